From an optimization exercise on the open Yosys and OpenROAD flow, aimed at small area; shortcuts taken in it are not production practice. Where RTL was checked, it was by simulation tests only, not by an equivalence proof against the original. Runs are listed by start time; runs that overlapped did not see each other's results, and the first one shown may already differ from the original design. Not every run is shown, and edits may drop behaviour that the tests do not exercise. No functional check of the RTL was part of runs 2 to 4. The clock port is modelled as an ideal driver; clocking choices that lean on that would not hold on a real chip. No activity file was given, so power comes from the tool's default toggle rates.

==> flow/design.v <==
module cdc_rx #(
    parameter int DW = 32,
    parameter int SYNC_DP = 2
) (
    input  logic i_vld,
    output logic i_rdy,
    input  logic [DW-1:0] i_dat,
    output logic o_vld,
    input  logic o_rdy,
    output logic [DW-1:0] o_dat,
    input  logic clk,
    input  logic rst_n
);
logic [SYNC_DP:0] sync_vld;
always_ff @(posedge clk or negedge rst_n) begin: p_sync_vld
    if (!rst_n)
        sync_vld <= {SYNC_DP+1{1'b0}};
    else
        sync_vld <= {i_vld,sync_vld[SYNC_DP:1]};
end: p_sync_vld
wire i_vld_sync = sync_vld[1];
wire i_vld_sync_nedge = (~i_vld_sync) & sync_vld[0];
wire i_rdy_set = ~o_vld & i_vld_sync & ~i_rdy;
always_ff @(posedge clk or negedge rst_n) begin: p_i_rdy
    if (!rst_n)
        i_rdy <= 1'b0;
    else if (i_rdy_set | i_vld_sync_nedge)
        i_rdy <= i_rdy_set | ~i_vld_sync_nedge;
end: p_i_rdy
always_ff @(posedge clk or negedge rst_n) begin: p_dat_r
    if (!rst_n)
        o_dat <= {DW{1'b0}};
    else if (i_rdy_set)
        o_dat <= i_dat;
end: p_dat_r
wire vld_clr = o_vld & o_rdy;
always_ff @(posedge clk or negedge rst_n) begin: p_o_vld
    if (!rst_n)
        o_vld <= 1'b0;
    else if (i_rdy_set | vld_clr)
        o_vld <= i_rdy_set | ~vld_clr;
end: p_o_vld
endmodule
module cdc_tx #(
    parameter int DW = 32,
    parameter int SYNC_DP = 2
) (
    input  logic i_vld,
    output logic i_rdy,
    input  logic [DW-1:0] i_dat,
    output logic o_vld,
    input  logic o_rdy,
    output logic [DW-1:0] o_dat,
    input  logic clk,
    input  logic rst_n
);
logic[SYNC_DP:0] sync_rdy;
always @(posedge clk or negedge rst_n) begin: p_sync_rdy
    if (!rst_n)
        sync_rdy <= {SYNC_DP+1{1'b0}};
    else
        sync_rdy <= {o_rdy,sync_rdy[SYNC_DP:1]};
end: p_sync_rdy
wire o_rdy_sync = sync_rdy[1];
wire o_rdy_nedge = ~o_rdy_sync & sync_rdy[0];
wire vld_set = i_vld & i_rdy;
wire vld_clr = o_vld & o_rdy_sync;
always @(posedge clk or negedge rst_n) begin: p_vld_r
    if (!rst_n)
        o_vld <= 1'b0;
    else if (vld_set | vld_clr)
        o_vld <= vld_set | (~vld_clr);
end: p_vld_r
always @(posedge clk or negedge rst_n) begin: p_dat_r
    if (!rst_n)
        o_dat <= {DW{1'b0}};
    else if (vld_set)
        o_dat <= i_dat;
end: p_dat_r
logic nrdy_r;
always @(posedge clk or negedge rst_n) begin: p_nrdy_r
    if (!rst_n)
        nrdy_r <= 1'b0;
    else if (vld_set | o_rdy_nedge)
        nrdy_r <= vld_set | (~o_rdy_nedge);
end: p_nrdy_r
assign i_rdy = (~nrdy_r) | o_rdy_nedge;
endmodule
module riscv_jtag_dtm_0p11 #(
   parameter int ASYNC_FF_LEVELS  = 2,
   parameter int DEBUG_DATA_BITS  = 34,
   parameter int DEBUG_ADDR_BITS = 5,  
   parameter int DEBUG_OP_BITS = 2,  
   parameter int DBUS_REQ_BITS = DEBUG_OP_BITS + DEBUG_ADDR_BITS + DEBUG_DATA_BITS,
   parameter int DBUS_RESP_BITS = DEBUG_OP_BITS + DEBUG_DATA_BITS,
   parameter int JTAG_VERSION  = 4'h1,
   parameter int JTAG_PART_NUM = 16'h0E31,  
   parameter int JTAG_MANUF_ID = 11'h489,   
   parameter int DBUS_IDLE_CYCLES = 3'h5
) (
    input  logic tdi,
    output logic tdo,
    output logic tdo_oe,
    input  logic tck,
    input  logic tms,
    input  logic trst,
    output logic                     dtm_req_valid,
    input  logic                     dtm_req_ready,
    output logic[DBUS_REQ_BITS-1:0]  dtm_req_bits,
    input  logic                     dtm_resp_valid,
    output logic                     dtm_resp_ready,
    input  logic[DBUS_RESP_BITS-1:0] dtm_resp_bits
);
   localparam IR_BITS = 5;
   localparam DEBUG_VERSION = 0;
   localparam TEST_LOGIC_RESET  = 4'h0;
   localparam RUN_TEST_IDLE     = 4'h1;
   localparam SELECT_DR         = 4'h2;
   localparam CAPTURE_DR        = 4'h3;
   localparam SHIFT_DR          = 4'h4;
   localparam EXIT1_DR          = 4'h5;
   localparam PAUSE_DR          = 4'h6;
   localparam EXIT2_DR          = 4'h7;
   localparam UPDATE_DR         = 4'h8;
   localparam SELECT_IR         = 4'h9;
   localparam CAPTURE_IR        = 4'hA;
   localparam SHIFT_IR          = 4'hB;
   localparam EXIT1_IR          = 4'hC;
   localparam PAUSE_IR          = 4'hD;
   localparam EXIT2_IR          = 4'hE;
   localparam UPDATE_IR         = 4'hF;
   localparam REG_BYPASS       = 5'b11111;
   localparam REG_IDCODE       = 5'b00001;
   localparam REG_DEBUG_ACCESS = 5'b10001;
   localparam REG_DTM_INFO     = 5'b10000;
   localparam DBUS_REG_BITS = DBUS_REQ_BITS;
   localparam SHIFT_REG_BITS = DBUS_REG_BITS;
   wire                                 i_dtm_req_valid;
   wire                                 i_dtm_req_ready;
   wire [DBUS_REQ_BITS - 1 :0]          i_dtm_req_bits;
   wire                                 i_dtm_resp_valid;
   wire                                 i_dtm_resp_ready;
   wire[DBUS_RESP_BITS - 1 : 0]         i_dtm_resp_bits;
   reg [IR_BITS -1 : 0 ]                irReg;
   wire [31:0]                          idcode;
   wire [31:0]                          dtminfo;
   reg [DBUS_REG_BITS - 1 : 0]          dbusReg;
   reg                                  dbusValidReg;
   reg [3:0]                            jtagStateReg;
   reg [SHIFT_REG_BITS -1 : 0]          shiftReg;
   reg                                  doDbusWriteReg;
   reg                                  doDbusReadReg;
   reg                                  busyReg;
   reg                                  stickyBusyReg;
   reg                                  stickyNonzeroRespReg;
   reg                                  skipOpReg;  
   reg                                  downgradeOpReg;  
   wire                                 busy;
   wire                                 nonzeroResp;
   wire [SHIFT_REG_BITS -1 : 0]         busyResponse;
   wire [SHIFT_REG_BITS -1 : 0]         nonbusyResponse;
   assign idcode  = {JTAG_VERSION[3:0], JTAG_PART_NUM[15:0], JTAG_MANUF_ID[10:0], 1'h1};
   wire [3:0]                           debugAddrBits = DEBUG_ADDR_BITS[3:0];
   wire [3:0]                           debugVersion = DEBUG_VERSION[3:0];
   wire [1:0]                           dbusStatus;
   wire [2:0]                           dbusIdleCycles;
   wire                                 dbusReset;
   assign dbusIdleCycles = DBUS_IDLE_CYCLES[2:0];
   assign dbusStatus = {stickyNonzeroRespReg, stickyNonzeroRespReg | stickyBusyReg};
   assign dbusReset = shiftReg[16];
   assign dtminfo = {15'b0,
                     1'b0,  
                     3'b0,
                     dbusIdleCycles,
                     dbusStatus,
                     debugAddrBits,
                     debugVersion};
   assign busy = (busyReg & ~i_dtm_resp_valid) | stickyBusyReg;
   assign nonzeroResp = (i_dtm_resp_valid ? | {i_dtm_resp_bits[DEBUG_OP_BITS-1:0]} : 1'b0) | stickyNonzeroRespReg;
   assign i_dtm_resp_ready = (jtagStateReg == CAPTURE_DR) &&
                           (irReg        == REG_DEBUG_ACCESS) &&
                           i_dtm_resp_valid;
   assign i_dtm_req_valid = dbusValidReg;
   assign i_dtm_req_bits  = dbusReg;
   assign busyResponse  = {{(DEBUG_ADDR_BITS +  DEBUG_DATA_BITS){1'b0}},
                           {(DEBUG_OP_BITS){1'b1}}};                                     
   assign nonbusyResponse =  {dbusReg[(DEBUG_DATA_BITS + DEBUG_OP_BITS) +: DEBUG_ADDR_BITS] ,      
                              i_dtm_resp_bits[DEBUG_OP_BITS +: DEBUG_DATA_BITS] ,                    
                              i_dtm_resp_bits[0 +: DEBUG_OP_BITS]                                    
                              };
   always @(posedge tck or posedge trst) begin
      if (trst) begin
         jtagStateReg <= TEST_LOGIC_RESET;
      end else begin
         case (jtagStateReg)
           TEST_LOGIC_RESET  : jtagStateReg <= tms ? TEST_LOGIC_RESET : RUN_TEST_IDLE;
           RUN_TEST_IDLE     : jtagStateReg <= tms ? SELECT_DR        : RUN_TEST_IDLE;
           SELECT_DR         : jtagStateReg <= tms ? SELECT_IR        : CAPTURE_DR;
           CAPTURE_DR        : jtagStateReg <= tms ? EXIT1_DR         : SHIFT_DR;
           SHIFT_DR          : jtagStateReg <= tms ? EXIT1_DR         : SHIFT_DR;
           EXIT1_DR          : jtagStateReg <= tms ? UPDATE_DR        : PAUSE_DR;
           PAUSE_DR          : jtagStateReg <= tms ? EXIT2_DR         : PAUSE_DR;
           EXIT2_DR          : jtagStateReg <= tms ? UPDATE_DR        : SHIFT_DR;
           UPDATE_DR         : jtagStateReg <= tms ? SELECT_DR        : RUN_TEST_IDLE;
           SELECT_IR         : jtagStateReg <= tms ? TEST_LOGIC_RESET : CAPTURE_IR;
           CAPTURE_IR        : jtagStateReg <= tms ? EXIT1_IR         : SHIFT_IR;
           SHIFT_IR          : jtagStateReg <= tms ? EXIT1_IR         : SHIFT_IR;
           EXIT1_IR          : jtagStateReg <= tms ? UPDATE_IR        : PAUSE_IR;
           PAUSE_IR          : jtagStateReg <= tms ? EXIT2_IR         : PAUSE_IR;
           EXIT2_IR          : jtagStateReg <= tms ? UPDATE_IR        : SHIFT_IR;
           UPDATE_IR         : jtagStateReg <= tms ? SELECT_DR        : RUN_TEST_IDLE;
         endcase  
      end  
   end  
   always @(posedge tck) begin
      case (jtagStateReg)
        CAPTURE_IR : shiftReg <= {{(SHIFT_REG_BITS-1){1'b0}}, 1'b1};  
        SHIFT_IR   : shiftReg <= {{(SHIFT_REG_BITS-IR_BITS){1'b0}}, tdi, shiftReg[IR_BITS-1 : 1]};
        CAPTURE_DR : case (irReg)
                       REG_BYPASS       : shiftReg <= {(SHIFT_REG_BITS){1'b0}};
                       REG_IDCODE       : shiftReg <= {{(SHIFT_REG_BITS-32){1'b0}}, idcode};
                       REG_DTM_INFO     : shiftReg <= {{(SHIFT_REG_BITS-32){1'b0}}, dtminfo};
                       REG_DEBUG_ACCESS : shiftReg <= busy ? busyResponse : nonbusyResponse;
                       default :  
                         shiftReg <= {(SHIFT_REG_BITS){1'b0}};
                     endcase
        SHIFT_DR   : case (irReg)
                       REG_BYPASS   : shiftReg <= {{(SHIFT_REG_BITS- 1){1'b0}}, tdi};
                       REG_IDCODE   : shiftReg <= {{(SHIFT_REG_BITS-32){1'b0}}, tdi, shiftReg[31:1]};
                       REG_DTM_INFO : shiftReg <= {{(SHIFT_REG_BITS-32){1'b0}}, tdi, shiftReg[31:1]};
                       REG_DEBUG_ACCESS : shiftReg <= {tdi, shiftReg[SHIFT_REG_BITS -1 : 1 ]};
                       default:  
                        shiftReg <= {{(SHIFT_REG_BITS- 1){1'b0}} , tdi};
                     endcase  
      endcase  
   end
   always @(negedge tck or posedge trst) begin
      if (trst) begin
         irReg <= REG_IDCODE;
      end else if (jtagStateReg == TEST_LOGIC_RESET) begin
         irReg <= REG_IDCODE;
      end else if (jtagStateReg == UPDATE_IR) begin
         irReg <= shiftReg[IR_BITS-1:0];
      end
   end
   always @(posedge tck or posedge trst) begin
      if (trst) begin
         busyReg <= 1'b0;
      end else if (i_dtm_req_valid) begin  
         busyReg <= 1'b1;
      end else if (i_dtm_resp_valid & i_dtm_resp_ready) begin  
         busyReg <= 1'b0;
      end
   end  
   always @(posedge tck or posedge trst) begin
      if (trst) begin
         skipOpReg            <= 1'b0;
         downgradeOpReg       <= 1'b0;
         stickyBusyReg        <= 1'b0;
         stickyNonzeroRespReg <= 1'b0;
      end else if (irReg == REG_DEBUG_ACCESS) begin
         case(jtagStateReg)
           CAPTURE_DR: begin
              skipOpReg      <= busy;
              downgradeOpReg <= (~busy & nonzeroResp);
              stickyBusyReg  <= busy;
              stickyNonzeroRespReg <= nonzeroResp;
           end
           UPDATE_DR: begin
              skipOpReg      <= 1'b0;
              downgradeOpReg <= 1'b0;
           end
         endcase  
      end else if (irReg == REG_DTM_INFO) begin
         case(jtagStateReg)
           UPDATE_DR: begin
              if (dbusReset) begin
                 stickyNonzeroRespReg <= 1'b0;
                 stickyBusyReg        <= 1'b0;
              end
           end
         endcase  
      end
   end  
   always @(posedge tck or posedge trst) begin
      if (trst) begin
         dbusReg <= {(DBUS_REG_BITS) {1'b0}};
         dbusValidReg <= 1'b0;
      end else if (jtagStateReg == UPDATE_DR) begin
         if (irReg == REG_DEBUG_ACCESS) begin
            if (skipOpReg) begin
            end else if (downgradeOpReg) begin
               dbusReg      <= {(DBUS_REG_BITS){1'b0}};  
               dbusValidReg <= 1'b1;
            end else begin
               dbusReg      <= shiftReg[DBUS_REG_BITS-1:0];
               dbusValidReg <= 1'b1;
            end
         end
      end else if (i_dtm_req_ready) begin
         dbusValidReg <= 1'b0;
      end
   end  
   always @(negedge tck or posedge trst) begin
      if (trst) begin
         tdo    <= 1'b0;
         tdo_oe <= 1'b0;
      end else if (jtagStateReg == SHIFT_IR) begin
         tdo    <= shiftReg[0];
         tdo_oe <= 1'b1;
      end else if (jtagStateReg == SHIFT_DR) begin
         tdo    <= shiftReg[0];
         tdo_oe <= 1'b1;
      end else begin
         tdo    <= 1'b0;
         tdo_oe <= 1'b0;
      end
   end  
   cdc_tx#(
     .DW      (41),
     .SYNC_DP (ASYNC_FF_LEVELS)
   ) u_cdc_tx (
     .o_vld  (dtm_req_valid),
     .o_rdy  (dtm_req_ready),
     .o_dat  (dtm_req_bits ),
     .i_vld  (i_dtm_req_valid),
     .i_rdy  (i_dtm_req_ready),
     .i_dat  (i_dtm_req_bits ),
     .clk    (tck),
     .rst_n  (~trst)
   );
   cdc_rx#(
     .DW      (36),
     .SYNC_DP (ASYNC_FF_LEVELS)
   ) u_cdc_rx (
     .i_vld  (dtm_resp_valid),
     .i_rdy  (dtm_resp_ready),
     .i_dat  (dtm_resp_bits ),
     .o_vld  (i_dtm_resp_valid),
     .o_rdy  (i_dtm_resp_ready),
     .o_dat  (i_dtm_resp_bits ),
     .clk    (tck),
     .rst_n  (~trst)
   );
endmodule
==> flow/run.sh <==
#!/bin/bash
# synth_recipe.tcl (not shown) runs the flow's synth.tcl, then flattens the netlist and writes it again
# the make line also repeats each setting of config.mk as NAME=value (left out here)
make -C /OpenROAD-flow-scripts/flow DESIGN_CONFIG=/design/flow/config.mk WORK_HOME=/design/flow/orfs CLKGATE_MAP_FILE= SYNTH_SCRIPT=/design/flow/synth_recipe.tcl finish
==> flow/config.mk <==
export PLATFORM = sky130hd
export DESIGN_NAME = riscv_jtag_dtm_0p11
export DESIGN_NICKNAME = riscv_jtag_dtm_0p11
export VERILOG_FILES = /design/flow/design.v
export SDC_FILE = /design/flow/constraint.sdc
export NUM_CORES = 4
export LEC_CHECK = 0
export ABC_AREA = 1
export CAP_MARGIN = 20
export CORE_MARGIN = 2
export CORE_UTILIZATION = 40
export SLEW_MARGIN = 20
==> flow/constraint.sdc <==
create_clock -name core_clock -period 20.0 [get_ports {tck}]
set_input_delay 4.0000 -clock core_clock [delete_from_list [all_inputs] [get_ports {tck}]]
set_output_delay 4.0000 -clock core_clock [all_outputs]
set_load 0.01 [all_outputs]
==> qor.yml, run 1 <==
status: "complete, no violations"
peakVddDrop_uv: 60.7
track_usage_pct: 17.3
antenna_cells: 0
grt-ovfl-total: 0
layoutNonFillerInstCount: 1182
max_slew_margin_pct: 43.9
ys_types: 38
core_area_um2: 19300
synthMuxAreaShare_pct: 2.87
worst_pin_slew_ns: 0.842
cts_tree: "yes"
hold_viol: 0
cts_setup_buffers: 0
finalSetupTns_ns: 0
worstPathBufferInverterCount: 1
globalplace.congestion: 0.900
drt_iter0_drc: 400
grt_setup_unrepaired: "false"
cts_resized: 0
cp.arrival_ns: 11.31
yosys_warnings: 3
cp_slowest_stage_delay_ns: 0.53
p_leak_uw: 0.00458
cts_htree_levels: 4
clk_pin_slew_worst_paths_ns: 0.06
die_area_um2: 20700
dieWidth_um: 144
syn_area_um2: 7830
drt.antenna.violating_nets: 0
path_cells: "clkdlybuf4s50_1"
dpl.hpwl_um: 11600
grt_pass1_wl_um: 27500
grt_pass1_vias: 5252
dr_total_vias: 5542
start_kind: "flip-flop"
ios: 87
synth.avg_cell_area_um2: 9.47
clock_latency_ns: 0.44
holdBufCountCts: 0
drt-total-wl_um: 16900
wl_met1_um: 9040
std_cell_rows: 51
wl_met3_um: 891
yosys.area_share.adder_pct: 0
cts.path.max_buffers: 2
power.density_nw_per_um2: 116
start_util_pct: 40.5
dr_wl_met2_um: 6740
areaGrowthSynthToFinish_pct: 21.5
final_max_slew_viol_count: 0
critPathKind: "reg2out"
critical_path_required_ns: 16.00
design_area_um2: 9520
place_inst: 1151
min_path_type: "reg2reg"
clock-sinks: 186
finalClockSkew_ns: 0.0337
synth_top_family_by_area: "simple AND/OR/NAND/NOR gates"
setup_viol: 0
timing.hold.ws_ns: 0.350
wl_per_cell_um: 14.3
endpoint_kind: "output port"
synth_compound_area_share_pct: 6.18
drive_above_1_share_pct: 9.71
yosys.area_share.simple_pct: 23.7
fillers: 1865
die_y_um: 144
critical_path.top_delay_family: "buffers and inverters"
pre_cts_ws_ns: 4.99
critical_path.slowest_cell: "clkdlybuf4s50_1"
antenna_found_initial: 0
io_buffers: 86
startpoint: "tdo_oe"
root_buffer: "clkbuf_16"
placed_cell_area_um2: 8920
postSynthCellCount: 827
drv_cap: 0
firstDrtPassIters: 5
highest_layer: "met4"
route.detailed.drc: 0
seq_area_frac_synth_pct: 62.1
final_nets: 947
postLayoutSetupSlackWorst_ns: 4.69
cts_buffers: 17
synth-xor-area-share_pct: 0
reg2reg_from: "irReg[0]"
worst-path-max-fanout: 1
ys_ff_latch: 186
grt_max_degree: 80
syn-num-nets: 869
vias_per_cell: 4.69
hold_start: "u_cdc_rx.sync_vld[2]"
## state kept, by name (all words and copies together) (netlist names), 3 cells and up
register	cells
dbusReg	41
u_cdc_tx.o_dat	41
u_cdc_rx.sync_vld	3
irReg	5
shiftReg	41
jtagStateReg	4
u_cdc_rx.o_dat	36
u_cdc_tx.sync_rdy	3
## layer usage
layer,global-route usage (%),up-vias
li1,-,2818
met1,27.5,2561
met2,23.1,147
met3,3.63,16
met4,6.14,0
met5,0,-
## final timing paths
path | endpoint | slack [ns] | cells past startpoint
worst max-delay path | tdo_oe | 4.69 | 1
worst min-delay path | u_cdc_rx.sync_vld[1] | 0.35 | 0
worst max register to register | dbusReg[15] | 7.78 | 8
worst min register to register | u_cdc_rx.sync_vld[1] | 0.35 | 0
max in group asynchronous | irReg[0] | 5.49 | 2
min in group asynchronous | u_cdc_tx.o_dat[25] | 4.08 | 2
## through the flow
step	utilization [%]	power, uW
2_1_floorplan	-	701
3_3_place_gp	46.0	771
3_5_place_dp	46.1	776
4_1_cts	49.2	1120
5_1_grt	49.2	1170
6_report	49.2	1110
## cell usage after synthesis
library cell,n,share of area (%)
nand2_1,326,16
buf_4,5,0.48
mux2_2,20,2.9
buf_2,9,0.57
o21ai_1,6,0.38
dfstp_2,1,0.34
inv_2,4,0.19
nand4_1,1,0.080
buf_6,3,0.43
nand2_4,2,0.29
o22ai_1,1,0.080
nor2_4,3,0.43
nand3b_1,1,0.096
buf_8,1,0.19
a22oi_2,1,0.16
buf_1,3,0.14
o21ai_2,10,1.1
nor2_8,1,0.26
a21boi_0,1,0.096
dfrtp_1,138,44
nand3_4,1,0.22
inv_1,49,2.3
clkinv_1,1,0.048
o21a_1,1,0.096
nand3_2,2,0.26
nand3_1,70,4.5
o211ai_1,2,0.19
dfrtn_1,6,1.9
o21ai_0,42,2.7
clkinv_4,1,0.11
nor2_2,2,0.16
a21oi_1,19,1.2
nor2_1,36,1.7
a31oi_1,2,0.16
clkinv_2,1,0.064
clkbuf_1,13,0.62
edfxtp_1,41,16
nand2_2,1,0.080
## cells by family (layout without fill, tap and decap cells)
| family | count (synthesis) | count (layout) |
|---|---|---|
| compound gates | 85 | 85 |
| simple gates | 446 | 446 |
| buf+inv | 90 | 180 |
| mux | 20 | 20 |
| flops | 186 | 186 |
## power by group
part	switching (uW)	internal, uW	leakage, uW
sequential	54.8	494	0.00229
clock	149	192	0.000300
combinational	140	78.5	0.00199
total	343	765	0.00458
## placed cells by master (no fill, tap or decap), types with 2 or more instances in the layout
cell	synthesis	layout
nand3_1	70	70
clkinv_4	1	3
inv_1	49	48
a21oi_1	19	19
edfxtp_1	41	41
nand2_1	326	326
dfrtn_1	6	6
nand3_2	2	2
nand2_4	2	2
dfrtp_1	138	138
inv_6	0	2
a31oi_1	2	2
buf_4	5	6
nor2_1	36	36
inv_2	4	4
nor2_4	3	3
clkdlybuf4s50_1	0	86
nor2_2	2	2
clkbuf_16	0	19
o21ai_1	6	6
o211ai_1	2	2
o21ai_2	10	11
mux2_2	20	20
o21ai_0	42	41
clkinv_2	1	3
## layout make-up
class / count / area [um^2] / share of cell area [%]
Tap cell: 265 / 332 / 3.48
Clock inverter: 11 / 111 / 1.17
Clock buffer: 21 / 493 / 5.18
Timing Repair Buffer: 93 / 933 / 9.81
Inverter: 55 / 218 / 2.29
Sequential cell: 186 / 4860 / 51.1
Multi-Input combinational cell: 551 / 2570 / 27.0
==> inputs of run 2 (changes only) <==
==> flow/design.v (replaced) <==
module riscv_jtag_dtm_0p11 (
    input  logic        tdi,
    output logic        tdo,
    output logic        tdo_oe,
    input  logic        tck,
    input  logic        tms,
    input  logic        trst,
    output logic        dtm_req_valid,
    input  logic        dtm_req_ready,
    output logic [40:0] dtm_req_bits,
    input  logic        dtm_resp_valid,
    output logic        dtm_resp_ready,
    input  logic [35:0] dtm_resp_bits
);
   localparam logic [3:0] TEST_LOGIC_RESET  = 4'h0;
   localparam logic [3:0] RUN_TEST_IDLE     = 4'h1;
   localparam logic [3:0] SELECT_DR         = 4'h2;
   localparam logic [3:0] CAPTURE_DR        = 4'h3;
   localparam logic [3:0] SHIFT_DR          = 4'h4;
   localparam logic [3:0] EXIT1_DR          = 4'h5;
   localparam logic [3:0] PAUSE_DR          = 4'h6;
   localparam logic [3:0] EXIT2_DR          = 4'h7;
   localparam logic [3:0] UPDATE_DR         = 4'h8;
   localparam logic [3:0] SELECT_IR         = 4'h9;
   localparam logic [3:0] CAPTURE_IR        = 4'hA;
   localparam logic [3:0] SHIFT_IR          = 4'hB;
   localparam logic [3:0] EXIT1_IR          = 4'hC;
   localparam logic [3:0] PAUSE_IR          = 4'hD;
   localparam logic [3:0] EXIT2_IR          = 4'hE;
   localparam logic [3:0] UPDATE_IR         = 4'hF;
   localparam logic [1:0] C_IDCODE  = 2'd0;
   localparam logic [1:0] C_DTMINFO = 2'd1;
   localparam logic [1:0] C_DBUS    = 2'd2;
   localparam logic [1:0] C_BYPASS  = 2'd3;
   localparam logic [31:0] IDCODE = 32'h10e31913;
   logic [3:0]  st;
   logic [1:0]  irc;
   logic [40:0] sr_n;         
   wire  [40:0] sr = ~sr_n;
   logic [40:0] dbus;         
   logic [35:0] rx_dat;       
   logic        rx_seen;      
   logic        got;          
   logic        busy_r;       
   logic        st_busy, st_err;
   logic        dbus_vld;     
   logic        nrdy;         
   logic [2:0]  rq_sync;
   logic [2:0]  rs_sync;
   wire s_cdr = (st == CAPTURE_DR);
   wire s_sdr = (st == SHIFT_DR);
   wire s_udr = (st == UPDATE_DR);
   wire s_cir = (st == CAPTURE_IR);
   wire s_sir = (st == SHIFT_IR);
   wire s_uir = (st == UPDATE_IR);
   wire s_tlr = (st == TEST_LOGIC_RESET);
   wire c_dbus = (irc == C_DBUS);
   wire c_info = (irc == C_DTMINFO);
   wire c_id   = (irc == C_IDCODE);
   wire c_byp  = (irc == C_BYPASS);
   wire busy = (busy_r & ~got) | st_busy;
   wire err  = (got & (|rx_dat[1:0])) | st_err;
   wire take = s_cdr & c_dbus & got;
   always_ff @(posedge tck or posedge trst) begin
      if (trst) begin
         st <= TEST_LOGIC_RESET;
      end else begin
         case (st)
           TEST_LOGIC_RESET  : st <= tms ? TEST_LOGIC_RESET : RUN_TEST_IDLE;
           RUN_TEST_IDLE     : st <= tms ? SELECT_DR        : RUN_TEST_IDLE;
           SELECT_DR         : st <= tms ? SELECT_IR        : CAPTURE_DR;
           CAPTURE_DR        : st <= tms ? EXIT1_DR         : SHIFT_DR;
           SHIFT_DR          : st <= tms ? EXIT1_DR         : SHIFT_DR;
           EXIT1_DR          : st <= tms ? UPDATE_DR        : PAUSE_DR;
           PAUSE_DR          : st <= tms ? EXIT2_DR         : PAUSE_DR;
           EXIT2_DR          : st <= tms ? UPDATE_DR        : SHIFT_DR;
           UPDATE_DR         : st <= tms ? SELECT_DR        : RUN_TEST_IDLE;
           SELECT_IR         : st <= tms ? TEST_LOGIC_RESET : CAPTURE_IR;
           CAPTURE_IR        : st <= tms ? EXIT1_IR         : SHIFT_IR;
           SHIFT_IR          : st <= tms ? EXIT1_IR         : SHIFT_IR;
           EXIT1_IR          : st <= tms ? UPDATE_IR        : PAUSE_IR;
           PAUSE_IR          : st <= tms ? EXIT2_IR         : PAUSE_IR;
           EXIT2_IR          : st <= tms ? UPDATE_IR        : SHIFT_IR;
           default           : st <= tms ? SELECT_DR        : RUN_TEST_IDLE;
         endcase
      end
   end
   always_ff @(posedge tck or posedge trst) begin
      if (trst)
         irc <= C_IDCODE;
      else if (s_tlr)
         irc <= C_IDCODE;
      else if (s_uir)
         case (sr[4:0])
           5'h01:   irc <= C_IDCODE;
           5'h10:   irc <= C_DTMINFO;
           5'h11:   irc <= C_DBUS;
           default: irc <= C_BYPASS;
         endcase
   end
   logic [40:0] cap;
   always_comb begin
      cap = '0;
      if (s_cir) begin
         cap[0] = 1'b1;
      end else begin
         case (irc)
           C_IDCODE:  cap[31:0] = IDCODE;
           C_DTMINFO: cap[31:0] = {22'b0, 3'd5, st_err, st_err | st_busy, 4'd5, 4'd0};
           C_DBUS:    cap = busy ? 41'd3 : {dbus[40:36], rx_seen ? rx_dat : 36'd0};
           default:   cap = '0;
         endcase
      end
   end
   logic [40:0] shv;
   always_comb begin
      shv = {tdi, sr[40:1]};
      if (s_sir)
         shv[4] = tdi;
      else if (c_id | c_info)
         shv[31] = tdi;
      else if (c_byp)
         shv[0] = tdi;
   end
   always_ff @(posedge tck) begin
      if (s_cir | s_cdr)
         sr_n <= ~cap;
      else if (s_sir | s_sdr)
         sr_n <= ~shv;
   end
   always_ff @(posedge tck or posedge trst) begin
      if (trst) begin
         st_busy <= 1'b0;
         st_err  <= 1'b0;
      end else if (s_cdr & c_dbus) begin
         st_busy <= busy;
         st_err  <= err;
      end else if (s_udr & c_info & sr[16]) begin
         st_busy <= 1'b0;
         st_err  <= 1'b0;
      end
   end
   wire send = s_udr & c_dbus & ~st_busy;
   always_ff @(posedge tck or posedge trst) begin
      if (trst)
         dbus[40:36] <= '0;
      else if (send)
         dbus[40:36] <= st_err ? 5'd0 : sr[40:36];
   end
   always_ff @(posedge tck) begin
      if (send)
         dbus[35:0] <= st_err ? 36'd0 : sr[35:0];
   end
   wire rq_rdy   = rq_sync[1];
   wire rq_nedge = ~rq_sync[1] & rq_sync[0];
   wire rq_irdy  = ~nrdy | rq_nedge;
   wire rq_set   = dbus_vld & rq_irdy;
   always_ff @(posedge tck) begin
      rq_sync <= {dtm_req_ready, rq_sync[2:1]};
   end
   always_ff @(posedge tck or posedge trst) begin
      if (trst)
         dbus_vld <= 1'b0;
      else if (send)
         dbus_vld <= 1'b1;
      else if (~s_udr & rq_irdy)
         dbus_vld <= 1'b0;
   end
   always_ff @(posedge tck or posedge trst) begin
      if (trst)
         busy_r <= 1'b0;
      else if (dbus_vld)
         busy_r <= 1'b1;
      else if (take)
         busy_r <= 1'b0;
   end
   always_ff @(posedge tck or posedge trst) begin
      if (trst)
         dtm_req_valid <= 1'b0;
      else if (rq_set)
         dtm_req_valid <= 1'b1;
      else if (rq_rdy)
         dtm_req_valid <= 1'b0;
   end
   always_ff @(posedge tck or posedge trst) begin
      if (trst)
         nrdy <= 1'b0;
      else if (rq_set)
         nrdy <= 1'b1;
      else if (rq_nedge)
         nrdy <= 1'b0;
   end
   always_ff @(posedge tck) begin
      if (rq_set)
         dtm_req_bits <= dbus;
   end
   wire rs_vld   = rs_sync[1];
   wire rs_nedge = ~rs_sync[1] & rs_sync[0];
   wire rs_set   = ~got & rs_vld & ~dtm_resp_ready;
   always_ff @(posedge tck or posedge trst) begin
      if (trst)
         rs_sync[2:1] <= '0;
      else
         rs_sync[2:1] <= {dtm_resp_valid, rs_sync[2]};
   end
   always_ff @(posedge tck) begin
      rs_sync[0] <= rs_sync[1];
   end
   always_ff @(posedge tck or posedge trst) begin
      if (trst)
         dtm_resp_ready <= 1'b0;
      else if (rs_set)
         dtm_resp_ready <= 1'b1;
      else if (rs_nedge)
         dtm_resp_ready <= 1'b0;
   end
   always_ff @(posedge tck or posedge trst) begin
      if (trst)
         got <= 1'b0;
      else if (rs_set)
         got <= 1'b1;
      else if (take)
         got <= 1'b0;
   end
   always_ff @(posedge tck or posedge trst) begin
      if (trst)
         rx_seen <= 1'b0;
      else if (rs_set)
         rx_seen <= 1'b1;
   end
   always_ff @(posedge tck) begin
      if (rs_set)
         rx_dat <= dtm_resp_bits;
   end
   always_ff @(negedge tck or posedge trst) begin
      if (trst) begin
         tdo    <= 1'b0;
         tdo_oe <= 1'b0;
      end else begin
         tdo    <= (s_sir | s_sdr) & sr[0];
         tdo_oe <= s_sir | s_sdr;
      end
   end
endmodule
--- a/flow/config.mk
+++ b/flow/config.mk
@@ -9,4 +9,7 @@
 export CAP_MARGIN = 20
 export CORE_MARGIN = 2
 export CORE_UTILIZATION = 40
+export CTS_BUF_LIST = sky130_fd_sc_hd__clkbuf_4 sky130_fd_sc_hd__clkbuf_8
+export CTS_CLUSTER_DIAMETER = 100
+export CTS_CLUSTER_SIZE = 30
 export SLEW_MARGIN = 20
==> run 2 against run 1 <==
  * Core utilization is 0.14 points higher
  * Sequential cell count is 4 lower
  * Count of clock-buffer cells in the layout shrank 3
  * Cell count down 27%
  * Global-route usage decreased by 2.2 points
==> qor.yml, run 2 <==
place_inst: 834  # -28%
ys_types: 39  # +2.6%
firstDrtPassIters: 6  # +1
grt-ovfl-total: 0  # unchanged
critical_path_required_ns: 16.00  # about the same
ys_ff_latch: 182  # -2.2%
power.total_uw: 1020  # -7.6%
synth.avg_cell_area_um2: 13.0  # +38%
drv_cap: 0  # unchanged
clk_pin_slew_worst_paths_ns: 0.09  # +0.03 ns
grt_pass1_vias: 4061  # -23%
cts.path.max_buffers: 2  # unchanged
hold_start: "rq_sync[2]"
dpl.hpwl_um: 9260  # -20%
cts_setup_buffers: 0  # unchanged
core_area_um2: 17200  # -11%
drt.antenna.violating_nets: 0  # unchanged
areaGrowthSynthToFinish_pct: 21.3
startpoint: "tdo_oe"
peakVddDrop_uv: 49.2  # -19%
globalplace.congestion: 0.890  # -1.1%
clock-sinks: 182  # -2.2%
hold_viol: 0  # unchanged
worst_pin_slew_ns: 0.929  # +0.0868 ns
finalSetupTns_ns: 0  # unchanged
layoutNonFillerInstCount: 867  # -27%
std_cell_rows: 48  # -5.9%
synth_area_leaders: "edfxtp_1 66%, dfrtp_1 7.9%, nand2_1 4.2%"
postSynthCellCount: 536  # -35%
cts_tree: "yes"
reg2reg_from: "st[1]"
track_usage_pct: 15.2  # -2.2 points
start_util_pct: 40.7  # +0.17 points
start_kind: "flip-flop"
holdBufCountCts: 0  # unchanged
synthArstFlopShare_pct: 13.2  # -65 points
seq_area_frac_synth_pct: 75.9  # +14 points
grt_pass1_wl_um: 21200  # -23%
synth_edf_count: 154  # +280%
io_buffers: 86  # unchanged
antenna_found_initial: 0  # unchanged
ys_top_cells_by_count: "154 x edfxtp_1, 78 x nand2_1, 65 x nor2_1"
setup_viol: 0  # unchanged
mostFrequentLayoutCell: "edfxtp_1"
drt_iter0_drc: 335  # -16%
grt_max_degree: 42  # -48%
power.density_nw_per_um2: 121  # +3.7%
clock_latency_ns: 0.46  # +0.02 ns
critical_path.slowest_cell: "clkdlybuf4s50_1"
reg_top3: "dbus (41), dtm_req_bits (41), sr_n (41)"
yosys_warnings: 1  # -2
syn_area_um2: 6990  # -11%
final_cell_mix: "154 x edfxtp_1, 86 x clkdlybuf4s50_1, 78 x nand2_1, 65 x nor2_1, 49 x inv_1"
die_area_um2: 18500  # -10%
max_slew_margin_pct: 37.7  # -6.2 points
synth_ff_type: "edfxtp_1"
yosysMostFrequentCell: "edfxtp_1"
route.detailed.drc: 0  # unchanged
root_buffer: "clkbuf_8"
cts_htree_levels: 4  # unchanged
cts_resized: 0  # unchanged
synth_largest_area_cell: "edfxtp_1"
critical_path.top_delay_family: "buffers and inverters"
syn-num-nets: 578  # -33%
cp_slowest_stage_delay_ns: 0.53  # about the same
wl_per_cell_um: 15.3  # +7.3%
dieWidth_um: 136  # -5.4%
timing.hold.ws_ns: 0.337  # -0.0128 ns
path_cells: "clkdlybuf4s50_1"
die_y_um: 136  # -5.4%
min_path_type: "reg2reg"
grt_setup_unrepaired: "false"
critPathKind: "reg2out"
drt-total-wl_um: 13300  # -21%
endpoint_kind: "output port"
cts_buffers: 17  # unchanged
dr_total_vias: 4253  # -23%
worstPathBufferInverterCount: 1  # unchanged
synth_top_area_share_pct: 66.2  # +22 points
vias_per_cell: 4.91  # +4.6%
ios: 87  # unchanged
p_leak_uw: 0.00319  # -30%
status: "complete, no violations"
finalClockSkew_ns: 0.0539  # +0.0203 ns
cp.arrival_ns: 11.32  # about the same
drive_above_1_share_pct: 9.50  # -0.20 points
final_nets: 671  # -29%
final_max_slew_viol_count: 0  # unchanged
antenna_cells: 0  # unchanged
worst-path-max-fanout: 1  # unchanged
-- run 2: cell types whose count changed in the layout (fill, tap and decap cells not counted), moves of 4 or more --
cell	delta
clkbuf_16	-19
nor2_1	+29
clkbuf_8	+16
edfxtp_1	+113
mux2_2	-20
nand4_1	+23
dfrtn_1	-4
o21ai_1	+18
dfrtp_1	-116
nand3_1	-45
o21ai_0	-22
nand2_1	-248
dfxtp_1	+4
o21ai_2	-11
-- run 2: per-layer routing --
| layer | global-route usage, % | up-vias | part of all wire, % |
|---|---|---|---|
| met2 | 21.5 | 162 | 44 |
| met3 | 3.88 | 26 | 6.8 |
| met5 | 0 | - | 0 |
| met4 | 7.58 | 0 | 2.2 |
| li1 | - | 2057 | - |
| met1 | 21.7 | 2008 | 47 |
-- run 2: layout make-up --
| type | instances | area (um^2) |
|---|---|---|
| Fill cell | 1500 | 8700 |
| Sequential cell | 182 | 5310 |
| Multi-Input combinational cell | 278 | 1360 |
| Timing Repair Buffer | 91 | 911 |
| Tap cell | 225 | 282 |
| Clock buffer | 18 | 241 |
| Inverter | 59 | 224 |
| Clock inverter | 14 | 158 |
-- run 2: cells by family after synthesis --
family / synth area share (%)
simple gates: 13.9
flops: 75.9
buf+inv: 4.74
compound gates: 5.41
-- run 2: path summary, 6_finish.rpt --
kind | endpoint | slack [ns] | cells past startpoint
min in group asynchronous | dbus[40] | 3.92 | 2
hold reg to reg | rq_sync[1] | 0.34 | 0
hold / removal | rq_sync[1] | 0.34 | 0
setup / recovery | tdo_oe | 4.68 | 1
max in group asynchronous | tdo_oe | 5.67 | 2
setup reg to reg | tdo | 8.73 | 4
-- run 2: per-stage QoR --
stage / worst slack [ns] / utilization [%] / area (um^2)
5_1_grt: 4.62 / 49.4 / 8480
4_1_cts: 4.65 / 49.2 / 8460
3_3_place_gp: 4.93 / 46.9 / 8060
6_report: 4.68 / 49.4 / 8480
3_5_place_dp: 4.83 / 46.9 / 8060
2_1_floorplan: 5.59 / - / 6990
-- run 2: power by group --
part	leakage, uW	total, uW	switching, uW	internal [uW]
sequential	0.00174	566	51.3	515
combinational	0.00125	212	140	72.1
clock	0.000201	246	140	106
==> inputs of run 3 (changes only) <==
==> flow/flow/run.sh (new file) <==
#!/bin/bash
# The standard layout, with two changes: port buffers use the smallest
# buffer cell, and clock tree synthesis uses small clock buffers in larger
# clusters and adds no dummy loads.
set -o pipefail
bash standard.sh \
  BUFFER_PORTS_ARGS="-buffer_cell sky130_fd_sc_hd__buf_1" \
  CTS_ARGS="-sink_clustering_enable -repair_clock_nets -dont_use_dummy_load -buf_list {sky130_fd_sc_hd__clkbuf_4 sky130_fd_sc_hd__clkbuf_8} -sink_clustering_size 30 -sink_clustering_max_diameter 100" \
  finish > standard.log 2>&1
==> flow/standard.sh (new file) <==
#!/bin/bash
# synth_recipe.tcl (not shown) runs the flow's synth.tcl, then flattens the netlist and writes it again
# the make line also repeats each setting of config.mk as NAME=value (left out here)
make -C /OpenROAD-flow-scripts/flow DESIGN_CONFIG=/design/flow/config.mk WORK_HOME=/design/flow/orfs CLKGATE_MAP_FILE= SYNTH_SCRIPT=/design/flow/synth_recipe.tcl "${@:-finish}"
--- a/flow/config.mk
+++ b/flow/config.mk
@@ -9,7 +9,4 @@
 export CAP_MARGIN = 20
 export CORE_MARGIN = 2
 export CORE_UTILIZATION = 40
-export CTS_BUF_LIST = sky130_fd_sc_hd__clkbuf_4 sky130_fd_sc_hd__clkbuf_8
-export CTS_CLUSTER_DIAMETER = 100
-export CTS_CLUSTER_SIZE = 30
 export SLEW_MARGIN = 20
removed: flow/run.sh
==> run 3 against run 2 <==
  * Sequential power is essentially flat
  * Register-to-register slack about the same
  * Cell count decreased by 1.7%
  * Routed wire length rose by 1.2%
  * Final area down 8.3%
  * Critical endpoint is now tdo
==> qor.yml, run 3 <==
synth_top_family_by_area: "simple AND/OR/NAND/NOR gates"
synth_top_area_share_pct: 66.2  # unchanged
min_path_type: "reg2reg"
finalSetupTns_ns: 0  # unchanged
die_area_um2: 18500  # unchanged
synth.avg_cell_area_um2: 13.0  # unchanged
worstHoldEndpoint: "rq_sync[1]"
rr_endpoint: "tdo"
p_leak_uw: 0.00288  # -9.7%
yosys_warnings: 1  # unchanged
synthArstFlopShare_pct: 13.2  # unchanged
critical_path.slowest_cell: "dfrtn_1"
cts_tree: "yes"
critPathKind: "reg2out"
seq_area_frac_synth_pct: 75.9  # unchanged
cp_slowest_stage_delay_ns: 0.38  # -0.15 ns
areaGrowthSynthToFinish_pct: 11.2
track_usage_pct: 15.2  # +0.055 points
cts_resized: 0  # unchanged
route.detailed.drc: 0  # unchanged
cp.arrival_ns: 10.92  # -0.40 ns
multi_input_area_um2: 1360  # unchanged
reg_top3: "dbus (41), dtm_req_bits (41), sr_n (41)"
endpoint_kind: "output port"
die_y_um: 136  # unchanged
ys_ff_latch: 182  # unchanged
ios: 87  # unchanged
syn-num-nets: 578  # unchanged
mostFrequentLayoutCell: "edfxtp_1"
seq_area_um2: 5310  # unchanged
setup_viol: 0  # unchanged
hold_depth: 0  # unchanged
yosys.area_share.simple_pct: 13.9  # unchanged
critical_path_required_ns: 16.00  # about the same
status: "complete, no violations"
postLayoutSetupSlackWorst_ns: 5.08  # +0.403 ns
hold_viol: 0  # unchanged
hold_start: "rq_sync[2]"
reg2reg_from: "st[1]"
cts_setup_buffers: 0  # unchanged
final_cell_mix: "154 x edfxtp_1, 86 x buf_1, 78 x nand2_1, 65 x nor2_1, 50 x inv_1"
antenna_cells: 0  # unchanged
dpl.hpwl_um: 9470  # +2.3%
dr_total_vias: 4270  # +0.40%
ys_types: 39  # unchanged
utilization_pct: 45.3  # -4.1 points
postSynthCellCount: 536  # unchanged
critical_path.top_delay_family: "flip-flops"
synth_area_leaders: "edfxtp_1 66%, dfrtp_1 7.9%, nand2_1 4.2%"
synth_edf_count: 154  # unchanged
worstPathBufferInverterCount: 1  # unchanged
cts.path.max_buffers: 2  # unchanged
pre_cts_ws_ns: 5.17  # +0.347 ns
max_slew_margin_pct: 36.2  # -1.5 points
power.density_nw_per_um2: 123  # +1.6%
ff2ff_path_depth: 4  # unchanged
start_util_pct: 40.7  # unchanged
clk_pin_slew_worst_paths_ns: 0.07  # -0.02 ns
synth_compound_area_share_pct: 5.41  # unchanged
final_max_slew_viol_count: 0  # unchanged
clock-sinks: 182  # unchanged
start_kind: "flip-flop"
antenna_found_initial: 0  # unchanged
finalClockSkew_ns: 0.0548  # +0.000848 ns
grt_pass1_vias: 3999  # -1.5%
root_buffer: "clkbuf_8"
rrSetupSlack_ns: 8.72  # about the same
grt_max_degree: 42  # unchanged
grt_pass1_wl_um: 21300  # +0.52%
synth_ff_type: "edfxtp_1"
ys_top_cells_by_count: "154 x edfxtp_1, 78 x nand2_1, 65 x nor2_1"
peakVddDrop_uv: 48.4  # -1.6%
cts_htree_levels: 4  # unchanged
placed_cell_area_um2: 7520  # -6.7%
syn_area_um2: 6990  # unchanged
power.total_uw: 954  # -6.8%
synth_largest_area_cell: "edfxtp_1"
grt-ovfl-total: 0  # unchanged
path_cells: "buf_1"
std_cell_rows: 48  # unchanged
worst_pin_slew_ns: 0.957  # +0.0279 ns
core_area_um2: 17200  # unchanged
drt_iter0_drc: 457  # +36%
fillers: 1601  # +6.7%
yosysMostFrequentCell: "edfxtp_1"
drt-total-wl_um: 13400  # +1.2%
vias_per_cell: 5.01  # +2.2%
holdBufCountCts: 0  # unchanged
yosys.area_share.adder_pct: 0  # unchanged
drt.antenna.violating_nets: 0  # unchanged
firstDrtPassIters: 6  # unchanged
cts_buffers: 17  # unchanged
design_area_um2: 7770  # -8.3%
dieWidth_um: 136  # unchanged
worst-path-max-fanout: 1  # unchanged
synth-xor-area-share_pct: 0  # unchanged
drv_cap: 0  # unchanged
globalplace.congestion: 0.826  # -7.2%
grt_setup_unrepaired: "false"
io_buffers: 86  # unchanged
wl_per_cell_um: 15.8  # +2.9%
clock_latency_ns: 0.44  # -0.02 ns
drive_above_1_share_pct: 7.34  # -2.2 points
final_nets: 671  # unchanged
startpoint: "tdo"
synthMuxAreaShare_pct: 0  # unchanged
## run 3: cell count changes in the layout (fill, tap and decap cells not counted)
cell	previous run	this run
clkinv_1	2	1
buf_1	0	86
clkinv_8	1	0
clkdlybuf4s50_1	86	0
bufinv_16	1	0
inv_1	49	50
inv_8	3	0
clkinvlp_4	1	0
clkbuf_4	1	0
clkinv_4	4	0
inv_6	4	0
## run 3: layout make-up
cell class	instances	area share (%)
repair buffers	91	4.80
inverters	59	2.88
clock buffers	17	3.01
multi-input cells	278	17.5
flip-flops and latches	182	68.2
well taps	225	3.62
## run 3: report_power, final
group	switching (uW)	internal (uW)	total (uW)	leakage (uW)
clock network	109	75.2	184	0.000122
logic	139	64.9	203	0.00102
registers	51.4	515	567	0.00174
## run 3: per-layer routing
| layer | routed length, um | global-route usage [%] | up-vias |
|---|---|---|---|
| met5 | 0 | 0 | - |
| met3 | 900 | 4.18 | 20 |
| met2 | 5960 | 21.6 | 173 |
| met4 | 203 | 5.96 | 0 |
| li1 | - | - | 2038 |
| met1 | 6370 | 22.3 | 2039 |
## run 3: logic make-up after synthesis
kind of cell | after synthesis
and+or+nand+nor | 209
DFF | 182
buffers and inverters | 76
AOI/OAI and AO/OA | 69
## run 3: stage by stage
| stage | cells | hold WS, ns |
|---|---|---|
| 2_1_floorplan | 536 | 0.310 |
| 3_3_place_gp | 834 | 0.313 |
| 3_5_place_dp | 834 | 0.317 |
| 4_1_cts | 851 | 0.336 |
| 5_1_grt | 852 | 0.349 |
| 6_report | 852 | 0.332 |
## run 3: worst max path at each step
stage | end | slack [ns] | cells past startpoint
final | tdo | 5.08 | 1
after global routing | tdo | 5.01 | 1
after CTS | tdo | 5.04 | 1
after detailed placement | tdo | 5.17 | 2
after global placement | tdo | 5.26 | 2
after floorplan | tdo | 5.59 | 0
==> inputs of run 4 (changes only) <==
--- a/flow/design.v
+++ b/flow/design.v
@@ -13,21 +13,21 @@
     input  logic [35:0] dtm_resp_bits
 );
    localparam logic [3:0] TEST_LOGIC_RESET  = 4'h0;
-   localparam logic [3:0] RUN_TEST_IDLE     = 4'h1;
-   localparam logic [3:0] SELECT_DR         = 4'h2;
-   localparam logic [3:0] CAPTURE_DR        = 4'h3;
-   localparam logic [3:0] SHIFT_DR          = 4'h4;
-   localparam logic [3:0] EXIT1_DR          = 4'h5;
-   localparam logic [3:0] PAUSE_DR          = 4'h6;
-   localparam logic [3:0] EXIT2_DR          = 4'h7;
-   localparam logic [3:0] UPDATE_DR         = 4'h8;
-   localparam logic [3:0] SELECT_IR         = 4'h9;
-   localparam logic [3:0] CAPTURE_IR        = 4'hA;
-   localparam logic [3:0] SHIFT_IR          = 4'hB;
-   localparam logic [3:0] EXIT1_IR          = 4'hC;
-   localparam logic [3:0] PAUSE_IR          = 4'hD;
-   localparam logic [3:0] EXIT2_IR          = 4'hE;
-   localparam logic [3:0] UPDATE_IR         = 4'hF;
+   localparam logic [3:0] RUN_TEST_IDLE     = 4'h9;
+   localparam logic [3:0] SELECT_DR         = 4'h8;
+   localparam logic [3:0] CAPTURE_DR        = 4'hB;
+   localparam logic [3:0] SHIFT_DR          = 4'hD;
+   localparam logic [3:0] EXIT1_DR          = 4'hE;
+   localparam logic [3:0] PAUSE_DR          = 4'hC;
+   localparam logic [3:0] EXIT2_DR          = 4'hF;
+   localparam logic [3:0] UPDATE_DR         = 4'hA;
+   localparam logic [3:0] SELECT_IR         = 4'h3;
+   localparam logic [3:0] CAPTURE_IR        = 4'h1;
+   localparam logic [3:0] SHIFT_IR          = 4'h5;
+   localparam logic [3:0] EXIT1_IR          = 4'h6;
+   localparam logic [3:0] PAUSE_IR          = 4'h4;
+   localparam logic [3:0] EXIT2_IR          = 4'h7;
+   localparam logic [3:0] UPDATE_IR         = 4'h2;
    localparam logic [1:0] C_IDCODE  = 2'd0;
    localparam logic [1:0] C_DTMINFO = 2'd1;
    localparam logic [1:0] C_DBUS    = 2'd2;
@@ -35,8 +35,7 @@
    localparam logic [31:0] IDCODE = 32'h10e31913;
    logic [3:0]  st;
    logic [1:0]  irc;
-   logic [40:0] sr_n;         
-   wire  [40:0] sr = ~sr_n;
+   logic [40:0] sr;           
    logic [40:0] dbus;         
    logic [35:0] rx_dat;       
    logic        rx_seen;      
@@ -98,35 +97,45 @@
            default: irc <= C_BYPASS;
          endcase
    end
+   wire g_rx  = c_dbus & ~busy & rx_seen;    
+   wire g_ad  = ~busy;                       
+   wire g_by  = c_dbus & busy;               
+   wire g_id  = c_id;
+   wire g_in  = c_info;
+   wire id_in = c_id | c_info;
    logic [40:0] cap;
    always_comb begin
-      cap = '0;
-      if (s_cir) begin
-         cap[0] = 1'b1;
-      end else begin
-         case (irc)
-           C_IDCODE:  cap[31:0] = IDCODE;
-           C_DTMINFO: cap[31:0] = {22'b0, 3'd5, st_err, st_err | st_busy, 4'd5, 4'd0};
-           C_DBUS:    cap = busy ? 41'd3 : {dbus[40:36], rx_seen ? rx_dat : 36'd0};
-           default:   cap = '0;
-         endcase
-      end
+      cap = {41{g_rx}} & {5'd0, rx_dat};
+      cap[40:36] = {5{g_ad}} & dbus[40:36];
+      cap[0] = g_by | (g_rx & rx_dat[0]) | g_id;
+      cap[1] = g_by | (g_rx & rx_dat[1]) | g_id;
+      for (int i = 2; i < 32; i++)
+         if (IDCODE[i])
+            cap[i] = cap[i] | g_id;
+      cap[4]  = cap[4]  | g_in;
+      cap[6]  = cap[6]  | g_in;
+      cap[8]  = cap[8]  | (g_in & (st_err | st_busy));
+      cap[9]  = cap[9]  | (g_in & st_err);
+      cap[10] = cap[10] | g_in;
+      cap[12] = cap[12] | g_in;
+      if (s_cir)
+         cap[4:0] = 5'd1;
    end
    logic [40:0] shv;
    always_comb begin
       shv = {tdi, sr[40:1]};
+      if (id_in)
+         shv[31] = tdi;
       if (s_sir)
          shv[4] = tdi;
-      else if (c_id | c_info)
-         shv[31] = tdi;
-      else if (c_byp)
+      if (s_sdr & c_byp)
          shv[0] = tdi;
    end
    always_ff @(posedge tck) begin
       if (s_cir | s_cdr)
-         sr_n <= ~cap;
+         sr <= cap;
       else if (s_sir | s_sdr)
-         sr_n <= ~shv;
+         sr <= shv;
    end
    always_ff @(posedge tck or posedge trst) begin
       if (trst) begin
==> flow/flow/run.sh (replaced) <==
#!/bin/bash
# Layout flow: the standard flow (standard.sh) with these changes.
#  - Synthesis is the standard synthesis script, except that ABC maps the
#    combinational logic with an area-only script (flow/abc_area.script);
#    registers are mapped before ABC runs, so they are the standard ones.
#  - Port buffers use the smallest buffer cell.
#  - Clock tree synthesis adds no dummy loads; its leaf buffers are then
#    sized down to the smallest clock buffer that keeps the clock slew low.
# Each tool's output goes to a log file in this folder.
set -o pipefail
WORK=$PWD
export FLOW_DIR=$WORK/flow
export CLK_LEAF_SLEW_NS=${CLK_LEAF_SLEW_NS:-0.105}

# synthesis script: synth_recipe.tcl, sourcing a copy of ORFS synth.tcl whose
# abc call uses our script
sed 's|^  log_cmd abc {\*}\$abc_args|  lset abc_args 1 $::env(FLOW_DIR)/abc_area.script\n  log_cmd abc {*}$abc_args|' \
  $FLOW_HOME/scripts/synth.tcl > $WORK/synth_core.tcl
grep -q 'lset abc_args 1' $WORK/synth_core.tcl || { echo "synth.tcl patch failed"; exit 1; }
sed "s|source \$::env(SCRIPTS_DIR)/synth.tcl|source $WORK/synth_core.tcl|" synth_recipe.tcl > $WORK/own_synth.tcl
grep -q synth_core.tcl $WORK/own_synth.tcl || { echo "synth_recipe.tcl patch failed"; exit 1; }

bash standard.sh \
  SYNTH_SCRIPT=$WORK/own_synth.tcl \
  BUFFER_PORTS_ARGS="-buffer_cell sky130_fd_sc_hd__buf_1" \
  CTS_ARGS="-sink_clustering_enable -repair_clock_nets -dont_use_dummy_load -buf_list {sky130_fd_sc_hd__clkbuf_4} -root_buf sky130_fd_sc_hd__clkbuf_8" \
  POST_CTS_TCL=$FLOW_DIR/post_cts.tcl \
  finish > standard.log 2>&1
==> flow/flow/abc_area.script (new file) <==
strash
dch -f
amap
topo
==> flow/flow/post_cts.tcl (new file) <==
# Runs after clock tree synthesis: give each leaf clock buffer the smallest
# clock buffer cell that keeps its estimated output slew under the limit,
# then legalize the placement again.
source $::env(FLOW_DIR)/size_clk.tcl
estimate_parasitics -placement
size_clock_buffers $::env(CLK_LEAF_SLEW_NS) {sky130_fd_sc_hd__clkbuf_4 sky130_fd_sc_hd__clkbuf_8 sky130_fd_sc_hd__clkbuf_16}
detailed_placement
estimate_parasitics -placement
==> flow/flow/size_clk.tcl (new file) <==
# Give each clock tree buffer that drives flip-flops the smallest clock
# buffer cell whose output slew, estimated from placement, stays under a limit.
proc clk_out_pin {inst} {
  return [get_pins -of_objects [get_cells [$inst getName]] -filter "direction==output"]
}
proc drives_flops {inst} {
  foreach it [[[$inst findITerm X] getNet] getITerms] {
    if {[string match "*df*" [[[$it getInst] getMaster] getName]]} { return 1 }
  }
  return 0
}
proc size_clock_buffers {limit_ns cells} {
  set block [ord::get_db_block]
  foreach inst [$block getInsts] {
    set mname [[$inst getMaster] getName]
    if {![string match "sky130_fd_sc_hd__clkbuf_*" $mname]} { continue }
    if {![drives_flops $inst]} { continue }
    foreach c $cells {
      replace_cell [get_cells [$inst getName]] $c
      estimate_parasitics -placement
      if {[get_property [clk_out_pin $inst] slew_max] <= $limit_ns} { break }
    }
    puts "size_clock_buffers: [$inst getName] -> [[$inst getMaster] getName] slew [get_property [clk_out_pin $inst] slew_max]"
  }
}
==> run 4 against run 3 <==
  * Global-route usage is 0.28 points lower
  * Total power is 7.4% higher
  * Core utilization is 1.4 points higher
  * Sequential power is 2% higher
  * Non-clock buffer count is 2 higher
  * Area after synthesis is 6.4% lower
  * Synthesized cell count is 18% lower
  * First-iteration DRC count is 34% lower
  * Highest routed layer unchanged
  * Routed wire length is 8.1% lower
  * Final area is 4.4% lower
  * Count of clock-buffer cells in the layout stayed put
==> qor.yml, run 4 <==
fillers: 1473  # -8.0%
vias_per_cell: 4.91  # -2.1%
cp.arrival_ns: 10.93  # about the same
syn_area_um2: 6550  # -6.4%
dr_total_vias: 3758  # -12%
syn-num-nets: 482  # -17%
status: "complete, no violations"
clk_pin_slew_worst_paths_ns: 0.07  # about the same
final_cell_mix: "154 x edfxtp_1, 86 x buf_1, 62 x clkinv_1, 59 x a21oi_1, 53 x nor2_1"
areaGrowthSynthToFinish_pct: 13.6
placed_cell_area_um2: 7220  # -4.0%
gr-max-usage-layer: "met2"
drive_above_1_share_pct: 5.27  # -2.1 points
peakVddDrop_uv: 60.4  # +25%
grt_pass1_vias: 3814  # -4.6%
seq_area_frac_synth_pct: 81.1  # +5.2 points
synth_ff_type: "edfxtp_1"
dieWidth_um: 132  # -3.1%
path_cells: "buf_1"
wl_per_cell_um: 16.1  # +2.2%
antenna_cells: 0  # unchanged
final_nets: 594  # -11%
cts_tree: "yes"
synth.avg_cell_area_um2: 14.9  # +14%
yosys_warnings: 1  # unchanged
hold_viol: 0  # unchanged
grt_setup_unrepaired: "false"
route.detailed.drc: 0  # unchanged
start_util_pct: 41.1  # +0.36 points
ios: 87  # unchanged
synth_top_area_share_pct: 70.7  # +4.5 points
drv_cap: 0  # unchanged
finalClockSkew_ns: 0.0406  # -0.0141 ns
io_buffers: 86  # unchanged
mostFrequentLayoutCell: "edfxtp_1"
setup_viol: 0  # unchanged
globalplace.congestion: 0.824  # -0.22%
grt-ovfl-total: 0  # unchanged
min_path_type: "reg2reg"
worstPathBufferInverterCount: 1  # unchanged
final_max_slew_viol_count: 0  # unchanged
synthArstFlopShare_pct: 13.2  # unchanged
synth_edf_count: 154  # unchanged
p_leak_uw: 0.00247  # -14%
std_cell_rows: 46  # -4.2%
clock-sinks: 182  # unchanged
critPathKind: "reg2out"
core_area_um2: 15900  # -7.2%
track_usage_pct: 15.0  # -0.28 points
max_slew_margin_pct: 40.4  # +4.2 points
clock_latency_ns: 0.43  # about the same
grt_max_degree: 44  # +4.8%
critical_path.top_delay_family: "flip-flops"
power.density_nw_per_um2: 138  # +12%
critical_path.slowest_cell: "dfrtn_1"
ys_top_cells_by_count: "154 x edfxtp_1, 62 x clkinv_1, 59 x a21oi_1"
cp_slowest_stage_delay_ns: 0.39  # about the same
postSynthCellCount: 440  # -18%
firstDrtPassIters: 5  # -1
reg_top3: "dbus (41), dtm_req_bits (41), sr (41)"
die_area_um2: 17400  # -6.2%
use_met1_pct: 17.9  # -4.4 points
synth_largest_area_cell: "edfxtp_1"
endpoint_kind: "output port"
worst_pin_slew_ns: 0.889  # -0.0675 ns
drt.antenna.violating_nets: 0  # unchanged
grt_pass1_wl_um: 19700  # -7.6%
design_area_um2: 7430  # -4.4%
multi_input_area_um2: 1040  # -23%
use_met3_pct: 4.31  # +0.13 points
worst-path-max-fanout: 1  # unchanged
met2_usage_pct: 25.5  # +3.9 points
drt-total-wl_um: 12300  # -8.1%
ys_ff_latch: 182  # unchanged
seq_area_um2: 5310  # unchanged
start_kind: "flip-flop"
die_y_um: 132  # -3.1%
critical_path_required_ns: 16.00  # about the same
finalSetupTns_ns: 0  # unchanged
synth_area_leaders: "edfxtp_1 71%, dfrtp_1 8.4%, a21oi_1 4.5%"
yosysMostFrequentCell: "edfxtp_1"
ys_types: 25  # -36%
dpl.hpwl_um: 7960  # -16%
drt_iter0_drc: 300  # -34%
antenna_found_initial: 0  # unchanged
-- run 4: cell count changes after synthesis, moves of 7 or more --
cell / delta
nand2_1: -64
clkinv_1: +61
inv_1: -50
a21oi_1: +43
o21ai_1: -24
nand4_1: -23
nand3_1: -21
a32o_1: +11
nor2_1: -10
inv_2: -7
-- run 4: per-layer routing --
| layer | wire [um] | vias to the layer above |
|---|---|---|
| met5 | 0 | - |
| met4 | 209 | 0 |
| met3 | 601 | 15 |
| met2 | 6400 | 107 |
| met1 | 5130 | 1812 |
| li1 | - | 1824 |
-- run 4: layout make-up --
class / instances / share of cell area (%)
clock buffer: 17 / 2.81
inverter: 62 / 3.13
multi-input combinational: 196 / 14.0
sequential: 182 / 71.4
tap: 216 / 3.64
timing repair buffer: 93 / 5.05
-- run 4: worst paths after layout --
check,startpoint,endpoint,slack [ns],cells after the start
max,tdo,tdo,5.07,1
min,rq_sync[2],rq_sync[1],0.33,0
max reg2reg,st[1],tdo,8.71,5
min in group asynchronous,trst,dbus[40],3.61,2
min reg2reg,rq_sync[2],rq_sync[1],0.33,0
max in group asynchronous,trst,tdo_oe,6.02,2
-- run 4: power by group --
part | switching [uW] | total, uW | internal, uW
logic | 193 | 273 | 80.3
registers | 33.5 | 578 | 545
clock network | 106 | 173 | 66.9
-- run 4: cell families (layout without fill, tap and decap cells) --
logic type | after synthesis | after routing | share of synthesized area (%)
AOI/OAI and AO/OA | 105 | 105 | 9.48
and+or+nand+nor | 91 | 91 | 5.91
buffers and inverters | 62 | 172 | 3.56
DFF | 182 | 182 | 81.1
-- run 4: worst reg2reg max path, stage by stage (launching register included) --
cell	delay (ns)
dfrtp_1	0.43
clkinv_1	0.11
nand2_1	0.12
nor2_1	0.22
clkinv_1	0.21
nor2_1	0.18
-- run 4: stage by stage --
stage          utilization (%)  cells  hold slack (ns)  setup WS, ns  power (uW)
2_1_floorplan                -    440            0.310          5.59         771
3_3_place_gp              45.3    749            0.313          5.49         849
3_5_place_dp              45.3    749            0.315          5.47         865
5_1_grt                   46.6    766            0.335          5.02        1090
6_report                  46.6    766            0.330          5.07        1020
==> inputs of run 5 (changes only) <==
--- a/flow/design.v
+++ b/flow/design.v
@@ -35,7 +35,8 @@
    localparam logic [31:0] IDCODE = 32'h10e31913;
    logic [3:0]  st;
    logic [1:0]  irc;
-   logic [40:0] sr;           
+   logic [40:0] sr_n;         
+   wire  [40:0] sr = ~sr_n;
    logic [40:0] dbus;         
    logic [35:0] rx_dat;       
    logic        rx_seen;      
@@ -131,11 +132,11 @@
       if (s_sdr & c_byp)
          shv[0] = tdi;
    end
-   always_ff @(posedge tck) begin
-      if (s_cir | s_cdr)
-         sr <= cap;
-      else if (s_sir | s_sdr)
-         sr <= shv;
+   wire sr_cap = s_cir | s_cdr;
+   wire sr_sh  = s_sir | s_sdr;
+   wire sr_hd  = ~(sr_cap | sr_sh);
+   always_ff @(posedge tck) begin
+      sr_n <= ~(({41{sr_cap}} & cap) | ({41{sr_sh}} & shv) | ({41{sr_hd}} & sr));
    end
    always_ff @(posedge tck or posedge trst) begin
       if (trst) begin
@@ -156,9 +157,10 @@
       else if (send)
          dbus[40:36] <= st_err ? 5'd0 : sr[40:36];
    end
-   always_ff @(posedge tck) begin
-      if (send)
-         dbus[35:0] <= st_err ? 36'd0 : sr[35:0];
+   wire db_ld = send & ~st_err;
+   wire db_hd = ~send & dbus_vld;
+   always_ff @(posedge tck) begin
+      dbus[35:0] <= ({36{db_ld}} & sr[35:0]) | ({36{db_hd}} & dbus[35:0]);
    end
    wire rq_rdy   = rq_sync[1];
    wire rq_nedge = ~rq_sync[1] & rq_sync[0];
--- a/flow/flow/run.sh
+++ b/flow/flow/run.sh
@@ -10,7 +10,7 @@
 set -o pipefail
 WORK=$PWD
 export FLOW_DIR=$WORK/flow
-export CLK_LEAF_SLEW_NS=${CLK_LEAF_SLEW_NS:-0.105}
+export CLK_LEAF_SLEW_NS=${CLK_LEAF_SLEW_NS:-0.115}
 
 # synthesis script: synth_recipe.tcl, sourcing a copy of ORFS synth.tcl whose
 # abc call uses our script
==> run 5 against run 4 <==
  * Via count rose by 6.1%
  * Combinational power fell by 29%
  * Sequential power fell by 15%
  * First-iteration DRC count fell by 5.7%
  * Count of clock-buffer cells in the layout did not move
  * Largest cell class unchanged
==> qor.yml, run 5 <==
max_slew_margin_pct: 27.2  # -13 points
wl_per_cell_um: 15.9  # -1.2%
utilization_pct: 46.7  # +0.089 points
areaGrowthSynthToFinish_pct: 13.3
postSynthCellCount: 476  # +8.2%
p_leak_uw: 0.00233  # -5.8%
synth_edf_count: 77  # -50%
antenna_found_initial: 0  # unchanged
min_path_type: "reg2reg"
synth_area_leaders: "edfxtp_1 38%, dfxtp_1 27%, dfrtp_1 9.2%"
hold_viol: 0  # unchanged
antenna_cells: 0  # unchanged
clock-sinks: 182  # unchanged
clk_pin_slew_worst_paths_ns: 0.10  # +0.03 ns
io_buffers: 86  # unchanged
worst_pin_slew_ns: 1.08  # +0.194 ns
critical_path_required_ns: 16.00  # about the same
dieWidth_um: 127  # -4.0%
ys_ff_latch: 182  # unchanged
yosysMostFrequentCell: "dfxtp_1"
final_cell_mix: "86 x buf_1, 81 x dfxtp_1, 77 x edfxtp_1, 68 x o22ai_1, 67 x clkinv_1"
synth_ff_type: "dfxtp_1"
synthArstFlopShare_pct: 13.2  # unchanged
dr_total_vias: 3989  # +6.1%
critical_path.slowest_cell: "dfrtn_1"
track_usage_pct: 15.9  # +0.94 points
drt-total-wl_um: 12300  # -0.66%
seq_area_frac_synth_pct: 75.4  # -5.7 points
drt_iter0_drc: 283  # -5.7%
clock_latency_ns: 0.45  # +0.02 ns
setup_viol: 0  # unchanged
die_y_um: 127  # -4.0%
grt_pass1_vias: 3938  # +3.3%
globalplace.congestion: 0.891  # +8.1%
final_max_slew_viol_count: 0  # unchanged
status: "complete, no violations"
worst-path-max-fanout: 1  # unchanged
grt_max_degree: 42  # -4.5%
hold_start: "rq_sync[2]"
ff2ff_path_depth: 6  # +1
synth_top_area_share_pct: 38.4  # -32 points
cp_slowest_stage_delay_ns: 0.40  # about the same
seq_area_um2: 4530  # -15%
synth.avg_cell_area_um2: 12.6  # -15%
cp.arrival_ns: 10.95  # +0.02 ns
reg_top3: "dbus (41), dtm_req_bits (41), sr_n (41)"
finalClockSkew_ns: 0.0626  # +0.0219 ns
multi_input_area_um2: 1240  # +19%
rr_endpoint: "tdo"
dpl.hpwl_um: 8240  # +3.5%
finalSetupTns_ns: 0  # unchanged
endpoint_kind: "output port"
syn-num-nets: 518  # +7.5%
drt.antenna.violating_nets: 0  # unchanged
drv_cap: 0  # unchanged
grt_pass1_wl_um: 19700  # +0.35%
vias_per_cell: 5.18  # +5.6%
grt-ovfl-total: 0  # unchanged
hold_depth: 0  # unchanged
ys_top_cells_by_count: "81 x dfxtp_1, 77 x edfxtp_1, 68 x o22ai_1"
power.density_nw_per_um2: 124  # -9.7%
start_kind: "flip-flop"
mostFrequentLayoutCell: "buf_1"
yosys_warnings: 1  # unchanged
firstDrtPassIters: 5  # unchanged
critPathKind: "reg2out"
worstHoldEndpoint: "rq_sync[1]"
critical_path.top_delay_family: "flip-flops"
path_cells: "buf_1"
fillers: 1321  # -10%
final_nets: 630  # +6.1%
ios: 87  # unchanged
ys_types: 27  # +8.0%
worstPathBufferInverterCount: 1  # unchanged
cts_tree: "yes"
start_util_pct: 41.2  # +0.17 points
core_area_um2: 14600  # -8.5%
route.detailed.drc: 0  # unchanged
die_area_um2: 16000  # -7.9%
synth_largest_area_cell: "edfxtp_1"
std_cell_rows: 44  # -4.3%
drive_above_1_share_pct: 4.44  # -0.84 points
syn_area_um2: 6010  # -8.1%
reg2reg_from: "st[1]"
rrSetupSlack_ns: 8.36  # -0.35 ns
cp.depth: 1  # unchanged
grt_setup_unrepaired: "false"
peakVddDrop_uv: 63.5  # +5.1%
-- run 5: cell count changes after synthesis, moves of 10 or more --
cell and change:
dfxtp_1 +77, edfxtp_1 -77, o22ai_1 +61, a21oi_1 -38, nor3_1 +13, a32o_1 -11
o21ai_0 -11, a2111oi_0 +10
-- run 5: worst max path at each step --
| stage | start | endpoint | slack, ns |
|---|---|---|---|
| 3_3_place_gp | tdo_oe | tdo_oe | 5.48 |
| 2_1_floorplan | tdo | tdo | 5.59 |
| 5_1_grt | tdo_oe | tdo_oe | 5.00 |
| 3_5_place_dp | tdo | tdo | 5.48 |
| 6_report | tdo_oe | tdo_oe | 5.05 |
-- run 5: layer usage --
layer,up-vias,GRT usage (%),wire length (um)
met3,17,4.22,626
met4,0,6.92,191
met1,1900,20.6,5480
met5,-,0,0
met2,127,25.3,5970
li1,1945,-,-
-- run 5: where the power goes --
group	internal, uW	switching [uW]	total, uW	leakage [uW]
logic	67.5	127	195	0.000488
registers	447	45.4	492	0.00174
clock network	58.6	103	161	0.000102
total	573	275	848	0.00233
-- run 5: area by class of cell --
class                      instances  area share, %
clock buffer                      17           2.70
inverter                          67           3.69
multi-input combinational        227           18.2
sequential                       182           66.5
tap                              184           3.38
timing repair buffer              93           5.51
-- run 5: kinds of logic after synthesis --
| family | synth area share (%) |
|---|---|
| AND/OR/NAND/NOR | 7.11 |
| flip-flops | 75.4 |
| AO/OA/AOI/OAI | 13.3 |
| buffers and inverters | 4.18 |
-- run 5: per-stage QoR --
| stage | total power, uW | setup WS [ns] | hold slack, ns | instances | instance area, um^2 |
|---|---|---|---|---|---|
| 6_report | 848 | 5.05 | 0.336 | 770 | 6810 |
| 5_1_grt | 899 | 5.00 | 0.352 | 770 | 6810 |
| 3_5_place_dp | 692 | 5.48 | 0.314 | 753 | 6630 |
| 3_3_place_gp | 679 | 5.48 | 0.310 | 753 | 6630 |
| 2_1_floorplan | 623 | 5.59 | 0.310 | 476 | 6010 |
==> inputs of run 6 (changes only) <==
--- a/flow/flow/run.sh
+++ b/flow/flow/run.sh
@@ -10,7 +10,7 @@
 set -o pipefail
 WORK=$PWD
 export FLOW_DIR=$WORK/flow
-export CLK_LEAF_SLEW_NS=${CLK_LEAF_SLEW_NS:-0.115}
+export CLK_LEAF_SLEW_NS=${CLK_LEAF_SLEW_NS:-0.12}
 
 # synthesis script: synth_recipe.tcl, sourcing a copy of ORFS synth.tcl whose
 # abc call uses our script
@@ -24,5 +24,6 @@
   SYNTH_SCRIPT=$WORK/own_synth.tcl \
   BUFFER_PORTS_ARGS="-buffer_cell sky130_fd_sc_hd__buf_1" \
   CTS_ARGS="-sink_clustering_enable -repair_clock_nets -dont_use_dummy_load -buf_list {sky130_fd_sc_hd__clkbuf_4} -root_buf sky130_fd_sc_hd__clkbuf_8" \
+  SLEW_MARGIN=5 CAP_MARGIN=5 \
   POST_CTS_TCL=$FLOW_DIR/post_cts.tcl \
   finish > standard.log 2>&1
==> flow/flow/post_cts.tcl (replaced) <==
# Runs after clock tree synthesis: give each leaf clock buffer the smallest
# clock buffer cell that keeps its estimated output slew under the limit,
# then legalize the placement again.
source $::env(FLOW_DIR)/size_clk.tcl
estimate_parasitics -placement
size_clock_buffers $::env(CLK_LEAF_SLEW_NS) {sky130_fd_sc_hd__clkbuf_2 sky130_fd_sc_hd__clkbuf_4 sky130_fd_sc_hd__clkbuf_8 sky130_fd_sc_hd__clkbuf_16}
detailed_placement
estimate_parasitics -placement
==> run 6 against run 5 <==
  * Synthesized cell count is the same
  * Largest cell class unchanged
  * Critical path depth unchanged
  * Area after synthesis is the same
  * Core utilization down 0.086 points
  * Count of clock-buffer cells in the layout unchanged
  * Via count shrank 0.13%
  * Final area decreased by 0.18%
  * Worst hold slack about the same
  * Register-to-register slack gained 0.03 ns
  * Die area is the same
  * Sequential cell count did not move
  * Clock skew is 0.018 ns lower
  * Critical endpoint unchanged
==> qor.yml, run 6 <==
route.detailed.drc: 0  # unchanged
drt.antenna.violating_nets: 0  # unchanged
drive_above_1_share_pct: 4.44  # unchanged
synth_ff_type: "dfxtp_1"
postLayoutSetupSlackWorst_ns: 5.05  # +0.00271 ns
postSynthCellCount: 476  # unchanged
antenna_cells: 0  # unchanged
yosys_warnings: 1  # unchanged
areaGrowthSynthToFinish_pct: 13.1
peakVddDrop_uv: 63.4  # -0.23%
synth_largest_area_cell: "edfxtp_1"
grt-ovfl-total: 0  # unchanged
std_cell_rows: 44  # unchanged
endpoint_kind: "output port"
synth_top_area_share_pct: 38.4  # unchanged
cts_tree: "yes"
grt_pass1_vias: 3921  # -0.43%
final_max_slew_viol_count: 0  # unchanged
die_area_um2: 16000  # unchanged
mostFrequentLayoutCell: "buf_1"
yosysMostFrequentCell: "dfxtp_1"
status: "complete, no violations"
pre_cts_ws_ns: 5.48  # unchanged
p_leak_uw: 0.00232  # -0.22%
p_sw_share_pct: 32.6  # +0.13 points
critical_path.top_delay_family: "flip-flops"
synth_edf_count: 77  # unchanged
drv_cap: 0  # unchanged
multi_input_area_um2: 1240  # unchanged
io_buffers: 86  # unchanged
finalSetupTns_ns: 0  # unchanged
grt_max_degree: 42  # unchanged
clk_pin_slew_worst_paths_ns: 0.10  # about the same
worst_pin_slew_ns: 1.09  # +0.0101 ns
synthArstFlopShare_pct: 13.2  # unchanged
clock-sinks: 182  # unchanged
fillers: 1322  # +0.076%
critical_path.slowest_cell: "dfrtn_1"
start_util_pct: 41.2  # unchanged
start_kind: "flip-flop"
globalplace.congestion: 0.891  # unchanged
wl_per_cell_um: 15.9  # -0.28%
power.share.clock_pct: 18.6  # -0.4 points
antenna_found_initial: 0  # unchanged
cp.arrival_ns: 10.95  # about the same
drt-total-wl_um: 12200  # -0.28%
ys_top_cells_by_count: "81 x dfxtp_1, 77 x edfxtp_1, 68 x o22ai_1"
vias_per_cell: 5.17  # -0.13%
syn_area_um2: 6010  # unchanged
ys_types: 27  # unchanged
synth.avg_cell_area_um2: 12.6  # unchanged
internal_power_uw: 569  # -0.73%
grt_setup_unrepaired: "false"
dr_total_vias: 3984  # -0.13%
syn-num-nets: 518  # unchanged
critical_path_required_ns: 16.00  # about the same
cp_slowest_stage_delay_ns: 0.40  # about the same
dpl.hpwl_um: 8240  # unchanged
ys_ff_latch: 182  # unchanged
power.density_nw_per_um2: 124  # -0.36%
core_area_um2: 14600  # unchanged
die_y_um: 127  # unchanged
setup_viol: 0  # unchanged
rrSetupSlack_ns: 8.39  # +0.03 ns
grt_pass1_wl_um: 19700  # -0.31%
worst-path-max-fanout: 1  # unchanged
finalClockSkew_ns: 0.0448  # -0.0177 ns
worstPathBufferInverterCount: 1  # unchanged
final_nets: 630  # unchanged
seq_area_frac_synth_pct: 75.4  # unchanged
seq_area_um2: 4530  # unchanged
combPwrFrac_pct: 23.1  # +0.2 points
dieWidth_um: 127  # unchanged
min_path_type: "reg2reg"
firstDrtPassIters: 5  # unchanged
clock_latency_ns: 0.44  # about the same
ios: 87  # unchanged
synth_area_leaders: "edfxtp_1 38%, dfxtp_1 27%, dfrtp_1 9.2%"
max_slew_margin_pct: 26.5  # -0.68 points
drt_iter0_drc: 317  # +12%
critPathKind: "reg2out"
reg_top3: "dbus (41), dtm_req_bits (41), sr_n (41)"
final_cell_mix: "86 x buf_1, 81 x dfxtp_1, 77 x edfxtp_1, 68 x o22ai_1, 67 x clkinv_1"
track_usage_pct: 15.9  # -0.045 points
switchingPower_uw: 275  # -0.16%
hold_viol: 0  # unchanged
path_cells: "buf_1"
seqPwrFrac_pct: 58.3  # +0.3 points
run 6: power by group through the flow:
| stage | registers [uW] | logic [uW] | clock network, uW |
|---|---|---|---|
| floorplan | 487 | 136 | 0 |
| finish | 492 | 195 | 157 |
| global placement | 497 | 183 | 0 |
| global route | 498 | 217 | 180 |
| detailed placement | 499 | 193 | 0 |
run 6: stage by stage:
step                hold slack, ns  cells  cell area (um^2)  util [%]  total power, uW
global route                 0.352    770              6800      46.6              894
floorplan                    0.310    476              6010         -              623
detailed placement           0.314    753              6630      45.4              692
global placement             0.310    753              6630      45.4              679
finish                       0.336    770              6800      46.6              844
run 6: worst paths after layout:
check                                start         end  depth (start not counted)
worst max-delay path                tdo_oe      tdo_oe                          1
worst min register to register  rq_sync[2]  rq_sync[1]                          0
worst min-delay path            rq_sync[2]  rq_sync[1]                          0
min in group asynchronous             trst    dbus[37]                          2
max in group asynchronous             trst      tdo_oe                          2
worst max register to register       st[1]         tdo                          6
run 6: area by class of cell:
type | instances | area share, %
well taps | 184 | 3.38
flip-flops and latches | 182 | 66.7
clock buffers | 17 | 2.52
repair buffers | 93 | 5.52
multi-input cells | 227 | 18.2
inverters | 67 | 3.70
run 6: metal layers:
layer	GRT usage (%)	share of wire, %	up-vias	wire [um]
met2	25.2	48	130	5910
met3	4.22	5.2	20	642
met1	20.6	45	1886	5460
li1	-	-	1948	-
met4	6.92	1.8	0	215
met5	0	0	-	0
run 6: cells by family (layout without fill, tap and decap cells):
logic type	after synthesis	count (layout)	share of synthesized area (%)
buffers and inverters	67	177	4.18
and+or+nand+nor	103	103	7.11
AOI/OAI and AO/OA	124	124	13.3
DFF	182	182	75.4
==> inputs of run 7 (changes only) <==
--- a/flow/design.v
+++ b/flow/design.v
@@ -201,9 +201,9 @@
       else if (rq_nedge)
          nrdy <= 1'b0;
    end
-   always_ff @(posedge tck) begin
-      if (rq_set)
-         dtm_req_bits <= dbus;
+   wire tx_hd = ~rq_set & dtm_req_valid;
+   always_ff @(posedge tck) begin
+      dtm_req_bits <= ({41{rq_set}} & dbus) | ({41{tx_hd}} & dtm_req_bits);
    end
    wire rs_vld   = rs_sync[1];
    wire rs_nedge = ~rs_sync[1] & rs_sync[0];
@@ -239,9 +239,9 @@
       else if (rs_set)
          rx_seen <= 1'b1;
    end
-   always_ff @(posedge tck) begin
-      if (rs_set)
-         rx_dat <= dtm_resp_bits;
+   wire rx_hd = ~rs_set & rx_seen;
+   always_ff @(posedge tck) begin
+      rx_dat <= ({36{rs_set}} & dtm_resp_bits) | ({36{rx_hd}} & rx_dat);
    end
    always_ff @(negedge tck or posedge trst) begin
       if (trst) begin
--- a/flow/flow/run.sh
+++ b/flow/flow/run.sh
@@ -10,7 +10,7 @@
 set -o pipefail
 WORK=$PWD
 export FLOW_DIR=$WORK/flow
-export CLK_LEAF_SLEW_NS=${CLK_LEAF_SLEW_NS:-0.12}
+export CLK_LEAF_SLEW_NS=${CLK_LEAF_SLEW_NS:-0.115}
 
 # synthesis script: synth_recipe.tcl, sourcing a copy of ORFS synth.tcl whose
 # abc call uses our script
@@ -24,6 +24,5 @@
   SYNTH_SCRIPT=$WORK/own_synth.tcl \
   BUFFER_PORTS_ARGS="-buffer_cell sky130_fd_sc_hd__buf_1" \
   CTS_ARGS="-sink_clustering_enable -repair_clock_nets -dont_use_dummy_load -buf_list {sky130_fd_sc_hd__clkbuf_4} -root_buf sky130_fd_sc_hd__clkbuf_8" \
-  SLEW_MARGIN=5 CAP_MARGIN=5 \
   POST_CTS_TCL=$FLOW_DIR/post_cts.tcl \
   finish > standard.log 2>&1
==> flow/flow/abc_area.script (replaced) <==
strash
&get -n
&st
&syn4
&dch
&nf -a -p
&put
topo
==> run 7 against run 6 <==
  * Sequential power up 2%
  * Highest routed layer unchanged
  * Register-to-register slack better by 0.08 ns
  * Total power up 6.5%
  * Synthesized cell count down 0.63%
  * Largest cell class unchanged
  * Cell count down 0.65%
  * Worst hold slack better by 0.0012 ns
==> qor.yml, run 7 <==
critPathKind: "reg2out"
drt.antenna.violating_nets: 0  # unchanged
seq_area_frac_synth_pct: 65.3  # -10 points
grt_pass1_wl_um: 22200  # +13%
ys_ff_latch: 182  # unchanged
drv_cap: 0  # unchanged
p_sw_share_pct: 33.5  # +0.94 points
worst-path-max-fanout: 1  # unchanged
hold_depth: 0  # unchanged
rr_endpoint: "tdo_oe"
hold_start: "rq_sync[2]"
grt_max_degree: 44  # +4.8%
syn_area_um2: 5770  # -4.1%
final_cell_mix: "158 x dfxtp_1, 86 x buf_1, 76 x a22o_1, 38 x o2bb2ai_1, 38 x o22ai_1"
finalClockSkew_ns: 0.0637  # +0.0189 ns
start_kind: "flip-flop"
yosysMostFrequentCell: "dfxtp_1"
drt-total-wl_um: 13900  # +13%
vias_per_cell: 5.69  # +10%
endpoint_kind: "output port"
final_nets: 629  # -0.16%
antenna_cells: 0  # unchanged
layoutNonFillerInstCount: 765  # -0.65%
worstHoldEndpoint: "rq_sync[1]"
clk_pin_slew_worst_paths_ns: 0.08  # -0.02 ns
final_max_slew_viol_count: 0  # unchanged
dpl.hpwl_um: 8520  # +3.5%
synth.avg_cell_area_um2: 12.2  # -3.5%
worstPathBufferInverterCount: 1  # unchanged
start_util_pct: 41.2  # about the same
hold_viol: 0  # unchanged
cp.arrival_ns: 10.93  # -0.02 ns
drive_above_1_share_pct: 5.47  # +1.0 points
route.detailed.drc: 0  # unchanged
combPwrFrac_pct: 24.5  # +1.4 points
yosys.area_share.simple_pct: 5.16  # -2.0 points
mostFrequentLayoutCell: "dfxtp_1"
io_buffers: 86  # unchanged
reg2reg_from: "st[2]"
synth_largest_area_cell: "dfxtp_1"
grt_setup_unrepaired: "false"
ys_types: 33  # +22%
power.share.clock_pct: 19.3  # +0.7 points
dr_total_vias: 4356  # +9.3%
antenna_found_initial: 0  # unchanged
max_slew_margin_pct: 33.3  # +6.8 points
synth_ff_type: "dfxtp_1"
clock-sinks: 182  # unchanged
std_cell_rows: 43  # -2.3%
ys_top_cells_by_count: "158 x dfxtp_1, 76 x a22o_1, 38 x o22ai_1, 38 x o2bb2ai_1, 27 x a21oi_1"
place_inst: 746  # -0.93%
die_area_um2: 15400  # -4.0%
drt_iter0_drc: 408  # +29%
firstDrtPassIters: 5  # unchanged
synthArstFlopShare_pct: 13.2  # unchanged
highest_layer: "met4"
syn-num-nets: 515  # -0.58%
cp_slowest_stage_delay_ns: 0.39  # about the same
p_leak_uw: 0.00251  # +7.8%
synth_compound_area_share_pct: 28.8  # +15 points
worst_pin_slew_ns: 1.00  # -0.0929 ns
status: "complete, no violations"
internal_power_uw: 597  # +5.0%
synth-xor-area-share_pct: 0.304  # +0.30 points
yosys_warnings: 1  # unchanged
wl_per_cell_um: 18.1  # +14%
globalplace.congestion: 0.849  # -4.7%
synthMuxAreaShare_pct: 0  # unchanged
yosys.area_share.adder_pct: 0  # unchanged
grt_pass1_vias: 4291  # +9.4%
finalSetupTns_ns: 0  # unchanged
reg_top3: "dbus (41), dtm_req_bits (41), sr_n (41)"
power.density_nw_per_um2: 134  # +8.3%
clock_latency_ns: 0.44  # about the same
wl_met1_um: 6510  # +19%
synth_top_family_by_area: "compound AO/OA/AOI/OAI gates"
path_cells: "buf_1"
wl_met3_um: 753  # +17%
setup_viol: 0  # unchanged
critical_path.slowest_cell: "dfrtn_1"
critical_path.top_delay_family: "flip-flops"
peakVddDrop_uv: 54.8  # -14%
areaGrowthSynthToFinish_pct: 16.0
synth_edf_count: 0  # -100%
switchingPower_uw: 301  # +9.6%
die_y_um: 124  # -2.0%
grt-ovfl-total: 0  # unchanged
track_usage_pct: 18.9  # +3.0 points
power.total_uw: 899  # +6.5%
rrSetupSlack_ns: 8.47  # +0.08 ns
min_path_type: "reg2reg"
dr_wl_met2_um: 6420  # +8.6%
postSynthCellCount: 473  # -0.63%
cts_tree: "yes"
synth_top_area_share_pct: 54.8  # +16 points
critical_path_required_ns: 16.00  # about the same
synth_area_leaders: "dfxtp_1 55%, a22o_1 12%, dfrtp_1 9.5%"
seqPwrFrac_pct: 56.1  # -2.2 points
dieWidth_um: 124  # -2.0%
core_area_um2: 14000  # -4.1%
ff2ff_path_depth: 3  # -3
ios: 87  # unchanged
[run 7: cell types whose count changed after synthesis, sizes merged, moves of 9 or more]
cell,change
o22ai,-30
edfxtp,-77
clkinv,-60
a22o,+76
nor3,-16
o2bb2ai,+38
nor2,-41
a211oi,+9
a2111oi,-10
dfxtp,+77
[run 7: worst max-delay path by stage]
stage / startpoint / endpoint / slack [ns] / cells after the start
3_3_place_gp: tdo_oe / tdo_oe / 5.48 / 1
3_5_place_dp: tdo_oe / tdo_oe / 5.47 / 1
6_report: tdo_oe / tdo_oe / 5.07 / 1
5_1_grt: tdo / tdo / 5.00 / 1
2_1_floorplan: tdo / tdo / 5.59 / 0
[run 7: worst reg2reg max path, delay by kind of cell, from the launching register on]
kind / cells / cell delay, ns
buffers and inverters: 2 / 0.65
DFF: 1 / 0.51
and+or+nand+nor: 1 / 0.15
[run 7: routing by layer]
metal / GRT usage, % / vias to the layer above
met5: 0 / -
met3: 5.27 / 12
met4: 5.06 / 0
met2: 30.0 / 126
li1: - / 2097
met1: 25.4 / 2121
[run 7: power groups by stage]
| stage | clock network, uW | registers [uW] | logic (uW) |
|---|---|---|---|
| detailed placement | 0 | 511 | 216 |
| global placement | 0 | 509 | 208 |
| floorplan | 0 | 492 | 154 |
| global route | 193 | 515 | 247 |
| finish | 173 | 504 | 221 |
[run 7: through the flow]
stage               cell area (um^2)  setup WS (ns)  utilization [%]  hold slack [ns]
floorplan                       5770           5.59                -            0.310
global placement                6420           5.48             45.9            0.317
detailed placement              6420           5.47             45.9            0.326
global route                    6690           5.00             47.8            0.347
finish                          6690           5.07             47.8            0.337
[run 7: cells by family (layout without fill, tap and decap cells)]
kind of cell / count (synthesis) / after routing
compound gates: 222 / 222
flops: 182 / 182
simple gates: 60 / 60
buf+inv: 7 / 119
xor+xnor: 2 / 2
[run 7: layout make-up]
type                    instances  area, um^2
fillers                      1337        7300
flip-flops and latches        182        3760
inverters                       7        26.3
repair buffers                 95         430
well taps                     180         225
clock buffers                  17         209
multi-input cells             284        2030
==> inputs of run 8 (changes only) <==
--- a/flow/flow/run.sh
+++ b/flow/flow/run.sh
@@ -24,5 +24,6 @@
   SYNTH_SCRIPT=$WORK/own_synth.tcl \
   BUFFER_PORTS_ARGS="-buffer_cell sky130_fd_sc_hd__buf_1" \
   CTS_ARGS="-sink_clustering_enable -repair_clock_nets -dont_use_dummy_load -buf_list {sky130_fd_sc_hd__clkbuf_4} -root_buf sky130_fd_sc_hd__clkbuf_8" \
+  SLEW_MARGIN=10 CAP_MARGIN=10 \
   POST_CTS_TCL=$FLOW_DIR/post_cts.tcl \
   finish > standard.log 2>&1
==> run 8 against run 7 <==
  * Still clean
  * Sequential share of layout area rose by 0.47 points
  * Synthesized cell count did not move
  * Combinational power fell by 2%
==> qor.yml, run 8 <==
status: "complete, no violations"
syn-num-nets: 515  # unchanged
peakVddDrop_uv: 54.9  # +0.12%
grt_pass1_vias: 4291  # unchanged
std_cell_rows: 43  # unchanged
timing.hold.ws_ns: 0.337  # +0.0000280 ns
synth_edf_count: 0  # unchanged
yosys_warnings: 1  # unchanged
critical_path.top_delay_family: "flip-flops"
route.detailed.drc: 0  # unchanged
ys_types: 33  # unchanged
grt-ovfl-total: 0  # unchanged
synth_ff_type: "dfxtp_1"
power.density_nw_per_um2: 135  # +0.29%
core_area_um2: 14000  # unchanged
hold_viol: 0  # unchanged
track_usage_pct: 18.9  # unchanged
final_max_slew_viol_count: 0  # unchanged
use_met1_pct: 25.4  # unchanged
firstDrtPassIters: 5  # unchanged
synth_largest_area_cell: "dfxtp_1"
cp.arrival_ns: 10.92  # about the same
use_met3_pct: 5.27  # unchanged
synth_area_leaders: "dfxtp_1 55%, a22o_1 12%, dfrtp_1 9.5%"
critical_path_required_ns: 16.00  # about the same
antenna_found_initial: 0  # unchanged
ios: 87  # unchanged
die_area_um2: 15400  # unchanged
drv_cap: 0  # unchanged
die_y_um: 124  # unchanged
dpl.hpwl_um: 8520  # unchanged
grt_pass1_wl_um: 22200  # unchanged
mostFrequentLayoutCell: "dfxtp_1"
io_buffers: 86  # unchanged
path_cells: "buf_1"
clock-sinks: 182  # unchanged
start_util_pct: 41.2  # unchanged
clk_pin_slew_worst_paths_ns: 0.07  # about the same
start_kind: "flip-flop"
seq_area_frac_synth_pct: 65.3  # unchanged
gr-max-usage-layer: "met2"
critPathKind: "reg2out"
endpoint_kind: "output port"
critical_path.slowest_cell: "dfrtn_1"
finalSetupTns_ns: 0  # unchanged
synth_top_area_share_pct: 54.8  # unchanged
antenna_cells: 0  # unchanged
grt_setup_unrepaired: "false"
setup_viol: 0  # unchanged
final_cell_mix: "158 x dfxtp_1, 86 x buf_1, 76 x a22o_1, 38 x o2bb2ai_1, 38 x o22ai_1"
cp_slowest_stage_delay_ns: 0.39  # about the same
yosysMostFrequentCell: "dfxtp_1"
max_slew_margin_pct: 25.9  # -7.4 points
met2_usage_pct: 30.0  # unchanged
drive_above_1_share_pct: 5.15  # -0.32 points
reg_top3: "dbus (41), dtm_req_bits (41), sr_n (41)"
design_area_um2: 6630  # -0.82%
areaGrowthSynthToFinish_pct: 15.0
clock_latency_ns: 0.44  # about the same
dieWidth_um: 124  # unchanged
worst_pin_slew_ns: 1.11  # +0.109 ns
dr_total_vias: 4367  # +0.25%
drt.antenna.violating_nets: 0  # unchanged
grt_max_degree: 44  # unchanged
p_leak_uw: 0.00248  # -0.92%
finalClockSkew_ns: 0.0614  # -0.00235 ns
final_nets: 627  # -0.32%
syn_area_um2: 5770  # unchanged
vias_per_cell: 5.72  # +0.52%
drt-total-wl_um: 13800  # -0.42%
synthArstFlopShare_pct: 13.2  # unchanged
placed_cell_area_um2: 6420  # unchanged
ys_top_cells_by_count: "158 x dfxtp_1, 76 x a22o_1, 38 x o22ai_1, 38 x o2bb2ai_1, 27 x a21oi_1"
globalplace.congestion: 0.849  # unchanged
synth.avg_cell_area_um2: 12.2  # unchanged
cts_tree: "yes"
drt_iter0_drc: 386  # -5.4%
ys_ff_latch: 182  # unchanged
postSynthCellCount: 473  # unchanged
worst-path-max-fanout: 1  # unchanged
worstPathBufferInverterCount: 1  # unchanged
min_path_type: "reg2reg"
wl_per_cell_um: 18.1  # -0.16%
==> run 8: kinds of logic (layout without fill, tap and decap cells) <==
| logic type | count (synthesis) | in the layout | share of synthesized area, % |
|---|---|---|---|
| xor gates and xnor gates | 2 | 2 | 0.304 |
| AOI/OAI and AO/OA | 222 | 222 | 28.8 |
| and+or+nand+nor | 60 | 60 | 5.16 |
| DFF | 182 | 182 | 65.3 |
| buffers and inverters | 7 | 117 | 0.456 |
==> run 8: layer usage <==
layer | up-vias | wire length (um)
met5 | - | 0
met4 | 0 | 148
met3 | 9 | 808
met2 | 124 | 6440
met1 | 2147 | 6410
li1 | 2087 | -
==> run 8: layout make-up <==
| type | count | area (um^2) |
|---|---|---|
| fillers | 1342 | 7350 |
| flip-flops and latches | 182 | 3760 |
| multi-input cells | 284 | 2030 |
| repair buffers | 93 | 375 |
| well taps | 180 | 225 |
| clock buffers | 17 | 209 |
| inverters | 7 | 26.3 |
==> run 8: path summary, 6_finish.rpt <==
kind                            start    endpoint  slack (ns)  depth (start not counted)
hold / removal             rq_sync[2]  rq_sync[1]        0.34                          0
max in group asynchronous        trst         tdo        5.98                          2
setup / recovery               tdo_oe      tdo_oe        5.08                          1
min in group asynchronous        trst      irc[0]        3.61                          2
hold reg to reg            rq_sync[2]  rq_sync[1]        0.34                          0
setup reg to reg                st[1]      tdo_oe        8.48                          3
==> run 8: metrics by stage <==
| stage | util [%] | power [uW] | std cells | setup WS, ns |
|---|---|---|---|---|
| global placement | 45.9 | 717 | 746 | 5.48 |
| finish | 47.4 | 894 | 763 | 5.08 |
| floorplan | - | 646 | 473 | 5.59 |
| global route | 47.4 | 951 | 763 | 5.00 |
| detailed placement | 45.9 | 728 | 746 | 5.47 |
==> run 8: worst reg2reg max path, stage by stage (launching register included) <==
cell      delay (ns)
dfrtp_1         0.49
nand3b_1        0.15
buf_4           0.44
clkinv_1        0.20
==> run 8: report_power, final <==
| group | switching [uW] | leakage (uW) | internal (uW) |
|---|---|---|---|
| Sequential | 66.0 | 0.00160 | 439 |
| Clock | 106 | 0.000112 | 67.0 |
| Combinational | 128 | 0.000775 | 88.6 |
| Total | 299 | 0.00248 | 594 |
==> inputs of run 9 (changes only) <==
--- a/flow/flow/run.sh
+++ b/flow/flow/run.sh
@@ -24,6 +24,6 @@
   SYNTH_SCRIPT=$WORK/own_synth.tcl \
   BUFFER_PORTS_ARGS="-buffer_cell sky130_fd_sc_hd__buf_1" \
   CTS_ARGS="-sink_clustering_enable -repair_clock_nets -dont_use_dummy_load -buf_list {sky130_fd_sc_hd__clkbuf_4} -root_buf sky130_fd_sc_hd__clkbuf_8" \
-  SLEW_MARGIN=10 CAP_MARGIN=10 \
+  SLEW_MARGIN=0 CAP_MARGIN=0 \
   POST_CTS_TCL=$FLOW_DIR/post_cts.tcl \
   finish > standard.log 2>&1
==> run 9 against run 8 <==
  * Sequential cell count did not move
  * Via count did not move
  * Critical endpoint unchanged
  * Critical path depth did not move
  * Total power did not move
  * Count of clock-buffer cells in the layout did not move
  * Non-clock buffer count did not move
  * Sequential share of layout area did not move
  * Still clean on timing, DRC and antenna
  * Routed wire length did not move
  * Highest routed layer unchanged
  * Global-route usage did not move
  * Die area did not move
  * Combinational power barely moved
==> qor.yml, run 9 <==
synthMuxAreaShare_pct: 0  # unchanged
power.total_uw: 894  # unchanged
vias_per_cell: 5.72  # unchanged
utilization_pct: 47.4  # unchanged
seq_area_frac_synth_pct: 65.3  # unchanged
syn-num-nets: 515  # unchanged
endpoint_kind: "output port"
p_leak_uw: 0.00248  # unchanged
synth_area_leaders: "dfxtp_1 55%, a22o_1 12%, dfrtp_1 9.5%"
clock-sinks: 182  # unchanged
core_area_um2: 14000  # unchanged
critical_path.top_delay_family: "flip-flops"
globalplace.congestion: 0.849  # unchanged
ios: 87  # unchanged
track_usage_pct: 18.9  # unchanged
worstPathBufferInverterCount: 1  # unchanged
worst-path-max-fanout: 1  # unchanged
yosys.area_share.adder_pct: 0  # unchanged
clock_latency_ns: 0.44  # about the same
synth_edf_count: 0  # unchanged
synth-xor-area-share_pct: 0.304  # unchanged
fillers: 1342  # unchanged
cts_tree: "yes"
mostFrequentLayoutCell: "dfxtp_1"
synth_largest_area_cell: "dfxtp_1"
layoutNonFillerInstCount: 763  # unchanged
clk_pin_slew_worst_paths_ns: 0.07  # about the same
dieWidth_um: 124  # unchanged
areaGrowthSynthToFinish_pct: 15.0  # unchanged
antenna_found_initial: 0  # unchanged
io_buffers: 86  # unchanged
cp.arrival_ns: 10.92  # about the same
die_area_um2: 15400  # unchanged
reg_top3: "dbus (41), dtm_req_bits (41), sr_n (41)"
crit_path_end: "tdo_oe"
ys_top_cells_by_count: "158 x dfxtp_1, 76 x a22o_1, 38 x o22ai_1, 38 x o2bb2ai_1, 27 x a21oi_1"
setup_viol: 0  # unchanged
postSynthCellCount: 473  # unchanged
yosys_warnings: 1  # unchanged
cp.depth: 1  # unchanged
final_nets: 627  # unchanged
start_kind: "flip-flop"
hold_viol: 0  # unchanged
syn_area_um2: 5770  # unchanged
firstDrtPassIters: 5  # unchanged
die_y_um: 124  # unchanged
critPathKind: "reg2out"
ff2ff_path_depth: 3  # unchanged
grt_pass1_wl_um: 22200  # unchanged
ys_ff_latch: 182  # unchanged
path_cells: "buf_1"
reg2reg_from: "st[1]"
start_util_pct: 41.2  # unchanged
antenna_cells: 0  # unchanged
worst_pin_slew_ns: 1.11  # unchanged
hold_start: "rq_sync[2]"
final_cell_mix: "158 x dfxtp_1, 86 x buf_1, 76 x a22o_1, 38 x o2bb2ai_1, 38 x o22ai_1"
synthArstFlopShare_pct: 13.2  # unchanged
cp_slowest_stage_delay_ns: 0.39  # about the same
grt_setup_unrepaired: "false"
placed_cell_area_um2: 6420  # unchanged
synth.avg_cell_area_um2: 12.2  # unchanged
power.density_nw_per_um2: 135  # unchanged
synth_compound_area_share_pct: 28.8  # unchanged
drive_above_1_share_pct: 5.15  # unchanged
yosys.area_share.simple_pct: 5.16  # unchanged
finalClockSkew_ns: 0.0614  # unchanged
drt-total-wl_um: 13800  # unchanged
grt_max_degree: 44  # unchanged
drv_cap: 0  # unchanged
dr_total_vias: 4367  # unchanged
critical_path.slowest_cell: "dfrtn_1"
design_area_um2: 6630  # unchanged
grt_pass1_vias: 4291  # unchanged
yosysMostFrequentCell: "dfxtp_1"
wl_per_cell_um: 18.1  # unchanged
startpoint: "tdo_oe"
place_inst: 746  # unchanged
synth_top_family_by_area: "compound AO/OA/AOI/OAI gates"
std_cell_rows: 43  # unchanged
max_slew_margin_pct: 25.9  # unchanged
drt.antenna.violating_nets: 0  # unchanged
route.detailed.drc: 0  # unchanged
final_max_slew_viol_count: 0  # unchanged
drt_iter0_drc: 386  # unchanged
grt-ovfl-total: 0  # unchanged
dpl.hpwl_um: 8520  # unchanged
ys_types: 33  # unchanged
peakVddDrop_uv: 54.9  # unchanged
status: "complete, no violations"
synth_ff_type: "dfxtp_1"
min_path_type: "reg2reg"
rrSetupSlack_ns: 8.48  # about the same
rr_endpoint: "tdo_oe"
synth_top_area_share_pct: 54.8  # unchanged
finalSetupTns_ns: 0  # unchanged
critical_path_required_ns: 16.00  # about the same
==> run 9: worst min-delay path by stage <==
stage	slack, ns	endpoint	depth (start not counted)
final	0.34	rq_sync[1]	0
after global routing	0.35	rq_sync[1]	0
after global placement	0.32	rq_sync[1]	0
after detailed placement	0.33	rq_sync[1]	0
after floorplan	0.31	rq_sync[1]	0
==> run 9: layout make-up <==
| type | instances | area [um^2] | share of cell area [%] |
|---|---|---|---|
| tap | 180 | 225 | 3.39 |
| clock buffer | 17 | 209 | 3.15 |
| timing repair buffer | 93 | 375 | 5.66 |
| inverter | 7 | 26.3 | 0.396 |
| multi-input combinational | 284 | 2030 | 30.7 |
| sequential | 182 | 3760 | 56.7 |
==> run 9: through the flow <==
step | setup slack [ns] | hold slack (ns)
3_3_place_gp | 5.48 | 0.317
6_report | 5.08 | 0.337
3_5_place_dp | 5.47 | 0.326
2_1_floorplan | 5.59 | 0.310
5_1_grt | 5.00 | 0.347
==> run 9: kinds of logic (layout without fill, tap and decap cells) <==
group / after synthesis / in the layout
compound gates: 222 / 222
flops: 182 / 182
simple gates: 60 / 60
buf+inv: 7 / 117
xor+xnor: 2 / 2
==> run 9: where the power goes <==
group | internal (uW) | switching (uW) | leakage [uW]
logic | 88.6 | 128 | 0.000775
clock network | 67.0 | 106 | 0.000112
registers | 439 | 66.0 | 0.00160
total | 594 | 299 | 0.00248
==> run 9: metal layers <==
layer	wire [um]	track usage (%)
met1	6410	25.4
met2	6440	30.0
met3	808	5.27
met4	148	5.06
met5	0	0
==> inputs of run 10 (changes only) <==
--- a/flow/flow/run.sh
+++ b/flow/flow/run.sh
@@ -24,6 +24,6 @@
   SYNTH_SCRIPT=$WORK/own_synth.tcl \
   BUFFER_PORTS_ARGS="-buffer_cell sky130_fd_sc_hd__buf_1" \
   CTS_ARGS="-sink_clustering_enable -repair_clock_nets -dont_use_dummy_load -buf_list {sky130_fd_sc_hd__clkbuf_4} -root_buf sky130_fd_sc_hd__clkbuf_8" \
-  SLEW_MARGIN=0 CAP_MARGIN=0 \
+  SLEW_MARGIN=10 CAP_MARGIN=10 CORE_UTILIZATION=60 \
   POST_CTS_TCL=$FLOW_DIR/post_cts.tcl \
   finish > standard.log 2>&1
==> run 10 against run 9 <==
  * Die area fell by 32%
  * Total power fell by 0.98%
  * Largest cell class unchanged
  * Count of clock-buffer cells in the layout unchanged
  * Non-clock buffer count is 1 higher
  * Final area fell by 1.2%
  * Critical endpoint is now tdo
  * Highest routed layer unchanged
  * Core utilization rose by 23 points
==> qor.yml, run 10 <==
crit_path_end: "tdo"
grt_max_degree: 44  # unchanged
globalplace.congestion: 0.854  # +0.66%
ys_ff_latch: 182  # unchanged
synth.avg_cell_area_um2: 12.2  # unchanged
final_cell_mix: "158 x dfxtp_1, 86 x buf_1, 76 x a22o_1, 38 x o2bb2ai_1, 38 x o22ai_1"
setup_viol: 0  # unchanged
synth_largest_area_cell: "dfxtp_1"
ff2ff_path_depth: 3  # unchanged
endpoint_kind: "output port"
antenna_found_initial: 0  # unchanged
dieWidth_um: 102  # -18%
drt-total-wl_um: 13000  # -6.1%
hold_start: "rq_sync[2]"
timing.hold.ws_ns: 0.330  # -0.00690 ns
mostFrequentLayoutCell: "dfxtp_1"
clock_latency_ns: 0.42  # -0.02 ns
std_cell_rows: 35  # -19%
startpoint: "tdo"
vias_per_cell: 6.14  # +7.3%
ys_top_cells_by_count: "158 x dfxtp_1, 76 x a22o_1, 38 x o22ai_1, 38 x o2bb2ai_1, 27 x a21oi_1"
yosys_warnings: 1  # unchanged
power.share.clock_pct: 18.3  # -1.0 points
grt_pass1_wl_um: 20900  # -6.2%
route.detailed.drc: 0  # unchanged
critical_path_required_ns: 16.00  # about the same
min_path_type: "reg2reg"
reg2reg_from: "st[2]"
die_area_um2: 10400  # -32%
die_y_um: 102  # -18%
wl_per_cell_um: 18.2  # +0.52%
rr_endpoint: "tdo_oe"
yosysMostFrequentCell: "dfxtp_1"
core_area_um2: 9280  # -34%
synth_edf_count: 0  # unchanged
rrSetupSlack_ns: 8.53  # +0.05 ns
switchingPower_uw: 299  # -0.21%
io_buffers: 86  # unchanged
path_cells: "buf_1"
grt_setup_unrepaired: "false"
finalClockSkew_ns: 0.0479  # -0.0135 ns
max_slew_margin_pct: 27.0  # +1.1 points
peakVddDrop_uv: 94.8  # +73%
drt.antenna.violating_nets: 0  # unchanged
cp_slowest_stage_delay_ns: 0.40  # about the same
drv_cap: 0  # unchanged
worst-path-max-fanout: 1  # unchanged
grt_pass1_vias: 4111  # -4.2%
critPathKind: "reg2out"
ios: 87  # unchanged
track_usage_pct: 26.0  # +7.1 points
p_sw_share_pct: 33.8  # +0.26 points
worst_pin_slew_ns: 1.09  # -0.0166 ns
seqPwrFrac_pct: 57.2  # +0.7 points
status: "complete, no violations"
reg_top3: "dbus (41), dtm_req_bits (41), sr_n (41)"
synthArstFlopShare_pct: 13.2  # unchanged
postSynthCellCount: 473  # unchanged
cts_tree: "yes"
internal_power_uw: 586  # -1.4%
syn_area_um2: 5770  # unchanged
p_leak_uw: 0.00248  # -0.22%
combPwrFrac_pct: 24.4  # +0.2 points
syn-num-nets: 515  # unchanged
areaGrowthSynthToFinish_pct: 13.6
synth_top_area_share_pct: 54.8  # unchanged
start_util_pct: 62.1  # +21 points
synth_ff_type: "dfxtp_1"
clock-sinks: 182  # unchanged
power.density_nw_per_um2: 135  # +0.25%
start_kind: "flip-flop"
final_max_slew_viol_count: 0  # unchanged
antenna_cells: 0  # unchanged
critical_path.top_delay_family: "flip-flops"
finalSetupTns_ns: 0  # unchanged
clk_pin_slew_worst_paths_ns: 0.08  # about the same
cp.depth: 1  # unchanged
cp.arrival_ns: 10.95  # +0.03 ns
synth_area_leaders: "dfxtp_1 55%, a22o_1 12%, dfrtp_1 9.5%"
grt-ovfl-total: 0  # unchanged
final_nets: 628  # +0.16%
dr_total_vias: 4378  # +0.25%
seq_area_frac_synth_pct: 65.3  # unchanged
hold_viol: 0  # unchanged
worstPathBufferInverterCount: 1  # unchanged
firstDrtPassIters: 4  # -1
drive_above_1_share_pct: 5.31  # +0.16 points
drt_iter0_drc: 221  # -43%
critical_path.slowest_cell: "dfrtn_1"
dpl.hpwl_um: 7820  # -8.3%
ys_types: 33  # unchanged
==> run 10: worst min path at each step <==
stage,end,depth (start not counted)
floorplan,rq_sync[1],0
global placement,rq_sync[1],0
detailed placement,rq_sync[1],0
global route,rq_sync[1],0
finish,rq_sync[1],0
==> run 10: power groups by stage <==
| stage | registers, uW | logic, uW | clock network (uW) |
|---|---|---|---|
| after floorplan | 492 | 154 | 0 |
| after global placement | 508 | 206 | 0 |
| after detailed placement | 512 | 216 | 0 |
| after global routing | 515 | 243 | 180 |
| final | 506 | 216 | 162 |
==> run 10: through the flow <==
stage	total power (uW)	util (%)	instance area, um^2	std cells	worst slack (ns)
2_1_floorplan	646	-	5770	473	5.59
3_3_place_gp	714	68.6	6370	696	5.45
5_1_grt	937	70.6	6550	713	5.00
3_5_place_dp	727	68.6	6370	696	5.45
6_report	885	70.6	6550	713	5.05
==> run 10: cells by family (layout without fill, tap and decap cells) <==
| group | after synthesis | count (layout) | synth area share (%) |
|---|---|---|---|
| flip-flops | 182 | 182 | 65.3 |
| AND/OR/NAND/NOR | 60 | 60 | 5.16 |
| XOR/XNOR | 2 | 2 | 0.304 |
| buffers and inverters | 7 | 118 | 0.456 |
| AO/OA/AOI/OAI | 222 | 222 | 28.8 |
==> run 10: cell type report <==
cell class	count	area, um^2
clock buffers	17	184
fillers	737	2730
inverters	7	26.3
multi-input cells	284	2030
flip-flops and latches	182	3760
well taps	129	161
repair buffers	94	383
==> run 10: routing by layer <==
layer | up-vias | share of wire (%) | GRT usage, %
met3 | 8 | 6.0 | 5.81
met1 | 2137 | 47 | 37.4
li1 | 2095 | - | -
met4 | 0 | 0.66 | 6.77
met2 | 138 | 46 | 40.2
met5 | - | 0 | 0
==> run 10: worst reg2reg max path, cell delays in order (launching register included) <==
cell and delay [ns]:
dfrtp_1 0.52, nand3b_1 0.15, buf_4 0.44, clkinv_1 0.17
==> inputs of run 11 (changes only) <==
--- a/flow/flow/run.sh
+++ b/flow/flow/run.sh
@@ -10,7 +10,7 @@
 set -o pipefail
 WORK=$PWD
 export FLOW_DIR=$WORK/flow
-export CLK_LEAF_SLEW_NS=${CLK_LEAF_SLEW_NS:-0.115}
+export CLK_LEAF_SLEW_NS=${CLK_LEAF_SLEW_NS:-0.11}
 
 # synthesis script: synth_recipe.tcl, sourcing a copy of ORFS synth.tcl whose
 # abc call uses our script
@@ -24,6 +24,6 @@
   SYNTH_SCRIPT=$WORK/own_synth.tcl \
   BUFFER_PORTS_ARGS="-buffer_cell sky130_fd_sc_hd__buf_1" \
   CTS_ARGS="-sink_clustering_enable -repair_clock_nets -dont_use_dummy_load -buf_list {sky130_fd_sc_hd__clkbuf_4} -root_buf sky130_fd_sc_hd__clkbuf_8" \
-  SLEW_MARGIN=10 CAP_MARGIN=10 CORE_UTILIZATION=60 \
+  SLEW_MARGIN=10 CAP_MARGIN=10 CORE_UTILIZATION=75 \
   POST_CTS_TCL=$FLOW_DIR/post_cts.tcl \
   finish > standard.log 2>&1
==> run 11 against run 10 <==
  * Core utilization grew 18 points
  * Routed wire length grew 13%
  * Largest cell class unchanged
  * Via count grew 7.7%
  * Total power grew 1.7%
  * Critical path type unchanged
  * Sequential share of layout area grew 0.45 points
  * Combinational power grew 4%
  * Non-clock buffer count shrank 1
  * Register-to-register slack lost 0.05 ns
  * Sequential cell count is the same
  * Critical path depth is the same
  * Clock skew shrank 0.0056 ns
  * Clock power is essentially flat
==> qor.yml, run 11 <==
synth_ff_type: "dfxtp_1"
hold_start: "rq_sync[2]"
finalClockSkew_ns: 0.0423  # -0.00561 ns
drt_iter0_drc: 447  # +100%
min_path_type: "reg2reg"
clock_latency_ns: 0.43  # about the same
globalplace.congestion: 0.921  # +7.8%
design_area_um2: 6500  # -0.78%
grt_pass1_vias: 4566  # +11%
finalSetupTns_ns: 0  # unchanged
antenna_cells: 0  # unchanged
die_area_um2: 8410  # -19%
met2_usage_pct: 57.8  # +18 points
use_met3_pct: 7.40  # +1.6 points
synth.avg_cell_area_um2: 12.2  # unchanged
setup_viol: 0  # unchanged
drive_above_1_share_pct: 5.15  # -0.16 points
use_met1_pct: 48.5  # +11 points
grt_pass1_wl_um: 23600  # +13%
startpoint: "tdo"
p_leak_uw: 0.00247  # -0.30%
critPathKind: "reg2out"
dpl.hpwl_um: 8620  # +10%
final_nets: 627  # -0.16%
ys_top_cells_by_count: "158 x dfxtp_1, 76 x a22o_1, 38 x o22ai_1, 38 x o2bb2ai_1, 27 x a21oi_1"
yosysMostFrequentCell: "dfxtp_1"
worstPathBufferInverterCount: 1  # unchanged
reg_top3: "dbus (41), dtm_req_bits (41), sr_n (41)"
antenna_found_initial: 0  # unchanged
status: "complete, no violations"
ys_ff_latch: 182  # unchanged
grt-ovfl-total: 0  # unchanged
synth_area_leaders: "dfxtp_1 55%, a22o_1 12%, dfrtp_1 9.5%"
track_usage_pct: 36.2  # +10 points
power.density_nw_per_um2: 138  # +2.5%
timing.hold.ws_ns: 0.340  # +0.00908 ns
hold_viol: 0  # unchanged
synth_top_area_share_pct: 54.8  # unchanged
core_area_um2: 7330  # -21%
final_max_slew_viol_count: 0  # unchanged
vias_per_cell: 6.91  # +13%
critical_path_required_ns: 16.00  # about the same
ys_types: 33  # unchanged
synthArstFlopShare_pct: 13.2  # unchanged
synth_largest_area_cell: "dfxtp_1"
synth_edf_count: 0  # unchanged
final_cell_mix: "158 x dfxtp_1, 86 x buf_1, 76 x a22o_1, 38 x o2bb2ai_1, 38 x o22ai_1"
utilization_pct: 88.7  # +18 points
grt_max_degree: 44  # unchanged
clock-sinks: 182  # unchanged
pre_cts_ws_ns: 5.46  # +0.00312 ns
cp.arrival_ns: 10.97  # +0.02 ns
die_y_um: 91.7  # -10%
postLayoutSetupSlackWorst_ns: 5.03  # -0.0252 ns
gr-max-usage-layer: "met2"
mostFrequentLayoutCell: "dfxtp_1"
reg2reg_from: "st[2]"
areaGrowthSynthToFinish_pct: 12.7
max_slew_margin_pct: 27.7  # +0.69 points
firstDrtPassIters: 7  # +3
endpoint_kind: "output port"
critical_path.top_delay_family: "flip-flops"
dieWidth_um: 91.7  # -10%
grt_setup_unrepaired: "false"
worst_pin_slew_ns: 1.08  # -0.0104 ns
path_cells: "buf_1"
yosys_warnings: 1  # unchanged
std_cell_rows: 31  # -11%
peakVddDrop_uv: 97.8  # +3.1%
critical_path.slowest_cell: "dfrtn_1"
io_buffers: 86  # unchanged
clk_pin_slew_worst_paths_ns: 0.09  # about the same
wl_per_cell_um: 21.5  # +18%
dr_total_vias: 4713  # +7.7%
worst-path-max-fanout: 1  # unchanged
start_util_pct: 78.7  # +17 points
syn-num-nets: 515  # unchanged
drv_cap: 0  # unchanged
postSynthCellCount: 473  # unchanged
route.detailed.drc: 0  # unchanged
placed_cell_area_um2: 6320  # -0.71%
cp_slowest_stage_delay_ns: 0.42  # +0.02 ns
syn_area_um2: 5770  # unchanged
drt-total-wl_um: 14700  # +13%
drt.antenna.violating_nets: 0  # unchanged
seq_area_frac_synth_pct: 65.3  # unchanged
ios: 87  # unchanged
start_kind: "flip-flop"
cts_tree: "yes"
run 11: cell count changes in the layout (fill, tap and decap cells not counted):
cell      delta
clkbuf_8     -1
clkbuf_4     +1
buf_4        -1
run 11: layout make-up:
cell class                 count  area (um^2)
inverter                       7         26.3
clock buffer                  17          178
sequential                   182         3760
tap                           99          124
fill                         345          830
timing repair buffer          93          375
multi-input combinational    284         2030
run 11: report_power, final:
part           internal [uW]  switching, uW
clock network           56.7            106
logic                   88.7            137
registers                439           73.8
run 11: cells by family (layout without fill, tap and decap cells):
group                     Yosys count  after routing  synth area share [%]
AOI/OAI and AO/OA                 222            222                  28.8
xor gates and xnor gates            2              2                 0.304
buffers and inverters               7            117                 0.456
DFF                               182            182                  65.3
and+or+nand+nor                    60             60                  5.16
run 11: path summary, 6_finish.rpt:
path	endpoint	cells after the start	slack, ns
min reg2reg	rq_sync[1]	0	0.34
max	tdo	1	5.03
min in group asynchronous	irc[1]	2	3.60
max reg2reg	tdo_oe	3	8.48
max in group asynchronous	tdo_oe	2	6.05
min	rq_sync[1]	0	0.34
run 11: per-stage QoR:
stage          power (uW)  std cells
6_report              900        682
3_5_place_dp          729        665
5_1_grt               940        682
2_1_floorplan         646        473
3_3_place_gp          709        665
run 11: metal layers:
layer,wire (um),vias to the layer above
met1,6010,2257
met4,523,0
met5,0,-
met2,6950,310
met3,1170,54
li1,-,2092
==> inputs of run 12 (changes only) <==
--- a/flow/flow/run.sh
+++ b/flow/flow/run.sh
@@ -24,6 +24,6 @@
   SYNTH_SCRIPT=$WORK/own_synth.tcl \
   BUFFER_PORTS_ARGS="-buffer_cell sky130_fd_sc_hd__buf_1" \
   CTS_ARGS="-sink_clustering_enable -repair_clock_nets -dont_use_dummy_load -buf_list {sky130_fd_sc_hd__clkbuf_4} -root_buf sky130_fd_sc_hd__clkbuf_8" \
-  SLEW_MARGIN=10 CAP_MARGIN=10 CORE_UTILIZATION=75 \
+  SLEW_MARGIN=10 CAP_MARGIN=10 CORE_UTILIZATION=60 \
   POST_CTS_TCL=$FLOW_DIR/post_cts.tcl \
   finish > standard.log 2>&1
==> run 12 against run 11 <==
  * Largest cell class unchanged
  * Highest routed layer unchanged
  * Area after synthesis unchanged
  * Clock skew increased by 0.0087 ns
  * Combinational power decreased by 4%
  * Via count decreased by 7.0%
  * Sequential share of layout area decreased by 0.56 points
  * Critical path depth unchanged
  * Total power decreased by 1.1%
  * First-iteration DRC count decreased by 36%
  * Critical path type unchanged
  * Final area increased by 0.98%
==> qor.yml, run 12 <==
yosys_warnings: 1  # unchanged
std_cell_rows: 35  # +13%
wl_per_cell_um: 18.2  # -15%
drt_iter0_drc: 288  # -36%
finalClockSkew_ns: 0.0510  # +0.00872 ns
start_kind: "flip-flop"
cp.arrival_ns: 10.95  # -0.02 ns
cts_tree: "yes"
hold_depth: 0  # unchanged
route.detailed.drc: 0  # unchanged
worst-path-max-fanout: 1  # unchanged
yosysMostFrequentCell: "dfxtp_1"
critical_path.slowest_cell: "dfrtn_1"
drt-total-wl_um: 13000  # -11%
worstPathBufferInverterCount: 1  # unchanged
synth_top_area_share_pct: 54.8  # unchanged
critical_path.top_delay_family: "flip-flops"
die_y_um: 102  # +11%
vias_per_cell: 6.15  # -11%
clk_pin_slew_worst_paths_ns: 0.08  # about the same
syn-num-nets: 515  # unchanged
ys_ff_latch: 182  # unchanged
syn_area_um2: 5770  # unchanged
synth.avg_cell_area_um2: 12.2  # unchanged
final_max_slew_viol_count: 0  # unchanged
path_cells: "buf_1"
io_buffers: 86  # unchanged
fillers: 737  # +110%
pre_cts_ws_ns: 5.45  # -0.00312 ns
ios: 87  # unchanged
multi_input_area_um2: 2030  # unchanged
synth_area_leaders: "dfxtp_1 55%, a22o_1 12%, dfrtp_1 9.5%"
track_usage_pct: 26.1  # -10 points
globalplace.congestion: 0.854  # -7.3%
final_nets: 628  # +0.16%
reg_top3: "dbus (41), dtm_req_bits (41), sr_n (41)"
grt_pass1_wl_um: 20900  # -11%
dieWidth_um: 102  # +11%
grt_setup_unrepaired: "false"
endpoint_kind: "output port"
seq_area_frac_synth_pct: 65.3  # unchanged
postLayoutSetupSlackWorst_ns: 5.05  # +0.0219 ns
core_area_um2: 9280  # +27%
critPathKind: "reg2out"
firstDrtPassIters: 4  # -3
synth_largest_area_cell: "dfxtp_1"
synth_ff_type: "dfxtp_1"
grt_pass1_vias: 4109  # -10%
drv_cap: 0  # unchanged
p_leak_uw: 0.00248  # +0.51%
min_path_type: "reg2reg"
antenna_cells: 0  # unchanged
antenna_found_initial: 0  # unchanged
critical_path_required_ns: 16.00  # about the same
drive_above_1_share_pct: 5.31  # +0.16 points
ys_types: 33  # unchanged
dr_total_vias: 4382  # -7.0%
cp_slowest_stage_delay_ns: 0.40  # -0.02 ns
max_slew_margin_pct: 26.2  # -1.5 points
power.total_uw: 890  # -1.1%
final_cell_mix: "158 x dfxtp_1, 86 x buf_1, 76 x a22o_1, 38 x o2bb2ai_1, 38 x o22ai_1"
status: "complete, no violations"
areaGrowthSynthToFinish_pct: 13.8
mostFrequentLayoutCell: "dfxtp_1"
clock_latency_ns: 0.43  # about the same
finalSetupTns_ns: 0  # unchanged
dpl.hpwl_um: 7820  # -9.3%
postSynthCellCount: 473  # unchanged
clock-sinks: 182  # unchanged
cp.depth: 1  # unchanged
die_area_um2: 10400  # +24%
grt_max_degree: 44  # unchanged
peakVddDrop_uv: 93.8  # -4.1%
ff2ff_path_depth: 3  # unchanged
grt-ovfl-total: 0  # unchanged
seq_area_um2: 3760  # unchanged
synthArstFlopShare_pct: 13.2  # unchanged
setup_viol: 0  # unchanged
ys_top_cells_by_count: "158 x dfxtp_1, 76 x a22o_1, 38 x o22ai_1, 38 x o2bb2ai_1, 27 x a21oi_1"
worst_pin_slew_ns: 1.10  # +0.0217 ns
power.density_nw_per_um2: 136  # -2.1%
drt.antenna.violating_nets: 0  # unchanged
hold_viol: 0  # unchanged
start_util_pct: 62.1  # -17 points
synth_edf_count: 0  # unchanged
## run 12: cell types whose count changed in the layout (fill, tap and decap cells not counted)
cell,delta
clkbuf_8,+3
buf_4,+1
clkbuf_4,-3
## run 12: logic make-up (layout without fill, tap and decap cells)
logic type      count (synthesis)  after routing  synth area share (%)
xor+xnor                        2              2                 0.304
buf+inv                         7            118                 0.456
compound gates                222            222                  28.8
flops                         182            182                  65.3
simple gates                   60             60                  5.16
## run 12: through the flow
stage / instances / hold WS (ns) / instance area [um^2] / utilization (%)
3_3_place_gp: 696 / 0.311 / 6370 / 68.6
3_5_place_dp: 696 / 0.313 / 6370 / 68.6
2_1_floorplan: 473 / 0.310 / 5770 / -
6_report: 713 / 0.333 / 6570 / 70.7
5_1_grt: 713 / 0.336 / 6570 / 70.7
## run 12: layer usage
| metal | part of all wire, % | track usage, % | vias to the layer above |
|---|---|---|---|
| li1 | - | - | 2092 |
| met1 | 48 | 37.5 | 2155 |
| met2 | 46 | 40.1 | 133 |
| met3 | 5.6 | 6.63 | 2 |
| met4 | 0.28 | 6.15 | 0 |
| met5 | 0 | 0 | - |
## run 12: area by class of cell
class / count / share of cell area (%)
Sequential cell: 182 / 57.3
Timing Repair Buffer: 94 / 5.83
Tap cell: 129 / 2.46
Inverter: 7 / 0.400
Clock buffer: 17 / 2.99
Multi-Input combinational cell: 284 / 31.0
## run 12: power breakdown
part / internal (uW) / switching (uW) / total, uW
clock network: 63.0 / 104 / 167
registers: 439 / 67.6 / 506
logic: 88.7 / 128 / 217
## run 12: final timing paths
kind                                 start          to  slack, ns
worst min register to register  rq_sync[2]  rq_sync[1]       0.33
worst max register to register       st[2]      tdo_oe       8.49
min in group asynchronous             trst      busy_r       3.58
worst min-delay path            rq_sync[2]  rq_sync[1]       0.33
worst max-delay path                   tdo         tdo       5.05
max in group asynchronous             trst      tdo_oe       6.21
==> inputs of run 13 (changes only) <==
--- a/flow/flow/run.sh
+++ b/flow/flow/run.sh
@@ -6,6 +6,8 @@
 #  - Port buffers use the smallest buffer cell.
 #  - Clock tree synthesis adds no dummy loads; its leaf buffers are then
 #    sized down to the smallest clock buffer that keeps the clock slew low.
+#  - A denser floorplan (CORE_UTILIZATION) and smaller repair margins
+#    (SLEW_MARGIN, CAP_MARGIN) than the defaults.
 # Each tool's output goes to a log file in this folder.
 set -o pipefail
 WORK=$PWD
@@ -24,6 +26,6 @@
   SYNTH_SCRIPT=$WORK/own_synth.tcl \
   BUFFER_PORTS_ARGS="-buffer_cell sky130_fd_sc_hd__buf_1" \
   CTS_ARGS="-sink_clustering_enable -repair_clock_nets -dont_use_dummy_load -buf_list {sky130_fd_sc_hd__clkbuf_4} -root_buf sky130_fd_sc_hd__clkbuf_8" \
-  SLEW_MARGIN=10 CAP_MARGIN=10 CORE_UTILIZATION=60 \
+  SLEW_MARGIN=10 CAP_MARGIN=10 CORE_UTILIZATION=70 \
   POST_CTS_TCL=$FLOW_DIR/post_cts.tcl \
   finish > standard.log 2>&1
==> run 13 against run 12 <==
  * First-iteration DRC count fell by 12%
  * Global-route usage grew 6.3 points
  * Via count up 4.7%
  * Sequential share of layout area increased by 0.37 points
==> qor.yml, run 13 <==
grt_setup_unrepaired: "false"
grt_pass1_wl_um: 22300  # +6.6%
grt_max_degree: 43  # -2.3%
fillers: 519  # -30%
peakVddDrop_uv: 103  # +10%
std_cell_rows: 33  # -5.7%
power.total_uw: 890  # about the same
drv_cap: 0  # unchanged
cp_slowest_stage_delay_ns: 0.42  # +0.02 ns
final_max_slew_viol_count: 0  # unchanged
vias_per_cell: 6.66  # +8.3%
critical_path.slowest_cell: "dfrtn_1"
worstPathBufferInverterCount: 1  # unchanged
antenna_cells: 0  # unchanged
ios: 87  # unchanged
drive_above_1_share_pct: 5.31  # unchanged
reg_top3: "dbus (41), dtm_req_bits (41), sr_n (41)"
mostFrequentLayoutCell: "dfxtp_1"
cp.arrival_ns: 10.95  # about the same
seq_area_frac_synth_pct: 65.3  # unchanged
hold_start: "rq_sync[2]"
yosys_warnings: 1  # unchanged
start_util_pct: 71.3  # +9.1 points
worst_pin_slew_ns: 1.13  # +0.0292 ns
finalSetupTns_ns: 0  # unchanged
areaGrowthSynthToFinish_pct: 13.1
clock-sinks: 182  # unchanged
synth_largest_area_cell: "dfxtp_1"
critical_path_required_ns: 16.00  # about the same
grt-ovfl-total: 0  # unchanged
path_cells: "buf_1"
wl_per_cell_um: 20.0  # +9.7%
synthArstFlopShare_pct: 13.2  # unchanged
synth_edf_count: 0  # unchanged
yosysMostFrequentCell: "dfxtp_1"
cts_tree: "yes"
drt.antenna.violating_nets: 0  # unchanged
utilization_pct: 80.6  # +9.9 points
drt-total-wl_um: 13800  # +6.0%
route.detailed.drc: 0  # unchanged
globalplace.congestion: 0.858  # +0.46%
final_nets: 628  # unchanged
reg2reg_from: "st[2]"
io_buffers: 86  # unchanged
multi_input_area_um2: 2030  # unchanged
ys_types: 33  # unchanged
final_cell_mix: "158 x dfxtp_1, 86 x buf_1, 76 x a22o_1, 38 x o2bb2ai_1, 38 x o22ai_1"
die_area_um2: 8980  # -14%
antenna_found_initial: 0  # unchanged
track_usage_pct: 32.4  # +6.3 points
synth_top_area_share_pct: 54.8  # unchanged
rr_endpoint: "tdo_oe"
clk_pin_slew_worst_paths_ns: 0.11  # +0.03 ns
syn-num-nets: 515  # unchanged
firstDrtPassIters: 5  # +1
synth.avg_cell_area_um2: 12.2  # unchanged
worstHoldEndpoint: "rq_sync[1]"
dr_total_vias: 4586  # +4.7%
hold_depth: 0  # unchanged
dieWidth_um: 94.8  # -7.1%
ys_ff_latch: 182  # unchanged
seq_area_um2: 3760  # unchanged
ff2ff_path_depth: 3  # unchanged
die_y_um: 94.8  # -7.1%
core_area_um2: 8090  # -13%
grt_pass1_vias: 4354  # +6.0%
ys_top_cells_by_count: "158 x dfxtp_1, 76 x a22o_1, 38 x o22ai_1, 38 x o2bb2ai_1, 27 x a21oi_1"
power.density_nw_per_um2: 137  # +0.71%
setup_viol: 0  # unchanged
start_kind: "flip-flop"
clock_latency_ns: 0.43  # about the same
status: "complete, no violations"
finalClockSkew_ns: 0.0547  # +0.00370 ns
synth_area_leaders: "dfxtp_1 55%, a22o_1 12%, dfrtp_1 9.5%"
worst-path-max-fanout: 1  # unchanged
place_inst: 672  # -3.4%
layoutNonFillerInstCount: 689  # -3.4%
hold_viol: 0  # unchanged
syn_area_um2: 5770  # unchanged
rrSetupSlack_ns: 8.06  # -0.43 ns
critPathKind: "reg2out"
p_leak_uw: 0.00248  # -0.21%
max_slew_margin_pct: 24.3  # -1.9 points
endpoint_kind: "output port"
min_path_type: "reg2reg"
critical_path.top_delay_family: "flip-flops"
synth_ff_type: "dfxtp_1"
dpl.hpwl_um: 8510  # +8.8%
postSynthCellCount: 473  # unchanged
drt_iter0_drc: 253  # -12%
[run 13: cell counts after synthesis]
No cell type changed its count.
[run 13: worst max path at each step]
stage	from	depth (start not counted)	end	slack, ns
5_1_grt	tdo	1	tdo	4.99
2_1_floorplan	tdo	0	tdo	5.59
3_3_place_gp	tdo	1	tdo	5.46
6_report	tdo	1	tdo	5.05
3_5_place_dp	tdo	1	tdo	5.47
[run 13: metal layers]
metal	up-vias	wire length, um	GRT usage [%]
met5	-	0	0
met4	0	239	12.0
met3	26	878	6.94
met2	210	6620	51.7
met1	2254	6020	43.6
li1	2096	-	-
[run 13: cell type report]
cell class                      count  area share [%]
Tap cell                          105            2.01
Clock buffer                       17            2.82
Multi-Input combinational cell    284            31.2
Timing Repair Buffer               94            5.87
Inverter                            7           0.403
Sequential cell                   182            57.7
[run 13: kinds of logic after synthesis]
group | after synthesis | share of synthesized area, %
compound gates | 222 | 28.8
buf+inv | 7 | 0.456
xor+xnor | 2 | 0.304
flops | 182 | 65.3
simple gates | 60 | 5.16
[run 13: where the power goes]
part	switching [uW]	leakage [uW]	internal [uW]
sequential	69.2	0.00160	439
combinational	133	0.000780	88.8
clock	102	0.000102	58.8
[run 13: through the flow]
step                setup slack [ns]  hold WS (ns)  instance area (um^2)
detailed placement              5.47         0.343                  6340
finish                          5.05         0.340                  6520
global placement                5.46         0.310                  6340
global route                    4.99         0.341                  6520
floorplan                       5.59         0.310                  5770
==> inputs of run 14 (changes only) <==
--- a/flow/design.v
+++ b/flow/design.v
@@ -46,7 +46,7 @@
    logic        dbus_vld;     
    logic        nrdy;         
    logic [2:0]  rq_sync;
-   logic [2:0]  rs_sync;
+   logic [2:1]  rs_sync;
    wire s_cdr = (st == CAPTURE_DR);
    wire s_sdr = (st == SHIFT_DR);
    wire s_udr = (st == UPDATE_DR);
@@ -206,7 +206,6 @@
       dtm_req_bits <= ({41{rq_set}} & dbus) | ({41{tx_hd}} & dtm_req_bits);
    end
    wire rs_vld   = rs_sync[1];
-   wire rs_nedge = ~rs_sync[1] & rs_sync[0];
    wire rs_set   = ~got & rs_vld & ~dtm_resp_ready;
    always_ff @(posedge tck or posedge trst) begin
       if (trst)
@@ -214,15 +213,12 @@
       else
          rs_sync[2:1] <= {dtm_resp_valid, rs_sync[2]};
    end
-   always_ff @(posedge tck) begin
-      rs_sync[0] <= rs_sync[1];
-   end
    always_ff @(posedge tck or posedge trst) begin
       if (trst)
          dtm_resp_ready <= 1'b0;
       else if (rs_set)
          dtm_resp_ready <= 1'b1;
-      else if (rs_nedge)
+      else if (~rs_vld)
          dtm_resp_ready <= 1'b0;
    end
    always_ff @(posedge tck or posedge trst) begin
==> run 14 against run 13 <==
  * Critical endpoint unchanged
  * Setup slack gained 0.027 ns
  * Clock power shrank 4%
  * First-iteration DRC count grew 10%
==> qor.yml, run 14 <==
cts_tree: "yes"
endpoint_kind: "output port"
route.detailed.drc: 0  # unchanged
fillers: 528  # +1.7%
io_buffers: 86  # unchanged
design_area_um2: 6440  # -1.2%
cp.arrival_ns: 10.92  # -0.03 ns
postSynthCellCount: 469  # -0.85%
drv_cap: 0  # unchanged
finalSetupTns_ns: 0  # unchanged
die_area_um2: 8930  # -0.56%
wl_met1_um: 5650  # -6.1%
worst_pin_slew_ns: 1.05  # -0.0878 ns
critPathKind: "reg2out"
wl_met3_um: 847  # -3.5%
core_area_um2: 8090  # unchanged
yosysMostFrequentCell: "dfxtp_1"
drt_iter0_drc: 279  # +10%
clk_pin_slew_worst_paths_ns: 0.09  # -0.02 ns
grt_pass1_vias: 4295  # -1.4%
worst-path-max-fanout: 1  # unchanged
synth_ff_type: "dfxtp_1"
drt-total-wl_um: 12900  # -5.9%
vias_per_cell: 6.50  # -2.3%
cp_slowest_stage_delay_ns: 0.40  # -0.02 ns
status: "complete, no violations"
critical_path_required_ns: 16.00  # about the same
start_util_pct: 70.8  # -0.42 points
min_path_type: "reg2reg"
synthArstFlopShare_pct: 13.3  # +0.073 points
std_cell_rows: 33  # unchanged
mostFrequentLayoutCell: "dfxtp_1"
grt_max_degree: 43  # unchanged
final_nets: 624  # -0.64%
ios: 87  # unchanged
dr_wl_met2_um: 6210  # -6.1%
dieWidth_um: 94.5  # -0.28%
placed_cell_area_um2: 6270  # -1.0%
antenna_found_initial: 0  # unchanged
die_y_um: 94.5  # -0.28%
grt_setup_unrepaired: "false"
critical_path.top_delay_family: "flip-flops"
firstDrtPassIters: 5  # unchanged
clock-sinks: 181  # -0.55%
setup_viol: 0  # unchanged
ys_ff_latch: 181  # -0.55%
syn-num-nets: 511  # -0.78%
synth_largest_area_cell: "dfxtp_1"
drt.antenna.violating_nets: 0  # unchanged
start_kind: "flip-flop"
track_usage_pct: 31.1  # -1.3 points
dr_total_vias: 4453  # -2.9%
areaGrowthSynthToFinish_pct: 12.4
wl_per_cell_um: 18.9  # -5.3%
yosys_warnings: 1  # unchanged
max_slew_margin_pct: 30.2  # +5.9 points
reg_top3: "dbus (41), dtm_req_bits (41), sr_n (41)"
synth.avg_cell_area_um2: 12.2  # +0.26%
clock_latency_ns: 0.41  # -0.02 ns
synth_edf_count: 0  # unchanged
synth_top_area_share_pct: 54.8  # about the same
antenna_cells: 0  # unchanged
power.density_nw_per_um2: 139  # +1.5%
globalplace.congestion: 0.813  # -5.3%
syn_area_um2: 5730  # -0.59%
timing.hold.ws_ns: 0.335  # -0.00505 ns
final_max_slew_viol_count: 0  # unchanged
worstPathBufferInverterCount: 1  # unchanged
final_cell_mix: "157 x dfxtp_1, 86 x buf_1, 75 x a22o_1, 38 x o22ai_1, 36 x o2bb2ai_1"
critical_path.slowest_cell: "dfrtn_1"
drive_above_1_share_pct: 5.00  # -0.31 points
ys_types: 36  # +9.1%
grt_pass1_wl_um: 21400  # -3.9%
p_leak_uw: 0.00241  # -2.7%
hold_viol: 0  # unchanged
synth_area_leaders: "dfxtp_1 55%, a22o_1 11%, dfrtp_1 9.6%"
finalClockSkew_ns: 0.0360  # -0.0187 ns
dpl.hpwl_um: 7990  # -6.1%
highest_layer: "met4"
grt-ovfl-total: 0  # unchanged
path_cells: "buf_1"
seq_area_frac_synth_pct: 65.3  # about the same
peakVddDrop_uv: 114  # +11%
ys_top_cells_by_count: "157 x dfxtp_1, 75 x a22o_1, 38 x o22ai_1"
## run 14: cell count changes after synthesis, sizes merged, moves of 3 or more
cell    before  now
o21ai       13   19
nand2b       6    2
a31oi        6    3
nand2       15   18
a21oi       27   31
nor2        17   11
## run 14: power by group
part,total [uW],leakage (uW),internal [uW],switching [uW]
combinational,208,0.000726,94.0,114
clock,155,0.0000963,54.7,100
sequential,530,0.00159,452,77.4
## run 14: cells by family (layout without fill, tap and decap cells)
group | after synthesis | in the layout | share of synthesized area [%]
xor+xnor | 2 | 2 | 0.306
flops | 181 | 181 | 65.3
compound gates | 226 | 226 | 29.1
buf+inv | 6 | 117 | 0.393
simple gates | 54 | 54 | 4.91
## run 14: final timing paths
path / endpoint / depth (start not counted) / slack [ns] / startpoint
min in group asynchronous: dbus[39] / 2 / 3.61 / trst
max: tdo / 1 / 5.08 / tdo
min: rq_sync[1] / 0 / 0.34 / rq_sync[2]
max reg2reg: tdo_oe / 3 / 8.48 / st[1]
min reg2reg: rq_sync[1] / 0 / 0.34 / rq_sync[2]
max in group asynchronous: tdo / 2 / 6.04 / trst
## run 14: layout make-up
class / instances / area (um^2) / area share [%]
Clock buffer: 17 / 171 / 2.66
Inverter: 6 / 22.5 / 0.349
Multi-Input combinational cell: 282 / 1990 / 30.9
Sequential cell: 181 / 3740 / 58.1
Tap cell: 105 / 131 / 2.04
Timing Repair Buffer: 94 / 383 / 5.94
## run 14: metrics by stage
stage               utilization, %  setup slack, ns  power (uW)  instances
global placement              77.5             5.49         724        668
floorplan                        -             5.59         665        469
detailed placement            77.5             5.48         739        668
global route                  79.6             5.04         946        685
finish                        79.6             5.08         893        685
## run 14: layer usage
metal / up-vias / track usage (%)
met3: 26 / 6.46
met4: 0 / 11.0
met5: - / 0
met1: 2160 / 43.0
met2: 190 / 49.0
li1: 2077 / -
==> inputs of run 15 (changes only) <==
--- a/flow/flow/run.sh
+++ b/flow/flow/run.sh
@@ -6,6 +6,8 @@
 #  - Port buffers use the smallest buffer cell.
 #  - Clock tree synthesis adds no dummy loads; its leaf buffers are then
 #    sized down to the smallest clock buffer that keeps the clock slew low.
+#  - The design repairs after placement and global routing use buffers no
+#    larger than buf_2 (flow/small_buffers.tcl).
 #  - A denser floorplan (CORE_UTILIZATION) and smaller repair margins
 #    (SLEW_MARGIN, CAP_MARGIN) than the defaults.
 # Each tool's output goes to a log file in this folder.
@@ -25,7 +27,9 @@
 bash standard.sh \
   SYNTH_SCRIPT=$WORK/own_synth.tcl \
   BUFFER_PORTS_ARGS="-buffer_cell sky130_fd_sc_hd__buf_1" \
-  CTS_ARGS="-sink_clustering_enable -repair_clock_nets -dont_use_dummy_load -buf_list {sky130_fd_sc_hd__clkbuf_4} -root_buf sky130_fd_sc_hd__clkbuf_8" \
+  CTS_ARGS="-sink_clustering_enable -repair_clock_nets -dont_use_dummy_load -buf_list {sky130_fd_sc_hd__clkbuf_4} -root_buf sky130_fd_sc_hd__clkbuf_4" \
   SLEW_MARGIN=10 CAP_MARGIN=10 CORE_UTILIZATION=70 \
   POST_CTS_TCL=$FLOW_DIR/post_cts.tcl \
+  PRE_RESIZE_TCL=$FLOW_DIR/small_buffers.tcl \
+  PRE_GLOBAL_ROUTE_TCL=$FLOW_DIR/small_buffers.tcl \
   finish > standard.log 2>&1
==> flow/flow/small_buffers.tcl (new file) <==
# Runs before the placement and global-route design repairs: keep them from
# using buffers larger than buf_2 on high-fanout nets.
set_dont_use {sky130_fd_sc_hd__buf_4 sky130_fd_sc_hd__buf_6 sky130_fd_sc_hd__buf_8 sky130_fd_sc_hd__buf_12 sky130_fd_sc_hd__buf_16 sky130_fd_sc_hd__bufbuf_8 sky130_fd_sc_hd__bufbuf_16}
==> run 15 against run 14 <==
  * Non-clock buffer count stayed put
  * Die area stayed put
  * Setup slack worse by 0.085 ns
  * Still clean
  * Highest routed layer unchanged
  * Count of clock-buffer cells in the layout stayed put
==> qor.yml, run 15 <==
dr_total_vias: 4458  # +0.11%
startpoint: "tdo"
timing.hold.ws_ns: 0.336  # +0.000365 ns
syn-num-nets: 511  # unchanged
clk_pin_slew_worst_paths_ns: 0.09  # about the same
critPathKind: "reg2out"
track_usage_pct: 31.1  # +0.052 points
std_cell_rows: 33  # unchanged
hold_viol: 0  # unchanged
min_path_type: "reg2reg"
clock_latency_ns: 0.53  # +0.12 ns
synth_area_leaders: "dfxtp_1 55%, a22o_1 11%, dfrtp_1 9.6%"
yosysMostFrequentCell: "dfxtp_1"
final_cell_mix: "157 x dfxtp_1, 86 x buf_1, 75 x a22o_1, 38 x o22ai_1, 36 x o2bb2ai_1"
grt-ovfl-total: 0  # unchanged
hold_depth: 0  # unchanged
ys_ff_latch: 181  # unchanged
ff2ff_path_depth: 3  # unchanged
peakVddDrop_uv: 115  # +0.22%
drv_cap: 0  # unchanged
worst-path-max-fanout: 1  # unchanged
p_leak_uw: 0.00241  # -0.11%
setup_viol: 0  # unchanged
critical_path_required_ns: 16.00  # about the same
drive_above_1_share_pct: 5.00  # unchanged
grt_max_degree: 43  # unchanged
firstDrtPassIters: 7  # +2
drt_iter0_drc: 267  # -4.3%
path_cells: "buf_1"
cts_tree: "yes"
synthArstFlopShare_pct: 13.3  # unchanged
grt_setup_unrepaired: "false"
max_slew_margin_pct: 30.4  # +0.29 points
ys_types: 36  # unchanged
dieWidth_um: 94.5  # unchanged
hold_start: "rq_sync[2]"
synth_largest_area_cell: "dfxtp_1"
dpl.hpwl_um: 7990  # unchanged
reg_top3: "dbus (41), dtm_req_bits (41), sr_n (41)"
utilization_pct: 79.6  # about the same
grt_pass1_vias: 4288  # -0.16%
vias_per_cell: 6.51  # +0.11%
wl_per_cell_um: 19.0  # +0.38%
design_area_um2: 6440  # about the same
critical_path.slowest_cell: "dfrtn_1"
die_area_um2: 8930  # unchanged
drt.antenna.violating_nets: 0  # unchanged
yosys_warnings: 1  # unchanged
cp_slowest_stage_delay_ns: 0.40  # about the same
globalplace.congestion: 0.813  # unchanged
synth_ff_type: "dfxtp_1"
reg2reg_from: "st[1]"
synth_edf_count: 0  # unchanged
drt-total-wl_um: 13000  # +0.38%
antenna_cells: 0  # unchanged
rr_endpoint: "tdo_oe"
finalSetupTns_ns: 0  # unchanged
start_kind: "flip-flop"
postSynthCellCount: 469  # unchanged
ios: 87  # unchanged
areaGrowthSynthToFinish_pct: 12.3  # about the same
route.detailed.drc: 0  # unchanged
worstPathBufferInverterCount: 1  # unchanged
finalClockSkew_ns: 0.0679  # +0.0319 ns
synth_top_area_share_pct: 54.8  # unchanged
start_util_pct: 70.8  # unchanged
clock-sinks: 181  # unchanged
ys_top_cells_by_count: "157 x dfxtp_1, 75 x a22o_1, 38 x o22ai_1"
grt_pass1_wl_um: 21400  # +0.16%
syn_area_um2: 5730  # unchanged
power.density_nw_per_um2: 138  # -0.13%
die_y_um: 94.5  # unchanged
synth.avg_cell_area_um2: 12.2  # unchanged
status: "complete, no violations"
cp.arrival_ns: 11.01  # +0.09 ns
place_inst: 668  # unchanged
placed_cell_area_um2: 6270  # unchanged
worst_pin_slew_ns: 1.04  # -0.00208 ns
rrSetupSlack_ns: 8.44  # -0.04 ns
final_nets: 624  # unchanged
critical_path.top_delay_family: "flip-flops"
endpoint_kind: "output port"
seq_area_frac_synth_pct: 65.3  # unchanged
worstHoldEndpoint: "rq_sync[1]"
mostFrequentLayoutCell: "dfxtp_1"
layoutNonFillerInstCount: 685  # unchanged
core_area_um2: 8090  # unchanged
antenna_found_initial: 0  # unchanged
final_max_slew_viol_count: 0  # unchanged
io_buffers: 86  # unchanged
run 15: cell counts after synthesis:
No cell type changed its count.
run 15: cells by family (layout without fill, tap and decap cells):
group                     Yosys count  in the layout  share of synthesized area, %
AOI/OAI and AO/OA                 226            226                          29.1
DFF                               181            181                          65.3
and+or+nand+nor                    54             54                          4.91
buffers and inverters               6            117                         0.393
xor gates and xnor gates            2              2                         0.306
run 15: layer usage:
metal | share of wire [%] | wire length (um) | GRT usage (%)
met1 | 44 | 5650 | 43.2
met2 | 48 | 6280 | 49.0
met3 | 6.6 | 852 | 6.94
met4 | 1.6 | 206 | 10.3
met5 | 0 | 0 | 0
run 15: stage by stage:
step	power (uW)	setup slack (ns)
after floorplan	665	5.59
final	891	4.99
after global placement	724	5.49
after detailed placement	739	5.48
after global routing	943	4.94
run 15: area by class of cell:
class / count / area, um^2
Fill cell: 530 / 1650
Inverter: 6 / 22.5
Timing Repair Buffer: 94 / 383
Multi-Input combinational cell: 282 / 1990
Tap cell: 105 / 131
Sequential cell: 181 / 3740
Clock buffer: 17 / 165
run 15: worst reg2reg max path: cells and delay by family (launching register included):
family	cells	cell delay, ns
buffers and inverters	2	0.65
and+or+nand+nor	1	0.16
DFF	1	0.51
run 15: where the power goes:
| part | internal, uW | switching [uW] | total, uW | leakage, uW |
|---|---|---|---|---|
| Clock | 51.6 | 101 | 153 | 0.0000937 |
| Sequential | 452 | 77.3 | 530 | 0.00159 |
| Combinational | 94.0 | 115 | 209 | 0.000726 |
| Total | 598 | 293 | 891 | 0.00241 |
run 15: worst max path at each step:
stage / endpoint / depth (start not counted)
after floorplan: tdo / 0
after global placement: tdo / 1
after detailed placement: tdo / 1
after global routing: tdo / 1
final: tdo / 1
==> inputs of run 16 (changes only) <==
--- a/flow/flow/run.sh
+++ b/flow/flow/run.sh
@@ -6,7 +6,7 @@
 #  - Port buffers use the smallest buffer cell.
 #  - Clock tree synthesis adds no dummy loads; its leaf buffers are then
 #    sized down to the smallest clock buffer that keeps the clock slew low.
-#  - The design repairs after placement and global routing use buffers no
+#  - The design repairs in placement and after global routing use buffers no
 #    larger than buf_2 (flow/small_buffers.tcl).
 #  - A denser floorplan (CORE_UTILIZATION) and smaller repair margins
 #    (SLEW_MARGIN, CAP_MARGIN) than the defaults.
@@ -30,6 +30,7 @@
   CTS_ARGS="-sink_clustering_enable -repair_clock_nets -dont_use_dummy_load -buf_list {sky130_fd_sc_hd__clkbuf_4} -root_buf sky130_fd_sc_hd__clkbuf_4" \
   SLEW_MARGIN=10 CAP_MARGIN=10 CORE_UTILIZATION=70 \
   POST_CTS_TCL=$FLOW_DIR/post_cts.tcl \
+  PRE_GLOBAL_PLACE_TCL=$FLOW_DIR/small_buffers.tcl \
   PRE_RESIZE_TCL=$FLOW_DIR/small_buffers.tcl \
   PRE_GLOBAL_ROUTE_TCL=$FLOW_DIR/small_buffers.tcl \
   finish > standard.log 2>&1
==> flow/flow/small_buffers.tcl (replaced) <==
# Runs before global placement, placement repair and global routing: keep them from
# using buffers larger than buf_2 on high-fanout nets.
set_dont_use {sky130_fd_sc_hd__buf_4 sky130_fd_sc_hd__buf_6 sky130_fd_sc_hd__buf_8 sky130_fd_sc_hd__buf_12 sky130_fd_sc_hd__buf_16 sky130_fd_sc_hd__bufbuf_8 sky130_fd_sc_hd__bufbuf_16}
==> run 16 against run 15 <==
  * Still clean on timing, DRC and antenna
  * Combinational power about the same
  * Routed wire length grew 4.4%
  * Critical path depth stayed put
  * Die area unchanged
  * Final area shrank 0.35%
  * Sequential power about the same
  * Synthesized cell count stayed put
  * Sequential cell count did not move
  * Cell count stayed put
  * Largest cell class unchanged
  * Highest routed layer unchanged
==> qor.yml, run 16 <==
finalClockSkew_ns: 0.0762  # +0.00822 ns
min_path_type: "reg2reg"
route.detailed.drc: 0  # unchanged
drv_cap: 0  # unchanged
hold_viol: 0  # unchanged
wl_per_cell_um: 19.8  # +4.4%
drive_above_1_share_pct: 3.79  # -1.2 points
io_buffers: 86  # unchanged
max_slew_margin_pct: 13.4  # -17 points
die_y_um: 94.5  # unchanged
power.density_nw_per_um2: 140  # +0.81%
core_area_um2: 8090  # unchanged
postSynthCellCount: 469  # unchanged
start_util_pct: 70.8  # unchanged
vias_per_cell: 6.59  # +1.3%
clock_latency_ns: 0.55  # +0.02 ns
synth_largest_area_cell: "dfxtp_1"
yosysMostFrequentCell: "dfxtp_1"
final_max_slew_viol_count: 0  # unchanged
clock-sinks: 181  # unchanged
std_cell_rows: 33  # unchanged
mostFrequentLayoutCell: "dfxtp_1"
critPathKind: "reg2out"
synthArstFlopShare_pct: 13.3  # unchanged
grt_setup_unrepaired: "false"
critical_path.slowest_cell: "dfrtn_1"
areaGrowthSynthToFinish_pct: 11.9
pre_cts_ws_ns: 5.49  # +0.0122 ns
critical_path_required_ns: 16.00  # about the same
endpoint_kind: "output port"
grt_max_degree: 42  # -2.3%
final_nets: 624  # unchanged
multi_input_area_um2: 1990  # unchanged
ys_types: 36  # unchanged
synth_ff_type: "dfxtp_1"
grt-ovfl-total: 0  # unchanged
combPwrFrac_pct: 23.4  # about the same
syn-num-nets: 511  # unchanged
seq_area_frac_synth_pct: 65.3  # unchanged
postLayoutSetupSlackWorst_ns: 4.98  # -0.0136 ns
dr_total_vias: 4517  # +1.3%
start_kind: "flip-flop"
grt_pass1_wl_um: 21300  # -0.51%
critical_path.top_delay_family: "flip-flops"
internal_power_uw: 597  # about the same
drt-total-wl_um: 13600  # +4.4%
synth_top_area_share_pct: 54.8  # unchanged
die_area_um2: 8930  # unchanged
fillers: 554  # +4.5%
finalSetupTns_ns: 0  # unchanged
dieWidth_um: 94.5  # unchanged
power.share.clock_pct: 17.3  # +0.2 points
switchingPower_uw: 298  # +1.6%
setup_viol: 0  # unchanged
grt_pass1_vias: 4286  # -0.047%
cts_tree: "yes"
dpl.hpwl_um: 8660  # +8.4%
worst_pin_slew_ns: 1.30  # +0.255 ns
synth_area_leaders: "dfxtp_1 55%, a22o_1 11%, dfrtp_1 9.6%"
globalplace.congestion: 0.832  # +2.3%
syn_area_um2: 5730  # unchanged
clk_pin_slew_worst_paths_ns: 0.08  # about the same
cp_slowest_stage_delay_ns: 0.40  # about the same
peakVddDrop_uv: 111  # -3.0%
yosys_warnings: 1  # unchanged
cp.arrival_ns: 11.02  # about the same
p_sw_share_pct: 33.3  # +0.36 points
path_cells: "buf_1"
ys_ff_latch: 181  # unchanged
antenna_cells: 0  # unchanged
seq_area_um2: 3740  # unchanged
final_cell_mix: "157 x dfxtp_1, 93 x buf_1, 75 x a22o_1, 38 x o22ai_1, 36 x o2bb2ai_1"
reg_top3: "dbus (41), dtm_req_bits (41), sr_n (41)"
drt_iter0_drc: 300  # +12%
synth_edf_count: 0  # unchanged
ys_top_cells_by_count: "157 x dfxtp_1, 75 x a22o_1, 38 x o22ai_1"
ios: 87  # unchanged
drt.antenna.violating_nets: 0  # unchanged
worst-path-max-fanout: 1  # unchanged
p_leak_uw: 0.00239  # -0.97%
synth.avg_cell_area_um2: 12.2  # unchanged
status: "complete, no violations"
worstPathBufferInverterCount: 1  # unchanged
firstDrtPassIters: 5  # -2
seqPwrFrac_pct: 59.3  # about the same
track_usage_pct: 31.2  # +0.11 points
antenna_found_initial: 0  # unchanged
timing.hold.ws_ns: 0.335  # -0.000714 ns
## run 16: final cells by class
type                    count  share of cell area, %
well taps                 105                   2.05
multi-input cells         282                   31.1
clock buffers              17                   2.67
flip-flops and latches    181                   58.3
repair buffers             94                   5.52
inverters                   6                  0.351
## run 16: routing by layer
metal | wire length (um) | global-route usage (%) | share of wire, %
met1 | 5870 | 41.2 | 43
met2 | 6490 | 49.8 | 48
met3 | 925 | 7.74 | 6.8
met4 | 281 | 12.9 | 2.1
met5 | 0 | 0 | 0
## run 16: per-stage QoR
stage	cells	util, %	total power [uW]	instance area [um^2]
6_report	685	79.3	895	6420
5_1_grt	685	79.3	941	6420
3_5_place_dp	668	77.2	739	6240
3_3_place_gp	668	77.2	722	6240
2_1_floorplan	469	-	665	5730
## run 16: power groups by stage
stage	logic (uW)	registers (uW)	clock network [uW]
5_1_grt	232	539	170
3_5_place_dp	205	534	0
3_3_place_gp	193	529	0
6_report	210	531	155
2_1_floorplan	155	511	0
## run 16: kinds of logic (layout without fill, tap and decap cells)
| group | Yosys count | after routing | synth area share, % |
|---|---|---|---|
| buffers and inverters | 6 | 117 | 0.393 |
| XOR/XNOR | 2 | 2 | 0.306 |
| flip-flops | 181 | 181 | 65.3 |
| AO/OA/AOI/OAI | 226 | 226 | 29.1 |
| AND/OR/NAND/NOR | 54 | 54 | 4.91 |
## run 16: path summary, 6_finish.rpt
check / cells after the start / endpoint / slack [ns] / from
setup / recovery: 1 / tdo / 4.98 / tdo
min in group asynchronous: 2 / st[0] / 3.47 / trst
hold reg to reg: 0 / rq_sync[1] / 0.33 / rq_sync[2]
hold / removal: 0 / rq_sync[1] / 0.33 / rq_sync[2]
max in group asynchronous: 2 / tdo_oe / 6.15 / trst
setup reg to reg: 2 / tdo_oe / 8.15 / st[1]
